What follows belongs to an exercise in optimizing a design on an open flow for small area, a short achievable clock period and few clock cycles per item; a production flow would make more cautious choices. Where RTL was checked, it was by simulation tests only, not by an equivalence proof against the original. The runs stand in the order in which they began. Some may have run side by side, so a run need not build on the results above it, and the first need not be the original design. Some runs may be left out. An edit can pass the tests and still lose a function that they never use. The RTL of runs 2, 3, 6, 7 and 11 was laid out without a check of its function. Power figures rest on the tool's default switching activity, not on a simulated workload.

==> design.v <==
`timescale 1ns/1ps
module ALU( input wire [31:0] op1,
           input wire [31:0] op2,
           input wire [3:0] alu_op,
           output reg [31:0] result,
           output reg zero
          );
    parameter AND_OP     = 4'b0000;
    parameter OR_OP      = 4'b0001;
    parameter ADD_OP     = 4'b0010;
    parameter SUB_OP     = 4'b0110;
    parameter SLT_OP     = 4'b0100;
    parameter LSR_OP     = 4'b1000;
    parameter LSL_OP     = 4'b1001;
    parameter ARSR_OP    = 4'b1010;
    parameter XOR_OP     = 4'b0101;
  always @(*)
    begin : ALU_OPERATION
      case(alu_op)
            AND_OP:   result = op1 & op2;    
            OR_OP:    result = op1 | op2;    
            ADD_OP:   result = op1 + op2;    
            SUB_OP:   result = op1 - op2;
            SLT_OP:   result = ($signed(op1) < $signed(op2)) ? 32'b1 : 32'b0; 
            LSR_OP:   result = op1 >> op2[4:0]; 
            LSL_OP:   result = op1 << op2[4:0];  
        ARSR_OP:  result = $unsigned($signed(op1) >>> op2[4:0]);            
            XOR_OP:   result = op1 ^ op2;  
            default:  result = 32'b0;       
        endcase
      zero = ( result == 32'b0 );
   end  
endmodule
module regfile #(parameter DATAWIDTH = 32)(
  input clk,                       
  input [4:0] readReg1,            
  input [4:0] readReg2,            
  input [4:0] writeReg,            
  input [DATAWIDTH-1:0] writeData, 
  input write,                     
  output reg [DATAWIDTH-1:0] readData1,  
  output reg [DATAWIDTH-1:0] readData2   
);
  reg [DATAWIDTH-1:0] reg_file[31:1];
  always @(posedge clk) begin
    if (write && (writeReg != 5'd0))
      reg_file[writeReg] <= writeData; 
  end
  always @(*) begin
    readData1 = (readReg1 == 5'd0) ? {DATAWIDTH{1'b0}} : reg_file[readReg1];
    readData2 = (readReg2 == 5'd0) ? {DATAWIDTH{1'b0}} : reg_file[readReg2];
  end
endmodule 
`timescale 1ns/1ps
module datapath #(parameter  INITIAL_PC = 32'h00400000)(
  input clk,
  input rst,
  input [31:0] instr,
  input PCSrc,
  input ALUSrc,
  input RegWrite,
  input MemToReg,
  input [3:0] ALUCtrl,
  input loadPC,
  output reg [31:0] PC,
  output Zero,
  output [31:0] dAddress,
  output [31:0] dWriteData,
  input [31:0] dReadData,
  output [31:0] WriteBackData
);
  reg [31:0] branch_offset;
  reg [31:0] immediate;
  wire [31:0] readData1, readData2, aluResult;
  wire [31:0] aluOp2;
  wire [31:0] writeBackDataMux;
  reg [31:0] nextPC;
  wire [6:0] opcode = instr[6:0];
  wire [4:0] rd = instr[11:7];
  wire [4:0] rs1 = instr[19:15];
  wire [4:0] rs2 = instr[24:20];
  regfile registers (
      .clk(clk),
      .readReg1(rs1),
      .readReg2(rs2),
      .writeReg(rd),
      .writeData(writeBackDataMux),
      .write(RegWrite),
      .readData1(readData1),
      .readData2(readData2)
  );
    always @(*) begin
        immediate = 32'b0;
        branch_offset = {{19{instr[31]}}, instr[31], instr[7], instr[30:25], instr[11:8], 1'b0};
        case (opcode)
            7'b0010011, 7'b0000011:  
                immediate = {{20{instr[31]}}, instr[31:20]};
            7'b0100011:  
                immediate = {{20{instr[31]}}, instr[31:25], instr[11:7]};
            default:
                immediate = 32'b0;
        endcase
    end
  always @(posedge clk or posedge rst) begin
      if (rst)
          PC <= INITIAL_PC;
      else if (loadPC) 
          PC <= nextPC;
  end
  always @(*) begin
    if (PCSrc)
      nextPC = PC + branch_offset;
    else
      nextPC = PC + 4;
  end
  assign aluOp2 = (ALUSrc) ? immediate : readData2;
  ALU ALU_unit (
      .op1(readData1),
      .op2(aluOp2),
      .alu_op(ALUCtrl),
      .result(aluResult),
      .zero(Zero)
  );
    assign dAddress = aluResult;
    assign dWriteData = readData2;
  assign writeBackDataMux = (MemToReg) ? dReadData : aluResult;
    assign WriteBackData = writeBackDataMux;
endmodule
`timescale 1ns/1ps
module top_proc #(
    parameter INITIAL_PC = 32'h0000_0000
)(
    input clk,
    input rst,
    input [31:0] instr,
    input [31:0] dReadData,
    output [31:0] PC,
    output [31:0] dAddress,
    output [31:0] dWriteData,
    output MemRead,
    output MemWrite
);
    reg MemRead_reg, MemWrite_reg, ALUSrc, MemToReg, RegWrite, loadPC, PCSrc;
    reg [3:0] ALUCtrl;
    wire [31:0] WriteBackData;
    wire Zero;
    datapath #(.INITIAL_PC(INITIAL_PC)) dp (
        .clk(clk),
        .rst(rst),
        .instr(instr),
        .dReadData(dReadData),
        .ALUSrc(ALUSrc),
        .ALUCtrl(ALUCtrl),
        .MemToReg(MemToReg),
        .RegWrite(RegWrite),
        .loadPC(loadPC),
        .PCSrc(PCSrc),
        .PC(PC),
        .dAddress(dAddress),
        .dWriteData(dWriteData),
        .WriteBackData(WriteBackData),
        .Zero(Zero)
     );
    typedef enum logic [2:0] {
      IF = 3'b000,   
      ID = 3'b001,   
      EX = 3'b010,   
      MEM = 3'b011,  
      WB = 3'b100    
    } state_t;
    state_t state, next_state;
    always @(posedge clk or posedge rst) begin
       if (rst) 
           state <= IF;  
       else 
           state <= next_state;
    end
    always @(*) begin
        case (state)
            IF: next_state = ID;
            ID: next_state = EX;
            EX: next_state = MEM;
            MEM: next_state = WB; 
            WB: next_state = IF;  
            default: next_state = IF; 
        endcase
    end
    always @(*) begin
      {MemRead_reg, MemWrite_reg, ALUSrc, MemToReg, RegWrite, loadPC, PCSrc} = 0;
        ALUCtrl = 4'b0000;
        case (instr[6:0])
           7'b0110011: begin  
             ALUSrc = 0;
             case ({instr[30], instr[14:12]})
                4'b0000: ALUCtrl = 4'b0010;  
                4'b1000: ALUCtrl = 4'b0110;  
                4'b0001: ALUCtrl = 4'b1001;  
                4'b0010: ALUCtrl = 4'b0100;  
                4'b0100: ALUCtrl = 4'b0101;  
                4'b0101: ALUCtrl = 4'b1000;  
                4'b1101: ALUCtrl = 4'b1010;  
                4'b0110: ALUCtrl = 4'b0001;  
                4'b0111: ALUCtrl = 4'b0000;  
                default: ALUCtrl = 4'b0000; 
              endcase
           end
           7'b0010011: begin  
              ALUSrc = 1;
              case (instr[14:12])
                3'b000: ALUCtrl = 4'b0010;  
                3'b001: ALUCtrl = 4'b1001;  
                3'b010: ALUCtrl = 4'b0100;  
                3'b100: ALUCtrl = 4'b0101;  
                3'b101: ALUCtrl = instr[30] ? 4'b1010 : 4'b1000;  
                3'b110: ALUCtrl = 4'b0001;  
                3'b111: ALUCtrl = 4'b0000;  
                default: ALUCtrl = 4'b0000;
              endcase
           end
           7'b0000011, 7'b0100011: begin  
              ALUSrc = 1; 
              ALUCtrl = 4'b0010;  
           end
           7'b1100011: begin  
              ALUSrc = 0;
              ALUCtrl = 4'b0110;  
           end
           default: ;
        endcase
       case (state)
         MEM: begin  
           MemRead_reg = (instr[6:0] == 7'b0000011);  
           MemWrite_reg = (instr[6:0] == 7'b0100011);  
         end
         WB: begin
            RegWrite = (instr[6:0] == 7'b0110011) || (instr[6:0] == 7'b0010011) ||
                       (instr[6:0] == 7'b0000011);
            MemToReg = (instr[6:0] == 7'b0000011);  
            loadPC = 1;
            PCSrc = (instr[6:0] == 7'b1100011) && Zero;
         end
         default: ;
     endcase
    end
    assign MemRead = MemRead_reg;
    assign MemWrite = MemWrite_reg;
endmodule
==> run.sh <==
#!/bin/bash
# synth_recipe.tcl (not shown) runs the flow's synth.tcl, then flattens the netlist and writes it again
# the make line also repeats each setting of config.mk as NAME=value (left out here)
make -C /OpenROAD-flow-scripts/flow DESIGN_CONFIG=/design/flow/config.mk WORK_HOME=/design/flow/orfs CLKGATE_MAP_FILE= SYNTH_SCRIPT=/design/flow/synth_recipe.tcl finish
==> config.mk <==
export PLATFORM = sky130hd
export DESIGN_NAME = top_proc
export DESIGN_NICKNAME = top_proc
export VERILOG_FILES = /design/flow/design.v
export SDC_FILE = /design/flow/constraint.sdc
export NUM_CORES = 8
export LEC_CHECK = 0
export CAP_MARGIN = 20
export CORE_MARGIN = 2
export CORE_UTILIZATION = 40
export SLEW_MARGIN = 20
==> constraint.sdc <==
create_clock -name core_clock -period 11.0 [get_ports {clk}]
set_input_delay 2.2000 -clock core_clock [delete_from_list [all_inputs] [get_ports {clk}]]
set_output_delay 2.2000 -clock core_clock [all_outputs]
set_load 0.01 [all_outputs]
==> summary.txt, run 1 <==
STA
  • Worst clock skew: ~0.087 ns
  • Tmin final: ~11 ns
  • Fmax: ~92 MHz
  • Final Cycle Share: about 100%
  • Final worst slack: 0.189 ns
  • Worst-margin pin slew: ~1.1 ns
  • Hold Vio Cnt, Final: 0
  • Max-slew headroom: 23.9%
  • # setup viols final: 0
  • Hold slack: between 0.4 and 0.5 ns
  • Max-slew violation count: 0

Floorplanning
  • Die area: 153000 um2
  • Die height: about 400 um
  • Num rows: approximately 140
  • Die W: 391 um
  • Num ports: around 160
  • Initial Util: 40.1%
  • Total core area: roughly 150000 um2

Run
  • Max cap viols: 0

Clock tree
  • Reg clk slew, reported paths: roughly 0.050 ns
  • Post-CTS Hold Fix Bufs: 0
  • Root Buffer: clkbuf_16
  • Sink Count: about 1k
  • CTS H-tree lvls: 3
  • Clk buf depth: 3
  • CTS tree: built
  • Clk latency of the worst-skew pair: slightly below 0.8 ns
  • CTS Buf Count: roughly 110
  • Post CTS Setup Buffer Count: 0

Placed design
  • Post-DP HPWL: roughly 160000 um
  • I/O Buffers: 162
  • Worst slack, placed: -0.462 ns
  • Placed cell area: 66400 um2
  • RePlAce Congestion: 1.03

Setup path
  • Origin of the worst setup path: instr[1]
  • Worst setup EP type: output port
  • WP data required: ~8.8 ns
  • Crit path max fanout: 4
  • Critical path type: input port to output port
  • CP arrival: 8.61 ns
  • Reg2reg path depth: 26
  • Critical path startpoint category: input port
  • R2r setup slk: around 2.7 ns
  • Worst reg2reg startpoint: dp.registers.reg_file[19][1]
  • Reg-to-Reg End: dp.PC[6]

Synth
  • Register area share after synthesis: 51.1%
  • Ys flop type: edfxtp_1
  • Commonest cells post-synth: edfxtp_1, mux2i_1, nor2_1
  • Synth Area per Inst: 12.7 um2
  • Yosys reg bits: 1026
  • Top-area cell type share of the netlist area: 49.7%
  • Area contributors post-synth: edfxtp_1, mux4_2, mux2i_1, ha_1, a21oi_1
  • Post-synth ARST share: 3.31%
  • Syn Nets: a little under 5k
  • Synthesized area: ~60000 um2
  • Yosys top cell by area: edfxtp_1
  • Synth warn: 4
  • Mapped Cells: 4715
  • Post-synth cell types: just over 100
  • Post-synth EDFFs: between 900 and 1k
  • Top-count cell post-synth: edfxtp_1

Min path
  • Worst min path class: flip-flop to flip-flop
  • Worst Min Path Start: state[2]
  • WHS Path Cells: 1
  • Hold endpoint: state[1]

Power and ir drop
  • Total Power: about 0.011 W
  • Flop pwr share: a little over two fifths
  • Psw: 0.00327 W
  • Internal power: 0.00754 W
  • Logic pwr share: 23.4%
  • PD cells: ~150 nW/um2
  • Leak pwr: 24.7 nW
  • Clock power frac: between 30% and 40%
  • Worst VDD drop: 0.149 mV
  • Switching part of the total power: 30.3%

Final layout
  • Seq. cell area: slightly above 30000 um2
  • Final Cell Area: around 70000 um2
  • Nets: 5262
  • Fraction of layout cells with a size suffix above 1: about 23%
  • Area occupied by multi-input gates: ~28000 um2
  • Syn-to-layout area delta: 17.0%
  • Layout filler cell count: ~13k

Global routing
  • Global route overflow: 0
  • First-pass GRT wire length: 343000 um
  • Vias in the first global route: around 46k
  • Pin count of the biggest net entering global routing: 60
  • GRT Total Usage: a little under a third
  • Antenna violations before repair: 7

Run status
  • Status: finished clean

Drt
  • WL/cell: roughly 34 um
  • Starting DRC count in detailed routing: approximately 6.6k
  • Final wirelength: about 240000 um
  • Vias/cell: about 6.6
  • # DRC: 0
  • DRT Pass-1 Iters: 8
  • Via count: around 47k
  • Post-route ant nets: 0
registers in the layout (all words and copies together), names as in the netlist:
| register | flops |
|---|---|
| state | 3 |
| dp.PC | 31 |
| dp.registers.reg_file | 992 |
placed cells by master, fill, tap and decap left out, types with 98 or more instances in the layout:
cell type	instances
a21oi_1	254
buf_4	421
clkbuf_16	107
clkdlybuf4s50_1	151
edfxtp_1	992
ha_1	130
inv_1	140
mux2_2	100
mux2i_1	317
mux4_2	316
nand2_1	208
nand3_1	106
nor2_1	263
o211ai_1	107
o21ai_0	233
o221ai_1	98
power groups by stage:
stage	Sequential [W]	Combinational, W	Clock (W)
final	0.00450	0.00253	0.00378
after global routing	0.00450	0.00266	0.00396
after CTS	0.00451	0.00245	0.00382
after detailed placement	0.00459	0.00244	0
after global placement	0.00459	0.00244	0
after floorplan	0.00459	0.00133	0
critical path, cell delays in order:
cell and delay [ns]:
clkdlybuf4s50_1 0.42, nor4bb_2 0.20, and3_1 0.19, buf_4 0.16, or3_4 0.42, a221o_1 0.36, and2_2 0.21, ha_1 0.29
nand2b_1 0.19, a221oi_1 0.27, buf_4 0.17, o21ai_0 0.11, o31ai_1 0.22, buf_4 0.16, o21ai_0 0.16, buf_4 0.20
a221o_1 0.30, o21ai_0 0.21, o211ai_1 0.35, a2111oi_1 0.88, a21oi_1 0.33, clkdlybuf4s50_1 0.58
repair_timing:
action                                  4_1_cts  5_1_grt
resized for setup                             7       20
endpoints found under the hold margin         0        0
endpoints found under the setup margin        2        8
area by class of cell:
type / count / area share, %
antenna: 1 / 0.00357
clock buffer: 126 / 3.92
clock inverter: 70 / 1.22
inverter: 149 / 0.797
multi-input combinational: 3174 / 39.3
sequential: 1026 / 43.7
tap: 2016 / 3.59
timing repair buffer: 605 / 7.46
kinds of logic after synthesis:
family	share of synthesized area, %
AOI/OAI and AO/OA	15.1
DFF	51.1
and+or+nand+nor	7.65
muxes	19.1
buffers and inverters	3.73
adders and majority gates	2.81
xor gates and xnor gates	0.540
other	0.00625
metrics by stage:
step / TNS (ns) / util (%) / std cells
3_3_place_gp: -0.717 / 44.4 / 6967
2_1_floorplan: 0 / - / 4715
6_report: 0 / 47.0 / 7167
5_1_grt: -0.0263 / 47.0 / 7166
3_5_place_dp: -0.598 / 44.5 / 6969
4_1_cts: 0 / 46.9 / 7165
worst max-delay path by stage:
stage,endpoint,slack (ns)
2_1_floorplan,dAddress[29],0.28
3_3_place_gp,dAddress[31],-0.51
3_5_place_dp,dAddress[31],-0.46
4_1_cts,dAddress[31],0.04
5_1_grt,dAddress[28],-0.02
6_report,dAddress[11],0.19
metal layers:
layer / vias to the layer above / track usage, % / routed length, um
met3: 599 / 6.14 / 25300
met5: - / 0 / 60
li1: 19700 / - / -
met1: 24100 / 42.0 / 94700
met2: 2995 / 48.7 / 110000
met4: 8 / 14.4 / 12500
Testbench counts, summed over its fixed seeds: cycles 185,576, instrs 37,128.
==> inputs of run 2 (changes only) <==
==> design.v (replaced) <==
`timescale 1ns/1ps
module ALU (
    input  wire [31:0] op1,
    input  wire [31:0] op2,
    input  wire        sub,       
    input  wire        arith,     
    input  wire        sel_add,   
    input  wire        sel_slt,
    input  wire        sel_sll,
    input  wire        sel_srl,   
    input  wire        sel_xor,
    input  wire        sel_or,
    input  wire        sel_and,
    output wire [31:0] result
);
    wire [31:0] op2x = op2 ^ {32{sub}};
    wire [31:0] sum  = op1 + op2x + {31'b0, sub};
    wire        lt   = (op1[31] ^ op2[31]) ? op1[31] : sum[31];
    wire [31:0] sll = op1 << op2[4:0];
    wire [31:0] srl = $unsigned($signed({arith & op1[31], op1}) >>> op2[4:0]);
    assign result = ({32{sel_add}} & sum)
                  | ({32{sel_slt}} & {31'b0, lt})
                  | ({32{sel_sll}} & sll)
                  | ({32{sel_srl}} & srl)
                  | ({32{sel_xor}} & (op1 ^ op2))
                  | ({32{sel_or}}  & (op1 | op2))
                  | ({32{sel_and}} & (op1 & op2));
endmodule
`timescale 1ns/1ps
module regfile #(parameter DATAWIDTH = 32)(
  input clk,
  input [4:0] readReg1,
  input [4:0] readReg2,
  input [4:0] writeReg,
  input [DATAWIDTH-1:0] writeData,
  input write,
  output [DATAWIDTH-1:0] readData1,
  output [DATAWIDTH-1:0] readData2
);
  reg [DATAWIDTH-1:0] reg_file[31:1];
  always @(posedge clk) begin
    if (write && (writeReg != 5'd0))
      reg_file[writeReg] <= writeData;
  end
  assign readData1 = (readReg1 == 5'd0) ? {DATAWIDTH{1'b0}} : reg_file[readReg1];
  assign readData2 = (readReg2 == 5'd0) ? {DATAWIDTH{1'b0}} : reg_file[readReg2];
endmodule
`timescale 1ns/1ps
module br_target (
    input  wire [31:0] pc,
    input  wire [12:1] off,      
    output wire [31:0] target
);
    wire [13:0] lo = {1'b0, pc[12:0]} + {1'b0, off[12:1], 1'b0};
    wire [18:0] hi   = pc[31:13];
    wire [18:0] hi_p = pc[31:13] + 19'd1;
    wire [18:0] hi_m = pc[31:13] - 19'd1;
    wire [18:0] hi_t = (lo[13] == off[12]) ? hi : (lo[13] ? hi_p : hi_m);
    assign target = {hi_t, lo[12:0]};
endmodule
`timescale 1ns/1ps
module top_proc #(
    parameter INITIAL_PC = 32'h0000_0000
)(
    input clk,
    input rst,
    input [31:0] instr,
    input [31:0] dReadData,
    output [31:0] PC,
    output [31:0] dAddress,
    output [31:0] dWriteData,
    output MemRead,
    output MemWrite
);
    localparam [6:0] OP_R  = 7'b0110011;
    localparam [6:0] OP_I  = 7'b0010011;
    localparam [6:0] OP_LW = 7'b0000011;
    localparam [6:0] OP_SW = 7'b0100011;
    localparam [6:0] OP_B  = 7'b1100011;
    reg  [31:0] pc_f;           
    reg  [31:0] pc_i;           
    reg         v_i;            
    reg  [31:0] ir;             
    reg         v_r;
    reg         r_pred;         
    reg  [31:0] r_alt;          
    reg  [31:0] e_a, e_b, e_sd;  
    reg  [31:0] e_alt;
    reg  [4:0]  e_rd;
    reg         e_we, e_load, e_store, e_beq, e_pred;
    reg         e_sub, e_arith;
    reg         e_add, e_slt, e_sll, e_srl, e_xor, e_or, e_and;
    reg  [31:0] m_res, m_sd;    
    reg  [4:0]  m_rd;
    reg         m_we, m_load, m_rdreq, m_wrreq;
    reg  [31:0] w_res;          
    reg  [4:0]  w_rd;
    reg         w_we, w_load;
    assign PC         = pc_f;
    assign dAddress   = m_res;
    assign dWriteData = m_sd;
    assign MemRead    = m_rdreq;
    assign MemWrite   = m_wrreq;
    wire        i_beq  = (instr[6:0] == OP_B);
    wire        i_pred = i_beq && (instr[19:15] == instr[24:20]);
    wire [31:0] i_target;
    br_target bt (
        .pc(pc_i),
        .off({instr[31], instr[7], instr[30:25], instr[11:8]}),
        .target(i_target)
    );
    wire [6:0] r_op  = ir[6:0];
    wire [2:0] r_f3  = ir[14:12];
    wire [4:0] r_rd  = ir[11:7];
    wire [4:0] r_rs1 = ir[19:15];
    wire [4:0] r_rs2 = ir[24:20];
    wire r_isR  = (r_op == OP_R);
    wire r_isI  = (r_op == OP_I);
    wire r_isLW = (r_op == OP_LW);
    wire r_isSW = (r_op == OP_SW);
    wire r_isB  = (r_op == OP_B);
    wire r_use2 = r_isR | r_isSW | r_isB;
    wire r_we   = (r_isR | r_isI | r_isLW) & (r_rd != 5'd0);
    wire [31:0] r_immI = {{20{ir[31]}}, ir[31:20]};
    wire [31:0] r_immS = {{20{ir[31]}}, ir[31:25], ir[11:7]};
    wire [31:0] r_imm  = r_isSW ? r_immS : r_immI;
    wire        r_useimm = r_isI | r_isLW | r_isSW;
    wire r_alu = r_isR | r_isI;
    wire r_sub = r_isR & ir[30] & (r_f3 == 3'b000) | (r_alu & (r_f3 == 3'b010));
    wire [31:0] rf_a, rf_b;
    wire [31:0] e_y;            
    wire [31:0] w_data = w_load ? dReadData : w_res;
    regfile registers (
        .clk(clk),
        .readReg1(r_rs1),
        .readReg2(r_rs2),
        .writeReg(w_rd),
        .writeData(w_data),
        .write(w_we),
        .readData1(rf_a),
        .readData2(rf_b)
    );
    wire fa_e = e_we & (e_rd == r_rs1);
    wire fa_m = m_we & (m_rd == r_rs1);
    wire fa_w = w_we & (w_rd == r_rs1);
    wire fb_e = e_we & (e_rd == r_rs2);
    wire fb_m = m_we & (m_rd == r_rs2);
    wire fb_w = w_we & (w_rd == r_rs2);
    wire [31:0] r_a = fa_e ? e_y : fa_m ? m_res : fa_w ? w_data : rf_a;
    wire [31:0] r_b = fb_e ? e_y : fb_m ? m_res : fb_w ? w_data : rf_b;
    wire stall = v_r & ((fa_e & e_load) | (~fa_e & fa_m & m_load) |
                        (r_use2 & ((fb_e & e_load) | (~fb_e & fb_m & m_load))));
    ALU alu (
        .op1(e_a), .op2(e_b), .sub(e_sub), .arith(e_arith),
        .sel_add(e_add), .sel_slt(e_slt), .sel_sll(e_sll), .sel_srl(e_srl),
        .sel_xor(e_xor), .sel_or(e_or), .sel_and(e_and),
        .result(e_y)
    );
    wire e_eq  = (e_a == e_b);
    wire mis   = e_beq & (e_eq != e_pred);
    always @(posedge clk or posedge rst) begin
        if (rst) begin
            pc_f <= INITIAL_PC;
            v_i  <= 1'b0;
        end else if (mis) begin
            pc_f <= e_alt;
            v_i  <= 1'b0;
        end else if (v_i & stall) begin
            pc_f <= pc_i;               
            v_i  <= 1'b0;
        end else if (v_i & i_pred) begin
            pc_f <= i_target;
            v_i  <= 1'b0;
        end else begin
            pc_f <= pc_f + 32'd4;
            v_i  <= 1'b1;
        end
    end
    always @(posedge clk) begin
        pc_i <= pc_f;
    end
    always @(posedge clk or posedge rst) begin
        if (rst)
            v_r <= 1'b0;
        else if (mis)
            v_r <= 1'b0;
        else if (!stall)
            v_r <= v_i;
    end
    always @(posedge clk) begin
        if (!stall) begin
            ir     <= instr;
            r_pred <= i_pred;
            r_alt  <= i_pred ? pc_f : i_target;
        end
    end
    wire go = v_r & ~stall & ~mis;
    always @(posedge clk or posedge rst) begin
        if (rst) begin
            e_we <= 1'b0; e_load <= 1'b0; e_store <= 1'b0; e_beq <= 1'b0;
        end else begin
            e_we    <= go & r_we;
            e_load  <= go & r_isLW;
            e_store <= go & r_isSW;
            e_beq   <= go & r_isB;
        end
    end
    always @(posedge clk) begin
        e_a    <= r_a;
        e_b    <= r_useimm ? r_imm : r_b;
        e_sd   <= r_b;
        e_alt  <= r_alt;
        e_pred <= r_pred;
        e_rd   <= r_rd;
        e_sub  <= r_sub;
        e_arith <= ir[30];
        e_add  <= ~r_alu | (r_f3 == 3'b000);
        e_slt  <= r_alu & (r_f3 == 3'b010);
        e_sll  <= r_alu & (r_f3 == 3'b001);
        e_srl  <= r_alu & (r_f3 == 3'b101);
        e_xor  <= r_alu & (r_f3 == 3'b100);
        e_or   <= r_alu & (r_f3 == 3'b110);
        e_and  <= r_alu & (r_f3 == 3'b111);
    end
    always @(posedge clk or posedge rst) begin
        if (rst) begin
            m_we <= 1'b0; m_load <= 1'b0; m_rdreq <= 1'b0; m_wrreq <= 1'b0;
        end else begin
            m_we    <= e_we;
            m_load  <= e_load;
            m_rdreq <= e_load;
            m_wrreq <= e_store;
        end
    end
    always @(posedge clk) begin
        m_res <= e_y;
        m_sd  <= e_sd;
        m_rd  <= e_rd;
    end
    always @(posedge clk or posedge rst) begin
        if (rst) begin
            w_we <= 1'b0; w_load <= 1'b0;
        end else begin
            w_we   <= m_we;
            w_load <= m_load;
        end
    end
    always @(posedge clk) begin
        w_res <= m_res;
        w_rd  <= m_rd;
    end
endmodule
==> run 2 against run 1 <==
Compared with the run above: still clean on timing, DRC and antenna; setup slack better by 4.1 ns; die area up 16%; synthesized area up 16%; synthesized cell count down 0.91%; design area up 12%; non-clock buffer count down 324; register-to-register slack better by 3.1 ns; clock skew down 0.059 ns; critical path type is now input port to flip-flop; largest power group unchanged.
==> summary.txt, run 2 <==
Run status
  • Status: finished clean

Drt
  • Starting DRC count in detailed routing: 6468 (-2.0%)
  • DRT Pass-1 Iters: 8 (unchanged)
  • WL/cell: 32.1 um (-4.9%)
  • Vias/cell: 6.39 (-3.5%)
  • # DRC: 0 (unchanged)
  • Via count: 45.9k (-3.3%)
  • Final wirelength: 231000 um (-4.7%)
  • Post-route ant nets: 0 (unchanged)

Floorplanning
  • Initial Util: 40.4% (+0.22 points)
  • Die W: 420 um (+7.5%)
  • Num ports: 164 (unchanged)
  • Die height: 420 um (+7.5%)
  • Num rows: 152 (+7.0%)
  • Total core area: 172000 um2 (+15%)
  • Die area: 177000 um2 (+16%)

Synth
  • Syn Nets: 4866 (-0.98%)
  • Synthesized area: 69400 um2 (+16%)
  • Mapped Cells: 4672 (-0.91%)
  • Yosys top cell by area: edfxtp_1
  • Synth warn: 2 (-2)
  • Post-synth EDFFs: 1057 (+6.6%)
  • Synth Area per Inst: 14.9 um2 (+17%)
  • Register area share after synthesis: 55.7% (+4.6 points)
  • Top-count cell post-synth: edfxtp_1
  • Area contributors post-synth: edfxtp_1, mux4_2, dfxtp_1, mux2i_1, ha_1
  • Commonest cells post-synth: edfxtp_1, mux4_2, dfxtp_1
  • Post-synth cell types: 90 (-12%)
  • Post-synth ARST share: 3.09% (-0.22 points)
  • Yosys reg bits: 1391 (+36%)
  • Top-area cell type share of the netlist area: 45.7% (-3.9 points)
  • Ys flop type: edfxtp_1

STA
  • Final Cycle Share: 61.5% (-37 points)
  • Tmin final: 6.76 ns (-4.05 ns)
  • Max-slew headroom: 20.2% (-3.8 points)
  • Max-slew violation count: 0 (unchanged)
  • Worst clock skew: 0.0286 ns (-0.0587 ns)
  • Hold Vio Cnt, Final: 0 (unchanged)
  • RSZ-0062 raised after global routing: false
  • # setup viols final: 0 (unchanged)
  • Worst-margin pin slew: 1.19 ns (+0.0742 ns)
  • Setup tns final: 0 ns (unchanged)
  • Fmax: 148 MHz (+60%)

Power and ir drop
  • Worst VDD drop: 0.138 mV (-7.4%)
  • PD cells: 185 nW/um2 (+20%)
  • Leak pwr: 26.6 nW (+7.5%)

Global routing
  • First-pass GRT wire length: 328000 um (-4.5%)
  • Pin count of the biggest net entering global routing: 130 (+120%)
  • Global route overflow: 0 (unchanged)
  • GRT Total Usage: 25.9% (-5.4 points)
  • Antenna violations before repair: 11 (+4)
  • Vias in the first global route: 45.0k (-2.5%)

Setup path
  • WP data required: 11.71 ns (+2.91 ns)
  • Reg2reg path depth: 10 (-62%)
  • Origin of the worst setup path: instr[8]
  • Reg-to-Reg End: e_sd[22]
  • Critical path type: input port to flip-flop
  • R2r setup slk: 5.77 ns (+3.09 ns)
  • CP arrival: 7.47 ns (-1.14 ns)
  • Crit path max fanout: 24 (+20)
  • Worst setup EP type: flip-flop
  • Worst reg2reg startpoint: e_b[0]
  • Critical path startpoint category: input port

Placed design
  • Dpl cells: 6915 (-0.77%)
  • I/O Buffers: 163 (+0.62%)
  • RePlAce Congestion: 0.989 (-3.5%)
  • Post-DP HPWL: 145000 um (-11%)

Min path
  • Hold endpoint: m_sd[22]
  • Worst Min Path Start: e_sd[22]
  • Worst min path class: flip-flop to flip-flop
  • WHS Path Cells: 0 (-1)

Clock tree
  • Clk buf depth: 3 (unchanged)
  • Clk latency of the worst-skew pair: 0.79 ns (about the same)
  • Post-cts sizing count: 0 (-7)
  • Post CTS Setup Buffer Count: 0 (unchanged)
  • CTS tree: built
  • CTS H-tree lvls: 4 (+1)
  • Root Buffer: clkbuf_16
  • CTS Buf Count: 146 (+36%)
  • Sink Count: 1391 (+36%)
  • Post-CTS Hold Fix Bufs: 0 (unchanged)
  • Reg clk slew, reported paths: 0.06 ns (about the same)

Final layout
  • Reg with most FFs: registers.reg_file
  • Commonest non-fill, non-tap cell in the layout: edfxtp_1
  • Most frequent cells in the layout: edfxtp_1, mux4_2, dfxtp_1
  • Fraction of layout cells with a size suffix above 1: 22.1% (-0.87 points)
  • Fin cells: 7186 (+0.27%)
  • Nets: 4950 (-5.9%)
  • Syn-to-layout area delta: 12.9%
  • Max reg flops: 992 (unchanged)

Run
  • Max cap viols: 0 (unchanged)
==> run 2: cell types whose count changed after synthesis, moves of 62 or more <==
| cell | delta |
|---|---|
| a211oi_1 | +79 |
| dfxtp_1 | +291 |
| edfxtp_1 | +65 |
| mux2i_1 | -111 |
| mux4_2 | +279 |
| o211ai_1 | -70 |
| o221ai_1 | -74 |
| xor2_1 | +62 |
==> run 2: power breakdown <==
| group | internal [W] | switching (W) |
|---|---|---|
| Combinational | 0.000986 | 0.00181 |
| Sequential | 0.00646 | 0.000357 |
| Clock | 0.00279 | 0.00212 |
| Total | 0.0102 | 0.00429 |
==> run 2: through the flow <==
step	setup WS, ns	hold slack (ns)	power (W)	cell area [um2]	utilization [%]
2_1_floorplan	4.71	0.310	0.00841	69400	-
3_3_place_gp	3.54	0.312	0.00961	73600	42.8
3_5_place_dp	3.49	0.312	0.00964	73600	42.8
4_1_cts	4.30	0.326	0.0145	78300	45.5
5_1_grt	3.98	0.328	0.0150	78300	45.6
6_report	4.24	0.326	0.0145	78300	45.6
==> run 2: cell type report <==
cell class,instances,area [um2]
diodes,3,7.51
clock inverters,72,667
repair buffers,281,2590
clock buffers,193,4020
well taps,2310,2890
fillers,15000,93600
inverters,124,465
flip-flops and latches,1391,38700
multi-input cells,2812,29000
==> run 2: routing by layer <==
metal	wire length [um]	track usage [%]	part of all wire, %	vias to the layer above
met1	93800	36.8	41	23900
met2	104000	38.7	45	2653
met3	23800	5.64	10	416
li1	-	-	-	18900
met5	81	0	0.035	-
met4	9200	10.1	4.0	12
==> run 2: worst max-delay path by stage <==
stage	endpoint	slack, ns	cells after the start
after floorplan	pc_f[30]	4.71	15
after global placement	pc_f[30]	3.54	16
after detailed placement	pc_f[30]	3.49	16
after CTS	pc_f[30]	4.30	16
after global routing	pc_f[30]	3.98	16
final	pc_f[30]	4.24	16
==> run 2: logic make-up (layout without fill, tap and decap cells) <==
kind of cell    Yosys count  after routing  share of synthesized area (%)
fa+ha+maj               128            128                           2.34
buf+inv                 469            670                           2.90
other cells               0              3                              0
flops                  1391           1391                           55.7
mux                     875            875                           23.7
xor+xnor                138            138                           1.77
compound gates          896            896                           8.56
simple gates            775            775                           5.07
==> run 2: worst max-delay path, cell delays in order <==
cell and delay (ns):
clkdlybuf4s50_1 0.42, ha_1 0.23, fa_1 0.43, a211oi_1 0.33, o21ai_1 0.15, a41o_1 0.35
a31oi_4 0.74, ha_1 0.45, a21oi_1 0.26, nand2_1 0.10, or3_1 0.34, o221ai_1 0.27
o21ai_0 0.24, a31oi_1 0.34, mux2_2 0.39, a41oi_1 0.20
==> inputs of run 3 (changes only) <==
--- a/design.v
+++ b/design.v
@@ -13,8 +13,8 @@
     input  wire        sel_and,
     output wire [31:0] result
 );
-    wire [31:0] op2x = op2 ^ {32{sub}};
-    wire [31:0] sum  = op1 + op2x + {31'b0, sub};
+    wire [31:0] sum;
+    add32 adder (.a(op1), .b(op2 ^ {32{sub}}), .cin(sub), .s(sum));
     wire        lt   = (op1[31] ^ op2[31]) ? op1[31] : sum[31];
     wire [31:0] sll = op1 << op2[4:0];
     wire [31:0] srl = $unsigned($signed({arith & op1[31], op1}) >>> op2[4:0]);
@@ -46,17 +46,76 @@
   assign readData2 = (readReg2 == 5'd0) ? {DATAWIDTH{1'b0}} : reg_file[readReg2];
 endmodule
 `timescale 1ns/1ps
+module add32 (
+    input  wire [31:0] a,
+    input  wire [31:0] b,
+    input  wire        cin,
+    output wire [31:0] s
+);
+    wire [31:0] p = a ^ b;
+    wire [31:0] g0 = (a & b) | {31'b0, p[0] & cin};
+    wire [31:0] G [0:5];
+    wire [31:0] P [0:5];
+    assign G[0] = g0;
+    assign P[0] = p;
+    genvar l, i;
+    generate
+        for (l = 0; l < 5; l = l + 1) begin : lvl
+            for (i = 0; i < 32; i = i + 1) begin : bit_
+                if (i >= (1 << l)) begin : comb
+                    assign G[l+1][i] = G[l][i] | (P[l][i] & G[l][i-(1<<l)]);
+                    assign P[l+1][i] = P[l][i] & P[l][i-(1<<l)];
+                end else begin : pass
+                    assign G[l+1][i] = G[l][i];
+                    assign P[l+1][i] = P[l][i];
+                end
+            end
+        end
+    endgenerate
+    assign s = p ^ {G[5][30:0], cin};
+endmodule
 module br_target (
     input  wire [31:0] pc,
     input  wire [12:1] off,      
     output wire [31:0] target
 );
-    wire [13:0] lo = {1'b0, pc[12:0]} + {1'b0, off[12:1], 1'b0};
-    wire [18:0] hi   = pc[31:13];
-    wire [18:0] hi_p = pc[31:13] + 19'd1;
-    wire [18:0] hi_m = pc[31:13] - 19'd1;
-    wire [18:0] hi_t = (lo[13] == off[12]) ? hi : (lo[13] ? hi_p : hi_m);
-    assign target = {hi_t, lo[12:0]};
+    wire [11:0] a = pc[12:1];
+    wire [11:0] b = off[12:1];
+    wire [11:0] p = a ^ b;
+    wire [11:0] G [0:4];
+    wire [11:0] P [0:4];
+    assign G[0] = a & b;
+    assign P[0] = p;
+    genvar l, i;
+    generate
+        for (l = 0; l < 4; l = l + 1) begin : lvl
+            for (i = 0; i < 12; i = i + 1) begin : bit_
+                if (i >= (1 << l)) begin : comb
+                    assign G[l+1][i] = G[l][i] | (P[l][i] & G[l][i-(1<<l)]);
+                    assign P[l+1][i] = P[l][i] & P[l][i-(1<<l)];
+                end else begin : pass
+                    assign G[l+1][i] = G[l][i];
+                    assign P[l+1][i] = P[l][i];
+                end
+            end
+        end
+    endgenerate
+    wire [11:0] lo = p ^ {G[4][10:0], 1'b0};
+    wire        c13 = G[4][11];
+    wire [18:0] hi = pc[31:13];
+    wire [18:0] all1, all0;      
+    assign all1[0] = 1'b1;
+    assign all0[0] = 1'b1;
+    generate
+        for (i = 1; i < 19; i = i + 1) begin : pre
+            assign all1[i] = &hi[i-1:0];
+            assign all0[i] = ~|hi[i-1:0];
+        end
+    endgenerate
+    wire [18:0] hi_p = hi ^ all1;
+    wire [18:0] hi_m = hi ^ all0;
+    wire [18:0] hi_t = (c13 == off[12]) ? hi : (c13 ? hi_p : hi_m);
+    assign target = {hi_t, lo, pc[0]};
 endmodule
 `timescale 1ns/1ps
 module top_proc #(
@@ -83,7 +142,7 @@
     reg  [31:0] ir;             
     reg         v_r;
     reg         r_pred;         
-    reg  [31:0] r_alt;          
+    reg  [31:0] pc_r;           
     reg  [31:0] e_a, e_b, e_sd;  
     reg  [31:0] e_alt;
     reg  [4:0]  e_rd;
@@ -127,6 +186,13 @@
     wire        r_useimm = r_isI | r_isLW | r_isSW;
     wire r_alu = r_isR | r_isI;
     wire r_sub = r_isR & ir[30] & (r_f3 == 3'b000) | (r_alu & (r_f3 == 3'b010));
+    wire [31:0] r_target;
+    br_target btr (
+        .pc(pc_r),
+        .off({ir[31], ir[7], ir[30:25], ir[11:8]}),
+        .target(r_target)
+    );
+    wire [31:0] r_alt = r_pred ? {pc_r[31:2] + 30'd1, pc_r[1:0]} : r_target;
     wire [31:0] rf_a, rf_b;
     wire [31:0] e_y;            
     wire [31:0] w_data = w_load ? dReadData : w_res;
@@ -146,8 +212,11 @@
     wire fb_e = e_we & (e_rd == r_rs2);
     wire fb_m = m_we & (m_rd == r_rs2);
     wire fb_w = w_we & (w_rd == r_rs2);
-    wire [31:0] r_a = fa_e ? e_y : fa_m ? m_res : fa_w ? w_data : rf_a;
-    wire [31:0] r_b = fb_e ? e_y : fb_m ? m_res : fb_w ? w_data : rf_b;
+    wire [31:0] r_a_old = fa_m ? m_res : fa_w ? w_data : rf_a;
+    wire [31:0] r_b_old = fb_m ? m_res : fb_w ? w_data : rf_b;
+    wire [31:0] r_a  = fa_e ? e_y : r_a_old;
+    wire [31:0] r_b  = fb_e ? e_y : r_b_old;
+    wire [31:0] r_op2 = (fb_e & ~r_useimm) ? e_y : (r_useimm ? r_imm : r_b_old);
     wire stall = v_r & ((fa_e & e_load) | (~fa_e & fa_m & m_load) |
                         (r_use2 & ((fb_e & e_load) | (~fb_e & fb_m & m_load))));
     ALU alu (
@@ -158,6 +227,14 @@
     );
     wire e_eq  = (e_a == e_b);
     wire mis   = e_beq & (e_eq != e_pred);
+    wire [29:0] pc_ones;         
+    genvar k;
+    generate
+        for (k = 0; k < 30; k = k + 1) begin : inc
+            assign pc_ones[k] = &pc_f[k+2:2];
+        end
+    endgenerate
+    wire [31:0] pc_inc = {pc_f[31:2] ^ {pc_ones[28:0], 1'b1}, pc_f[1:0]};
     always @(posedge clk or posedge rst) begin
         if (rst) begin
             pc_f <= INITIAL_PC;
@@ -172,7 +249,7 @@
             pc_f <= i_target;
             v_i  <= 1'b0;
         end else begin
-            pc_f <= pc_f + 32'd4;
+            pc_f <= pc_inc;
             v_i  <= 1'b1;
         end
     end
@@ -191,7 +268,7 @@
         if (!stall) begin
             ir     <= instr;
             r_pred <= i_pred;
-            r_alt  <= i_pred ? pc_f : i_target;
+            pc_r   <= pc_i;
         end
     end
     wire go = v_r & ~stall & ~mis;
@@ -207,9 +284,9 @@
     end
     always @(posedge clk) begin
         e_a    <= r_a;
-        e_b    <= r_useimm ? r_imm : r_b;
+        e_b    <= r_op2;
         e_sd   <= r_b;
-        e_alt  <= r_alt;
+        e_alt  <= r_alt;         
         e_pred <= r_pred;
         e_rd   <= r_rd;
         e_sub  <= r_sub;
==> run 3 against run 2 <==
Compared with the run above: sequential cell count unchanged; non-clock buffer count fell by 7; synthesized cell count up 2.7%; worst hold slack worse by 0.00060 ns; maximum frequency up 37%; clock-buffer cell count grew 3; synthesized area is 0.50% higher; die area up 0.49%; global-route usage about the same; sequential power is essentially flat.
==> summary.txt, run 3 <==
STA
  • Worst-margin pin slew: 1.11 ns (-0.0743 ns)
  • Hold Vio Cnt, Final: 0 (unchanged)
  • Final Cycle Share: 45.0% (-16 points)
  • Tmin final: 4.95 ns (-1.81 ns)
  • Worst clock skew: 0.0333 ns (+0.00478 ns)
  • # setup viols final: 0 (unchanged)
  • Max-slew violation count: 0 (unchanged)
  • Fmax: 202 MHz (+37%)
  • Setup tns final: 0 ns (unchanged)
  • RSZ-0062 raised after global routing: false
  • Max-slew headroom: 25.9% (+5.7 points)

Global routing
  • Antenna violations before repair: 15 (+4)
  • Global route overflow: 0 (unchanged)
  • Vias in the first global route: 45.8k (+1.8%)
  • GRT Total Usage: 25.9% (+0.041 points)
  • Pin count of the biggest net entering global routing: 121 (-6.9%)
  • First-pass GRT wire length: 334000 um (+2.0%)

Synth
  • Syn Nets: 4991 (+2.6%)
  • Post-synth ARST share: 3.09% (unchanged)
  • Top-area cell type share of the netlist area: 45.5% (-0.23 points)
  • Register area share after synthesis: 55.4% (-0.27 points)
  • Post-synth EDFFs: 1057 (unchanged)
  • Top-count cell post-synth: edfxtp_1
  • Synth warn: 4 (+2)
  • Yosys reg bits: 1391 (unchanged)
  • Mapped Cells: 4797 (+2.7%)
  • Synth Area per Inst: 14.5 um2 (-2.1%)
  • Area contributors post-synth: edfxtp_1, mux4_2, dfxtp_1, mux2i_1, ha_1
  • Post-synth cell types: 91 (+1.1%)
  • Synthesized area: 69700 um2 (+0.50%)
  • Commonest cells post-synth: edfxtp_1, mux4_2, dfxtp_1
  • Ys flop type: edfxtp_1
  • Yosys top cell by area: edfxtp_1

Setup path
  • Crit path max fanout: 120 (+400%)
  • Worst setup EP type: flip-flop
  • Critical path type: flip-flop to flip-flop
  • WP data required: 11.66 ns (-0.05 ns)
  • Crit path max-delay family: buffers and inverters
  • CP bufs+invs: 3 (+2)
  • CP arrival: 5.61 ns (-1.86 ns)
  • CP max stage delay: 0.77 ns (+0.03 ns)
  • CP max stage cell: buf_4
  • CP Cell Sequence: buf_12, buf_12, buf_4, mux4_2, mux4_2, a221o_1, a21oi_1, o22ai_1, nor2_1, a21oi_1
  • Critical path startpoint category: flip-flop

Drt
  • Post-route ant nets: 0 (unchanged)
  • # DRC: 0 (unchanged)
  • Starting DRC count in detailed routing: 6135 (-5.1%)
  • DRT Pass-1 Iters: 8 (unchanged)
  • WL/cell: 31.9 um (-0.74%)
  • Final wirelength: 234000 um (+1.3%)
  • Vias/cell: 6.34 (-0.65%)
  • Via count: 46.5k (+1.4%)

Floorplanning
  • Die W: 422 um (+0.24%)
  • Die area: 178000 um2 (+0.49%)
  • Total core area: 173000 um2 (+0.88%)
  • Initial Util: 40.2% (-0.15 points)
  • Die height: 422 um (+0.24%)
  • Num rows: 153 (+0.66%)
  • Num ports: 164 (unchanged)

Run status
  • Status: finished clean

Final layout
  • Fraction of layout cells with a size suffix above 1: 21.9% (-0.20 points)
  • Syn-to-layout area delta: 13.2%
  • Fin cells: 7335 (+2.1%)
  • Commonest non-fill, non-tap cell in the layout: edfxtp_1
  • Nets: 5075 (+2.5%)
  • Max reg flops: 992 (unchanged)
  • Most frequent cells in the layout: edfxtp_1, mux4_2, dfxtp_1
  • Final Cell Area: 78900 um2 (+0.76%)
  • Reg with most FFs: registers.reg_file

Placed design
  • Post-DP HPWL: 148000 um (+2.6%)
  • Placed cell area: 74100 um2 (+0.73%)
  • Dpl cells: 7058 (+2.1%)
  • RePlAce Congestion: 0.932 (-5.8%)
  • I/O Buffers: 163 (unchanged)

Clock tree
  • Clk latency of the worst-skew pair: 0.81 ns (+0.02 ns)
  • Post CTS Setup Buffer Count: 0 (unchanged)
  • CTS Buf Count: 146 (unchanged)
  • Root Buffer: clkbuf_16
  • CTS H-tree lvls: 4 (unchanged)
  • Sink Count: 1391 (unchanged)
  • Post-CTS Hold Fix Bufs: 0 (unchanged)
  • Clk buf depth: 3 (unchanged)
  • CTS tree: built
  • Post-cts sizing count: 0 (unchanged)
  • Reg clk slew, reported paths: 0.06 ns (about the same)

Power and ir drop
  • Worst VDD drop: 0.134 mV (-2.7%)
  • Leak pwr: 26.6 nW (+0.12%)
  • PD cells: 184 nW/um2 (-0.54%)

Run
  • Max cap viols: 0 (unchanged)

Min path
  • Worst min path class: flip-flop to flip-flop
-- run 3: path summary, 6_finish.rpt --
check / slack [ns] / cells after the start / end / from
setup / recovery: 6.05 / 10 / e_b[2] / flip-flop
hold / removal: 0.32 / 0 / m_sd[17] / e_sd[17]
setup reg to reg: 6.05 / 10 / e_b[2] / flip-flop
hold reg to reg: 0.32 / 0 / m_sd[17] / e_sd[17]
max in group asynchronous: 8.56 / 3 / w_load / rst
min in group asynchronous: 1.92 / 3 / v_i / rst
-- run 3: power by group --
part | internal (W) | switching (W) | leakage [nW]
combinational | 0.000999 | 0.00179 | 11.7
clock | 0.00279 | 0.00217 | 2.35
sequential | 0.00644 | 0.000376 | 12.5
total | 0.0102 | 0.00433 | 26.6
-- run 3: cell type report --
class	instances	area (um2)
fillers	15200	94500
flip-flops and latches	1391	38700
multi-input cells	2939	29500
clock buffers	196	4060
well taps	2325	2910
repair buffers	274	2580
clock inverters	76	723
inverters	129	484
diodes	5	12.5
-- run 3: cells by family (layout without fill, tap and decap cells) --
family	after synthesis	in the layout	synth area share, %
flip-flops	1391	1391	55.4
XOR/XNOR	155	155	1.95
AO/OA/AOI/OAI	943	943	8.79
multiplexers	848	848	23.0
other	0	5	0
AND/OR/NAND/NOR	865	865	5.79
adder cells (fa/ha/maj)	128	128	2.33
buffers and inverters	467	675	2.72
-- run 3: worst reg2reg max path, stage by stage (launching register included) --
cell and delay, ns:
dfxtp_4 0.57, buf_12 0.55, buf_12 0.69, buf_4 0.85
mux4_2 0.42, mux4_2 0.45, a221o_1 0.29, a21oi_1 0.50
o22ai_1 0.29, nor2_1 0.15, a21oi_1 0.05
-- run 3: layer usage --
metal	global-route usage, %	wire [um]	part of all wire, %
met1	33.6	90100	39
met2	42.0	112000	48
met3	4.39	19000	8.1
met4	13.2	13100	5.6
met5	0	92	0.039
-- run 3: metrics by stage --
step | hold slack (ns) | worst slack (ns) | util (%) | total power [W]
after floorplan | 0.310 | 6.43 | - | 0.00839
after global placement | 0.313 | 5.49 | 42.7 | 0.00962
after detailed placement | 0.312 | 5.48 | 42.7 | 0.00965
after CTS | 0.327 | 6.21 | 45.5 | 0.0146
after global routing | 0.329 | 5.98 | 45.5 | 0.0150
final | 0.325 | 6.05 | 45.5 | 0.0146
==> inputs of run 4 (changes only) <==
==> design.v (replaced) <==
`timescale 1ns/1ps
module fetch_next (
    input  wire [31:0] instr,
    input  wire [31:0] pc_i,      
    input  wire [31:0] pc_f,      
    input  wire        v_i,       
    input  wire [31:0] e_alt,
    input  wire        e_beq,
    input  wire [31:0] e_a,
    input  wire [31:0] e_b,
    input  wire        v_r,
    input  wire [31:0] ir,
    input  wire        e_we,
    input  wire        e_load,
    input  wire [4:0]  e_rd,
    input  wire        m_we,
    input  wire        m_load,
    input  wire [4:0]  m_rd,
    output wire        mis,
    output wire        stall,
    output wire [31:0] pc_nx,
    output wire        v_nx,
    output wire        pred,      
    output wire [31:0] target     
);
    assign mis = e_beq & (e_a == e_b);
    wire [4:0] rs1 = ir[19:15];
    wire [4:0] rs2 = ir[24:20];
    wire use2 = (ir[6:0] == 7'b0110011) | (ir[6:0] == 7'b0100011) | (ir[6:0] == 7'b1100011);
    wire a_e = e_we & (e_rd == rs1);
    wire a_m = m_we & (m_rd == rs1);
    wire b_e = e_we & (e_rd == rs2);
    wire b_m = m_we & (m_rd == rs2);
    assign stall = v_r & ((a_e & e_load) | (~a_e & a_m & m_load) |
                          (use2 & ((b_e & e_load) | (~b_e & b_m & m_load))));
    assign pred = (instr[6:0] == 7'b1100011) && (instr[19:15] == instr[24:20]);
    wire [11:0] a = pc_i[12:1];
    wire [11:0] b = {instr[31], instr[7], instr[30:25], instr[11:8]};
    wire [11:0] p = a ^ b;
    wire [11:0] G [0:4];
    wire [11:0] P [0:4];
    assign G[0] = a & b;
    assign P[0] = p;
    genvar l, i;
    generate
        for (l = 0; l < 4; l = l + 1) begin : lvl
            for (i = 0; i < 12; i = i + 1) begin : bit_
                if (i >= (1 << l)) begin : comb
                    assign G[l+1][i] = G[l][i] | (P[l][i] & G[l][i-(1<<l)]);
                    assign P[l+1][i] = P[l][i] & P[l][i-(1<<l)];
                end else begin : pass
                    assign G[l+1][i] = G[l][i];
                    assign P[l+1][i] = P[l][i];
                end
            end
        end
    endgenerate
    wire [11:0] lo = p ^ {G[4][10:0], 1'b0};
    wire        c13 = G[4][11];
    wire [18:0] hi = pc_i[31:13];
    wire [18:0] all1, all0;      
    assign all1[0] = 1'b1;
    assign all0[0] = 1'b1;
    generate
        for (i = 1; i < 19; i = i + 1) begin : pre
            assign all1[i] = &hi[i-1:0];
            assign all0[i] = ~|hi[i-1:0];
        end
    endgenerate
    wire [18:0] hi_t = (c13 == b[11]) ? hi : (c13 ? hi ^ all1 : hi ^ all0);
    assign target = {hi_t, lo, pc_i[0]};
    wire [29:0] ones;            
    genvar k;
    generate
        for (k = 0; k < 30; k = k + 1) begin : inc
            assign ones[k] = &pc_f[k+2:2];
        end
    endgenerate
    wire [31:0] pc_inc = {pc_f[31:2] ^ {ones[28:0], 1'b1}, pc_f[1:0]};
    wire take = v_i & pred & ~mis & ~stall;
    assign pc_nx  = mis ? e_alt : (v_i & stall) ? pc_i : take ? target : pc_inc;
    assign v_nx   = ~mis & ~(v_i & stall) & ~take;
endmodule
`timescale 1ns/1ps
module top_proc #(
    parameter INITIAL_PC = 32'h0000_0000
)(
    input clk,
    input rst,
    input [31:0] instr,
    input [31:0] dReadData,
    output [31:0] PC,
    output [31:0] dAddress,
    output [31:0] dWriteData,
    output MemRead,
    output MemWrite
);
    localparam [6:0] OP_R  = 7'b0110011;
    localparam [6:0] OP_I  = 7'b0010011;
    localparam [6:0] OP_LW = 7'b0000011;
    localparam [6:0] OP_SW = 7'b0100011;
    localparam [6:0] OP_B  = 7'b1100011;
    reg  [31:0] pc_f;           
    reg  [31:0] pc_i;           
    reg         v_i;            
    reg  [31:0] ir;             
    reg         v_r;
    reg         r_pred;         
    reg  [31:0] r_alt;          
    reg  [31:0] e_a, e_b;       
    reg  [31:0] e_alt;          
    reg  [4:0]  e_rd;
    reg         e_we, e_load, e_store, e_beq;    
    reg         e_sub, e_arith;
    reg         e_add, e_slt, e_sll, e_srl, e_xor, e_or, e_and;
    reg  [31:0] m_res, m_sd;    
    reg  [4:0]  m_rd;
    reg         m_we, m_load, m_rdreq, m_wrreq;
    reg  [31:0] w_res;          
    reg  [4:0]  w_rd;
    reg         w_we, w_load;
    assign PC         = pc_f;
    assign dAddress   = m_res;
    assign dWriteData = m_sd;
    assign MemRead    = m_rdreq;
    assign MemWrite   = m_wrreq;
    wire [31:0] pc_nx, i_target;
    wire        v_nx, i_pred;
    wire        stall, mis;
    fetch_next fn (
        .instr(instr), .pc_i(pc_i), .pc_f(pc_f), .v_i(v_i),
        .e_alt(e_alt), .e_beq(e_beq), .e_a(e_a), .e_b(e_b),
        .v_r(v_r), .ir(ir), .e_we(e_we), .e_load(e_load), .e_rd(e_rd),
        .m_we(m_we), .m_load(m_load), .m_rd(m_rd),
        .mis(mis), .stall(stall),
        .pc_nx(pc_nx), .v_nx(v_nx), .pred(i_pred), .target(i_target)
    );
    wire [6:0] r_op  = ir[6:0];
    wire [2:0] r_f3  = ir[14:12];
    wire [4:0] r_rd  = ir[11:7];
    wire [4:0] r_rs1 = ir[19:15];
    wire [4:0] r_rs2 = ir[24:20];
    wire r_isR  = (r_op == OP_R);
    wire r_isI  = (r_op == OP_I);
    wire r_isLW = (r_op == OP_LW);
    wire r_isSW = (r_op == OP_SW);
    wire r_isB  = (r_op == OP_B);
    wire r_we   = (r_isR | r_isI | r_isLW) & (r_rd != 5'd0);
    wire [31:0] r_immI = {{20{ir[31]}}, ir[31:20]};
    wire [31:0] r_immS = {{20{ir[31]}}, ir[31:25], ir[11:7]};
    wire [31:0] r_imm  = r_isSW ? r_immS : r_immI;
    wire        r_useimm = r_isI | r_isLW | r_isSW;
    wire r_alu = r_isR | r_isI;
    wire r_sub = r_isR & ir[30] & (r_f3 == 3'b000) | (r_alu & (r_f3 == 3'b010));
    wire [31:0] rf_a, rf_b;
    wire [31:1] r_sel1, r_sel2;
    genvar q;
    generate
        for (q = 1; q < 32; q = q + 1) begin : dec
            assign r_sel1[q] = (r_rs1 == q);
            assign r_sel2[q] = (r_rs2 == q);
        end
    endgenerate
    wire [31:0] e_y;            
    wire [31:0] w_data = w_load ? dReadData : w_res;
    reg  [31:0] rf [31:1];
    always @(posedge clk) begin
        if (w_we)
            rf[w_rd] <= w_data;             
    end
    integer ri;
    reg [31:0] rf_a_r, rf_b_r;
    always @(*) begin
        rf_a_r = 32'b0;
        rf_b_r = 32'b0;
        for (ri = 1; ri < 32; ri = ri + 1) begin
            rf_a_r = rf_a_r | ({32{r_sel1[ri]}} & rf[ri]);
            rf_b_r = rf_b_r | ({32{r_sel2[ri]}} & rf[ri]);
        end
    end
    assign rf_a = rf_a_r;
    assign rf_b = rf_b_r;
    wire fa_e = e_we & (e_rd == r_rs1);
    wire fa_m = m_we & (m_rd == r_rs1);
    wire fa_w = w_we & (w_rd == r_rs1);
    wire fb_e = e_we & (e_rd == r_rs2);
    wire fb_m = m_we & (m_rd == r_rs2);
    wire fb_w = w_we & (w_rd == r_rs2);
    wire [31:0] r_a_old = fa_m ? m_res : fa_w ? w_data : rf_a;
    wire [31:0] r_b_old = fb_m ? m_res : fb_w ? w_data : rf_b;
    wire [31:0] r_a  = fa_e ? e_y : r_a_old;
    wire [31:0] r_b  = fb_e ? e_y : r_b_old;
    wire [31:0] r_op2 = (fb_e & ~r_useimm) ? e_y : (r_useimm ? r_imm : r_b_old);
    wire [31:0] ad_b = e_b ^ {32{e_sub}};
    wire [31:0] ad_p = e_a ^ ad_b;
    wire [31:0] ad_G [0:5];
    wire [31:0] ad_P [0:5];
    assign ad_G[0] = (e_a & ad_b) | {31'b0, ad_p[0] & e_sub};
    assign ad_P[0] = ad_p;
    genvar al, ai;
    generate
        for (al = 0; al < 5; al = al + 1) begin : ks
            for (ai = 0; ai < 32; ai = ai + 1) begin : b_
                if (ai >= (1 << al)) begin : comb
                    assign ad_G[al+1][ai] = ad_G[al][ai] | (ad_P[al][ai] & ad_G[al][ai-(1<<al)]);
                    assign ad_P[al+1][ai] = ad_P[al][ai] & ad_P[al][ai-(1<<al)];
                end else begin : pass
                    assign ad_G[al+1][ai] = ad_G[al][ai];
                    assign ad_P[al+1][ai] = ad_P[al][ai];
                end
            end
        end
    endgenerate
    wire [31:0] e_sum = ad_p ^ {ad_G[5][30:0], e_sub};
    wire        e_lt  = (e_a[31] ^ e_b[31]) ? e_a[31] : e_sum[31];
    wire [31:0] e_ar, e_shl, e_shr;
    generate
        for (ai = 0; ai < 32; ai = ai + 1) begin : rev
            assign e_ar[ai]  = e_a[31-ai];
            assign e_shl[ai] = e_shr[31-ai];
        end
    endgenerate
    wire [31:0] e_shin = e_sll ? e_ar : e_a;
    assign e_shr = $unsigned($signed({e_arith & e_a[31], e_shin}) >>> e_b[4:0]);
    assign e_y = ({32{e_add}} & e_sum)
               | ({32{e_slt}} & {31'b0, e_lt})
               | ({32{e_sll}} & e_shl)
               | ({32{e_srl}} & e_shr)
               | ({32{e_xor}} & (e_a ^ e_b))
               | ({32{e_or}}  & (e_a | e_b))
               | ({32{e_and}} & (e_a & e_b));
    always @(posedge clk or posedge rst) begin
        if (rst) begin
            pc_f <= INITIAL_PC;
            v_i  <= 1'b0;
        end else begin
            pc_f <= pc_nx;
            v_i  <= v_nx;
        end
    end
    always @(posedge clk) begin
        pc_i <= pc_f;
    end
    always @(posedge clk or posedge rst) begin
        if (rst)
            v_r <= 1'b0;
        else if (mis)
            v_r <= 1'b0;
        else if (!stall)
            v_r <= v_i;
    end
    always @(posedge clk) begin
        if (!stall) begin
            ir     <= instr;
            r_pred <= i_pred;
            r_alt  <= i_target;
        end
    end
    wire go = v_r & ~stall & ~mis;
    always @(posedge clk or posedge rst) begin
        if (rst) begin
            e_we <= 1'b0; e_load <= 1'b0; e_store <= 1'b0; e_beq <= 1'b0;
        end else begin
            e_we    <= go & r_we;
            e_load  <= go & r_isLW;
            e_store <= go & r_isSW;
            e_beq   <= go & r_isB & ~r_pred;    
        end
    end
    always @(posedge clk) begin
        e_a    <= r_a;
        e_b    <= r_op2;
        e_alt  <= r_isSW ? r_b : r_alt;
        e_rd   <= r_rd;
        e_sub  <= r_sub;
        e_arith <= ir[30];
        e_add  <= ~r_alu | (r_f3 == 3'b000);
        e_slt  <= r_alu & (r_f3 == 3'b010);
        e_sll  <= r_alu & (r_f3 == 3'b001);
        e_srl  <= r_alu & (r_f3 == 3'b101);
        e_xor  <= r_alu & (r_f3 == 3'b100);
        e_or   <= r_alu & (r_f3 == 3'b110);
        e_and  <= r_alu & (r_f3 == 3'b111);
    end
    always @(posedge clk or posedge rst) begin
        if (rst) begin
            m_we <= 1'b0; m_load <= 1'b0; m_rdreq <= 1'b0; m_wrreq <= 1'b0;
        end else begin
            m_we    <= e_we;
            m_load  <= e_load;
            m_rdreq <= e_load;
            m_wrreq <= e_store;
        end
    end
    always @(posedge clk) begin
        m_res <= e_y;
        m_sd  <= e_alt;
        m_rd  <= e_rd;
    end
    always @(posedge clk or posedge rst) begin
        if (rst) begin
            w_we <= 1'b0; w_load <= 1'b0;
        end else begin
            w_we   <= m_we;
            w_load <= m_load;
        end
    end
    always @(posedge clk) begin
        w_res <= m_res;
        w_rd  <= m_rd;
    end
endmodule
==> flow/run.sh (new file) <==
#!/bin/bash
set -euo pipefail
bash standard.sh synth > synth.log 2>&1
bash standard.sh SETUP_SLACK_MARGIN=7.5 floorplan > floorplan.log 2>&1
bash standard.sh SETUP_SLACK_MARGIN=7.5 place > place.log 2>&1
bash standard.sh SETUP_SLACK_MARGIN=7.5 cts > cts.log 2>&1
bash standard.sh SETUP_SLACK_MARGIN=7.5 route > route.log 2>&1
bash standard.sh SETUP_SLACK_MARGIN=7.5 finish > finish.log 2>&1
==> standard.sh (new file) <==
#!/bin/bash
# synth_recipe.tcl (not shown) runs the flow's synth.tcl, then flattens the netlist and writes it again
# the make line also repeats each setting of config.mk as NAME=value (left out here)
make -C /OpenROAD-flow-scripts/flow DESIGN_CONFIG=/design/flow/config.mk WORK_HOME=/design/flow/orfs CLKGATE_MAP_FILE= SYNTH_SCRIPT=/design/flow/synth_recipe.tcl "${@:-finish}"
--- a/config.mk
+++ b/config.mk
@@ -7,5 +7,10 @@
 export LEC_CHECK = 0
 export CAP_MARGIN = 20
 export CORE_MARGIN = 2
-export CORE_UTILIZATION = 40
+export CORE_UTILIZATION = 45
+export CTS_BUF_LIST = sky130_fd_sc_hd__clkbuf_16
+export CTS_CLUSTER_DIAMETER = 80
+export CTS_CLUSTER_SIZE = 20
+export SETUP_SLACK_MARGIN = 5
 export SLEW_MARGIN = 20
+export SYNTH_HIERARCHICAL = 1
removed: run.sh
==> run 4 against run 3 <==
Compared with the run above: core utilization is 7.6 points higher; power is 6.8% lower; synthesized area decreased by 6.7%; now fails the layout checks on slew limit; non-clock buffer count grew 267; design area shrank 3.4%; maximum frequency increased by 28%.
==> summary.txt, run 4 <==
Run status
  • Status: failed layout checks
  • SO Viols: slew limit

Power and ir drop
  • Logic pwr share: 26.2% (+7.1 points)
  • Leak pwr: 27.7 nW (+4.0%)
  • Worst VDD drop: 0.193 mV (+44%)
  • Psw: 0.00465 W (+7.3%)
  • Switching part of the total power: 34.2% (+4.5 points)
  • PD cells: 178 nW/um2 (-3.5%)
  • Internal power: 0.00892 W (-13%)
  • Clock power frac: 23.8% (-10 points)
  • Flop pwr share: 50.0% (+3.2 points)

Drt
  • Vias/cell: 7.72 (+22%)
  • # DRC: 0 (unchanged)
  • Final wirelength: 336000 um (+43%)
  • WL/cell: 43.5 um (+36%)
  • Via count: 59.6k (+28%)
  • Post-route ant nets: 0 (unchanged)
  • Starting DRC count in detailed routing: 13.9k (+130%)
  • DRT Pass-1 Iters: 12 (+4)

Setup path
  • Critical path startpoint category: input port
  • Origin of the worst setup path: instr[8]
  • CP max stage cell: a2111o_1
  • CP bufs+invs: 1 (-2)
  • R2r setup slk: 7.32 ns (+1.27 ns)
  • Worst setup EP type: flip-flop
  • WP data required: 11.68 ns (+0.02 ns)
  • Worst reg2reg startpoint: ir[24]
  • Crit path to: pc_f[22]
  • CP Cell Sequence: buf_8, ha_4, fa_2, a211oi_4, o211a_4, o311ai_4, and2_4, o32a_1, xor2_1, a2111o_1, nand3_1
  • Reg-to-Reg End: e_alt[23]
  • Crit path max fanout: 4 (-97%)
  • CP arrival: 4.55 ns (-1.06 ns)
  • Worst path depth: 11 (+1)
  • Reg2reg path depth: 11 (+1)
  • CP max stage delay: 0.38 ns (-0.39 ns)
  • Crit path max-delay family: compound AO/OA/AOI/OAI gates
  • Critical path type: input port to flip-flop

Floorplanning
  • Initial Util: 45.3% (+5.1 points)
  • Total core area: 144000 um2 (-17%)
  • Die area: 148000 um2 (-17%)
  • Num ports: 164 (unchanged)
  • Die W: 384 um (-8.8%)
  • Die height: 384 um (-8.8%)
  • Num rows: 139 (-9.2%)

Synth
  • Post-synth EDFFs: 1057 (unchanged)
  • Commonest cells post-synth: edfxtp_1, a22oi_1, nand2_1
  • Post-synth ARST share: 3.19% (+0.099 points)
  • Area contributors post-synth: edfxtp_1, a22oi_1, dfxtp_1, nand3_1, nand2_1
  • Ys flop type: edfxtp_1
  • Yosys top cell by area: edfxtp_1
  • Top-area cell type share of the netlist area: 48.8% (+3.2 points)
  • Synth Area per Inst: 11.8 um2 (-19%)
  • Register area share after synthesis: 58.0% (+2.6 points)
  • Top-count cell post-synth: edfxtp_1
  • Yosys reg bits: 1348 (-3.1%)
  • Syn Nets: 5685 (+14%)
  • Mapped Cells: 5506 (+15%)
  • Synth warn: 8 (+4)
  • Post-synth cell types: 111 (+22%)
  • Synthesized area: 65100 um2 (-6.7%)

Placed design
  • Post-DP HPWL: 188000 um (+27%)
  • Placed cell area: 69100 um2 (-6.7%)
  • RePlAce Congestion: 1.03 (+11%)
  • I/O Buffers: 163 (unchanged)

STA
  • # setup viols final: 0 (unchanged)
  • Max-slew headroom: -3.60% (-29 points)
  • Fmax: 259 MHz (+28%)
  • Setup tns final: 0 ns (unchanged)
  • Worst clock skew: 0.0645 ns (+0.0311 ns)
  • Hold Vio Cnt, Final: 0 (unchanged)
  • Tmin final: 3.87 ns (-1.09 ns)
  • Worst-margin pin slew: 1.55 ns (+0.442 ns)
  • Max-slew violation count: 26 (+26)
  • Final Cycle Share: 35.1% (-9.9 points)
  • RSZ-0062 raised after global routing: true

Global routing
  • Global route overflow: 0 (unchanged)
  • Antenna violations before repair: 29 (+14)
  • GRT Total Usage: 43.4% (+17 points)
  • Grt met1 use: 56.4% (+23 points)
  • Pin count of the biggest net entering global routing: 55 (-55%)
  • Vias in the first global route: 53.3k (+16%)
  • GR peak layer: met2
  • Global Route met3 Usage: 18.8% (+14 points)
  • First-pass GRT wire length: 442000 um (+32%)
  • Met2 GRT Util: 57.8% (+16 points)

Final layout
  • Area occupied by multi-input gates: 27900 um2 (-5.4%)
  • Commonest non-fill, non-tap cell in the layout: edfxtp_1
  • Syn-to-layout area delta: 17.2%
  • Max reg flops: 992 (unchanged)
  • Final Cell Area: 76300 um2 (-3.4%)
  • Most frequent cells in the layout: edfxtp_1, a22oi_1, nand2_1
  • Layout filler cell count: 12.4k (-18%)
  • Nets: 5924 (+17%)
  • Fraction of layout cells with a size suffix above 1: 21.0% (-0.88 points)
  • Seq. cell area: 38000 um2 (-1.9%)
  • Reg with most FFs: rf

Min path
  • Worst min path class: flip-flop to flip-flop

Run
  • Max cap viols: 0 (unchanged)

Clock tree
  • Root Buffer: clkbuf_16
  • Reg clk slew, reported paths: 0.08 ns (+0.02 ns)
  • Sink Count: 1348 (-3.1%)
  • CTS H-tree lvls: 3 (-1)
  • Clk latency of the worst-skew pair: 0.79 ns (-0.02 ns)
  • Clk buf depth: 3 (unchanged)
  • CTS Buf Count: 81 (-45%)
  • CTS tree: built
-- run 4: how the worst min path moves through the flow --
| stage | from | to | slack [ns] | cells past startpoint |
|---|---|---|---|---|
| after floorplan | e_alt[15] | m_sd[15] | 0.32 | 0 |
| final | e_store | m_wrreq | 0.36 | 0 |
| after CTS | e_alt[26] | m_sd[26] | 0.36 | 0 |
| after detailed placement | e_alt[26] | m_sd[26] | 0.34 | 0 |
| after global placement | e_store | m_wrreq | 0.33 | 0 |
| after global routing | e_store | m_wrreq | 0.36 | 0 |
-- run 4: cell families after synthesis --
| logic type | after synthesis | synth area share, % |
|---|---|---|
| DFF | 1348 | 58.0 |
| AOI/OAI and AO/OA | 1431 | 16.2 |
| and+or+nand+nor | 1704 | 13.4 |
| muxes | 195 | 4.19 |
| xor gates and xnor gates | 182 | 2.45 |
| adders and majority gates | 113 | 2.20 |
| buffers and inverters | 533 | 3.47 |
-- run 4: repair_timing --
item / 4_1_cts / 5_1_grt
gates resized for setup: 881 / 290
setup endpoints to repair: 313 / 234
pin swaps: 84 / 92
hold buffers: 0 / 0
cloned: 18 / 12
buffers inserted: 133 / 73
-- run 4: stage by stage --
| stage | setup WS (ns) | total power, W | std cells | util, % | hold slack, ns |
|---|---|---|---|---|---|
| 3_3_place_gp | 5.66 | 0.00952 | 7329 | 48.1 | 0.335 |
| 4_1_cts | 7.11 | 0.0130 | 7599 | 51.7 | 0.356 |
| 6_report | 7.13 | 0.0136 | 7713 | 53.1 | 0.356 |
| 3_5_place_dp | 5.68 | 0.00953 | 7329 | 48.1 | 0.338 |
| 2_1_floorplan | 6.48 | 0.00813 | 5506 | - | 0.323 |
| 5_1_grt | 7.07 | 0.0137 | 7687 | 53.0 | 0.364 |
-- run 4: power by group through the flow --
stage                     combinational, W  sequential, W  clock, W
final                              0.00356        0.00679   0.00323
after global routing               0.00362        0.00677   0.00335
after CTS                          0.00313        0.00672   0.00317
after detailed placement           0.00274        0.00679         0
after global placement             0.00273        0.00679         0
after floorplan                    0.00153        0.00660         0
-- run 4: area by class of cell --
type,count,area share (%)
clock buffer,82,2.69
timing repair buffer,541,6.73
sequential,1348,49.8
multi-input combinational,3643,36.5
clock inverter,37,0.382
antenna,29,0.0951
timing repair inverter,3,0.0197
inverter,127,0.648
tap,1903,3.12
-- run 4: Yosys stat by module (local to each module, per instance) --
| module | cells | flip-flops and latches | copies in the design |
|---|---|---|---|
| top_proc | 4984 | 1348 | 1 |
| fetch_next | 522 | 0 | 1 |
-- run 4: worst register-to-register path: cells and delay by family, from the launching register on --
family          cells  cell delay [ns]
simple gates        5             1.49
buf+inv             3             0.73
compound gates      2             0.63
flops               1             0.42
mux                 1             0.30
-- run 4: per-layer routing --
metal	vias up	share of wire (%)
li1	22100	-
met1	28600	34
met2	6891	38
met3	1887	18
met4	20	9.5
met5	-	0.064
Testbench counts for the RTL of run 4, summed over its fixed seeds: cycles 44,945, instrs 37,128.
==> inputs of run 5 (changes only) <==
--- a/design.v
+++ b/design.v
@@ -4,36 +4,44 @@
     input  wire [31:0] pc_i,      
     input  wire [31:0] pc_f,      
     input  wire        v_i,       
+    input  wire        stall,
+    input  wire        rfix,
+    input  wire [31:0] r_tgt,
     input  wire [31:0] e_alt,
-    input  wire        e_beq,
+    input  wire        e_beq,     
     input  wire [31:0] e_a,
     input  wire [31:0] e_b,
-    input  wire        v_r,
+    input  wire        v_r,       
     input  wire [31:0] ir,
-    input  wire        e_we,
+    input  wire        e_we,      
     input  wire        e_load,
     input  wire [4:0]  e_rd,
-    input  wire        m_we,
-    input  wire        m_load,
-    input  wire [4:0]  m_rd,
     output wire        mis,
-    output wire        stall,
     output wire [31:0] pc_nx,
     output wire        v_nx,
     output wire        pred,      
-    output wire [31:0] target     
+    output wire [31:0] target,    
+    output wire        inc,       
+    output wire        dec,       
+    output wire        hz_e,      
+    output wire        hz_m       
 );
     assign mis = e_beq & (e_a == e_b);
-    wire [4:0] rs1 = ir[19:15];
-    wire [4:0] rs2 = ir[24:20];
-    wire use2 = (ir[6:0] == 7'b0110011) | (ir[6:0] == 7'b0100011) | (ir[6:0] == 7'b1100011);
-    wire a_e = e_we & (e_rd == rs1);
-    wire a_m = m_we & (m_rd == rs1);
-    wire b_e = e_we & (e_rd == rs2);
-    wire b_m = m_we & (m_rd == rs2);
-    assign stall = v_r & ((a_e & e_load) | (~a_e & a_m & m_load) |
-                          (use2 & ((b_e & e_load) | (~b_e & b_m & m_load))));
-    assign pred = (instr[6:0] == 7'b1100011) && (instr[19:15] == instr[24:20]);
+    wire [6:0] op = instr[6:0];
+    wire [4:0] rs1 = instr[19:15];
+    wire [4:0] rs2 = instr[24:20];
+    assign pred = (op == 7'b1100011) && (rs1 == rs2);
+    wire       use2 = (op == 7'b0110011) | (op == 7'b0100011) | (op == 7'b1100011);
+    wire [4:0] y_rd = ir[11:7];
+    wire       y_wr = (ir[6:0] == 7'b0110011) | (ir[6:0] == 7'b0010011) | (ir[6:0] == 7'b0000011);
+    wire       y_we = v_r & y_wr & (y_rd != 5'd0);
+    wire       y_ld = v_r & (ir[6:0] == 7'b0000011) & (y_rd != 5'd0);
+    wire       y1 = (y_rd == rs1);
+    wire       y2 = (y_rd == rs2) & use2;
+    wire       z1 = (e_rd == rs1) & ~(y_we & y1);
+    wire       z2 = (e_rd == rs2) & use2 & ~(y_we & y2);
+    assign hz_e = y_ld & (y1 | y2);
+    assign hz_m = e_load & e_we & (z1 | z2);
     wire [11:0] a = pc_i[12:1];
     wire [11:0] b = {instr[31], instr[7], instr[30:25], instr[11:8]};
     wire [11:0] p = a ^ b;
@@ -56,30 +64,39 @@
         end
     endgenerate
     wire [11:0] lo = p ^ {G[4][10:0], 1'b0};
-    wire        c13 = G[4][11];
-    wire [18:0] hi = pc_i[31:13];
+    assign target = {pc_i[31:13], lo, pc_i[0]};
+    assign inc = G[4][11] & ~b[11];
+    assign dec = ~G[4][11] & b[11];
+    wire [29:0] ones;            
+    genvar k;
+    generate
+        for (k = 0; k < 30; k = k + 1) begin : incr
+            assign ones[k] = &pc_f[k+2:2];
+        end
+    endgenerate
+    wire [31:0] pc_inc = {pc_f[31:2] ^ {ones[28:0], 1'b1}, pc_f[1:0]};
+    wire again = v_i & stall;
+    wire take  = v_i & pred & ~stall & ~mis & ~rfix;
+    assign pc_nx = mis ? e_alt : rfix ? r_tgt : again ? pc_i : take ? target : pc_inc;
+    assign v_nx  = ~mis & ~rfix & ~again & ~take;
+endmodule
+module hi_adjust (
+    input  wire [18:0] hi,
+    input  wire        inc,
+    input  wire        dec,
+    output wire [18:0] y
+);
     wire [18:0] all1, all0;      
     assign all1[0] = 1'b1;
     assign all0[0] = 1'b1;
+    genvar i;
     generate
         for (i = 1; i < 19; i = i + 1) begin : pre
             assign all1[i] = &hi[i-1:0];
             assign all0[i] = ~|hi[i-1:0];
         end
     endgenerate
-    wire [18:0] hi_t = (c13 == b[11]) ? hi : (c13 ? hi ^ all1 : hi ^ all0);
-    assign target = {hi_t, lo, pc_i[0]};
-    wire [29:0] ones;            
-    genvar k;
-    generate
-        for (k = 0; k < 30; k = k + 1) begin : inc
-            assign ones[k] = &pc_f[k+2:2];
-        end
-    endgenerate
-    wire [31:0] pc_inc = {pc_f[31:2] ^ {ones[28:0], 1'b1}, pc_f[1:0]};
-    wire take = v_i & pred & ~mis & ~stall;
-    assign pc_nx  = mis ? e_alt : (v_i & stall) ? pc_i : take ? target : pc_inc;
-    assign v_nx   = ~mis & ~(v_i & stall) & ~take;
+    assign y = hi ^ (({19{inc}} & all1) | ({19{dec}} & all0));
 endmodule
 `timescale 1ns/1ps
 module top_proc #(
@@ -107,6 +124,8 @@
     reg         v_r;
     reg         r_pred;         
     reg  [31:0] r_alt;          
+    reg         r_inc, r_dec;   
+    reg         r_hze, r_hzm;   
     reg  [31:0] e_a, e_b;       
     reg  [31:0] e_alt;          
     reg  [4:0]  e_rd;
@@ -124,16 +143,18 @@
     assign dWriteData = m_sd;
     assign MemRead    = m_rdreq;
     assign MemWrite   = m_wrreq;
-    wire [31:0] pc_nx, i_target;
-    wire        v_nx, i_pred;
-    wire        stall, mis;
+    wire [31:0] pc_nx, i_target, r_tgt;
+    wire        v_nx, i_pred, i_inc, i_dec, hz_e, hz_m;
+    wire        mis;
+    wire        stall = v_r & (r_hze | r_hzm);
+    wire        rfix = v_r & r_pred & (r_inc | r_dec);
     fetch_next fn (
         .instr(instr), .pc_i(pc_i), .pc_f(pc_f), .v_i(v_i),
+        .stall(stall), .rfix(rfix), .r_tgt(r_tgt),
         .e_alt(e_alt), .e_beq(e_beq), .e_a(e_a), .e_b(e_b),
         .v_r(v_r), .ir(ir), .e_we(e_we), .e_load(e_load), .e_rd(e_rd),
-        .m_we(m_we), .m_load(m_load), .m_rd(m_rd),
-        .mis(mis), .stall(stall),
-        .pc_nx(pc_nx), .v_nx(v_nx), .pred(i_pred), .target(i_target)
+        .mis(mis), .pc_nx(pc_nx), .v_nx(v_nx), .pred(i_pred),
+        .target(i_target), .inc(i_inc), .dec(i_dec), .hz_e(hz_e), .hz_m(hz_m)
     );
     wire [6:0] r_op  = ir[6:0];
     wire [2:0] r_f3  = ir[14:12];
@@ -152,6 +173,9 @@
     wire        r_useimm = r_isI | r_isLW | r_isSW;
     wire r_alu = r_isR | r_isI;
     wire r_sub = r_isR & ir[30] & (r_f3 == 3'b000) | (r_alu & (r_f3 == 3'b010));
+    wire [18:0] r_tgthi;
+    hi_adjust hadj (.hi(r_alt[31:13]), .inc(r_inc), .dec(r_dec), .y(r_tgthi));
+    assign r_tgt = {r_tgthi, r_alt[12:0]};
     wire [31:0] rf_a, rf_b;
     wire [31:1] r_sel1, r_sel2;
     genvar q;
@@ -191,6 +215,15 @@
     wire [31:0] r_a  = fa_e ? e_y : r_a_old;
     wire [31:0] r_b  = fb_e ? e_y : r_b_old;
     wire [31:0] r_op2 = (fb_e & ~r_useimm) ? e_y : (r_useimm ? r_imm : r_b_old);
+    always @(posedge clk) begin
+        if (stall) begin
+            r_hzm <= r_hze;
+            r_hze <= 1'b0;
+        end else begin
+            r_hze <= hz_e;
+            r_hzm <= hz_m;
+        end
+    end
     wire [31:0] ad_b = e_b ^ {32{e_sub}};
     wire [31:0] ad_p = e_a ^ ad_b;
     wire [31:0] ad_G [0:5];
@@ -254,6 +287,8 @@
             ir     <= instr;
             r_pred <= i_pred;
             r_alt  <= i_target;
+            r_inc  <= i_inc;
+            r_dec  <= i_dec;
         end
     end
     wire go = v_r & ~stall & ~mis;
@@ -270,7 +305,7 @@
     always @(posedge clk) begin
         e_a    <= r_a;
         e_b    <= r_op2;
-        e_alt  <= r_isSW ? r_b : r_alt;
+        e_alt  <= r_isSW ? r_b : r_tgt;
         e_rd   <= r_rd;
         e_sub  <= r_sub;
         e_arith <= ir[30];
==> flow/run.sh (replaced) <==
#!/bin/bash
set -euo pipefail
bash standard.sh synth > synth.log 2>&1
bash standard.sh SETUP_SLACK_MARGIN=7.5 SKIP_GATE_CLONING=1 floorplan > floorplan.log 2>&1
bash standard.sh SETUP_SLACK_MARGIN=7.5 SKIP_GATE_CLONING=1 place > place.log 2>&1
bash standard.sh SETUP_SLACK_MARGIN=7.5 SKIP_GATE_CLONING=1 cts > cts.log 2>&1
bash standard.sh SETUP_SLACK_MARGIN=7.5 SKIP_GATE_CLONING=1 route > route.log 2>&1
bash standard.sh SETUP_SLACK_MARGIN=7.5 SKIP_GATE_CLONING=1 finish > finish.log 2>&1
==> run 5 against run 4 <==
Compared with the run above: now clean on timing, DRC and antenna; global-route usage down 0.60 points; final cell count down 3.4%; clock power about the same; non-clock buffer count up 35; sequential cell count up 4; setup slack better by 0.25 ns; combinational power about the same; synthesized cell count down 4.9%; worst hold slack worse by 0.015 ns; clock skew down 0.032 ns; design area down 2.8%; largest power group unchanged; highest routed layer unchanged.
==> summary.txt, run 5 <==
Final layout
  • Final Cell Area: 74200 um2 (-2.8%)
  • Area occupied by multi-input gates: 25800 um2 (-7.3%)
  • Reg with most FFs: rf
  • Nets: 5702 (-3.7%)
  • Most frequent cells in the layout: edfxtp_1, a22oi_1, nand2_1
  • Layout filler cell count: 12.0k (-3.9%)
  • Max reg flops: 992 (unchanged)
  • Seq. cell area: 38000 um2 (+0.21%)
  • Syn-to-layout area delta: 17.2% (about the same)
  • Commonest non-fill, non-tap cell in the layout: edfxtp_1
  • Fraction of layout cells with a size suffix above 1: 21.1% (+0.12 points)

Clock tree
  • CTS tree: built
  • Clk buf depth: 3 (unchanged)
  • Sink Count: 1352 (+0.30%)
  • Root Buffer: clkbuf_16
  • CTS Buf Count: 82 (+1.2%)
  • Post-CTS Hold Fix Bufs: 0 (unchanged)
  • Reg clk slew, reported paths: 0.09 ns (about the same)
  • Clk latency of the worst-skew pair: 0.74 ns (-0.05 ns)
  • CTS H-tree lvls: 3 (unchanged)

Setup path
  • Critical path startpoint category: flip-flop
  • Reg-to-Reg End: e_a[13]
  • R2r setup slk: 7.38 ns (+0.06 ns)
  • CP arrival: 4.27 ns (-0.28 ns)
  • Worst setup EP type: flip-flop
  • Critical path type: flip-flop to flip-flop
  • Reg2reg path depth: 12 (+1)
  • Worst reg2reg startpoint: ir[19]
  • WP data required: 11.65 ns (-0.03 ns)
  • Crit path max fanout: 32 (+28)

Floorplanning
  • Die W: 379 um (-1.4%)
  • Num ports: 164 (unchanged)
  • Die area: 144000 um2 (-2.7%)
  • Total core area: 140000 um2 (-2.9%)
  • Num rows: 137 (-1.4%)
  • Initial Util: 45.4% (about the same)
  • Die height: 379 um (-1.4%)

Synth
  • Commonest cells post-synth: edfxtp_1, a22oi_1, nand2_1
  • Ys flop type: edfxtp_1
  • Mapped Cells: 5236 (-4.9%)
  • Synthesized area: 63300 um2 (-2.8%)
  • Area contributors post-synth: edfxtp_1, a22oi_1, dfxtp_1, nand2_1, ha_1
  • Synth Area per Inst: 12.1 um2 (+2.2%)
  • Synth warn: 8 (unchanged)
  • Yosys reg bits: 1352 (+0.30%)
  • Post-synth EDFFs: 1059 (+0.19%)
  • Syn Nets: 5415 (-4.7%)
  • Top-count cell post-synth: edfxtp_1
  • Post-synth cell types: 100 (-9.9%)
  • Post-synth ARST share: 3.18% (-0.0094 points)
  • Top-area cell type share of the netlist area: 50.3% (+1.5 points)
  • Register area share after synthesis: 59.9% (+1.8 points)
  • Yosys top cell by area: edfxtp_1

Power and ir drop
  • Worst VDD drop: 0.121 mV (-37%)
  • PD cells: 183 nW/um2 (+2.8%)
  • Leak pwr: 26.4 nW (-4.6%)

Placed design
  • Post-DP HPWL: 176000 um (-6.1%)
  • I/O Buffers: 163 (unchanged)
  • Placed cell area: 67600 um2 (-2.2%)
  • RePlAce Congestion: 1.03 (-0.66%)

Drt
  • Vias/cell: 7.44 (-3.6%)
  • WL/cell: 42.9 um (-1.3%)
  • Final wirelength: 320000 um (-4.7%)
  • DRT Pass-1 Iters: 9 (-3)
  • Post-route ant nets: 0 (unchanged)
  • # DRC: 0 (unchanged)
  • Starting DRC count in detailed routing: 11.7k (-16%)
  • Via count: 55.5k (-6.9%)

STA
  • Setup tns final: 0 ns (unchanged)
  • Max-slew headroom: 21.2% (+25 points)
  • # setup viols final: 0 (unchanged)
  • Final Cycle Share: 32.9% (-2.3 points)
  • Fmax: 276 MHz (+6.9%)
  • Hold Vio Cnt, Final: 0 (unchanged)
  • Tmin final: 3.62 ns (-0.249 ns)
  • Max-slew violation count: 0 (-100%)
  • RSZ-0062 raised after global routing: true
  • Worst-margin pin slew: 1.18 ns (-0.372 ns)
  • Worst clock skew: 0.0324 ns (-0.0321 ns)

Run status
  • Status: finished clean

Min path
  • Worst Min Path Start: e_alt[16]
  • Worst min path class: flip-flop to flip-flop
  • Hold endpoint: m_sd[16]
  • WHS Path Cells: 0 (unchanged)

Global routing
  • Global route overflow: 0 (unchanged)
  • Antenna violations before repair: 15 (-48%)
  • Pin count of the biggest net entering global routing: 71 (+29%)
  • GRT Total Usage: 42.8% (-0.60 points)
  • Vias in the first global route: 51.3k (-3.7%)
  • First-pass GRT wire length: 422000 um (-4.5%)

Run
  • Max cap viols: 0 (unchanged)
[run 5: changes by cell type after synthesis, sizes merged, moves of 17 or more]
| cell | delta |
|---|---|
| xnor2 | +25 |
| o21ai | +29 |
| and2 | -67 |
| a22oi | +183 |
| xor2 | -17 |
| nor2 | +30 |
| nand3 | -222 |
| o211ai | -18 |
| nand4 | -34 |
| a2111oi | -42 |
| a21oi | +33 |
| and3 | -110 |
| nand2 | +57 |
| a31oi | -28 |
[run 5: how the worst max path moves through the flow]
stage                        startpoint         to  slack [ns]  cells past startpoint
after detailed placement  dReadData[24]  e_alt[24]        6.02                      7
after floorplan                instr[8]   pc_f[11]        7.02                      9
after global placement    dReadData[24]    e_b[24]        6.05                      7
after global routing           instr[2]   pc_f[19]        7.31                     12
after CTS                         e_sub  e_alt[20]        7.41                     13
final                            ir[19]    e_a[13]        7.38                     12
[run 5: area by class of cell]
class	instances	share of cell area [%]
multi-input combinational	3395	34.8
timing repair buffer	576	6.88
inverter	116	0.594
antenna	9	0.0304
clock buffer	83	2.80
clock inverter	42	0.393
tap	1876	3.17
sequential	1352	51.3
[run 5: repair_timing]
action                                  4_1_cts  5_1_grt
pin swaps                                    47       77
resized for setup                           722      277
buffers inserted                            162      101
endpoints found under the setup margin      254      144
[run 5: Yosys stat by module (local to each module, per instance)]
| module | copies in the design | cells inside | flip-flops and latches | area [um2] |
|---|---|---|---|---|
| hi_adjust | 1 | 76 | 0 | 522 |
| fetch_next | 1 | 448 | 0 | 3070 |
| top_proc | 1 | 4712 | 1352 | 59700 |
[run 5: per-stage QoR]
stage,power (W),std cells,hold slack [ns],worst slack [ns],util [%]
after floorplan,0.00818,5236,0.327,7.02,-
after global placement,0.00962,7050,0.340,6.05,48.4
final,0.0136,7449,0.341,7.38,53.1
after detailed placement,0.00964,7051,0.343,6.02,48.5
after global routing,0.0138,7444,0.349,7.31,53.1
after CTS,0.0130,7338,0.344,7.41,51.7
[run 5: per-layer routing]
layer / GRT usage, % / up-vias / wire, um
li1: - / 21100 / -
met1: 51.0 / 26900 / 104000
met4: 32.4 / 18 / 32400
met2: 62.4 / 5648 / 133000
met3: 16.2 / 1759 / 49800
met5: 0.583 / - / 273
[run 5: report_power, final]
part / internal (W) / total (W) / switching, W / leakage (nW)
sequential: 0.00639 / 0.00681 / 0.000421 / 12.1
clock: 0.00142 / 0.00322 / 0.00180 / 1.25
combinational: 0.00124 / 0.00354 / 0.00230 / 13.0
total: 0.00905 / 0.0136 / 0.00452 / 26.4
[run 5: cell families (layout without fill, tap and decap cells)]
family                   count (synthesis)  count (layout)  synth area share [%]
AND/OR/NAND/NOR                       1328            1328                  10.0
other                                    0               9                     0
flip-flops                            1352            1352                  59.9
AO/OA/AOI/OAI                         1571            1571                  18.0
adder cells (fa/ha/maj)                113             113                  2.26
buffers and inverters                  489             817                  3.19
XOR/XNOR                               190             190                  2.63
multiplexers                           193             193                  4.05
[run 5: worst max-delay path: stages (launching register included)]
cell,delay [ns]
edfxtp_1,0.38
buf_4,0.20
buf_4,0.15
or3_1,0.44
nor2_4,0.14
buf_4,0.74
a22oi_1,0.28
nand3_1,0.15
nor3_1,0.05
and3_1,0.24
nor3_1,0.44
a211oi_1,0.11
a21oi_1,0.15
Testbench counts for the RTL of run 5, summed over its fixed seeds: cycles 44,945, instrs 37,128.
==> inputs of run 6 (changes only) <==
--- a/design.v
+++ b/design.v
@@ -5,10 +5,9 @@
     input  wire [31:0] pc_f,      
     input  wire        v_i,       
     input  wire        stall,
-    input  wire        rfix,
-    input  wire [31:0] r_tgt,
     input  wire [31:0] e_alt,
     input  wire        e_beq,     
+    input  wire        e_fix,     
     input  wire [31:0] e_a,
     input  wire [31:0] e_b,
     input  wire        v_r,       
@@ -26,7 +25,7 @@
     output wire        hz_e,      
     output wire        hz_m       
 );
-    assign mis = e_beq & (e_a == e_b);
+    assign mis = e_fix | (e_beq & (e_a == e_b));
     wire [6:0] op = instr[6:0];
     wire [4:0] rs1 = instr[19:15];
     wire [4:0] rs2 = instr[24:20];
@@ -76,9 +75,9 @@
     endgenerate
     wire [31:0] pc_inc = {pc_f[31:2] ^ {ones[28:0], 1'b1}, pc_f[1:0]};
     wire again = v_i & stall;
-    wire take  = v_i & pred & ~stall & ~mis & ~rfix;
-    assign pc_nx = mis ? e_alt : rfix ? r_tgt : again ? pc_i : take ? target : pc_inc;
-    assign v_nx  = ~mis & ~rfix & ~again & ~take;
+    wire take  = v_i & pred & ~stall & ~mis;
+    assign pc_nx = mis ? e_alt : again ? pc_i : take ? target : pc_inc;
+    assign v_nx  = ~mis & ~again & ~take;
 endmodule
 module hi_adjust (
     input  wire [18:0] hi,
@@ -126,6 +125,8 @@
     reg  [31:0] r_alt;          
     reg         r_inc, r_dec;   
     reg         r_hze, r_hzm;   
+    reg  [3:0]  r_p1lo, r_p2lo;  
+    reg  [7:0]  r_p1hi, r_p2hi;  
     reg  [31:0] e_a, e_b;       
     reg  [31:0] e_alt;          
     reg  [4:0]  e_rd;
@@ -144,14 +145,14 @@
     assign MemRead    = m_rdreq;
     assign MemWrite   = m_wrreq;
     wire [31:0] pc_nx, i_target, r_tgt;
+    reg         e_fix;          
     wire        v_nx, i_pred, i_inc, i_dec, hz_e, hz_m;
     wire        mis;
     wire        stall = v_r & (r_hze | r_hzm);
-    wire        rfix = v_r & r_pred & (r_inc | r_dec);
     fetch_next fn (
         .instr(instr), .pc_i(pc_i), .pc_f(pc_f), .v_i(v_i),
-        .stall(stall), .rfix(rfix), .r_tgt(r_tgt),
-        .e_alt(e_alt), .e_beq(e_beq), .e_a(e_a), .e_b(e_b),
+        .stall(stall),
+        .e_alt(e_alt), .e_beq(e_beq), .e_fix(e_fix), .e_a(e_a), .e_b(e_b),
         .v_r(v_r), .ir(ir), .e_we(e_we), .e_load(e_load), .e_rd(e_rd),
         .mis(mis), .pc_nx(pc_nx), .v_nx(v_nx), .pred(i_pred),
         .target(i_target), .inc(i_inc), .dec(i_dec), .hz_e(hz_e), .hz_m(hz_m)
@@ -181,8 +182,8 @@
     genvar q;
     generate
         for (q = 1; q < 32; q = q + 1) begin : dec
-            assign r_sel1[q] = (r_rs1 == q);
-            assign r_sel2[q] = (r_rs2 == q);
+            assign r_sel1[q] = r_p1lo[q % 4] & r_p1hi[q / 4];
+            assign r_sel2[q] = r_p2lo[q % 4] & r_p2hi[q / 4];
         end
     endgenerate
     wire [31:0] e_y;            
@@ -287,19 +288,26 @@
             ir     <= instr;
             r_pred <= i_pred;
             r_alt  <= i_target;
+            r_p1lo <= 4'b1 << instr[16:15];
+            r_p1hi <= 8'b1 << instr[19:17];
+            r_p2lo <= 4'b1 << instr[21:20];
+            r_p2hi <= 8'b1 << instr[24:22];
             r_inc  <= i_inc;
             r_dec  <= i_dec;
         end
     end
     wire go = v_r & ~stall & ~mis;
+    wire r_bnext = ({ir[31], ir[7], ir[30:25], ir[11:8]} == 12'd2);
     always @(posedge clk or posedge rst) begin
         if (rst) begin
             e_we <= 1'b0; e_load <= 1'b0; e_store <= 1'b0; e_beq <= 1'b0;
+            e_fix <= 1'b0;
         end else begin
             e_we    <= go & r_we;
             e_load  <= go & r_isLW;
             e_store <= go & r_isSW;
-            e_beq   <= go & r_isB & ~r_pred;    
+            e_beq   <= go & r_isB & ~r_pred & ~r_bnext;    
+            e_fix   <= go & r_pred & (r_inc | r_dec);
         end
     end
     always @(posedge clk) begin
--- a/config.mk
+++ b/config.mk
@@ -8,7 +8,7 @@
 export CAP_MARGIN = 20
 export CORE_MARGIN = 2
 export CORE_UTILIZATION = 45
-export CTS_BUF_LIST = sky130_fd_sc_hd__clkbuf_16
+export CTS_BUF_LIST = sky130_fd_sc_hd__clkbuf_8 sky130_fd_sc_hd__clkbuf_16
 export CTS_CLUSTER_DIAMETER = 80
 export CTS_CLUSTER_SIZE = 20
 export SETUP_SLACK_MARGIN = 5
==> run 6 against run 5 <==
Compared with the run above: via count grew 0.98%; final cell count shrank 3.4%; die area grew 0.76%; critical path depth shrank 4; synthesized cell count shrank 3.3%; first-iteration DRC count grew 20%; synthesized area grew 0.77%; non-clock buffer count shrank 68; combinational power grew 3%; worst hold slack gained 0.025 ns; clock power grew 3%; register-to-register slack lost 0.16 ns; critical endpoint is now e_b[13].
==> summary.txt, run 6 <==
Clock tree
  • Sink Count: 1377 (+1.8%)
  • Root Buffer: clkbuf_16
  • Clk buf depth: 3 (unchanged)
  • Reg clk slew, reported paths: 0.09 ns (about the same)
  • CTS Buf Count: 85 (+3.7%)
  • CTS H-tree lvls: 3 (unchanged)
  • CTS tree: built
  • Clk latency of the worst-skew pair: 0.76 ns (+0.02 ns)
  • Post-CTS Hold Fix Bufs: 0 (unchanged)

Floorplanning
  • Num ports: 164 (unchanged)
  • Die W: 380 um (+0.38%)
  • Die height: 380 um (+0.38%)
  • Num rows: 138 (+0.73%)
  • Die area: 145000 um2 (+0.76%)
  • Initial Util: 45.2% (-0.15 points)
  • Total core area: 141000 um2 (+1.1%)

Final layout
  • Fraction of layout cells with a size suffix above 1: 20.3% (-0.80 points)
  • Commonest non-fill, non-tap cell in the layout: edfxtp_1
  • Syn-to-layout area delta: 15.3%
  • Layout filler cell count: 12.0k (+0.13%)
  • Max reg flops: 992 (unchanged)
  • Reg with most FFs: rf
  • Nets: 5423 (-4.9%)
  • Most frequent cells in the layout: edfxtp_1, a22oi_1, buf_4

Power and ir drop
  • PD cells: 188 nW/um2 (+3.0%)
  • Leak pwr: 25.2 nW (-4.7%)
  • Total Power: 0.0139 W (+2.1%)
  • Worst VDD drop: 0.183 mV (+51%)

Setup path
  • Critical path type: flip-flop to flip-flop
  • CP max stage cell: a211oi_1
  • Critical path startpoint category: flip-flop
  • CP Cell Sequence: mux2_2, mux4_2, mux2i_2, and2_1, a211oi_1, a221o_1, o21ai_2, o21ai_0
  • Reg2reg path depth: 8 (-4)
  • R2r setup slk: 7.23 ns (-0.16 ns)
  • Crit path max fanout: 7 (-78%)
  • Worst setup EP type: flip-flop
  • CP arrival: 4.41 ns (+0.14 ns)
  • Reg-to-Reg End: e_b[13]
  • CP max stage delay: 1.03 ns (+0.29 ns)
  • WP data required: 11.64 ns (about the same)
  • Worst reg2reg startpoint: e_a[26]

Min path
  • Worst Min Path Start: e_alt[6]
  • Hold endpoint: m_sd[6]
  • WHS Path Cells: 0 (unchanged)
  • Worst min path class: flip-flop to flip-flop

Drt
  • WL/cell: 44.6 um (+3.9%)
  • DRT Pass-1 Iters: 17 (+8)
  • Via count: 56.0k (+0.98%)
  • # DRC: 0 (unchanged)
  • Starting DRC count in detailed routing: 14.0k (+20%)
  • Post-route ant nets: 0 (unchanged)
  • Final wirelength: 321000 um (+0.30%)
  • Vias/cell: 7.78 (+4.6%)

Synth
  • Synth warn: 8 (unchanged)
  • Syn Nets: 5244 (-3.2%)
  • Top-area cell type share of the netlist area: 51.0% (+0.75 points)
  • Post-synth cell types: 95 (-5.0%)
  • Ys flop type: edfxtp_1
  • Post-synth EDFFs: 1083 (+2.3%)
  • Yosys reg bits: 1377 (+1.8%)
  • Synth Area per Inst: 12.6 um2 (+4.2%)
  • Area contributors post-synth: edfxtp_1, dfxtp_1, a22oi_1, a22o_1, a221oi_1
  • Top-count cell post-synth: edfxtp_1
  • Register area share after synthesis: 60.6% (+0.71 points)
  • Commonest cells post-synth: edfxtp_1, a22oi_1, clkbuf_1
  • Synthesized area: 63800 um2 (+0.77%)
  • Mapped Cells: 5065 (-3.3%)
  • Yosys top cell by area: edfxtp_1
  • Post-synth ARST share: 3.20% (+0.015 points)

STA
  • Tmin final: 3.77 ns (+0.155 ns)
  • Worst clock skew: 0.0566 ns (+0.0242 ns)
  • Max-slew violation count: 0 (unchanged)
  • Hold Vio Cnt, Final: 0 (unchanged)
  • Max-slew headroom: 13.0% (-8.2 points)
  • Fmax: 265 MHz (-4.1%)
  • Final Cycle Share: 34.3% (+1.4 points)
  • # setup viols final: 0 (unchanged)
  • Worst-margin pin slew: 1.30 ns (+0.123 ns)
  • RSZ-0062 raised after global routing: true
  • Setup tns final: 0 ns (unchanged)

Global routing
  • Antenna violations before repair: 19 (+4)
  • First-pass GRT wire length: 426000 um (+0.94%)
  • Vias in the first global route: 50.9k (-0.89%)
  • Pin count of the biggest net entering global routing: 63 (-11%)
  • GRT Total Usage: 42.6% (-0.20 points)
  • Global route overflow: 0 (unchanged)

Placed design
  • Post-DP HPWL: 185000 um (+5.0%)
  • RePlAce Congestion: 1.01 (-1.4%)
  • I/O Buffers: 163 (unchanged)

Run status
  • Status: finished clean

Run
  • Max cap viols: 0 (unchanged)
## run 6: cell count changes in the layout (fill, tap and decap cells not counted), sizes merged, moves of 60 or more
cell	change
and2	+60
a221oi	+205
a22oi	-478
and3	-71
nand2	-210
buf	-64
a22o	+232
## run 6: area by class of cell
type	instances	area [um2]	share of cell area, %
flip-flops and latches	1377	38800	52.8
multi-input cells	3152	24800	33.8
repair buffers	508	4530	6.16
well taps	1890	2360	3.22
clock buffers	85	2130	2.89
inverters	120	484	0.659
clock inverters	43	330	0.449
diodes	19	47.5	0.0647
## run 6: worst max-delay path, delay by kind of cell (launching register included)
kind,cells,cell delay (ns)
flip-flops,1,0.73
multiplexers,3,0.80
AO/OA/AOI/OAI,4,1.89
AND/OR/NAND/NOR,1,0.22
## run 6: how the worst max path moves through the flow
| stage | depth (start not counted) | start | endpoint | slack [ns] |
|---|---|---|---|---|
| finish | 8 | e_a[26] | e_b[13] | 7.23 |
| global route | 15 | e_sub | e_b[25] | 7.34 |
| CTS | 11 | instr[0] | pc_f[19] | 7.34 |
| detailed placement | 7 | instr[23] | pc_f[29] | 5.63 |
| global placement | 7 | instr[23] | pc_f[30] | 5.59 |
| floorplan | 9 | instr[8] | r_inc | 7.17 |
## run 6: Yosys stat by module, one instance, submodules excluded
module,cells,copies in the design,flip-flops and latches
fetch_next,405,1,0
top_proc,4584,1,1377
hi_adjust,76,1,0
## run 6: cell families (layout without fill, tap and decap cells)
group / Yosys count / in the layout / share of synthesized area [%]
AOI/OAI and AO/OA: 1602 / 1602 / 19.1
DFF: 1377 / 1377 / 60.6
and+or+nand+nor: 1068 / 1068 / 8.43
buffers and inverters: 536 / 756 / 3.35
xor gates and xnor gates: 191 / 191 / 2.62
muxes: 178 / 178 / 3.67
adders and majority gates: 113 / 113 / 2.24
other: 0 / 19 / 0
## run 6: per-stage QoR
stage	cell area [um2]	util [%]	cells	setup slack [ns]	hold WS (ns)
2_1_floorplan	64000	-	5065	7.17	0.324
3_3_place_gp	67800	48.1	6869	5.59	0.348
3_5_place_dp	67800	48.1	6869	5.63	0.344
4_1_cts	72200	51.2	7123	7.34	0.360
5_1_grt	73500	52.1	7176	7.34	0.373
6_report	73500	52.1	7194	7.23	0.366
## run 6: what timing repair did
action	in CTS	in global routing
endpoints found under the hold margin	0	0
setup buffers	126	52
setup endpoints to repair	284	163
pin swaps	42	61
gates cloned	0	0
resized for setup	721	222
## run 6: metal layers
layer | share of wire (%) | global-route usage, % | vias up
met4 | 8.7 | 27.2 | 24
met2 | 39 | 57.1 | 6271
met3 | 18 | 18.1 | 1718
li1 | - | - | 20700
met5 | 0.11 | 0.198 | -
met1 | 35 | 56.1 | 27300
## run 6: report_power, final
part	switching (W)	leakage [nW]	internal [W]	total, W
clock	0.00187	1.28	0.00145	0.00332
sequential	0.000383	12.6	0.00652	0.00690
combinational	0.00237	11.3	0.00127	0.00363
==> inputs of run 7 (changes only) <==
--- a/design.v
+++ b/design.v
@@ -5,6 +5,10 @@
     input  wire [31:0] pc_f,      
     input  wire        v_i,       
     input  wire        stall,
+    input  wire        i_bp,      
+    input  wire        btb_v,
+    input  wire [12:2] btb_tag,
+    input  wire [12:1] btb_off,
     input  wire [31:0] e_alt,
     input  wire        e_beq,     
     input  wire        e_fix,     
@@ -16,6 +20,10 @@
     input  wire        e_load,
     input  wire [4:0]  e_rd,
     output wire        mis,
+    output wire        refuse,    
+    output wire        bp_nx,     
+    output wire        btb_we,    
+    output wire        btb_inv,   
     output wire [31:0] pc_nx,
     output wire        v_nx,
     output wire        pred,      
@@ -74,10 +82,30 @@
         end
     endgenerate
     wire [31:0] pc_inc = {pc_f[31:2] ^ {ones[28:0], 1'b1}, pc_f[1:0]};
-    wire again = v_i & stall;
-    wire take  = v_i & pred & ~stall & ~mis;
-    assign pc_nx = mis ? e_alt : again ? pc_i : take ? target : pc_inc;
-    assign v_nx  = ~mis & ~again & ~take;
+    wire        hit = btb_v & (pc_f[12:2] == btb_tag);
+    wire [11:0] ba = pc_f[12:1];
+    wire [11:0] bb = btb_off;
+    wire [11:0] bg = ba & bb;
+    wire [11:0] bp = ba ^ bb;
+    wire [11:0] bc;              
+    assign bc[0] = 1'b0;
+    generate
+        for (i = 1; i < 12; i = i + 1) begin : bcar
+            assign bc[i] = bg[i-1] | (bp[i-1] & bc[i-1]);
+        end
+    endgenerate
+    wire [31:0] btgt = {pc_f[31:13], bp ^ bc, pc_f[0]};
+    wire bp_ok  = pred & (b == btb_off);
+    wire wrong  = v_i & i_bp & ~bp_ok;           
+    wire again  = v_i & stall;
+    wire take   = v_i & pred & ~i_bp & ~stall & ~mis;
+    assign refuse  = wrong;
+    assign pc_nx = mis ? e_alt : (again | wrong) ? pc_i : take ? target :
+                   hit ? btgt : pc_inc;
+    assign v_nx  = ~mis & ~again & ~wrong & ~take;
+    assign bp_nx = hit & ~mis & ~again & ~wrong & ~take;
+    assign btb_we  = take & ~inc & ~dec;
+    assign btb_inv = wrong & ~mis & ~again;
 endmodule
 module hi_adjust (
     input  wire [18:0] hi,
@@ -147,14 +175,19 @@
     wire [31:0] pc_nx, i_target, r_tgt;
     reg         e_fix;          
     wire        v_nx, i_pred, i_inc, i_dec, hz_e, hz_m;
-    wire        mis;
+    wire        mis, refuse, bp_nx, btb_we, btb_inv;
+    reg         i_bp;           
+    reg         btb_v;          
+    reg  [12:2] btb_tag;
+    reg  [12:1] btb_off;
     wire        stall = v_r & (r_hze | r_hzm);
     fetch_next fn (
         .instr(instr), .pc_i(pc_i), .pc_f(pc_f), .v_i(v_i),
-        .stall(stall),
+        .stall(stall), .i_bp(i_bp), .btb_v(btb_v), .btb_tag(btb_tag), .btb_off(btb_off),
         .e_alt(e_alt), .e_beq(e_beq), .e_fix(e_fix), .e_a(e_a), .e_b(e_b),
         .v_r(v_r), .ir(ir), .e_we(e_we), .e_load(e_load), .e_rd(e_rd),
-        .mis(mis), .pc_nx(pc_nx), .v_nx(v_nx), .pred(i_pred),
+        .mis(mis), .refuse(refuse), .bp_nx(bp_nx), .btb_we(btb_we), .btb_inv(btb_inv),
+        .pc_nx(pc_nx), .v_nx(v_nx), .pred(i_pred),
         .target(i_target), .inc(i_inc), .dec(i_dec), .hz_e(hz_e), .hz_m(hz_m)
     );
     wire [6:0] r_op  = ir[6:0];
@@ -267,9 +300,22 @@
         if (rst) begin
             pc_f <= INITIAL_PC;
             v_i  <= 1'b0;
+            i_bp <= 1'b0;
+            btb_v <= 1'b0;
         end else begin
             pc_f <= pc_nx;
             v_i  <= v_nx;
+            i_bp <= bp_nx;
+            if (btb_we)
+                btb_v <= 1'b1;
+            else if (btb_inv)
+                btb_v <= 1'b0;
+        end
+    end
+    always @(posedge clk) begin
+        if (btb_we) begin
+            btb_tag <= pc_i[12:2];
+            btb_off <= {instr[31], instr[7], instr[30:25], instr[11:8]};
         end
     end
     always @(posedge clk) begin
@@ -281,7 +327,7 @@
         else if (mis)
             v_r <= 1'b0;
         else if (!stall)
-            v_r <= v_i;
+            v_r <= v_i & ~refuse;
     end
     always @(posedge clk) begin
         if (!stall) begin
==> run 7 against run 6 <==
Compared with the run above: first-iteration DRC count grew 1.8%; global-route usage is 0.14 points higher; wire length increased by 1.6%; clock power is 5% higher; still clean on timing, DRC and antenna; via count grew 1.8%; combinational power rose by 5.8%.
==> summary.txt, run 7 <==
Drt
  • Final wirelength: 326000 um (+1.6%)
  • Post-route ant nets: 0 (unchanged)
  • # DRC: 0 (unchanged)
  • Vias/cell: 7.83 (+0.56%)
  • Starting DRC count in detailed routing: 14.2k (+1.8%)
  • DRT Pass-1 Iters: 14 (-3)
  • Via count: 57.0k (+1.8%)
  • WL/cell: 44.8 um (+0.39%)

Final layout
  • Fraction of layout cells with a size suffix above 1: 23.3% (+3.0 points)
  • Most frequent cells in the layout: edfxtp_1, a22oi_1, buf_4
  • Layout filler cell count: 12.0k (+0.42%)
  • Nets: 5491 (+1.3%)
  • Layout Utilization: 53.1% (+1.0 points)
  • Reg with most FFs: rf
  • Commonest non-fill, non-tap cell in the layout: edfxtp_1
  • Fin cells: 7280 (+1.2%)
  • Final Cell Area: 76200 um2 (+3.6%)
  • Syn-to-layout area delta: 17.5%
  • Max reg flops: 992 (unchanged)

Synth
  • Post-synth ARST share: 3.28% (+0.086 points)
  • Synth warn: 8 (unchanged)
  • Commonest cells post-synth: edfxtp_1, a22oi_1, clkbuf_1
  • Top-count cell post-synth: edfxtp_1
  • Syn Nets: 5231 (-0.25%)
  • Ys flop type: edfxtp_1
  • Synth Area per Inst: 12.9 um2 (+2.1%)
  • Top-area cell type share of the netlist area: 51.2% (+0.23 points)
  • Post-synth EDFFs: 1106 (+2.1%)
  • Mapped Cells: 5041 (-0.47%)
  • Yosys top cell by area: edfxtp_1
  • Synthesized area: 64800 um2 (+1.7%)
  • Yosys reg bits: 1402 (+1.8%)
  • Register area share after synthesis: 60.7% (+0.15 points)
  • Area contributors post-synth: edfxtp_1, dfxtp_1, a22oi_1, a22o_1, a221oi_1
  • Post-synth cell types: 97 (+2.1%)

Setup path
  • CP max stage cell: edfxtp_1
  • Reg2reg path depth: 17 (+9)
  • Crit path max fanout: 2 (-5)
  • Worst setup EP type: flip-flop
  • Worst path depth: 17 (+9)
  • Critical path type: flip-flop to flip-flop
  • WP data required: 11.63 ns (about the same)
  • R2r setup slk: 5.76 ns (-1.46 ns)
  • Origin of the worst setup path: btb_off[1]
  • Critical path startpoint category: flip-flop
  • CP Cell Sequence: ha_2, fa_2, fa_2, fa_2, fa_2, fa_2, fa_2, fa_2, fa_2, fa_2, fa_2, xnor2_1, nor4_1, a21oi_1, xnor2_1, a222oi_1, o21ai_1
  • CP max stage delay: 0.43 ns (-0.60 ns)
  • CP arrival: 5.86 ns (+1.45 ns)
  • Crit path max-delay family: adder cells
  • Worst reg2reg startpoint: btb_off[1]
  • Critical path's most frequent cell: fa_2
  • CP bufs+invs: 0 (unchanged)
  • Reg-to-Reg End: pc_f[12]

STA
  • Hold Vio Cnt, Final: 0 (unchanged)
  • Max-slew violation count: 0 (unchanged)
  • Tmin final: 5.24 ns (+1.46 ns)
  • Final Cycle Share: 47.6% (+13 points)
  • Worst-margin pin slew: 1.24 ns (-0.0681 ns)
  • Worst clock skew: 0.0400 ns (-0.0166 ns)
  • Fmax: 191 MHz (-28%)
  • Setup tns final: 0 ns (unchanged)
  • # setup viols final: 0 (unchanged)
  • Hold slack: 0.360 ns (-0.00690 ns)
  • Max-slew headroom: 17.4% (+4.3 points)
  • RSZ-0062 raised after global routing: true

Clock tree
  • Post-CTS Hold Fix Bufs: 0 (unchanged)
  • Clk buf depth: 3 (unchanged)
  • CTS H-tree lvls: 3 (unchanged)
  • CTS Buf Count: 87 (+2.4%)
  • CTS tree: built
  • Clk latency of the worst-skew pair: 0.76 ns (about the same)
  • Reg clk slew, reported paths: 0.09 ns (about the same)
  • Root Buffer: clkbuf_16
  • Sink Count: 1402 (+1.8%)

Floorplanning
  • Num rows: 139 (+0.72%)
  • Initial Util: 45.2% (about the same)
  • Die W: 384 um (+0.82%)
  • Num ports: 164 (unchanged)
  • Die area: 147000 um2 (+1.6%)
  • Die height: 384 um (+0.82%)
  • Total core area: 143000 um2 (+1.6%)

Min path
  • Worst min path class: flip-flop to flip-flop
  • WHS Path Cells: 0 (unchanged)
  • Worst Min Path Start: e_store
  • Hold endpoint: m_wrreq

Global routing
  • First-pass GRT wire length: 432000 um (+1.5%)
  • Global route overflow: 0 (unchanged)
  • GR peak layer: met2
  • Grt met1 use: 55.0% (-1.0 points)
  • Pin count of the biggest net entering global routing: 65 (+3.2%)
  • Vias in the first global route: 52.2k (+2.6%)
  • Met2 GRT Util: 57.3% (+0.25 points)
  • Global Route met3 Usage: 19.7% (+1.6 points)
  • GRT Total Usage: 42.7% (+0.14 points)
  • Antenna violations before repair: 19 (unchanged)

Power and ir drop
  • Leak pwr: 26.2 nW (+4.3%)
  • Switching part of the total power: 33.0% (-0.30 points)
  • Worst VDD drop: 0.177 mV (-3.3%)
  • Flop pwr share: 48.8% (-1.0 points)
  • Logic pwr share: 26.8% (+0.6 points)
  • Internal power: 0.00959 W (+3.9%)
  • PD cells: 188 nW/um2 (-0.20%)
  • Clock power frac: 24.5% (+0.6 points)
  • Psw: 0.00473 W (+2.5%)

Placed design
  • Post-DP HPWL: 187000 um (+1.1%)
  • Dpl cells: 6857 (-0.17%)
  • RePlAce Congestion: 1.00 (-0.78%)
  • Placed cell area: 68900 um2 (+1.5%)
  • I/O Buffers: 163 (unchanged)

Run
  • Max cap viols: 0 (unchanged)

Run status
  • Status: finished clean
==> run 7: cell types whose count changed after synthesis, moves of 23 or more <==
cell	previous run	this run
a221oi_1	232	268
xnor2_1	72	101
o21ai_0	134	97
a22o_1	255	283
a22oi_1	389	363
edfxtp_1	1083	1106
nor2_1	227	165
==> run 7: cell families (layout without fill, tap and decap cells) <==
group                      after synthesis  in the layout  synth area share [%]
buffers and inverters                  542            847                  3.40
other                                    0             31                     0
adders and majority gates              124            124                  2.53
DFF                                   1402           1402                  60.7
muxes                                  177            177                  3.73
and+or+nand+nor                        994            994                  7.81
AOI/OAI and AO/OA                     1591           1591                  18.9
xor gates and xnor gates               211            211                  2.85
==> run 7: final cells by class <==
cell class	instances	area, um2	area share, %
Inverter	133	523	0.687
Multi-Input combinational cell	3097	25700	33.7
Timing Repair Buffer	580	5280	6.93
Tap cell	1903	2380	3.13
Sequential cell	1402	39500	51.9
Clock buffer	91	2270	2.98
Antenna cell	31	77.6	0.102
Clock inverter	43	400	0.526
==> run 7: worst max-delay path by stage <==
stage               slack (ns)          to
floorplan                 6.02    pc_f[12]
global placement          4.89  btb_off[8]
detailed placement        5.24  btb_off[8]
CTS                       5.83    pc_f[12]
global route              5.59    pc_f[12]
finish                    5.76    pc_f[12]
==> run 7: power groups by stage <==
stage,Clock [W],Sequential (W),Combinational [W]
CTS,0.00347,0.00697,0.00329
global route,0.00365,0.00699,0.00391
finish,0.00350,0.00698,0.00384
global placement,0,0.00709,0.00279
detailed placement,0,0.00709,0.00280
floorplan,0,0.00691,0.00153
==> run 7: layer usage <==
metal	up-vias	share of wire [%]
met2	6561	39
met4	19	9.2
li1	20800	-
met5	-	0.057
met1	27800	34
met3	1825	18
==> run 7: timing repair <==
item                                    4_1_cts  5_1_grt
endpoints found under the setup margin      382      261
pin swaps                                    71       79
resized for setup                           935      264
setup buffers                               171       86
==> run 7: modules after synthesis, one instance, submodules excluded <==
module,cells inside,times used
top_proc,4482,1
fetch_next,483,1
hi_adjust,76,1
==> run 7: through the flow <==
stage,total power (W),setup slack [ns]
floorplan,0.00844,6.02
global placement,0.00988,4.89
detailed placement,0.00989,5.24
CTS,0.0137,5.83
global route,0.0146,5.59
finish,0.0143,5.76
==> inputs of run 8 (changes only) <==
--- a/design.v
+++ b/design.v
@@ -7,8 +7,9 @@
     input  wire        stall,
     input  wire        i_bp,      
     input  wire        btb_v,
-    input  wire [12:2] btb_tag,
+    input  wire [12:1] btb_tag,
     input  wire [12:1] btb_off,
+    input  wire [12:1] btb_tgt,
     input  wire [31:0] e_alt,
     input  wire        e_beq,     
     input  wire        e_fix,     
@@ -82,19 +83,8 @@
         end
     endgenerate
     wire [31:0] pc_inc = {pc_f[31:2] ^ {ones[28:0], 1'b1}, pc_f[1:0]};
-    wire        hit = btb_v & (pc_f[12:2] == btb_tag);
-    wire [11:0] ba = pc_f[12:1];
-    wire [11:0] bb = btb_off;
-    wire [11:0] bg = ba & bb;
-    wire [11:0] bp = ba ^ bb;
-    wire [11:0] bc;              
-    assign bc[0] = 1'b0;
-    generate
-        for (i = 1; i < 12; i = i + 1) begin : bcar
-            assign bc[i] = bg[i-1] | (bp[i-1] & bc[i-1]);
-        end
-    endgenerate
-    wire [31:0] btgt = {pc_f[31:13], bp ^ bc, pc_f[0]};
+    wire        hit = btb_v & (pc_inc[12:1] == btb_tag);
+    wire [31:0] btgt = {pc_f[31:13], btb_tgt, pc_f[0]};
     wire bp_ok  = pred & (b == btb_off);
     wire wrong  = v_i & i_bp & ~bp_ok;           
     wire again  = v_i & stall;
@@ -104,7 +94,7 @@
                    hit ? btgt : pc_inc;
     assign v_nx  = ~mis & ~again & ~wrong & ~take;
     assign bp_nx = hit & ~mis & ~again & ~wrong & ~take;
-    assign btb_we  = take & ~inc & ~dec;
+    assign btb_we  = take;
     assign btb_inv = wrong & ~mis & ~again;
 endmodule
 module hi_adjust (
@@ -177,13 +167,15 @@
     wire        v_nx, i_pred, i_inc, i_dec, hz_e, hz_m;
     wire        mis, refuse, bp_nx, btb_we, btb_inv;
     reg         i_bp;           
+    reg         btb_fill;       
     reg         btb_v;          
-    reg  [12:2] btb_tag;
+    reg  [12:1] btb_tag;
     reg  [12:1] btb_off;
+    reg  [12:1] btb_tgt;
     wire        stall = v_r & (r_hze | r_hzm);
     fetch_next fn (
         .instr(instr), .pc_i(pc_i), .pc_f(pc_f), .v_i(v_i),
-        .stall(stall), .i_bp(i_bp), .btb_v(btb_v), .btb_tag(btb_tag), .btb_off(btb_off),
+        .stall(stall), .i_bp(i_bp), .btb_v(btb_v), .btb_tag(btb_tag), .btb_off(btb_off), .btb_tgt(btb_tgt),
         .e_alt(e_alt), .e_beq(e_beq), .e_fix(e_fix), .e_a(e_a), .e_b(e_b),
         .v_r(v_r), .ir(ir), .e_we(e_we), .e_load(e_load), .e_rd(e_rd),
         .mis(mis), .refuse(refuse), .bp_nx(bp_nx), .btb_we(btb_we), .btb_inv(btb_inv),
@@ -301,21 +293,24 @@
             pc_f <= INITIAL_PC;
             v_i  <= 1'b0;
             i_bp <= 1'b0;
+            btb_fill <= 1'b0;
             btb_v <= 1'b0;
         end else begin
             pc_f <= pc_nx;
             v_i  <= v_nx;
             i_bp <= bp_nx;
-            if (btb_we)
-                btb_v <= 1'b1;
+            btb_fill <= btb_we;
+            if (btb_fill)
+                btb_v <= ~r_inc & ~r_dec;    
             else if (btb_inv)
                 btb_v <= 1'b0;
         end
     end
     always @(posedge clk) begin
-        if (btb_we) begin
-            btb_tag <= pc_i[12:2];
-            btb_off <= {instr[31], instr[7], instr[30:25], instr[11:8]};
+        if (btb_fill) begin
+            btb_tag <= pc_i[12:1];
+            btb_tgt <= r_alt[12:1];
+            btb_off <= {ir[31], ir[7], ir[30:25], ir[11:8]};
         end
     end
     always @(posedge clk) begin
==> run 8 against run 7 <==
Compared with the run above: core utilization down 0.93 points; synthesized cell count down 1.2%; worst hold slack better by 0.0071 ns; global-route usage down 2.2 points; critical path depth down 5; sequential cell count up 14; wire length down 4.4%; combinational power down 9.6%; sequential share of layout area up 1.5 points; synthesized area up 0.11%; final cell count down 1.8%; critical endpoint is now pc_f[31]; highest routed layer unchanged.
==> summary.txt, run 8 <==
Run status
  • Status: finished clean

Floorplanning
  • Num rows: 139 (unchanged)
  • Total core area: 143000 um2 (unchanged)
  • Die W: 384 um (about the same)
  • Die height: 384 um (about the same)
  • Num ports: 164 (unchanged)
  • Initial Util: 45.3% (+0.051 points)
  • Die area: 147000 um2 (+0.11%)

Synth
  • Largest family of logic cells by synthesized area: compound AO/OA/AOI/OAI gates
  • Synth Area per Inst: 13.0 um2 (+1.3%)
  • Mux contribution to synthesized area: 3.84% (+0.10 points)
  • Top-count cell post-synth: edfxtp_1
  • Synth Area in Compound Gates: 18.7% (-0.29 points)
  • Post-Synth Simple-Gate Area: 7.76% (-0.051 points)
  • Top-area cell type share of the netlist area: 51.8% (+0.54 points)
  • Adder-cell area share of the yosys netlist: 2.20% (-0.33 points)
  • Commonest cells post-synth: edfxtp_1, clkbuf_1, a221oi_1
  • Yosys top cell by area: edfxtp_1
  • Post-synth EDFFs: 1119 (+1.2%)
  • XOR/XNOR Fraction of Synth Area: 3.01% (+0.16 points)
  • Synthesized area: 64900 um2 (+0.11%)
  • Yosys reg bits: 1416 (+1.0%)
  • Area contributors post-synth: edfxtp_1, dfxtp_1, a221oi_1, a22o_1, a22oi_1
  • Syn Nets: 5159 (-1.4%)
  • Post-synth cell types: 98 (+1.0%)
  • Ys flop type: edfxtp_1
  • Mapped Cells: 4980 (-1.2%)
  • Register area share after synthesis: 61.3% (+0.57 points)
  • Synth warn: 8 (unchanged)
  • Post-synth ARST share: 3.32% (+0.038 points)

Clock tree
  • CTS tree: built
  • CTS H-tree lvls: 3 (unchanged)
  • Clk buf depth: 3 (unchanged)
  • Sink Count: 1416 (+1.0%)
  • Clk latency of the worst-skew pair: 0.74 ns (-0.02 ns)
  • Reg clk slew, reported paths: 0.09 ns (about the same)
  • CTS Buf Count: 83 (-4.6%)
  • Root Buffer: clkbuf_16

Final layout
  • Nets: 5358 (-2.4%)
  • Fraction of layout cells with a size suffix above 1: 20.9% (-2.4 points)
  • Syn-to-layout area delta: 15.3%
  • Most frequent cells in the layout: edfxtp_1, a22o_1, a221oi_1
  • Reg with most FFs: rf
  • Max reg flops: 992 (unchanged)
  • Fin cells: 7147 (-1.8%)
  • Layout filler cell count: 12.0k (-0.24%)
  • Commonest non-fill, non-tap cell in the layout: edfxtp_1

Drt
  • Vias/cell: 7.65 (-2.3%)
  • DRT Pass-1 Iters: 11 (-3)
  • Via count: 54.7k (-4.1%)
  • Final wirelength: 312000 um (-4.4%)
  • # DRC: 0 (unchanged)
  • WL/cell: 43.6 um (-2.6%)
  • Starting DRC count in detailed routing: 12.4k (-13%)
  • Post-route ant nets: 0 (unchanged)

STA
  • Hold Vio Cnt, Final: 0 (unchanged)
  • RSZ-0062 raised after global routing: true
  • Max-slew violation count: 0 (unchanged)
  • Tmin final: 3.64 ns (-1.60 ns)
  • # setup viols final: 0 (unchanged)
  • Hold slack: 0.367 ns (+0.00708 ns)
  • Fmax: 275 MHz (+44%)
  • Setup tns final: 0 ns (unchanged)
  • Worst clock skew: 0.0281 ns (-0.0119 ns)
  • Worst-margin pin slew: 1.21 ns (-0.0261 ns)
  • Final Cycle Share: 33.1% (-15 points)
  • Max-slew headroom: 19.1% (+1.7 points)

Setup path
  • Crit path max-delay family: simple AND/OR/NAND/NOR gates
  • CP max stage delay: 0.60 ns (+0.17 ns)
  • Critical path startpoint category: input port
  • CP Cell Sequence: buf_12, xnor2_4, nand2_2, or4_4, o31ai_4, buf_6, nand2_8, buf_12, buf_8, and3_4, a21oi_2, o21ai_1
  • CP arrival: 4.27 ns (-1.59 ns)
  • CP bufs+invs: 4 (+4)
  • Worst setup EP type: flip-flop
  • Crit path max fanout: 8 (+6)
  • WP data required: 11.63 ns (about the same)
  • CP max stage cell: or4_4
  • Critical path's most frequent cell: buf_12
  • Critical path type: input port to flip-flop

Global routing
  • Global route overflow: 0 (unchanged)
  • Pin count of the biggest net entering global routing: 65 (unchanged)
  • Vias in the first global route: 50.7k (-2.9%)
  • Antenna violations before repair: 17 (-2)
  • First-pass GRT wire length: 413000 um (-4.4%)
  • GRT Total Usage: 40.5% (-2.2 points)

Run
  • Max cap viols: 0 (unchanged)

Power and ir drop
  • Worst VDD drop: 0.118 mV (-33%)
  • PD cells: 185 nW/um2 (-1.7%)
  • Leak pwr: 25.9 nW (-1.3%)

Placed design
  • Dpl cells: 6796 (-0.89%)
  • Post-DP HPWL: 179000 um (-4.3%)
  • RePlAce Congestion: 0.970 (-3.4%)
  • I/O Buffers: 163 (unchanged)

Min path
  • Worst min path class: flip-flop to flip-flop
## run 8: cell types whose count changed after synthesis, moves of 13 or more
cell	before	now
edfxtp_1	1106	1119
nand3_1	103	86
and3_1	19	42
a221oi_1	268	311
o21ai_1	55	11
nand2_1	251	222
a211oi_1	67	51
o21ai_0	97	143
a22o_1	283	306
a22oi_1	363	299
## run 8: final timing paths
| check | startpoint | endpoint | slack (ns) | cells past startpoint |
|---|---|---|---|---|
| setup reg to reg | r_p1lo[3] | e_a[1] | 7.36 | 9 |
| hold reg to reg | e_alt[1] | m_sd[1] | 0.37 | 0 |
| hold / removal | e_alt[1] | m_sd[1] | 0.37 | 0 |
| max in group asynchronous | rst | pc_f[15] | 8.49 | 3 |
| min in group asynchronous | rst | pc_f[4] | 1.97 | 3 |
| setup / recovery | instr[20] | pc_f[31] | 7.36 | 12 |
## run 8: kinds of logic (layout without fill, tap and decap cells)
logic type	Yosys count	count (layout)
other cells	0	16
simple gates	978	978
fa+ha+maj	113	113
compound gates	1561	1561
mux	177	177
flops	1416	1416
buf+inv	520	768
xor+xnor	215	215
## run 8: metal layers
layer | global-route usage, % | routed length (um) | up-vias
met3 | 17.4 | 51800 | 1857
met4 | 28.5 | 29700 | 18
met2 | 58.7 | 128000 | 5847
met1 | 48.3 | 102000 | 26500
met5 | 0.260 | 155 | -
li1 | - | - | 20500
## run 8: per-module statistics from Yosys (local to each module, per instance)
module      cell area [um2]  cells
fetch_next             3240    435
hi_adjust               522     76
top_proc              61100   4469
## run 8: power breakdown
part | total [W] | switching (W) | internal (W)
sequential | 0.00706 | 0.000396 | 0.00666
combinational | 0.00347 | 0.00225 | 0.00122
clock | 0.00331 | 0.00185 | 0.00146
total | 0.0138 | 0.00450 | 0.00934
## run 8: timing repair
action,4_1_cts,5_1_grt
buffers inserted,124,76
gates cloned,0,0
endpoints found under the hold margin,0,0
gates resized for setup,841,218
setup endpoints to repair,259,157
hold buffers,0,0
pin swaps,40,59
## run 8: area by class of cell
cell class,instances,area (um2),area share (%)
timing repair buffer,511,4590,6.14
inverter,123,495,0.662
tap,1903,2380,3.18
antenna,16,40.0,0.0535
sequential,1416,40000,53.4
clock inverter,47,283,0.378
clock buffer,87,2170,2.89
multi-input combinational,3044,24900,33.3
## run 8: stage by stage
stage	util [%]	cell area (um2)	total power, W	setup slack, ns
2_1_floorplan	-	65000	0.00844	6.90
3_3_place_gp	48.1	68900	0.00979	5.55
3_5_place_dp	48.1	68900	0.00981	5.46
5_1_grt	52.2	74800	0.0141	7.31
4_1_cts	51.1	73300	0.0133	7.40
6_report	52.2	74800	0.0138	7.36
Testbench counts for the RTL of run 8, summed over its fixed seeds: cycles 43,757, instrs 37,128.
==> inputs of run 9 (changes only) <==
==> flow/run.sh (replaced) <==
#!/bin/bash
# Layout: the standard flow (standard.sh) with its standard synthesis
# and these changes to how the layout is made (the SDC, the clock period
# and the flow scripts are unchanged):
#  - no gate cloning in timing repair (its clones can leave nets over the
#    max-slew limit at the end);
#  - every port still gets its buffer, but a plain buf_2 instead of the
#    delay cell buffer_ports picks by itself.
# Each step's full output goes to its own log file in this folder (ORFS
# also keeps per-step logs under orfs/logs/).
set -euo pipefail
K=(SETUP_SLACK_MARGIN=7.5 SKIP_GATE_CLONING=1 "BUFFER_PORTS_ARGS=-buffer_cell sky130_fd_sc_hd__buf_2")
bash standard.sh synth > synth.log 2>&1
bash standard.sh "${K[@]}" floorplan > floorplan.log 2>&1
bash standard.sh "${K[@]}" place > place.log 2>&1
bash standard.sh "${K[@]}" cts > cts.log 2>&1
bash standard.sh "${K[@]}" route > route.log 2>&1
bash standard.sh "${K[@]}" finish > finish.log 2>&1
==> run 9 against run 8 <==
Compared with the run above: via count shrank 0.37%; core utilization shrank 0.56 points; maximum frequency shrank 1.5%; die area is the same; clock power grew 1%.
==> summary.txt, run 9 <==
Power and ir drop
  • PD cells: 184 nW/um2 (-0.75%)
  • Leak pwr: 25.6 nW (-0.99%)
  • Worst VDD drop: 0.183 mV (+55%)

Synth
  • Mux contribution to synthesized area: 3.84% (unchanged)
  • Post-synth cell types: 98 (unchanged)
  • Post-synth EDFFs: 1119 (unchanged)
  • Mapped Cells: 4980 (unchanged)
  • Yosys reg bits: 1416 (unchanged)
  • Post-Synth Simple-Gate Area: 7.76% (unchanged)
  • Ys flop type: edfxtp_1
  • Syn Nets: 5159 (unchanged)
  • Top-count cell post-synth: edfxtp_1
  • Synth Area in Compound Gates: 18.7% (unchanged)
  • Post-synth ARST share: 3.32% (unchanged)
  • Synthesized area: 64900 um2 (unchanged)
  • Commonest cells post-synth: edfxtp_1, clkbuf_1, a221oi_1
  • Register area share after synthesis: 61.3% (unchanged)
  • Area contributors post-synth: edfxtp_1, dfxtp_1, a221oi_1, a22o_1, a22oi_1
  • Adder-cell area share of the yosys netlist: 2.20% (unchanged)
  • Synth Area per Inst: 13.0 um2 (unchanged)
  • Synth warn: 8 (unchanged)
  • XOR/XNOR Fraction of Synth Area: 3.01% (unchanged)
  • Top-area cell type share of the netlist area: 51.8% (unchanged)
  • Yosys top cell by area: edfxtp_1
  • Largest family of logic cells by synthesized area: compound AO/OA/AOI/OAI gates

Drt
  • Starting DRC count in detailed routing: 12.2k (-2.0%)
  • WL/cell: 43.3 um (-0.57%)
  • Post-route ant nets: 0 (unchanged)
  • # DRC: 0 (unchanged)
  • DRT Pass-1 Iters: 13 (+2)
  • Via count: 54.5k (-0.37%)
  • Vias/cell: 7.66 (+0.14%)
  • Final wirelength: 308000 um (-1.1%)

Min path
  • WHS Path Cells: 0 (unchanged)
  • Hold endpoint: m_sd[29]
  • Worst Min Path Start: e_alt[29]
  • Worst min path class: flip-flop to flip-flop

STA
  • # setup viols final: 0 (unchanged)
  • Final Cycle Share: 33.6% (+0.49 points)
  • Fmax: 271 MHz (-1.5%)
  • Hold Vio Cnt, Final: 0 (unchanged)
  • Final worst slack: 7.31 ns (-0.0542 ns)
  • Setup tns final: 0 ns (unchanged)
  • Max-slew violation count: 0 (unchanged)
  • Worst clock skew: 0.0527 ns (+0.0246 ns)
  • RSZ-0062 raised after global routing: true
  • Tmin final: 3.69 ns (+0.0542 ns)
  • Hold slack: 0.363 ns (-0.00345 ns)
  • Worst-margin pin slew: 1.17 ns (-0.0378 ns)
  • Max-slew headroom: 21.8% (+2.7 points)

Final layout
  • Layout filler cell count: 12.1k (+1.1%)
  • Reg with most FFs: rf
  • Nets: 5328 (-0.56%)
  • Layout Utilization: 51.7% (-0.56 points)
  • Most frequent cells in the layout: edfxtp_1, a22o_1, a221oi_1
  • Syn-to-layout area delta: 14.1%
  • Fraction of layout cells with a size suffix above 1: 20.8% (-0.025 points)
  • Max reg flops: 992 (unchanged)
  • Area occupied by multi-input gates: 24700 um2 (-0.89%)
  • Seq. cell area: 39900 um2 (about the same)
  • Final Cell Area: 74000 um2 (-1.1%)
  • Commonest non-fill, non-tap cell in the layout: edfxtp_1

Run status
  • Status: finished clean

Floorplanning
  • Num ports: 164 (unchanged)
  • Total core area: 143000 um2 (unchanged)
  • Num rows: 139 (unchanged)
  • Initial Util: 45.3% (unchanged)
  • Die W: 384 um (unchanged)
  • Die height: 384 um (unchanged)
  • Die area: 147000 um2 (unchanged)

Clock tree
  • Clk latency of the worst-skew pair: 0.77 ns (+0.03 ns)
  • Root Buffer: clkbuf_16
  • CTS H-tree lvls: 3 (unchanged)
  • CTS tree: built
  • Clk buf depth: 3 (unchanged)
  • Sink Count: 1416 (unchanged)
  • Reg clk slew, reported paths: 0.09 ns (about the same)
  • CTS Buf Count: 85 (+2.4%)

Setup path
  • Worst reg2reg startpoint: r_p2hi[3]
  • Reg2reg path depth: 10 (+1)
  • CP Cell Sequence: buf_4, and2_2, buf_4, a22oi_1, nand3_1, nor4_4, a211oi_1, a211oi_2, a21oi_2, mux2_2
  • Critical path startpoint category: flip-flop
  • CP max stage delay: 0.61 ns (about the same)
  • Crit path max fanout: 19 (+11)
  • CP arrival: 4.37 ns (+0.10 ns)
  • Reg-to-Reg End: e_alt[5]
  • Crit path max-delay family: buffers and inverters
  • Worst setup EP type: flip-flop
  • Critical path's most frequent cell: buf_4
  • WP data required: 11.68 ns (+0.05 ns)
  • R2r setup slk: 7.31 ns (-0.05 ns)
  • CP max stage cell: buf_4
  • Critical path type: flip-flop to flip-flop
  • CP bufs+invs: 2 (-2)

Placed design
  • Worst slack, placed: 6.06 ns (+0.598 ns)
  • I/O Buffers: 163 (unchanged)
  • RePlAce Congestion: 0.983 (+1.3%)
  • Placed cell area: 68100 um2 (-1.2%)
  • Post-DP HPWL: 179000 um (-0.14%)

Global routing
  • Antenna violations before repair: 17 (unchanged)
  • GRT Total Usage: 40.5% (about the same)
  • First-pass GRT wire length: 414000 um (+0.18%)
  • Pin count of the biggest net entering global routing: 65 (unchanged)
  • Vias in the first global route: 50.5k (-0.29%)
  • Global route overflow: 0 (unchanged)

Run
  • Max cap viols: 0 (unchanged)
[run 9: cell counts after synthesis]
Identical to the previous run, type by type.
[run 9: worst register-to-register path, cell delays in order (launching register included)]
cell and delay [ns]:
edfxtp_1 0.32, buf_4 0.47, and2_2 0.65, buf_4 0.62, a22oi_1 0.19, nand3_1 0.19
nor4_4 0.09, a211oi_1 0.32, a211oi_2 0.10, a21oi_2 0.42, mux2_2 0.25
[run 9: cell families after synthesis]
kind of cell,count (synthesis)
fa+ha+maj,113
buf+inv,520
xor+xnor,215
flops,1416
mux,177
simple gates,978
compound gates,1561
[run 9: cell type report]
class | count | share of cell area, %
diodes | 12 | 0.0406
clock buffers | 87 | 2.91
clock inverters | 47 | 0.487
inverters | 123 | 0.673
multi-input cells | 3044 | 33.4
flip-flops and latches | 1416 | 54.0
well taps | 1903 | 3.22
repair buffers | 479 | 5.36
[run 9: repair_timing]
item / CTS / global route
hold buffers: 0 / 0
setup buffers: 110 / 60
pin swaps: 39 / 61
setup endpoints to repair: 236 / 146
resized for setup: 333 / 174
[run 9: modules after synthesis, one instance, submodules excluded]
module | flops+latches | area (um2) | copies in the design
top_proc | 1416 | 61100 | 1
fetch_next | 0 | 3240 | 1
hi_adjust | 0 | 522 | 1
[run 9: how the worst max path moves through the flow]
stage	end	slack [ns]	start	cells past startpoint
finish	e_alt[5]	7.31	r_p2hi[3]	10
global placement	e_b[6]	5.97	dReadData[6]	7
CTS	e_b[0]	7.36	e_sub	12
floorplan	pc_f[16]	6.90	instr[17]	9
global route	pc_f[22]	7.32	instr[22]	11
detailed placement	pc_f[12]	6.06	instr[18]	10
[run 9: metrics by stage]
stage	std cells	total power (W)
finish	7111	0.0136
global route	7099	0.0139
CTS	7038	0.0132
detailed placement	6794	0.00969
global placement	6793	0.00968
floorplan	4980	0.00844
[run 9: report_power, final]
group,internal [W],total (W),switching (W)
logic,0.00107,0.00316,0.00209
clock network,0.00147,0.00335,0.00188
registers,0.00667,0.00707,0.000405
total,0.00921,0.0136,0.00438
[run 9: metal layers]
metal  vias to the layer above  part of all wire, %  global-route usage (%)
met5                         -                0.060                   0.227
met4                        18                  8.9                    27.4
li1                      20400                    -                       -
met3                      1699                   16                    16.9
met1                     26600                   33                    49.0
met2                      5743                   42                    58.8
==> inputs of run 10 (changes only) <==
--- a/config.mk
+++ b/config.mk
@@ -13,4 +13,4 @@
 export CTS_CLUSTER_SIZE = 20
 export SETUP_SLACK_MARGIN = 5
 export SLEW_MARGIN = 20
-export SYNTH_HIERARCHICAL = 1
+export SYNTH_HIERARCHICAL = 0
==> run 10 against run 9 <==
Compared with the run above: still clean on timing, DRC and antenna; synthesized cell count shrank 0.54%; power rose by 4.9%; synthesized area decreased by 1.0%; clock skew is 0.00080 ns lower; critical path depth grew 1; design area decreased by 0.59%; largest cell class unchanged.
==> summary.txt, run 10 <==
Placed design
  • Placed cell area: 67500 um2 (-0.79%)
  • Post-DP HPWL: 175000 um (-2.0%)
  • RePlAce Congestion: 1.00 (+1.7%)
  • Worst slack, placed: 5.66 ns (-0.400 ns)
  • Dpl cells: 6759 (-0.52%)
  • I/O Buffers: 163 (unchanged)

Floorplanning
  • Num rows: 138 (-0.72%)
  • Num ports: 164 (unchanged)
  • Initial Util: 45.4% (+0.085 points)
  • Die W: 382 um (-0.50%)
  • Die area: 146000 um2 (-1.0%)
  • Die height: 382 um (-0.50%)
  • Total core area: 142000 um2 (-1.2%)

Final layout
  • Area occupied by multi-input gates: 24400 um2 (-1.3%)
  • Commonest non-fill, non-tap cell in the layout: edfxtp_1
  • Layout filler cell count: 12.0k (-1.1%)
  • Fraction of layout cells with a size suffix above 1: 20.6% (-0.25 points)
  • Seq. cell area: 39900 um2 (about the same)
  • Reg with most FFs: rf
  • Nets: 5295 (-0.62%)
  • Fin cells: 7064 (-0.66%)
  • Syn-to-layout area delta: 14.5%
  • Max reg flops: 992 (unchanged)
  • Final Cell Area: 73600 um2 (-0.59%)
  • Most frequent cells in the layout: edfxtp_1, a221oi_1, a22o_1

Run status
  • Status: finished clean

Drt
  • Highest routed layer: met5
  • Final wirelength: 306000 um (-0.78%)
  • Met1 wire length: 102000 um (about the same)
  • Routed wl met2: 128000 um (-0.40%)
  • Post-route ant nets: 0 (unchanged)
  • Via count: 53.8k (-1.2%)
  • WL/cell: 43.3 um (-0.12%)
  • Vias/cell: 7.62 (-0.56%)
  • # DRC: 0 (unchanged)
  • DRT Pass-1 Iters: 13 (unchanged)
  • Starting DRC count in detailed routing: 12.0k (-1.8%)
  • DR WL met3: 48200 um (-4.3%)

Setup path
  • Critical path type: flip-flop to flip-flop
  • Crit path max fanout: 17 (-2)
  • Worst setup EP type: flip-flop
  • Reg2reg path depth: 11 (+1)
  • Worst reg2reg startpoint: r_p2hi[2]
  • Reg-to-Reg End: e_b[13]
  • Critical path startpoint category: flip-flop
  • R2r setup slk: 7.32 ns (+0.02 ns)
  • WP data required: 11.65 ns (-0.03 ns)
  • CP arrival: 4.33 ns (-0.04 ns)

Synth
  • Register area share after synthesis: 61.9% (+0.63 points)
  • Top-count cell post-synth: edfxtp_1
  • Synthesized area: 64200 um2 (-1.0%)
  • Synth warn: 2 (-6)
  • Synth Area per Inst: 13.0 um2 (-0.48%)
  • Area contributors post-synth: edfxtp_1, dfxtp_1, a221oi_1, a22o_1, a22oi_1
  • Post-synth cell types: 82 (-16%)
  • Post-synth EDFFs: 1119 (unchanged)
  • Syn Nets: 5132 (-0.52%)
  • Yosys reg bits: 1416 (unchanged)
  • Mapped Cells: 4953 (-0.54%)
  • Post-synth ARST share: 3.32% (unchanged)
  • Ys flop type: edfxtp_1
  • Yosys top cell by area: edfxtp_1
  • Commonest cells post-synth: edfxtp_1, a221oi_1, clkbuf_1
  • Top-area cell type share of the netlist area: 52.3% (+0.53 points)

STA
  • Worst clock skew: 0.0519 ns (-0.000796 ns)
  • Final Cycle Share: 33.4% (-0.15 points)
  • Hold Vio Cnt, Final: 0 (unchanged)
  • Fmax: 272 MHz (+0.45%)
  • Hold slack: 0.356 ns (-0.00708 ns)
  • RSZ-0062 raised after global routing: true
  • # setup viols final: 0 (unchanged)
  • Worst-margin pin slew: 1.14 ns (-0.0348 ns)
  • Final worst slack: 7.32 ns (+0.0167 ns)
  • Tmin final: 3.68 ns (-0.0167 ns)
  • Setup tns final: 0 ns (unchanged)
  • Max-slew headroom: 24.1% (+2.3 points)
  • Max-slew violation count: 0 (unchanged)

Global routing
  • Global route overflow: 0 (unchanged)
  • GRT Total Usage: 40.3% (-0.17 points)
  • Vias in the first global route: 49.8k (-1.5%)
  • Antenna violations before repair: 18 (+1)
  • Pin count of the biggest net entering global routing: 65 (unchanged)
  • First-pass GRT wire length: 408000 um (-1.5%)

Clock tree
  • CTS tree: built
  • Clk latency of the worst-skew pair: 0.78 ns (about the same)
  • Clk buf depth: 3 (unchanged)
  • Sink Count: 1416 (unchanged)
  • CTS Buf Count: 86 (+1.2%)
  • Reg clk slew, reported paths: 0.09 ns (about the same)
  • Root Buffer: clkbuf_16
  • CTS H-tree lvls: 3 (unchanged)
  • Post-CTS Hold Fix Bufs: 0 (unchanged)

Min path
  • Worst min path class: flip-flop to flip-flop
  • Hold endpoint: m_sd[26]
  • Worst Min Path Start: e_alt[26]
  • WHS Path Cells: 0 (unchanged)

Power and ir drop
  • Leak pwr: 25.2 nW (-1.7%)
  • Worst VDD drop: 0.169 mV (-7.6%)
  • PD cells: 194 nW/um2 (+5.5%)

Run
  • Max cap viols: 0 (unchanged)
[run 10: cell types whose count changed in the layout (fill, tap and decap cells not counted), moves of 17 or more]
cell	delta
and2_4	-19
buf_6	-17
o21ai_0	-24
a21oi_1	+27
o21ai_1	+26
nor2_1	+18
nand2_1	-17
and2_2	+19
xnor2_1	-23
[run 10: per-layer routing]
metal | up-vias | GRT usage, %
met1 | 26300 | 48.9
li1 | 20300 | -
met2 | 5489 | 58.6
met5 | - | 0.761
met3 | 1642 | 16.2
met4 | 25 | 27.9
[run 10: worst max-delay path, stage by stage (launching register included)]
cell      delay, ns
edfxtp_1       0.56
buf_4          0.18
and2_4         0.47
buf_4          0.55
a22oi_1        0.20
nand4_1        0.18
nor4_2         0.05
nand4_1        0.35
o21ai_1        0.18
o21ai_0        0.36
mux2i_4        0.15
o21ai_1        0.33
[run 10: worst max-delay path by stage]
stage,startpoint,to
after floorplan,instr[21],pc_f[25]
after global placement,e_b[1],pc_f[24]
after detailed placement,e_b[1],pc_f[24]
after CTS,instr[17],pc_f[26]
after global routing,instr[3],pc_f[28]
final,r_p2hi[2],e_b[13]
[run 10: area by class of cell]
class / count / share of cell area [%]
antenna: 11 / 0.0374
clock buffer: 91 / 3.08
clock inverter: 44 / 0.542
inverter: 121 / 0.656
multi-input combinational: 3033 / 33.1
sequential: 1416 / 54.3
tap: 1890 / 3.21
timing repair buffer: 458 / 5.07
[run 10: repair_timing]
action,4_1_cts,5_1_grt
setup buffers,99,60
pin swaps,43,62
resized for setup,312,198
endpoints found under the setup margin,237,219
[run 10: cells by family after synthesis]
| kind of cell | count (synthesis) | synth area share, % |
|---|---|---|
| mux | 170 | 3.77 |
| fa+ha+maj | 113 | 2.22 |
| flops | 1416 | 61.9 |
| compound gates | 1580 | 18.8 |
| buf+inv | 504 | 2.98 |
| simple gates | 996 | 7.94 |
| xor+xnor | 174 | 2.37 |
[run 10: through the flow]
stage | total power (W) | utilization [%]
6_report | 0.0143 | 52.0
4_1_cts | 0.0138 | 51.0
5_1_grt | 0.0145 | 52.0
2_1_floorplan | 0.00871 | -
3_3_place_gp | 0.0101 | 47.7
3_5_place_dp | 0.0101 | 47.7
[run 10: power breakdown]
group / switching (W) / leakage (nW) / internal (W)
registers: 0.000473 / 12.9 / 0.00677
logic: 0.00230 / 10.9 / 0.00120
clock network: 0.00193 / 1.39 / 0.00159
total: 0.00470 / 25.2 / 0.00955
==> inputs of run 11 (changes only) <==
--- a/design.v
+++ b/design.v
@@ -7,6 +7,7 @@
     input  wire        stall,
     input  wire        i_bp,      
     input  wire        btb_v,
+    input  wire        btb_fill,  
     input  wire [12:1] btb_tag,
     input  wire [12:1] btb_off,
     input  wire [12:1] btb_tgt,
@@ -83,7 +84,7 @@
         end
     endgenerate
     wire [31:0] pc_inc = {pc_f[31:2] ^ {ones[28:0], 1'b1}, pc_f[1:0]};
-    wire        hit = btb_v & (pc_inc[12:1] == btb_tag);
+    wire        hit = btb_v & ~btb_fill & (pc_inc[12:1] == btb_tag);
     wire [31:0] btgt = {pc_f[31:13], btb_tgt, pc_f[0]};
     wire bp_ok  = pred & (b == btb_off);
     wire wrong  = v_i & i_bp & ~bp_ok;           
@@ -175,7 +176,7 @@
     wire        stall = v_r & (r_hze | r_hzm);
     fetch_next fn (
         .instr(instr), .pc_i(pc_i), .pc_f(pc_f), .v_i(v_i),
-        .stall(stall), .i_bp(i_bp), .btb_v(btb_v), .btb_tag(btb_tag), .btb_off(btb_off), .btb_tgt(btb_tgt),
+        .stall(stall), .i_bp(i_bp), .btb_v(btb_v), .btb_fill(btb_fill), .btb_tag(btb_tag), .btb_off(btb_off), .btb_tgt(btb_tgt),
         .e_alt(e_alt), .e_beq(e_beq), .e_fix(e_fix), .e_a(e_a), .e_b(e_b),
         .v_r(v_r), .ir(ir), .e_we(e_we), .e_load(e_load), .e_rd(e_rd),
         .mis(mis), .refuse(refuse), .bp_nx(bp_nx), .btb_we(btb_we), .btb_inv(btb_inv),
==> run 11 against run 10 <==
Compared with the run above: first-iteration DRC count increased by 4.6%; final cell count is 3.2% higher; clock skew down 0.0075 ns; non-clock buffer count grew 43; via count grew 5.6%; sequential share of layout area fell by 1.0 points; largest cell class unchanged; clock power is 1% lower; core utilization up 0.16 points; global-route usage increased by 1.9 points; sequential power barely moved.
==> summary.txt, run 11 <==
Setup path
  • CP bufs+invs: 3 (+1)
  • Critical path startpoint category: flip-flop
  • Crit path max-delay family: buffers and inverters
  • Worst reg2reg startpoint: r_p2lo[0]
  • CP max stage delay: 0.58 ns (+0.02 ns)
  • CP max stage cell: and2_4
  • Critical path's most frequent cell: buf_4
  • Worst path depth: 10 (-1)
  • R2r setup slk: 7.23 ns (-0.09 ns)
  • CP arrival: 4.45 ns (+0.12 ns)
  • Crit path max fanout: 23 (+6)
  • Crit path to: e_alt[18]
  • Reg-to-Reg End: e_alt[18]
  • Worst setup EP type: flip-flop
  • CP Cell Sequence: buf_4, and2_4, buf_4, a222oi_1, o2111ai_1, nor4_1, buf_4, o311a_1, a21oi_2, mux2_2
  • Reg2reg path depth: 10 (-1)
  • WP data required: 11.69 ns (+0.04 ns)
  • Critical path type: flip-flop to flip-flop
  • Origin of the worst setup path: r_p2lo[0]

Global routing
  • Vias in the first global route: 51.9k (+4.2%)
  • Global Route met3 Usage: 18.9% (+2.7 points)
  • Pin count of the biggest net entering global routing: 82 (+26%)
  • Met2 GRT Util: 59.2% (+0.65 points)
  • Global route overflow: 0 (unchanged)
  • GRT Total Usage: 42.2% (+1.9 points)
  • Antenna violations before repair: 14 (-4)
  • GR peak layer: met2
  • Grt met1 use: 51.3% (+2.4 points)
  • First-pass GRT wire length: 430000 um (+5.4%)

STA
  • Final Cycle Share: 34.2% (+0.80 points)
  • Hold Vio Cnt, Final: 0 (unchanged)
  • Max-slew headroom: 21.1% (-3.0 points)
  • RSZ-0062 raised after global routing: true
  • Tmin final: 3.77 ns (+0.0875 ns)
  • # setup viols final: 0 (unchanged)
  • Max-slew violation count: 0 (unchanged)
  • Setup tns final: 0 ns (unchanged)
  • Final worst slack: 7.23 ns (-0.0875 ns)
  • Worst clock skew: 0.0444 ns (-0.00747 ns)
  • Worst-margin pin slew: 1.18 ns (+0.0421 ns)
  • Fmax: 266 MHz (-2.3%)

Synth
  • Synth Area per Inst: 12.7 um2 (-2.2%)
  • Syn Nets: 5320 (+3.7%)
  • Post-synth EDFFs: 1119 (unchanged)
  • Largest family of logic cells by synthesized area: compound AO/OA/AOI/OAI gates
  • Post-synth cell types: 84 (+2.4%)
  • Synth warn: 2 (unchanged)
  • Top-area cell type share of the netlist area: 51.5% (-0.79 points)
  • Top-count cell post-synth: edfxtp_1
  • Post-synth ARST share: 3.32% (unchanged)
  • Yosys reg bits: 1416 (unchanged)
  • Register area share after synthesis: 61.0% (-0.94 points)
  • Yosys top cell by area: edfxtp_1
  • Post-Synth Simple-Gate Area: 8.87% (+0.93 points)
  • Mux contribution to synthesized area: 3.98% (+0.22 points)
  • Synthesized area: 65200 um2 (+1.5%)
  • Adder-cell area share of the yosys netlist: 2.19% (-0.034 points)
  • Ys flop type: edfxtp_1
  • XOR/XNOR Fraction of Synth Area: 2.32% (-0.053 points)
  • Commonest cells post-synth: edfxtp_1, a22oi_1, clkbuf_1
  • Synth Area in Compound Gates: 18.6% (-0.20 points)
  • Area contributors post-synth: edfxtp_1, dfxtp_1, a22oi_1, a22o_1, a221oi_1
  • Mapped Cells: 5141 (+3.8%)

Drt
  • Vias/cell: 7.79 (+2.2%)
  • # DRC: 0 (unchanged)
  • Starting DRC count in detailed routing: 12.5k (+4.6%)
  • Via count: 56.8k (+5.6%)
  • WL/cell: 44.3 um (+2.4%)
  • Post-route ant nets: 0 (unchanged)
  • DRT Pass-1 Iters: 12 (-1)
  • Final wirelength: 323000 um (+5.7%)

Clock tree
  • CTS H-tree lvls: 3 (unchanged)
  • Sink Count: 1416 (unchanged)
  • Clk buf depth: 3 (unchanged)
  • CTS Buf Count: 86 (unchanged)
  • Root Buffer: clkbuf_16
  • CTS tree: built
  • Reg clk slew, reported paths: 0.08 ns (about the same)
  • Post-CTS Hold Fix Bufs: 0 (unchanged)
  • Clk latency of the worst-skew pair: 0.77 ns (about the same)

Min path
  • Worst min path class: flip-flop to flip-flop

Final layout
  • Reg with most FFs: rf
  • Fraction of layout cells with a size suffix above 1: 21.3% (+0.71 points)
  • Syn-to-layout area delta: 15.0%
  • Nets: 5507 (+4.0%)
  • Most frequent cells in the layout: edfxtp_1, a22oi_1, buf_4
  • Max reg flops: 992 (unchanged)
  • Commonest non-fill, non-tap cell in the layout: edfxtp_1

Placed design
  • I/O Buffers: 163 (unchanged)
  • Post-DP HPWL: 189000 um (+7.9%)
  • RePlAce Congestion: 0.994 (-0.52%)
  • Worst slack, placed: 5.66 ns (-0.00131 ns)

Floorplanning
  • Num ports: 164 (unchanged)
  • Initial Util: 45.4% (about the same)
  • Total core area: 144000 um2 (+1.6%)
  • Die height: 385 um (+0.76%)
  • Num rows: 139 (+0.72%)
  • Die area: 148000 um2 (+1.5%)
  • Die W: 385 um (+0.76%)

Power and ir drop
  • Worst VDD drop: 0.124 mV (-27%)
  • PD cells: 192 nW/um2 (-0.98%)
  • Leak pwr: 25.7 nW (+2.2%)

Run status
  • Status: finished clean

Run
  • Max cap viols: 0 (unchanged)
## run 11: cell count changes after synthesis, sizes merged, moves of 28 or more
| cell | change |
|---|---|
| nand3 | +48 |
| a22oi | +133 |
| a221oi | -92 |
| nor2 | +32 |
| mux2 | +28 |
| nand2 | +51 |
| a22o | -68 |
## run 11: timing repair
item | in CTS | in global routing
cloned | 0 | 0
pin swaps | 38 | 58
gates resized for setup | 332 | 174
endpoints found under the setup margin | 218 | 159
setup buffers | 111 | 57
## run 11: through the flow
| step | hold WS [ns] | cell area, um2 | instances | total power (W) | utilization [%] |
|---|---|---|---|---|---|
| global placement | 0.338 | 68800 | 6971 | 0.0103 | 47.8 |
| CTS | 0.368 | 73600 | 7215 | 0.0140 | 51.2 |
| detailed placement | 0.352 | 68800 | 6972 | 0.0103 | 47.8 |
| floorplan | 0.326 | 65600 | 5141 | 0.00880 | - |
| global route | 0.379 | 74900 | 7276 | 0.0146 | 52.1 |
| finish | 0.370 | 75000 | 7293 | 0.0144 | 52.1 |
## run 11: cell type report
type | count | area [um2]
Tap cell | 1903 | 2380
Antenna cell | 18 | 45.0
Timing Repair Buffer | 501 | 4190
Clock inverter | 42 | 345
Multi-Input combinational cell | 3200 | 25400
Inverter | 123 | 489
Fill cell | 12100 | 68800
Clock buffer | 90 | 2240
Sequential cell | 1416 | 39900
## run 11: how the worst min path moves through the flow
stage          cells after the start       end  slack [ns]  startpoint
4_1_cts                            0   m_wrreq        0.37     e_store
6_report                           0   m_sd[1]        0.37    e_alt[1]
5_1_grt                            0   m_sd[1]        0.38    e_alt[1]
3_3_place_gp                       0   m_wrreq        0.34     e_store
2_1_floorplan                      0  m_sd[11]        0.33   e_alt[11]
3_5_place_dp                       0   m_wrreq        0.35     e_store
## run 11: power by group
part           total, W  switching [W]  leakage [nW]  internal, W
Combinational   0.00370        0.00244          11.6      0.00126
Sequential      0.00721       0.000438          12.8      0.00677
Clock           0.00347        0.00191          1.36      0.00155
## run 11: kinds of logic after synthesis
kind of cell    Yosys count
buf+inv                 525
simple gates           1149
mux                     187
xor+xnor                168
flops                  1416
compound gates         1583
fa+ha+maj               113
## run 11: metal layers
metal / routed length (um) / share of wire, %
met1: 107000 / 33
met2: 130000 / 40
met3: 54200 / 17
met4: 32000 / 9.9
met5: 408 / 0.13

[separate check: timing with driven ports]
In the flow no input, the clock included, has a driving cell. The finished layouts below were timed again as built, in two steps. Step 1, drivers: a clkbuf_16 drives clk and a buf_2 each remaining input, both assumed. Step 2 moves the port delays by t, midway between the first and last clock arrival at a register: inputs arrive t later, outputs are due t later. That takes back most of the time a late clock gives input paths. Three values: ideal, step 1, step 2; two values: the first two.
run	t, ns	setup slack, ns	worst data-port slew with drivers (ns)
run 1	0.825	0.189 / 0.161 / 0.161	0.13
run 2	0.863	4.240 / 4.300 / 3.437	0.10
run 3	0.885	6.048 / 6.048 / 5.427	0.14
run 4	0.839	7.134 / 7.185 / 6.346	0.09
run 5	0.810	7.382 / 7.364 / 6.646	0.08
run 6	0.812	7.227 / 7.227 / 6.698	0.14
run 7	0.831	5.763 / 5.763 / 5.763	0.18
run 8	0.807	7.359 / 7.360 / 6.583	0.12
run 9	0.823	7.305 / 7.305 / 6.552	0.08
run 10	0.827	7.322 / 7.322 / 6.547	0.16
run 11	0.822	7.234 / 7.234 / 6.591	0.14
For run 2, which loses most, drivers alone change the setup slack by +0.060 ns; drivers and shift together by -0.803 ns.
